Source: an optimization exercise on an open RTL-to-GDS flow (aim: small area). Production flows keep margins and buffers that such runs may drop.
At most, simulation tests tie the RTL to the original design; equivalence was not proved.
Order is by start time. A run may have started before the one above it ended, and the first run may already hold edits.
The series may have gaps, and a smaller design here may also do less where the tests do not look.
Function not checked in run 6: the RTL went through the layout flow alone. The clock port is modelled as an ideal driver; clocking choices that lean on that would not hold on a real chip.

--- run.sh ---
#!/bin/bash
# synth_recipe.tcl (not shown) runs the flow's synth.tcl, then flattens the netlist and writes it again
# the make line also repeats each setting of config.mk as NAME=value (left out here)
make -C /OpenROAD-flow-scripts/flow DESIGN_CONFIG=/design/flow/config.mk WORK_HOME=/design/flow/orfs CLKGATE_MAP_FILE= SYNTH_SCRIPT=/design/flow/synth_recipe.tcl finish
--- design.v ---
module mkGreyscale(CLK,
		   RST_N,
		   rgb_in,
		   gry_out);
  input  CLK;
  input  RST_N;
  input  [23 : 0] rgb_in;
  output [7 : 0] gry_out;
  wire [7 : 0] gry_out;
  wire [8 : 0] _0_CONCAT_rgb_in_BITS_15_TO_8_PLUS_0_CONCAT_rgb_ETC__q1,
	       b51_PLUS_0_CONCAT_rgb_in_BITS_23_TO_16__q2,
	       b__h751;
  assign gry_out = b51_PLUS_0_CONCAT_rgb_in_BITS_23_TO_16__q2[8:1] ;
  assign _0_CONCAT_rgb_in_BITS_15_TO_8_PLUS_0_CONCAT_rgb_ETC__q1 =
	     { 1'd0, rgb_in[15:8] } + { 1'd0, rgb_in[7:0] } ;
  assign b51_PLUS_0_CONCAT_rgb_in_BITS_23_TO_16__q2 =
	     b__h751 + { 1'd0, rgb_in[23:16] } ;
  assign b__h751 =
	     { 1'd0,
	       _0_CONCAT_rgb_in_BITS_15_TO_8_PLUS_0_CONCAT_rgb_ETC__q1[8:1] } ;
endmodule   
module mkThreshold(CLK,
		   RST_N,
		   gry_in,
		   threshold,
		   bin_out);
  input  CLK;
  input  RST_N;
  input  [7 : 0] gry_in;
  input  [7 : 0] threshold;
  output bin_out;
  wire bin_out;
  assign bin_out = gry_in >= threshold ;
endmodule   
module mkBlur(CLK,
	      RST_N,
	      bin_in,
	      gry_out,
	      hsync,
	      vde);
  input  CLK;
  input  RST_N;
  input  bin_in;
  output [7 : 0] gry_out;
  input  hsync;
  input  vde;
  wire [7 : 0] gry_out;
  wire [3 : 0] blurred__wget;
  wire blurred__whas;
  reg [1 : 0] lastPxl;
  wire [1 : 0] lastPxl__D_IN;
  wire lastPxl__EN;
  reg [639 : 0] lastRow;
  wire [639 : 0] lastRow__D_IN;
  wire lastRow__EN;
  reg ready;
  wire ready__D_IN, ready__EN;
  reg working;
  wire working__D_IN, working__EN;
  reg [10 : 0] x;
  wire [10 : 0] x__D_IN;
  wire x__EN;
  wire WILL_FIRE_RL_blur_pixel, WILL_FIRE_RL_new_pixel;
  wire [10 : 0] MUX_x__write_1__VAL_1;
  wire [3 : 0] MUX_blurred__wset_1__VAL_1, MUX_blurred__wset_1__VAL_2;
  wire [639 : 0] x__h734, y__h782;
  wire [10 : 0] x__h645;
  assign gry_out = blurred__whas ? {2{blurred__wget}} : 8'd0 ;
  assign WILL_FIRE_RL_blur_pixel = ready && working ;
  assign WILL_FIRE_RL_new_pixel = !hsync && ready ;
  assign MUX_blurred__wset_1__VAL_1 =
	     { (x__h645[9:0] < 10'd640) && lastRow[x__h645[9:0]], lastPxl, bin_in } ;
  assign MUX_blurred__wset_1__VAL_2 = {4{bin_in}} ;
  assign MUX_x__write_1__VAL_1 = x + 11'd1 ;
  assign blurred__wget =
	     WILL_FIRE_RL_blur_pixel ?
	       MUX_blurred__wset_1__VAL_1 :
	       MUX_blurred__wset_1__VAL_2 ;
  assign blurred__whas = WILL_FIRE_RL_blur_pixel || ready && !working ;
  assign lastPxl__D_IN = { bin_in, lastPxl[1] } ;
  assign lastPxl__EN = WILL_FIRE_RL_blur_pixel ;
  assign lastRow__D_IN = bin_in ? lastRow | x__h734 : lastRow & y__h782 ;
  assign lastRow__EN = WILL_FIRE_RL_blur_pixel ;
  assign ready__D_IN = 1'd1 ;
  assign ready__EN = hsync && !ready ;
  assign working__D_IN = x != 11'd960 ;
  assign working__EN = x == 11'd960 || x == 11'd320 ;
  assign x__D_IN = WILL_FIRE_RL_new_pixel ? MUX_x__write_1__VAL_1 : 11'd0 ;
  assign x__EN = WILL_FIRE_RL_new_pixel || hsync && x != 11'd0 && ready ;
  assign x__h645 = x - 11'd320 ;
  assign x__h734 = 640'd1 << x__h645 ;
  assign y__h782 = ~x__h734 ;
  always@(posedge CLK)
  begin
    if (!RST_N)
      begin
        lastPxl <=  2'd0;
	lastRow <=  640'd0;
	ready <=  1'd0;
	working <=  1'd0;
	x <=  11'd0;
      end
    else
      begin
        if (lastPxl__EN) lastPxl <=  lastPxl__D_IN;
	if (lastRow__EN) lastRow <=  lastRow__D_IN;
	if (ready__EN) ready <=  ready__D_IN;
	if (working__EN) working <=  working__D_IN;
	if (x__EN) x <=  x__D_IN;
      end
  end
endmodule   
module mkEdge(CLK,
	      RST_N,
	      bin_in,
	      bin_out,
	      hsync,
	      vde);
  input  CLK;
  input  RST_N;
  input  bin_in;
  output bin_out;
  input  hsync;
  input  vde;
  wire bin_out;
  wire filtered__wget, filtered__whas;
  reg [639 : 0] lastRow;
  wire [639 : 0] lastRow__D_IN;
  wire lastRow__EN;
  reg ready;
  wire ready__D_IN, ready__EN;
  reg working;
  wire working__D_IN, working__EN;
  reg [10 : 0] x;
  wire [10 : 0] x__D_IN;
  wire x__EN;
  wire WILL_FIRE_RL_new_pixel, WILL_FIRE_RL_no_filter;
  wire [10 : 0] MUX_x__write_1__VAL_1;
  wire MUX_filtered__wset_1__SEL_2, MUX_filtered__wset_1__VAL_2;
  wire [639 : 0] x__h672, y__h720;
  wire [10 : 0] x__h648;
  wire x__h613, y__h614;
  assign bin_out = filtered__whas && filtered__wget ;
  assign WILL_FIRE_RL_no_filter = ready && !working ;
  assign WILL_FIRE_RL_new_pixel = vde && !hsync && ready ;
  assign MUX_filtered__wset_1__SEL_2 = vde && ready && working ;
  assign MUX_filtered__wset_1__VAL_2 = x__h613 & y__h614 ;
  assign MUX_x__write_1__VAL_1 = x + 11'd1 ;
  assign filtered__wget =
	     WILL_FIRE_RL_no_filter ? bin_in : MUX_filtered__wset_1__VAL_2 ;
  assign filtered__whas = WILL_FIRE_RL_no_filter || vde && ready && working ;
  assign lastRow__D_IN = bin_in ? lastRow | x__h672 : lastRow & y__h720 ;
  assign lastRow__EN = MUX_filtered__wset_1__SEL_2 ;
  assign ready__D_IN = 1'd1 ;
  assign ready__EN = hsync && !ready ;
  assign working__D_IN = x != 11'd960 ;
  assign working__EN = x == 11'd960 || x == 11'd320 ;
  assign x__D_IN = WILL_FIRE_RL_new_pixel ? MUX_x__write_1__VAL_1 : 11'd0 ;
  assign x__EN = WILL_FIRE_RL_new_pixel || hsync && x != 11'd0 && ready ;
  assign x__h613 = (x__h648[9:0] < 10'd640) && lastRow[x__h648[9:0]] ;
  assign x__h648 = x - 11'd320 ;
  assign x__h672 = 640'd1 << x__h648 ;
  assign y__h614 = ~bin_in ;
  assign y__h720 = ~x__h672 ;
  always@(posedge CLK)
  begin
    if (!RST_N)
      begin
        lastRow <=  640'd0;
	ready <=  1'd0;
	working <=  1'd0;
	x <=  11'd0;
      end
    else
      begin
        if (lastRow__EN) lastRow <=  lastRow__D_IN;
	if (ready__EN) ready <=  ready__D_IN;
	if (working__EN) working <=  working__D_IN;
	if (x__EN) x <=  x__D_IN;
      end
  end
endmodule   
module mkMix(CLK,
	     RST_N,
	     bin_in,
	     rgb_in,
	     rgb_out);
  input  CLK;
  input  RST_N;
  input  bin_in;
  input  [23 : 0] rgb_in;
  output [23 : 0] rgb_out;
  wire [23 : 0] rgb_out;
  wire [7 : 0] blue__wget, green__wget, red__wget;
  assign rgb_out = { red__wget, green__wget, blue__wget } ;
  assign red__wget = bin_in ? 8'd255 : { 2'd0, rgb_in[23:18] } ;
  assign green__wget = bin_in ? 8'd255 : { 2'd0, rgb_in[15:10] } ;
  assign blue__wget = bin_in ? 8'd255 : { 2'd0, rgb_in[7:2] } ;
endmodule   
module filters
(
	CLK,
	RST,
	HSync,
	VDE,
	Display,
	RGBin,
	Threshold,
	ProcessOut,
	DisplayOut
);
input         CLK;
input         RST;
input         HSync;
input         VDE;
input  [ 5:0] Display;
input  [23:0] RGBin;
input  [ 7:0] Threshold;
output        ProcessOut;
output [23:0] DisplayOut;
	wire [ 7:0] greyOut;
	wire        thresh1Out;
	wire [ 7:0] blurOut;
	wire        thresh2Out;
	wire        edgeOut;
	wire [23:0] mixOut;
	reg hClk, hSyncLast, hSyncLast2;
	assign ProcessOut = Display[5] ? edgeOut    :
	                    Display[4] ? edgeOut    :
	                    Display[3] ? thresh2Out :
	                    Display[2] ? blurOut[7] :
	                    Display[1] ? thresh1Out :
	                    Display[0] ? greyOut[7] :
	                                 greyOut[7] ;
	assign DisplayOut = Display[5] ?     mixOut       :
	                    Display[4] ? {24{edgeOut}}    :
	                    Display[3] ? {24{thresh2Out}} :
	                    Display[2] ? { 3{blurOut}}    :
	                    Display[1] ? {24{thresh1Out}} :
	                    Display[0] ? { 3{greyOut}}    :
	                                     RGBin        ;
	always @(posedge CLK)
	begin
		hSyncLast <= VDE;
		hSyncLast2 <= hSyncLast;
		if (hSyncLast && !hSyncLast2) begin
			hClk <= 1'b1;
		end else begin
			hClk <= 1'b0;
		end
	end
	mkGreyscale Greyscale (
		.rgb_in     (RGBin),	
		.gry_out    (greyOut)
	);
	mkThreshold Threshold1 (
		.threshold  (Threshold),
		.gry_in     (greyOut),
		.bin_out    (thresh1Out)
	);
	mkBlur Blur (
		.CLK        (CLK),
		.RST_N      (RST),
		.hsync      (hClk),
		.vde        (VDE),
		.bin_in     (thresh1Out),
		.gry_out    (blurOut)
	);
	mkThreshold Threshold2 (
		.threshold  (8'hFF),
		.gry_in     (blurOut),
		.bin_out    (thresh2Out)
	);
	mkEdge Edge (
		.CLK        (CLK),
		.RST_N      (RST),
		.hsync      (hClk),
		.vde        (VDE),
		.bin_in     (thresh2Out),
		.bin_out    (edgeOut)
	);
	mkMix Mix (
		.bin_in     (edgeOut),
		.rgb_in     (RGBin),
		.rgb_out    (mixOut)
	);
endmodule
--- config.mk ---
export PLATFORM = sky130hd
export DESIGN_NAME = filters
export DESIGN_NICKNAME = filters
export VERILOG_FILES = /design/flow/design.v
export SDC_FILE = /design/flow/constraint.sdc
export NUM_CORES = 4
export LEC_CHECK = 0
export CAP_MARGIN = 20
export CORE_MARGIN = 2
export CORE_UTILIZATION = 45
export PLACE_DENSITY = 0.6
export SLEW_MARGIN = 20
--- constraint.sdc ---
create_clock -name core_clock -period 12.0 [get_ports {CLK}]
set_input_delay 2.4000 -clock core_clock [delete_from_list [all_inputs] [get_ports {CLK}]]
set_output_delay 2.4000 -clock core_clock [all_outputs]
set_load 0.01 [all_outputs]
==> results.cfg, run 1 <==
[status]
status = complete, no violations

[synth]
ys_seq_area_share_pct = 41.4
synth_fp_nets = 7497
yosys_register_bits = 1311
yosysUniqueCellTypes = 78
synth_cells = 7409
async_reset_ff_share_pct = 0
ys_warn_count = 3
syn_area_per_cell_um2 = 8.57
synth_edf_count = 0
ys.flop_type = dfxtp_1
synth_area_um2 = 63500

[routing]
drc = 0
first_iter_violations = 7622
route.met3.wl_mm = 24.0
wl_met2_mm = 96.1
wl_per_cell_um = 25.3
wl_met1_mm = 97.4
ant_nets = 0
vias = 58300
dr.max_layer_used = met5
dr.pass1.iters = 8
viasPerCell = 6.51
totalWireLength_mm = 227

[sta]
tns_ns = 0
min_period_ns = 10.89
worst_pin_slew_ns = 1.31
fin_crit_sh_pct = 90.8
finClkSkew_ns = 0.0335
setup_viol = 0
timing_hold_violations_final = 0
final_max_slew_viol_count = 0
relSlewSlack_pct = 12.6
grt_setup_unrepaired = no
fmax_ghz = 0.0918

[global_route]
grt_antenna_before_repair = 9
track_usage_pct = 30.3
overflow = 0
grt_max_degree = 231
grt_pass1_wl_mm = 345
grt_pass1_vias = 54300

[clock_network]
cts.sinks = 1311
cts_hold_buf = 0
numCtsBuffers = 145
clk_pin_slew_ns = 0.06
cts_buffer_depth = 3
cts_setup_buffers = 0
htreeDepth = 4
cts-resized-gates = 0
insertion_delay_ns = 0.80
clockRootBuffer = clkbuf_16
cts_tree = yes

[floorplan]
start_util_pct = 45.4
dieHeight_um = 380
dieArea_um2 = 144000
die_w_um = 380
design.core.area_um2 = 140000
core.rowCount = 137
io_pins = 67

[min_path]
hp-class = flip-flop to flip-flop
min_from = hSyncLast
holdPathEnd = hSyncLast2
min_path_cells = 0

[worst_setup_path]
crit_required_ns = 9.60
cp_data_arrival_time_ns = 8.49
ff2ff_path_depth = 13
max_stage_delay_ns = 0.53
ff2ff_setup_slack_ns = 4.38
critPathCaptureType = output port
slowest_stage = mux2i_2
cp_cell_sequence = clkdlybuf4s50_1 > inv_1 > fa_1 > inv_1 > a21oi_1 > o21ai_0 > a21oi_1 > o21bai_1 > xor2_1 > ha_1 > a21o_1 > a31oi_1 > nor2b_1 > o21ai_0 > nand2_1 > ha_1 > o21ai_0 > o21ba_4 > a311oi_4 > mux2i_2 > nand2b_1 > o21ai_0 > clkdlybuf4s50_1
cp_max_fo = 19
critPathKind = input port to output port
critPathLaunchType = input port
r2r_start = Blur.x[2]
cp_common_cell = o21ai_0

[finish]
layout_commonest_cell = dfxtp_1
nets = 7044
syn2layout_area_growth_pct = 9.29
final_util_pct = 49.7
layout_common_cells = 1301 x dfxtp_1, 1015 x a21oi_1, 882 x nor2_1
fillers = 13100
drive_above_1_share_pct = 10.5

[placement]
portBuffers = 65
post-dp-hpwl_mm = 134
gp_congestion = 0.949

[flow_run]
max-cap-violations = 0
==> final cells by class <==
class | instances | area, um^2 | share of cell area (%)
diodes | 2 | 5.00 | 0.00722
clock buffers | 231 | 4440 | 6.40
clock inverters | 30 | 379 | 0.547
inverters | 37 | 146 | 0.211
multi-input cells | 5276 | 34000 | 49.0
flip-flops and latches | 1311 | 26300 | 37.9
well taps | 1876 | 2350 | 3.38
repair buffers | 185 | 1760 | 2.54
==> through the flow <==
step | hold WS (ns) | setup slack (ns) | std cells | instance area, um^2
2_1_floorplan | 0.324 | 3.18 | 7409 | 63500
4_1_cts | 0.349 | 1.06 | 8942 | 69300
3_3_place_gp | 0.328 | 1.02 | 8680 | 64400
5_1_grt | 0.363 | 0.733 | 8946 | 69400
6_report | 0.349 | 1.11 | 8948 | 69400
3_5_place_dp | 0.339 | 1.10 | 8681 | 64400
==> Yosys cell counts (9+ instances only) <==
cell	instances	area, um^2
o21ai_0	743	3720
xnor2_1	12	105
nor2_1	922	3460
mux2i_1	101	1010
xor2_1	14	123
a31oi_1	16	100
inv_1	28	105
a211oi_1	358	2690
or2_2	10	62.6
a21oi_1	1015	5080
a22oi_1	45	338
o22ai_1	18	113
clkbuf_1	565	2120
ha_1	44	551
nor3_1	22	110
a21o_1	11	82.6
buf_2	118	591
mux2_2	26	293
nand2_1	405	1520
buf_4	22	165
and3_1	14	87.6
buf_6	16	180
mux4_2	297	6690
o21a_1	10	75.1
nand3_1	685	3430
nand2b_1	17	106
buf_1	63	236
nor2b_1	28	175
and2_1	23	144
dfxtp_1	1311	26200
or3_1	57	357
a311oi_1	262	2290
o211ai_1	9	67.6
==> logic make-up (layout without fill, tap and decap cells) <==
family                   Yosys count  count (layout)  share of synthesized area (%)
adder cells (fa/ha/maj)           46              46                          0.930
XOR/XNOR                          26              26                          0.359
buffers and inverters            822             483                           5.43
AND/OR/NAND/NOR                 2226            2226                           15.4
other                              0               2                              0
AO/OA/AOI/OAI                   2553            2553                           23.9
multiplexers                     425             425                           12.6
flip-flops                      1311            1311                           41.4
==> how the worst max path moves through the flow <==
stage,to,depth (start not counted),from
2_1_floorplan,DisplayOut[19],22,RGBin[1]
3_3_place_gp,DisplayOut[23],23,RGBin[1]
3_5_place_dp,DisplayOut[23],23,RGBin[1]
4_1_cts,DisplayOut[15],23,RGBin[1]
5_1_grt,DisplayOut[6],23,RGBin[1]
6_report,DisplayOut[23],23,RGBin[1]
==> per-layer routing <==
layer	track usage (%)	vias to the layer above
li1	-	26400
met5	0	-
met4	11.7	18
met1	43.6	28300
met2	43.9	2967
met3	7.09	549
==> critical path, delay by kind of cell <==
| kind | cells | cell delay [ns] |
|---|---|---|
| muxes | 1 | 0.53 |
| and+or+nand+nor | 3 | 0.65 |
| adders and majority gates | 3 | 1.04 |
| buffers and inverters | 4 | 1.20 |
| xor gates and xnor gates | 1 | 0.23 |
| AOI/OAI and AO/OA | 11 | 2.42 |
Power of run 1 is not shown: the default activity estimate is doubtful for this run.
==> run 2, diff against run 1 <==
==> design.v (replaced) <==
module mkGreyscale(CLK,
		   RST_N,
		   rgb_in,
		   gry_out);
  input  CLK;
  input  RST_N;
  input  [23 : 0] rgb_in;
  output [7 : 0] gry_out;
  wire [7 : 0] gry_out;
  wire [8 : 0] _0_CONCAT_rgb_in_BITS_15_TO_8_PLUS_0_CONCAT_rgb_ETC__q1,
	       b51_PLUS_0_CONCAT_rgb_in_BITS_23_TO_16__q2,
	       b__h751;
  assign gry_out = b51_PLUS_0_CONCAT_rgb_in_BITS_23_TO_16__q2[8:1] ;
  assign _0_CONCAT_rgb_in_BITS_15_TO_8_PLUS_0_CONCAT_rgb_ETC__q1 =
	     { 1'd0, rgb_in[15:8] } + { 1'd0, rgb_in[7:0] } ;
  assign b51_PLUS_0_CONCAT_rgb_in_BITS_23_TO_16__q2 =
	     b__h751 + { 1'd0, rgb_in[23:16] } ;
  assign b__h751 =
	     { 1'd0,
	       _0_CONCAT_rgb_in_BITS_15_TO_8_PLUS_0_CONCAT_rgb_ETC__q1[8:1] } ;
endmodule   
module mkThreshold(CLK,
		   RST_N,
		   gry_in,
		   threshold,
		   bin_out);
  input  CLK;
  input  RST_N;
  input  [7 : 0] gry_in;
  input  [7 : 0] threshold;
  output bin_out;
  wire bin_out;
  assign bin_out = gry_in >= threshold ;
endmodule   
module mkBlur(CLK, RST_N, ready, seen, working, sh, sh_n, phase, bin_in, blur_out);
  input  CLK;
  input  RST_N;
  input  ready;
  input  seen;
  input  working;
  input  sh;
  input  sh_n;
  input  phase;
  input  bin_in;
  output [3 : 0] blur_out;
  reg [638 : 0] lastRow;
  reg [1 : 0]   lastPxl;
  wire row_bit = sh && seen && (lastRow[638] ^ phase);
  assign blur_out = working ? { row_bit, lastPxl, bin_in } :
                    ready   ? {4{bin_in}} : 4'd0;
  always @(posedge CLK)
  begin
    lastRow <= ~((lastRow | {639{sh}}) &
                 ({lastRow[637 : 0], bin_in ^ phase} | {639{sh_n}}));
    if (!RST_N)
      lastPxl <= 2'd0;
    else if (working)
      lastPxl <= { bin_in, lastPxl[1] };
  end
endmodule
module mkEdge(CLK, ready, seen, working, sh, sh_n, phase, vde, bin_in, bin_out);
  input  CLK;
  input  ready;
  input  seen;
  input  working;
  input  sh;
  input  sh_n;
  input  phase;
  input  vde;
  input  bin_in;
  output bin_out;
  reg [638 : 0] lastRow;
  wire row_bit = sh && seen && (lastRow[638] ^ phase);
  assign bin_out = ready && (working ? (vde && row_bit && !bin_in) : bin_in);
  always @(posedge CLK)
    lastRow <= ~((lastRow | {639{sh}}) &
                 ({lastRow[637 : 0], bin_in ^ phase} | {639{sh_n}}));
endmodule
module mkMix(CLK,
	     RST_N,
	     bin_in,
	     rgb_in,
	     rgb_out);
  input  CLK;
  input  RST_N;
  input  bin_in;
  input  [23 : 0] rgb_in;
  output [23 : 0] rgb_out;
  wire [23 : 0] rgb_out;
  wire [7 : 0] blue__wget, green__wget, red__wget;
  assign rgb_out = { red__wget, green__wget, blue__wget } ;
  assign red__wget = bin_in ? 8'd255 : { 2'd0, rgb_in[23:18] } ;
  assign green__wget = bin_in ? 8'd255 : { 2'd0, rgb_in[15:10] } ;
  assign blue__wget = bin_in ? 8'd255 : { 2'd0, rgb_in[7:2] } ;
endmodule   
module filters
(
	CLK,
	RST,
	HSync,
	VDE,
	Display,
	RGBin,
	Threshold,
	ProcessOut,
	DisplayOut
);
input         CLK;
input         RST;
input         HSync;
input         VDE;
input  [ 5:0] Display;
input  [23:0] RGBin;
input  [ 7:0] Threshold;
output        ProcessOut;
output [23:0] DisplayOut;
	wire [ 7:0] greyOut;
	wire        thresh1Out;
	wire [ 3:0] blur4;
	wire [ 7:0] blurOut = {2{blur4}};
	wire        thresh2Out = &blur4;
	wire        edgeOut;
	wire [23:0] mixOut;
	reg hSyncLast, hSyncLast2, hClk;
	always @(posedge CLK)
	begin
		hSyncLast  <= VDE;
		hSyncLast2 <= hSyncLast;
		hClk       <= hSyncLast && !hSyncLast2;
	end
	reg        ready, seen, working, sh, sh_n, phase;
	reg  [9:0] x;
	wire       inc       = VDE && !hClk && ready && x != 10'd961;
	wire [9:0] x_next    = inc ? x + 10'd1 : (hClk && ready) ? 10'd0 : x;
	wire       work_next = (x == 10'd960) ? 1'b0 : (x == 10'd320) ? 1'b1 : working;
	wire       sh_next   = work_next && x_next != 10'd960;
	always @(posedge CLK)
	begin
		if (!RST) begin
			ready   <= 1'b0;
			seen    <= 1'b0;
			working <= 1'b0;
			sh      <= 1'b0;
			sh_n    <= 1'b1;
			phase   <= 1'b0;
			x       <= 10'd0;
		end else begin
			if (hClk) ready <= 1'b1;
			if (hClk && ready) seen <= 1'b1;
			working <= work_next;
			sh      <= sh_next;
			sh_n    <= !sh_next;
			phase   <= !phase;
			x       <= x_next;
		end
	end
	assign ProcessOut = Display[5] ? edgeOut    :
	                    Display[4] ? edgeOut    :
	                    Display[3] ? thresh2Out :
	                    Display[2] ? blurOut[7] :
	                    Display[1] ? thresh1Out :
	                                 greyOut[7] ;
	assign DisplayOut = Display[5] ?     mixOut       :
	                    Display[4] ? {24{edgeOut}}    :
	                    Display[3] ? {24{thresh2Out}} :
	                    Display[2] ? { 3{blurOut}}    :
	                    Display[1] ? {24{thresh1Out}} :
	                    Display[0] ? { 3{greyOut}}    :
	                                     RGBin        ;
	mkGreyscale Greyscale (
		.rgb_in     (RGBin),
		.gry_out    (greyOut)
	);
	mkThreshold Threshold1 (
		.threshold  (Threshold),
		.gry_in     (greyOut),
		.bin_out    (thresh1Out)
	);
	mkBlur Blur (
		.CLK        (CLK),
		.RST_N      (RST),
		.ready      (ready),
		.seen       (seen),
		.working    (working),
		.sh         (sh),
		.sh_n       (sh_n),
		.phase      (phase),
		.bin_in     (thresh1Out),
		.blur_out   (blur4)
	);
	mkEdge Edge (
		.CLK        (CLK),
		.ready      (ready),
		.seen       (seen),
		.working    (working),
		.sh         (sh),
		.sh_n       (sh_n),
		.phase      (phase),
		.vde        (VDE),
		.bin_in     (thresh2Out),
		.bin_out    (edgeOut)
	);
	mkMix Mix (
		.bin_in     (edgeOut),
		.rgb_in     (RGBin),
		.rgb_out    (mixOut)
	);
endmodule
==> results.cfg, run 2 <==
[floorplan]
dieHeight_um = 293
io_pins = 67
die_w_um = 293
start_util_pct = 45.6
core.rowCount = 105
dieArea_um2 = 85800
design.core.area_um2 = 82400

[placement]
portBuffers = 65
dpl-instance-area_um2 = 38600
post-dp-hpwl_mm = 34.1
gp_congestion = 0.828

[routing]
ant_nets = 0
totalWireLength_mm = 61.0
dr.pass1.iters = 5
wl_met1_mm = 31.3
vias = 23600
drc = 0
viasPerCell = 5.49
wl_met2_mm = 26.5
dr.max_layer_used = met4
route.met3.wl_mm = 1.72
first_iter_violations = 1370
wl_per_cell_um = 14.2

[worst_setup_path]
timing.rr.end = Edge.lastRow[269]
critPathKind = input port to output port
cp_max_fo = 16
critPathLaunchType = input port
ff2ff_path_depth = 4
slowest_stage = o21ai_0
max_stage_delay_ns = 0.70
critPathCaptureType = output port
cp_data_arrival_time_ns = 8.32
r2r_start = sh_n
crit_required_ns = 9.60
crit_cells = 21
cp_cell_sequence = clkdlybuf4s50_1 > ha_1 > nor2b_1 > o21ai_0 > nand2b_1 > a21o_1 > a21oi_1 > xnor2_1 > ha_1 > nand2_1 > o21ba_2 > or3_1 > and2_1 > ha_1 > a21oi_1 > o21ai_0 > a21oi_2 > a21oi_1 > o21ai_0 > o221ai_1 > clkdlybuf4s50_1
ff2ff_setup_slack_ns = 7.87
critPathTopFamily = compound AO/OA/AOI/OAI gates
crit_buf_inv = 2

[finish]
layout_common_cells = 1297 x dfxtp_1, 1278 x o22ai_1, 118 x clkbuf_16
reg.largest.list = Blur.lastRow: 639 flops, Edge.lastRow: 639 flops, x: 10 flops
syn2layout_area_growth_pct = 13.6
drive_above_1_share_pct = 6.98
multi_input_area_um2 = 10300
layout_commonest_cell = dfxtp_1
diodes = 0
nets = 3207
fillers = 7004
finish.instance_area_um2 = 42700
ff_latch_area_um2 = 26000

[synth]
yosysMostFrequentCell = dfxtp_1
yosys.area.top_type = dfxtp_1
yosysUniqueCellTypes = 64
yosys_register_bits = 1299
synth_area_um2 = 37600
syn_area_per_cell_um2 = 11.6
ys_warn_count = 3
synthTopCellsByCount = 1299 x dfxtp_1, 1278 x o22ai_1, 261 x clkbuf_1, 36 x nand2_1, 35 x buf_1
ys.flop_type = dfxtp_1
async_reset_ff_share_pct = 0
synth_fp_nets = 3308
synth_top_area_share_pct = 69.2
netlist_top_cells_area = dfxtp_1 69%, o22ai_1 21%, clkbuf_1 2.6%, ha_1 0.90%, o21ai_0 0.44%
synth_edf_count = 0
synth_cells = 3237
ys_seq_area_share_pct = 69.2

[sta]
worst_pin_slew_ns = 1.10
grt_setup_unrepaired = no
timing_hold_violations_final = 0
min_period_ns = 10.72
finClkSkew_ns = 0.0268
final_max_slew_viol_count = 0
tns_ns = 0
fmax_ghz = 0.0933
setup_viol = 0
whs_ns = 0.343
relSlewSlack_pct = 26.9
fin_crit_sh_pct = 89.3

[clock_network]
numCtsBuffers = 118
cts_setup_buffers = 0
htreeDepth = 3
cts_hold_buf = 0
cts_tree = yes
cts.sinks = 1299
cts_buffer_depth = 3
insertion_delay_ns = 0.67
clk_pin_slew_ns = 0.06
clockRootBuffer = clkbuf_16
cts-resized-gates = 0

[global_route]
track_usage_pct = 14.1
grt_pass1_vias = 22600
grt_pass1_wl_mm = 106
grt_antenna_before_repair = 0
overflow = 0
grt_max_degree = 297

[min_path]
hp-class = flip-flop to flip-flop
min_from = hSyncLast
holdPathEnd = hSyncLast2
min_path_cells = 0

[status]
status = complete, no violations

[flow_run]
max-cap-violations = 0
## run 2: worst max-delay path by stage
stage	slack, ns	end	start
2_1_floorplan	3.41	DisplayOut[15]	RGBin[2]
3_3_place_gp	1.21	DisplayOut[13]	RGBin[10]
3_5_place_dp	1.22	DisplayOut[13]	RGBin[10]
4_1_cts	1.21	DisplayOut[13]	RGBin[10]
5_1_grt	0.79	DisplayOut[13]	RGBin[2]
6_report	1.28	DisplayOut[5]	RGBin[10]
## run 2: layout make-up
class                      instances  area share (%)
sequential                      1299            61.0
clock buffer                     178            8.18
tap                             1070            3.14
timing repair buffer              84            2.09
clock inverter                    42            1.26
inverter                          28           0.246
multi-input combinational       1605            24.1
## run 2: metrics by stage
step                setup WS (ns)  instances  util (%)
finish                       1.28       4306      51.8
floorplan                    3.41       3237         -
CTS                          1.21       4304      51.7
global route                0.791       4306      51.8
detailed placement           1.22       4084      46.8
global placement             1.21       4084      46.8
## run 2: routing by layer
metal,global-route usage [%],vias to the layer above
met5,0,-
met4,4.75,0
met3,2.57,108
met2,22.5,188
met1,19.2,11000
li1,-,12400
## run 2: cells by family (layout without fill, tap and decap cells)
group | after synthesis | after routing | synth area share (%)
adders and majority gates | 29 | 29 | 1.01
AOI/OAI and AO/OA | 1441 | 1441 | 24.3
DFF | 1299 | 1299 | 69.2
and+or+nand+nor | 115 | 115 | 1.58
muxes | 6 | 6 | 0.160
buffers and inverters | 333 | 332 | 3.39
xor gates and xnor gates | 14 | 14 | 0.326
Power of run 2 is not shown: the default activity estimate is doubtful for this run.
==> run 3, diff against run 2 <==
--- a/config.mk
+++ b/config.mk
@@ -10,2 +10,5 @@
 export CORE_UTILIZATION = 45
+export CTS_BUF_LIST = sky130_fd_sc_hd__clkbuf_8
+export CTS_CLUSTER_DIAMETER = 60
+export CTS_CLUSTER_SIZE = 20
 export PLACE_DENSITY = 0.6
==> results.cfg, run 3 <==
[routing]
vias = 23400
ant_nets = 0
wl_per_cell_um = 14.2
first_iter_violations = 1322
totalWireLength_mm = 60.1
drc = 0
dr.pass1.iters = 5
viasPerCell = 5.54

[worst_setup_path]
cp_data_arrival_time_ns = 8.35
crit_path_start = RGBin[10]
critPathLaunchType = input port
max_stage_delay_ns = 0.75
cp_max_fo = 16
critPathCaptureType = output port
crit_required_ns = 9.60
critPathKind = input port to output port
slowest_stage = o21ai_0
cp_cell_sequence = clkdlybuf4s50_1 > ha_1 > nor2b_1 > o21ai_0 > nand2b_1 > a21o_1 > a21oi_1 > xnor2_1 > ha_1 > nand2_1 > o21ba_2 > or3_1 > and2_1 > ha_1 > a21oi_1 > o21ai_0 > a21oi_2 > a21oi_1 > o21ai_0 > o221ai_1 > clkdlybuf4s50_1
r2r_start = sh

[sta]
relSlewSlack_pct = 25.3
min_period_ns = 10.75
fin_crit_sh_pct = 89.5
worst_pin_slew_ns = 1.12
final_max_slew_viol_count = 0
fmax_ghz = 0.0931
finClkSkew_ns = 0.0599
grt_setup_unrepaired = no
setup_viol = 0
timing_hold_violations_final = 0
tns_ns = 0

[min_path]
min_from = hSyncLast
hp-class = flip-flop to flip-flop

[synth]
yosysMostFrequentCell = dfxtp_1
synth_compound_area_share_pct = 24.3
synth_fa_ha_area_share_pct = 1.01
synth_area_um2 = 37600
synth_top_area_share_pct = 69.2
synthXorXnorAreaFrac_pct = 0.326
yosys.area_share.simple_pct = 1.58
netlist_top_cells_area = dfxtp_1 69%, o22ai_1 21%, clkbuf_1 2.6%, ha_1 0.90%, o21ai_0 0.44%
async_reset_ff_share_pct = 0
syn_area_per_cell_um2 = 11.6
yosys_register_bits = 1299
synth_top_family_by_area = compound AO/OA/AOI/OAI gates
yosys.area.top_type = dfxtp_1
ys_warn_count = 3
yosysUniqueCellTypes = 64
ys_seq_area_share_pct = 69.2
synth_cells = 3237
ys.flop_type = dfxtp_1
synthMuxAreaShare_pct = 0.160
synth_fp_nets = 3308
synthTopCellsByCount = 1299 x dfxtp_1, 1278 x o22ai_1, 261 x clkbuf_1, 36 x nand2_1, 35 x buf_1
synth_edf_count = 0

[global_route]
overflow = 0
grt_pass1_vias = 22200
grt_max_degree = 297
grt_antenna_before_repair = 1
grt_pass1_wl_mm = 104
track_usage_pct = 13.8

[finish]
nets = 3174
drive_above_1_share_pct = 5.11
layout_commonest_cell = dfxtp_1
layout_common_cells = 1297 x dfxtp_1, 1278 x o22ai_1, 89 x clkbuf_8
reg.largest.list = Blur.lastRow: 639 flops, Edge.lastRow: 639 flops, x: 10 flops
syn2layout_area_growth_pct = 7.47
fillers = 7181

[clock_network]
cts_hold_buf = 0
cts_tree = yes
insertion_delay_ns = 0.72
cts_setup_buffers = 0
cts-resized-gates = 0
numCtsBuffers = 84
cts.sinks = 1299
htreeDepth = 3
clockRootBuffer = clkbuf_8
clk_pin_slew_ns = 0.11
cts_buffer_depth = 3

[flow_run]
max-cap-violations = 0

[placement]
gp_congestion = 0.828
portBuffers = 65
post-dp-hpwl_mm = 34.1

[floorplan]
start_util_pct = 45.6
dieArea_um2 = 85800
design.core.area_um2 = 82400
dieHeight_um = 293
die_w_um = 293
core.rowCount = 105
io_pins = 67

[status]
status = complete, no violations
-- run 3: metal layers --
metal	global-route usage [%]	up-vias	wire length (um)
met3	2.31	95	1620
li1	-	12200	-
met2	22.0	161	25900
met4	4.12	0	1250
met1	19.3	10900	31300
met5	0	-	0
-- run 3: critical path, delay by kind of cell --
family | cells | cell delay [ns]
AO/OA/AOI/OAI | 10 | 2.85
buffers and inverters | 2 | 1.12
adder cells (fa/ha/maj) | 3 | 0.90
AND/OR/NAND/NOR | 5 | 0.85
XOR/XNOR | 1 | 0.21
-- run 3: per-stage QoR --
step | setup slack [ns] | util [%] | hold slack (ns) | area, um^2 | cells
after floorplan | 3.41 | - | 0.324 | 37600 | 3237
after global placement | 1.21 | 46.8 | 0.328 | 38600 | 4084
after detailed placement | 1.22 | 46.8 | 0.330 | 38600 | 4084
after CTS | 1.21 | 48.9 | 0.354 | 40300 | 4215
after global routing | 0.791 | 49.0 | 0.359 | 40400 | 4219
final | 1.25 | 49.0 | 0.351 | 40400 | 4220
-- run 3: worst paths after layout --
| path | to | slack [ns] | cells after the start |
|---|---|---|---|
| setup / recovery | DisplayOut[13] | 1.25 | 21 |
| hold / removal | hSyncLast2 | 0.35 | 0 |
| setup reg to reg | Blur.lastRow[258] | 7.88 | 5 |
| hold reg to reg | hSyncLast2 | 0.35 | 0 |
-- run 3: layout make-up --
cell class,instances,area [um^2],area share (%)
Antenna cell,2,5.00,0.0124
Clock buffer,89,1220,3.03
Clock inverter,42,492,1.22
Inverter,28,105,0.260
Multi-Input combinational cell,1605,10300,25.5
Sequential cell,1299,26000,64.4
Tap cell,1070,1340,3.32
Timing Repair Buffer,85,907,2.25
-- run 3: kinds of logic (layout without fill, tap and decap cells) --
group	count (synthesis)	count (layout)
buf+inv	333	244
simple gates	115	115
flops	1299	1299
fa+ha+maj	29	29
mux	6	6
other cells	0	2
xor+xnor	14	14
compound gates	1441	1441
Power of run 3 is not shown: the default activity estimate is doubtful for this run.
==> run 4, diff against run 3 <==
--- a/config.mk
+++ b/config.mk
@@ -10,5 +10,5 @@
 export CORE_UTILIZATION = 45
-export CTS_BUF_LIST = sky130_fd_sc_hd__clkbuf_8
-export CTS_CLUSTER_DIAMETER = 60
-export CTS_CLUSTER_SIZE = 20
+export CTS_BUF_LIST = sky130_fd_sc_hd__clkbuf_16
+export CTS_CLUSTER_DIAMETER = 80
+export CTS_CLUSTER_SIZE = 30
 export PLACE_DENSITY = 0.6
==> results.cfg, run 4 <==
[worst_setup_path]
critPathCaptureType = output port
crit_required_ns = 9.60
cp_cell_sequence = clkdlybuf4s50_1 > ha_1 > nor2b_1 > o21ai_0 > nand2b_1 > a21o_1 > a21oi_1 > xnor2_1 > ha_1 > nand2_1 > o21ba_2 > or3_1 > and2_1 > ha_1 > a21oi_1 > o21ai_0 > a21oi_2 > a21oi_1 > o21ai_0 > o221ai_1 > clkdlybuf4s50_1
critPathLaunchType = input port
critPathKind = input port to output port
max_stage_delay_ns = 0.76
cp_max_fo = 16
cp_data_arrival_time_ns = 8.37
slowest_stage = o21ai_0

[sta]
worst_pin_slew_ns = 1.08
setup_viol = 0
tns_ns = 0
finClkSkew_ns = 0.0349
final_max_slew_viol_count = 0
fin_crit_sh_pct = 89.7
grt_setup_unrepaired = no
min_period_ns = 10.77
relSlewSlack_pct = 27.7
fmax_ghz = 0.0929
timing_hold_violations_final = 0

[floorplan]
dieArea_um2 = 85800
start_util_pct = 45.6
die_w_um = 293
design.core.area_um2 = 82400
dieHeight_um = 293
io_pins = 67
core.rowCount = 105

[global_route]
grt_pass1_vias = 22000
overflow = 0
grt_antenna_before_repair = 0
grt_pass1_wl_mm = 103
grt_max_degree = 297
track_usage_pct = 13.5

[min_path]
hp-class = flip-flop to flip-flop

[clock_network]
cts_buffer_depth = 3
cts_hold_buf = 0
cts_tree = yes
cts-resized-gates = 0
clockRootBuffer = clkbuf_16
cts_setup_buffers = 0
htreeDepth = 2
insertion_delay_ns = 0.64
numCtsBuffers = 51
cts.sinks = 1299
clk_pin_slew_ns = 0.10

[finish]
layout_common_cells = 1297 x dfxtp_1, 1278 x o22ai_1, 65 x clkdlybuf4s50_1
nets = 3141
drive_above_1_share_pct = 3.15
fillers = 7163
layout_commonest_cell = dfxtp_1
syn2layout_area_growth_pct = 6.95
reg.largest.list = Blur.lastRow: 639 flops, Edge.lastRow: 639 flops, x: 10 flops

[placement]
portBuffers = 65
post-dp-hpwl_mm = 34.1
gp_congestion = 0.828

[synth]
synthTopCellsByCount = 1299 x dfxtp_1, 1278 x o22ai_1, 261 x clkbuf_1, 36 x nand2_1, 35 x buf_1
ys_seq_area_share_pct = 69.2
yosysUniqueCellTypes = 64
async_reset_ff_share_pct = 0
netlist_top_cells_area = dfxtp_1 69%, o22ai_1 21%, clkbuf_1 2.6%, ha_1 0.90%, o21ai_0 0.44%
synth_fp_nets = 3308
yosys.area.top_type = dfxtp_1
yosysMostFrequentCell = dfxtp_1
synth_area_um2 = 37600
synth_cells = 3237
yosys_register_bits = 1299
ys.flop_type = dfxtp_1
syn_area_per_cell_um2 = 11.6
synth_edf_count = 0
ys_warn_count = 3
synth_top_area_share_pct = 69.2

[routing]
drc = 0
ant_nets = 0
first_iter_violations = 1356
dr.pass1.iters = 5
viasPerCell = 5.58
wl_per_cell_um = 14.3
totalWireLength_mm = 59.2
vias = 23200

[flow_run]
max-cap-violations = 0

[status]
status = complete, no violations
## run 4: cell count changes in the layout (fill, tap and decap cells not counted), sizes merged
cell / delta
diode: -1
inv: -20
clkinvlp: -5
clkinv: -3
clkbuf: -36
bufinv: -4
## run 4: path summary, 6_finish.rpt
check | startpoint | to | slack, ns | cells past startpoint
hold reg to reg | hSyncLast | hSyncLast2 | 0.35 | 0
setup reg to reg | sh_n | Blur.lastRow[256] | 7.87 | 4
setup / recovery | RGBin[10] | DisplayOut[13] | 1.23 | 21
hold / removal | hSyncLast | hSyncLast2 | 0.35 | 0
## run 4: worst max-delay path: cells and delay by family
family / cells / cell delay (ns)
AND/OR/NAND/NOR: 5 / 0.85
adder cells (fa/ha/maj): 3 / 0.90
buffers and inverters: 2 / 1.12
AO/OA/AOI/OAI: 10 / 2.87
XOR/XNOR: 1 / 0.21
## run 4: layout make-up
cell class	instances	area [um^2]	share of cell area, %
Inverter	28	105	0.262
Timing Repair Buffer	85	907	2.26
Multi-Input combinational cell	1605	10300	25.6
Antenna cell	1	2.50	0.00623
Tap cell	1070	1340	3.33
Clock inverter	10	198	0.492
Sequential cell	1299	26000	64.7
Clock buffer	53	1330	3.30
## run 4: metrics by stage
stage          utilization, %  worst slack [ns]  instances  hold slack, ns  area, um^2
5_1_grt                  48.8             0.791       4150           0.357       40200
6_report                 48.8              1.23       4151           0.350       40200
4_1_cts                  48.7              1.21       4147           0.353       40100
3_3_place_gp             46.8              1.21       4084           0.328       38600
3_5_place_dp             46.8              1.22       4084           0.330       38600
2_1_floorplan               -              3.41       3237           0.324       37600
## run 4: logic make-up (layout without fill, tap and decap cells)
logic type	Yosys count	in the layout	synth area share [%]
AOI/OAI and AO/OA	1441	1441	24.3
xor gates and xnor gates	14	14	0.326
adders and majority gates	29	29	1.01
buffers and inverters	333	176	3.39
DFF	1299	1299	69.2
muxes	6	6	0.160
other	0	1	0
and+or+nand+nor	115	115	1.58
## run 4: metal layers
metal / track usage, % / up-vias / wire length (um)
li1: - / 12100 / -
met1: 18.8 / 10800 / 31000
met2: 22.4 / 130 / 25700
met3: 1.99 / 59 / 1490
met4: 3.01 / 0 / 955
met5: 0 / - / 0
Power of run 4 is not shown: the default activity estimate is doubtful for this run.
==> run 5, diff against run 4 <==
--- a/config.mk
+++ b/config.mk
@@ -9,3 +9,3 @@
 export CORE_MARGIN = 2
-export CORE_UTILIZATION = 45
+export CORE_UTILIZATION = 70
 export CTS_BUF_LIST = sky130_fd_sc_hd__clkbuf_16
@@ -13,3 +13,3 @@
 export CTS_CLUSTER_SIZE = 30
-export PLACE_DENSITY = 0.6
+export PLACE_DENSITY = 0.8
 export SLEW_MARGIN = 20
==> results.cfg, run 5 <==
[status]
status = complete, no violations

[sta]
finalWorstSetupSlack_ns = 1.15
relSlewSlack_pct = 26.1
setup_viol = 0
fmax_ghz = 0.0922
grt_setup_unrepaired = no
final_max_slew_viol_count = 0
min_period_ns = 10.85
timing_hold_violations_final = 0
worst_pin_slew_ns = 1.11
finClkSkew_ns = 0.0380
fin_crit_sh_pct = 90.4
tns_ns = 0

[synth]
synth_edf_count = 0
ys_warn_count = 3
synth_fp_nets = 3308
netlist_top_cells_area = dfxtp_1 69%, o22ai_1 21%, clkbuf_1 2.6%, ha_1 0.90%, o21ai_0 0.44%
yosys_register_bits = 1299
synth_top_area_share_pct = 69.2
ys.flop_type = dfxtp_1
synth_cells = 3237
synthTopCellsByCount = 1299 x dfxtp_1, 1278 x o22ai_1, 261 x clkbuf_1, 36 x nand2_1, 35 x buf_1
yosysUniqueCellTypes = 64
yosys.area.top_type = dfxtp_1
async_reset_ff_share_pct = 0
synth_area_um2 = 37600
syn_area_per_cell_um2 = 11.6
ys_seq_area_share_pct = 69.2
yosysMostFrequentCell = dfxtp_1

[global_route]
grt_util_met1_pct = 31.6
grt_max_degree = 305
use_met3_pct = 2.60
grt_antenna_before_repair = 0
top_usage_layer = met2
grt_pass1_wl_mm = 104
use_met2_pct = 34.3
overflow = 0
grt_pass1_vias = 21500
track_usage_pct = 21.6

[finish]
diodes = 0
nets = 3138
layout_common_cells = 1297 x dfxtp_1, 1278 x o22ai_1, 65 x clkdlybuf4s50_1
fillers = 3354
reg.largest.list = Blur.lastRow: 639 flops, Edge.lastRow: 639 flops, x: 10 flops
multi_input_area_um2 = 10300
drive_above_1_share_pct = 2.93
stdcell_count = 3760
syn2layout_area_growth_pct = 5.27
layout_commonest_cell = dfxtp_1
finish.instance_area_um2 = 39600
ff_latch_area_um2 = 26000

[worst_setup_path]
critPathLaunchType = input port
crit_required_ns = 9.60
timing.rr.end = Blur.lastRow[566]
critPathKind = input port to output port
ff2ff_setup_slack_ns = 8.02
critPathCaptureType = output port
cp_max_fo = 16
cp_data_arrival_time_ns = 8.45
r2r_start = sh
ff2ff_path_depth = 5

[routing]
dr.pass1.iters = 5
viasPerCell = 6.24
wl_per_cell_um = 16.4
drc = 0
first_iter_violations = 1448
ant_nets = 0
totalWireLength_mm = 61.8
vias = 23500

[floorplan]
dieArea_um2 = 55500
core.rowCount = 84
io_pins = 67
design.core.area_um2 = 52800
dieHeight_um = 236
start_util_pct = 71.2
die_w_um = 236

[flow_run]
max-cap-violations = 0

[clock_network]
cts-resized-gates = 0
cts_buffer_depth = 3
cts_hold_buf = 0
insertion_delay_ns = 0.64
clockRootBuffer = clkbuf_16
clk_pin_slew_ns = 0.09
numCtsBuffers = 50
cts.sinks = 1299
cts_tree = yes
htreeDepth = 2
cts_setup_buffers = 0

[placement]
post-dp-hpwl_mm = 35.8
portBuffers = 65
place_ws_ns = 1.22
dp.cells = 3701
dpl-instance-area_um2 = 38100
gp_congestion = 0.866

[min_path]
min_from = hSyncLast
hp-class = flip-flop to flip-flop
min_path_cells = 0
holdPathEnd = hSyncLast2
## run 5: logic make-up after synthesis
kind of cell	count (synthesis)	synth area share, %
and+or+nand+nor	115	1.58
AOI/OAI and AO/OA	1441	24.3
DFF	1299	69.2
buffers and inverters	333	3.39
adders and majority gates	29	1.01
xor gates and xnor gates	14	0.326
muxes	6	0.160
## run 5: final cells by class
| class | instances | share of cell area (%) |
|---|---|---|
| Sequential cell | 1299 | 65.8 |
| Multi-Input combinational cell | 1605 | 26.0 |
| Clock buffer | 52 | 3.29 |
| Timing Repair Buffer | 83 | 2.25 |
| Tap cell | 688 | 2.18 |
| Inverter | 28 | 0.266 |
| Clock inverter | 5 | 0.231 |
## run 5: critical path, cell delays in order
cell	delay (ns)
clkdlybuf4s50_1	0.62
ha_1	0.32
nor2b_1	0.14
o21ai_0	0.15
nand2b_1	0.11
a21o_1	0.19
a21oi_1	0.23
xnor2_1	0.18
ha_1	0.29
nand2_1	0.08
o21ba_2	0.18
or3_1	0.36
and2_1	0.18
ha_1	0.30
a21oi_1	0.17
o21ai_0	0.15
a21oi_2	0.58
a21oi_1	0.14
o21ai_0	0.76
o221ai_1	0.33
clkdlybuf4s50_1	0.57
## run 5: worst max path at each step
stage | start | to | slack (ns)
global placement | RGBin[2] | DisplayOut[23] | 1.31
floorplan | RGBin[2] | DisplayOut[15] | 3.41
detailed placement | RGBin[2] | DisplayOut[13] | 1.22
CTS | RGBin[10] | DisplayOut[13] | 1.22
global route | RGBin[10] | DisplayOut[13] | 0.82
finish | RGBin[10] | DisplayOut[13] | 1.15
## run 5: stage by stage
stage	util, %	hold slack (ns)
global route	75.0	0.376
CTS	74.8	0.365
finish	75.0	0.358
global placement	72.2	0.330
floorplan	-	0.324
detailed placement	72.2	0.349
## run 5: per-layer routing
metal / vias to the layer above / part of all wire, %
met5: - / 0
met4: 0 / 1.9
met3: 80 / 2.4
met2: 202 / 46
met1: 11100 / 50
li1: 12100 / -
Power of run 5 is not shown: the default activity estimate is doubtful for this run.
==> run 6, diff against run 5 <==
--- a/design.v
+++ b/design.v
@@ -130,8 +130,15 @@
 	end
+	localparam [9:0] X0   = 10'b0000000001;
+	localparam [9:0] X320 = 10'b1001100000;
+	localparam [9:0] X959 = 10'b0000111000;
+	localparam [9:0] X960 = 10'b0001110000;
+	localparam [9:0] X961 = 10'b0011100001;
 	reg        ready, seen, working, sh, sh_n, phase;
 	reg  [9:0] x;
-	wire       inc       = VDE && !hClk && ready && x != 10'd961;
-	wire [9:0] x_next    = inc ? x + 10'd1 : (hClk && ready) ? 10'd0 : x;
-	wire       work_next = (x == 10'd960) ? 1'b0 : (x == 10'd320) ? 1'b1 : working;
-	wire       sh_next   = work_next && x_next != 10'd960;
+	wire       at320  = x == X320;
+	wire       at959  = x == X959;
+	wire       at960  = x == X960;
+	wire       inc    = VDE && !hClk && ready && x != X961;
+	wire [9:0] x_next = inc ? {x[8:0], x[9] ^ x[6]} : (hClk && ready) ? X0 : x;
+	wire       sh_next = at320 || (sh && !(at959 && inc));
 	always @(posedge CLK)
@@ -145,3 +152,3 @@
 			phase   <= 1'b0;
-			x       <= 10'd0;
+			x       <= X0;
 		end else begin
@@ -149,3 +156,4 @@
 			if (hClk && ready) seen <= 1'b1;
-			working <= work_next;
+			if (at960) working <= 1'b0;
+			else if (at320) working <= 1'b1;
 			sh      <= sh_next;
@@ -156,15 +164,13 @@
 	end
-	assign ProcessOut = Display[5] ? edgeOut    :
-	                    Display[4] ? edgeOut    :
-	                    Display[3] ? thresh2Out :
-	                    Display[2] ? blurOut[7] :
-	                    Display[1] ? thresh1Out :
-	                                 greyOut[7] ;
-	assign DisplayOut = Display[5] ?     mixOut       :
-	                    Display[4] ? {24{edgeOut}}    :
-	                    Display[3] ? {24{thresh2Out}} :
-	                    Display[2] ? { 3{blurOut}}    :
-	                    Display[1] ? {24{thresh1Out}} :
-	                    Display[0] ? { 3{greyOut}}    :
-	                                     RGBin        ;
+	wire s54   = Display[5] | Display[4];
+	wire s3    = !s54 && Display[3];
+	wire s2    = !s54 && !Display[3] && Display[2];
+	wire s1    = !s54 && !Display[3] && !Display[2] && Display[1];
+	wire s0    = !s54 && !Display[3] && !Display[2] && !Display[1] && Display[0];
+	wire snone = !s54 && !Display[3] && !Display[2] && !Display[1] && !Display[0];
+	wire       common = (s54 && edgeOut) || (s3 && thresh2Out) || (s1 && thresh1Out);
+	wire [7:0] chan   = {8{common}} | ({8{s2}} & blurOut) | ({8{s0}} & greyOut);
+	assign ProcessOut = chan[7] || (snone && greyOut[7]);
+	assign DisplayOut = {3{chan}} | ({24{snone}} & RGBin) |
+	                    ({24{Display[5]}} & {2'b00, RGBin[23:18], 2'b00, RGBin[15:10], 2'b00, RGBin[7:2]});
 	mkGreyscale Greyscale (
==> results.cfg, run 6 <==
[status]
status = complete, no violations

[worst_setup_path]
critPathKind = input port to output port
cp_cell_sequence = clkdlybuf4s50_1 > inv_1 > fa_1 > inv_1 > a21oi_1 > o21bai_1 > a21o_1 > a21oi_1 > xnor2_1 > ha_1 > a2111o_1 > o21ai_0 > inv_1 > ha_1 > and3_1 > nand2_1 > or4_1 > and2_1 > o221ai_1 > a221o_1 > clkdlybuf4s50_1
slowest_stage = clkdlybuf4s50_1
critPathTopFamily = compound AO/OA/AOI/OAI gates
crit_cells = 21
critPathCapture = DisplayOut[16]
crit_path_start = RGBin[1]
ff2ff_path_depth = 4
cp_max_fo = 4
cp_data_arrival_time_ns = 7.91
r2r_start = sh
crit_required_ns = 9.60
timing.rr.end = Blur.lastRow[311]
crit_buf_inv = 5
critPathLaunchType = input port
max_stage_delay_ns = 0.53
critPathCaptureType = output port
cp_common_cell = inv_1
ff2ff_setup_slack_ns = 7.98

[finish]
layout_commonest_cell = dfxtp_1
layout_common_cells = 1297 x dfxtp_1, 1279 x o22ai_1, 65 x clkdlybuf4s50_1
diodes = 0
reg.largest.list = Blur.lastRow: 639 flops, Edge.lastRow: 639 flops, x: 10 flops
nets = 3024
syn2layout_area_growth_pct = 5.18
stdcell_count = 3648
drive_above_1_share_pct = 2.74
final_util_pct = 74.0

[min_path]
hp-class = flip-flop to flip-flop

[sta]
worst_pin_slew_ns = 1.14
timing_hold_violations_final = 0
finClkSkew_ns = 0.0280
setup_viol = 0
fmax_ghz = 0.0970
final_max_slew_viol_count = 0
min_period_ns = 10.31
fin_crit_sh_pct = 85.9
grt_setup_unrepaired = no
tns_ns = 0
relSlewSlack_pct = 24.0

[floorplan]
core.rowCount = 84
dieArea_um2 = 54500
dieHeight_um = 233
start_util_pct = 70.4
design.core.area_um2 = 52300
io_pins = 67
die_w_um = 233

[synth]
yosys_register_bits = 1299
synth_cells = 3113
synthTopCellsByCount = 1299 x dfxtp_1, 1279 x o22ai_1, 255 x clkbuf_1, 36 x buf_1
synth_fp_nets = 3181
yosys.area.top_type = dfxtp_1
synth_area_um2 = 36800
yosysMostFrequentCell = dfxtp_1
ys_warn_count = 3
yosysUniqueCellTypes = 56
synth_top_area_share_pct = 70.6
synth_edf_count = 0
syn_area_per_cell_um2 = 11.8
netlist_top_cells_area = dfxtp_1 71%, o22ai_1 22%, clkbuf_1 2.6%, ha_1 0.82%, a221o_1 0.41%
ys.flop_type = dfxtp_1
ys_seq_area_share_pct = 70.6
async_reset_ff_share_pct = 0

[placement]
gp_congestion = 0.864
dp.cells = 3592
post-dp-hpwl_mm = 32.1
portBuffers = 65

[global_route]
grt_pass1_vias = 21200
overflow = 0
grt_max_degree = 283
grt_antenna_before_repair = 0
track_usage_pct = 20.1
grt_pass1_wl_mm = 95.3

[flow_run]
max-cap-violations = 0

[clock_network]
cts-resized-gates = 0
htreeDepth = 2
clockRootBuffer = clkbuf_16
cts_hold_buf = 0
clk_pin_slew_ns = 0.10
cts_tree = yes
numCtsBuffers = 49
cts.sinks = 1299
cts_buffer_depth = 3
cts_setup_buffers = 0
insertion_delay_ns = 0.63

[routing]
first_iter_violations = 1266
ant_nets = 0
wl_per_cell_um = 15.5
dr.pass1.iters = 5
vias = 22500
drc = 0
viasPerCell = 6.17
totalWireLength_mm = 56.4
==> run 6: cell count changes in the layout (fill, tap and decap cells not counted), moves of 6 or more <==
| cell | delta |
|---|---|
| o21ai_0 | -20 |
| a21oi_1 | -17 |
| nand2_1 | -12 |
| o211ai_1 | -12 |
| a221o_1 | +9 |
| o21a_1 | -9 |
| a21o_1 | -8 |
| inv_1 | -7 |
| nor2b_1 | +7 |
| a211oi_1 | -6 |
| and2_1 | -6 |
| mux2i_1 | -6 |
| nor3_1 | -6 |
==> run 6: per-layer routing <==
| metal | up-vias | wire length, um | track usage, % |
|---|---|---|---|
| met4 | 0 | 921 | 5.18 |
| li1 | 11700 | - | - |
| met2 | 212 | 25800 | 34.9 |
| met1 | 10600 | 28100 | 26.8 |
| met3 | 61 | 1610 | 2.47 |
| met5 | - | 0 | 0 |
==> run 6: cell families after synthesis <==
kind of cell / count (synthesis) / share of synthesized area, %
buffers and inverters: 314 / 3.21
AO/OA/AOI/OAI: 1372 / 23.7
XOR/XNOR: 17 / 0.404
flip-flops: 1299 / 70.6
AND/OR/NAND/NOR: 85 / 1.19
adder cells (fa/ha/maj): 26 / 0.924
==> run 6: layout make-up <==
class / count / area (um^2)
flip-flops and latches: 1299 / 26000
fillers: 3554 / 13600
multi-input cells: 1500 / 9650
clock buffers: 49 / 1230
repair buffers: 85 / 868
well taps: 688 / 861
inverters: 21 / 78.8
clock inverters: 6 / 50.0
==> run 6: how the worst min path moves through the flow <==
stage	to	cells after the start	start
after global routing	hSyncLast2	0	hSyncLast
after global placement	hSyncLast2	0	hSyncLast
after detailed placement	hSyncLast2	0	hSyncLast
final	hSyncLast2	0	hSyncLast
after CTS	hSyncLast2	0	hSyncLast
after floorplan	hSyncLast2	0	hSyncLast
==> run 6: through the flow <==
step / cell area [um^2] / hold slack (ns) / worst slack (ns)
after CTS: 38700 / 0.354 / 1.63
after detailed placement: 37400 / 0.342 / 1.64
after global placement: 37400 / 0.328 / 1.71
after global routing: 38800 / 0.354 / 1.28
after floorplan: 36800 / 0.324 / 3.42
final: 38800 / 0.349 / 1.69
==> run 6: worst register-to-register path: stages (launching register included) <==
cell     delay [ns]
dfxtp_4        1.05
buf_12         0.74
buf_4          1.00
buf_6          0.77
o22ai_1        0.32
Power of run 6 is not shown: the default activity estimate is doubtful for this run.
==> run 7, diff against run 6 <==
--- a/design.v
+++ b/design.v
@@ -1,29 +1,26 @@
-module mkGreyscale(CLK,
-		   RST_N,
-		   rgb_in,
-		   gry_out);
-  input  CLK;
-  input  RST_N;
+module mkGreyscale(rgb_in, gry_out);
   input  [23 : 0] rgb_in;
   output [7 : 0] gry_out;
-  wire [7 : 0] gry_out;
-  wire [8 : 0] _0_CONCAT_rgb_in_BITS_15_TO_8_PLUS_0_CONCAT_rgb_ETC__q1,
-	       b51_PLUS_0_CONCAT_rgb_in_BITS_23_TO_16__q2,
-	       b__h751;
-  assign gry_out = b51_PLUS_0_CONCAT_rgb_in_BITS_23_TO_16__q2[8:1] ;
-  assign _0_CONCAT_rgb_in_BITS_15_TO_8_PLUS_0_CONCAT_rgb_ETC__q1 =
-	     { 1'd0, rgb_in[15:8] } + { 1'd0, rgb_in[7:0] } ;
-  assign b51_PLUS_0_CONCAT_rgb_in_BITS_23_TO_16__q2 =
-	     b__h751 + { 1'd0, rgb_in[23:16] } ;
-  assign b__h751 =
-	     { 1'd0,
-	       _0_CONCAT_rgb_in_BITS_15_TO_8_PLUS_0_CONCAT_rgb_ETC__q1[8:1] } ;
-endmodule   
-module mkThreshold(CLK,
-		   RST_N,
-		   gry_in,
-		   threshold,
-		   bin_out);
-  input  CLK;
-  input  RST_N;
+  wire [7 : 0] r = rgb_in[23:16], g = rgb_in[15:8], b = rgb_in[7:0];
+  wire [8 : 0] c1, c2;
+  wire [7 : 0] s1, s2;
+  assign c1[1] = g[0] & b[0];
+  genvar i;
+  generate
+    for (i = 1; i < 8; i = i + 1) begin : add1
+      assign s1[i]   = g[i] ^ b[i] ^ c1[i];
+      assign c1[i+1] = (g[i] & b[i]) | (c1[i] & (g[i] ^ b[i]));
+    end
+  endgenerate
+  wire [7 : 0] h = {c1[8], s1[7:1]};
+  assign c2[1] = h[0] & r[0];
+  generate
+    for (i = 1; i < 8; i = i + 1) begin : add2
+      assign s2[i]   = h[i] ^ r[i] ^ c2[i];
+      assign c2[i+1] = (h[i] & r[i]) | (c2[i] & (h[i] ^ r[i]));
+    end
+  endgenerate
+  assign gry_out = {c2[8], s2[7:1]};
+endmodule
+module mkThreshold(gry_in, threshold, bin_out);
   input  [7 : 0] gry_in;
@@ -31,5 +28,12 @@
   output bin_out;
-  wire bin_out;
-  assign bin_out = gry_in >= threshold ;
-endmodule   
+  wire [8 : 0] c;
+  assign c[0] = 1'b1;
+  genvar i;
+  generate
+    for (i = 0; i < 8; i = i + 1) begin : cmp
+      assign c[i+1] = (gry_in[i] & ~threshold[i]) | (c[i] & (gry_in[i] | ~threshold[i]));
+    end
+  endgenerate
+  assign bin_out = c[8];
+endmodule
 module mkBlur(CLK, RST_N, ready, seen, working, sh, sh_n, phase, bin_in, blur_out);
--- a/config.mk
+++ b/config.mk
@@ -7,2 +7,3 @@
 export LEC_CHECK = 0
+export ABC_AREA = 1
 export CAP_MARGIN = 20
==> results.cfg, run 7 <==
[status]
status = complete, no violations

[placement]
dpl-instance-area_um2 = 37100
post-dp-hpwl_mm = 31.5
gp_congestion = 0.917
dp.cells = 3596
portBuffers = 65

[finish]
fillers = 3344
layout_commonest_cell = dfxtp_1
syn2layout_area_growth_pct = 5.30
reg.largest.list = Blur.lastRow: 639 flops, Edge.lastRow: 639 flops, x: 10 flops
stdcell_count = 3653
layout_common_cells = 1297 x dfxtp_1, 1278 x o22ai_1, 72 x nand2_1
drive_above_1_share_pct = 2.93
nets = 3024
diodes = 0
finish.instance_area_um2 = 38500

[floorplan]
dieHeight_um = 233
dieArea_um2 = 54100
io_pins = 67
design.core.area_um2 = 51500
start_util_pct = 71.0
die_w_um = 233
core.rowCount = 83

[clock_network]
insertion_delay_ns = 0.63
clk_pin_slew_ns = 0.11
htreeDepth = 2
cts_hold_buf = 0
cts_setup_buffers = 0
numCtsBuffers = 49
cts.sinks = 1299
cts-resized-gates = 0
cts_tree = yes
clockRootBuffer = clkbuf_16
cts_buffer_depth = 3

[synth]
async_reset_ff_share_pct = 0
synth_fp_nets = 3181
ys_seq_area_share_pct = 71.1
yosysUniqueCellTypes = 30
syn_area_per_cell_um2 = 11.7
yosys.area.top_type = dfxtp_1
synth_cells = 3125
synthTopCellsByCount = 1299 x dfxtp_1, 1278 x o22ai_1, 258 x clkbuf_1, 72 x nand2_1, 55 x inv_1
synth_edf_count = 0
synth_area_um2 = 36600
ys.flop_type = dfxtp_1
yosysMostFrequentCell = dfxtp_1
synth_top_area_share_pct = 71.1
ys_warn_count = 3
yosys_register_bits = 1299
netlist_top_cells_area = dfxtp_1 71%, o22ai_1 22%, clkbuf_1 2.6%, fa_1 0.77%, nand2_1 0.74%

[worst_setup_path]
timing.rr.end = Blur.lastRow[158]
critPathKind = input port to output port
cp_common_cell = fa_1
cp_max_fo = 25
r2r_start = sh_n
cp_data_arrival_time_ns = 9.01
slowest_stage = clkdlybuf4s50_1
max_stage_delay_ns = 0.55
critPathCaptureType = output port
ff2ff_setup_slack_ns = 7.87
ff2ff_path_depth = 5
cp_cell_sequence = clkdlybuf4s50_1 > inv_1 > fa_1 > fa_1 > fa_1 > fa_1 > fa_1 > fa_1 > fa_1 > fa_1 > fa_1 > inv_1 > o21ai_0 > inv_1 > nand2_2 > nand2_2 > nand4_2 > o21ai_2 > nand2_2 > nand2_2 > nand2_2 > a21oi_4 > nand4_1 > clkdlybuf4s50_1
critPathLaunchType = input port
crit_required_ns = 9.60

[routing]
drc = 0
first_iter_violations = 1255
dr.pass1.iters = 4
vias = 22400
viasPerCell = 6.14
ant_nets = 0
wl_per_cell_um = 15.2
totalWireLength_mm = 55.5

[global_route]
grt_pass1_vias = 21200
overflow = 0
grt_antenna_before_repair = 0
grt_pass1_wl_mm = 94.9
track_usage_pct = 20.0
grt_max_degree = 288

[sta]
final_max_slew_viol_count = 0
grt_setup_unrepaired = no
worst_pin_slew_ns = 1.21
fmax_ghz = 0.0876
setup_viol = 0
relSlewSlack_pct = 19.6
fin_crit_sh_pct = 95.1
timing_hold_violations_final = 0
whs_ns = 0.373
finClkSkew_ns = 0.0408
min_period_ns = 11.41
tns_ns = 0

[min_path]
holdPathEnd = hSyncLast2
hp-class = flip-flop to flip-flop
min_from = hSyncLast
min_path_cells = 0

[flow_run]
max-cap-violations = 0
[run 7: cell count changes after synthesis, moves of 6 or more]
| cell | before | now |
|---|---|---|
| nand2b_1 | 6 | 0 |
| a22oi_1 | 7 | 18 |
| a221o_1 | 15 | 0 |
| nor2b_1 | 11 | 0 |
| nand2_1 | 24 | 72 |
| o21ai_0 | 13 | 5 |
| fa_1 | 2 | 14 |
| inv_1 | 21 | 55 |
| xnor2_1 | 12 | 1 |
| ha_1 | 24 | 0 |
| nand4_1 | 1 | 26 |
[run 7: cell families (layout without fill, tap and decap cells)]
logic type,Yosys count,after routing,synth area share (%)
compound gates,1324,1324,22.7
xor+xnor,3,3,0.0719
fa+ha+maj,14,14,0.766
buf+inv,349,197,3.62
flops,1299,1299,71.1
simple gates,136,136,1.70
[run 7: worst max-delay path, delay by kind of cell]
kind / cells / cell delay (ns)
AO/OA/AOI/OAI: 3 / 0.67
adder cells (fa/ha/maj): 9 / 3.89
buffers and inverters: 5 / 1.32
AND/OR/NAND/NOR: 7 / 0.72
[run 7: per-layer routing]
metal | vias to the layer above | GRT usage, % | part of all wire [%]
li1 | 11700 | - | -
met1 | 10500 | 26.2 | 49
met2 | 224 | 35.1 | 47
met3 | 73 | 2.46 | 2.8
met4 | 0 | 5.12 | 1.7
met5 | - | 0 | 0
[run 7: how the worst max path moves through the flow]
stage / start / end / slack, ns / cells past startpoint
final: RGBin[1] / DisplayOut[14] / 0.59 / 24
after global placement: RGBin[1] / DisplayOut[5] / 0.66 / 24
after global routing: RGBin[1] / DisplayOut[14] / 0.12 / 24
after detailed placement: RGBin[1] / DisplayOut[5] / 0.56 / 24
after floorplan: RGBin[1] / DisplayOut[10] / 2.16 / 23
after CTS: RGBin[1] / DisplayOut[5] / 0.55 / 24
[run 7: area by class of cell]
class	instances	area (um^2)	area share, %
multi-input combinational	1477	9240	24.0
sequential	1299	26000	67.6
clock inverter	5	43.8	0.114
clock buffer	51	1280	3.31
inverter	57	214	0.556
tap	680	851	2.21
timing repair buffer	84	870	2.26
[run 7: stage by stage]
step	worst slack, ns	utilization (%)
3_3_place_gp	0.660	72.1
2_1_floorplan	2.16	-
3_5_place_dp	0.560	72.1
4_1_cts	0.554	74.7
6_report	0.591	74.7
5_1_grt	0.121	74.7
Power of run 7 is not shown: the default activity estimate is doubtful for this run.
==> run 8, diff against run 7 <==
--- a/config.mk
+++ b/config.mk
@@ -7,3 +7,2 @@
 export LEC_CHECK = 0
-export ABC_AREA = 1
 export CAP_MARGIN = 20
==> results.cfg, run 8 <==
[synth]
synth_edf_count = 0
synth_top_area_share_pct = 71.1
synthTopCellsByCount = 1299 x dfxtp_1, 1283 x o22ai_1, 253 x clkbuf_1, 38 x nand2_1, 32 x buf_1
netlist_top_cells_area = dfxtp_1 71%, o22ai_1 22%, clkbuf_1 2.6%, fa_1 0.77%, nand2_1 0.39%
yosys_register_bits = 1299
syn_area_per_cell_um2 = 11.9
yosysUniqueCellTypes = 48
synth_fp_nets = 3128
ys.flop_type = dfxtp_1
ys_seq_area_share_pct = 71.1
yosysMostFrequentCell = dfxtp_1
async_reset_ff_share_pct = 0
synth_cells = 3072
yosys.area.top_type = dfxtp_1
synth_area_um2 = 36600
ys_warn_count = 3

[sta]
timing_hold_violations_final = 0
min_period_ns = 11.54
setup_viol = 0
finClkSkew_ns = 0.0206
relSlewSlack_pct = 25.0
worst_pin_slew_ns = 1.12
fmax_ghz = 0.0866
tns_ns = 0
final_max_slew_viol_count = 0
fin_crit_sh_pct = 96.2
finalWorstSetupSlack_ns = 0.458
grt_setup_unrepaired = no

[placement]
gp_congestion = 0.795
dp.cells = 3542
portBuffers = 65
post-dp-hpwl_mm = 32.2
place_ws_ns = 0.450

[worst_setup_path]
critPathCaptureType = output port
critPathTopFamily = adder cells
crit_buf_inv = 3
crit_required_ns = 9.60
cp_common_cell = fa_1
critPathLaunchType = input port
slowest_stage = fa_1
cp_cell_sequence = clkdlybuf4s50_1 > inv_1 > fa_1 > fa_1 > fa_1 > fa_1 > fa_1 > fa_1 > fa_1 > fa_1 > fa_1 > a222oi_1 > o211a_1 > o21a_4 > a2bb2oi_4 > o221ai_1 > clkdlybuf4s50_1
critPathKind = input port to output port
cp_max_fo = 19
max_stage_delay_ns = 0.56
cp_data_arrival_time_ns = 9.14

[global_route]
track_usage_pct = 20.3
grt_antenna_before_repair = 0
grt_pass1_wl_mm = 95.5
grt_max_degree = 242
grt_pass1_vias = 20500
overflow = 0

[finish]
layout_common_cells = 1297 x dfxtp_1, 1283 x o22ai_1, 65 x clkdlybuf4s50_1
diodes = 0
nets = 2969
stdcell_count = 3598
layout_commonest_cell = dfxtp_1
reg.largest.list = Blur.lastRow: 639 flops, Edge.lastRow: 639 flops, x: 10 flops
drive_above_1_share_pct = 2.88
syn2layout_area_growth_pct = 5.21

[clock_network]
clk_pin_slew_ns = 0.11
cts_hold_buf = 0
cts_tree = yes
cts.sinks = 1299
htreeDepth = 2
cts-resized-gates = 0
numCtsBuffers = 49
insertion_delay_ns = 0.62
clockRootBuffer = clkbuf_16
cts_setup_buffers = 0
cts_buffer_depth = 3

[floorplan]
io_pins = 67
design.core.area_um2 = 51500
dieArea_um2 = 54100
core.rowCount = 83
die_w_um = 233
dieHeight_um = 233
start_util_pct = 71.0

[status]
status = complete, no violations

[routing]
drc = 0
viasPerCell = 6.15
dr.pass1.iters = 5
ant_nets = 0
wl_per_cell_um = 15.6
vias = 22100
totalWireLength_mm = 56.0
first_iter_violations = 1296

[min_path]
hp-class = flip-flop to flip-flop

[flow_run]
max-cap-violations = 0
-- run 8: per-stage QoR --
step	area (um^2)	utilization, %	hold WS, ns
after CTS	38400	74.6	0.359
after floorplan	36600	-	0.324
after global placement	37100	72.1	0.331
after global routing	38500	74.7	0.365
after detailed placement	37100	72.1	0.338
final	38500	74.7	0.356
-- run 8: final timing paths --
| path | cells after the start | endpoint | slack (ns) | startpoint |
|---|---|---|---|---|
| setup reg to reg | 5 | Edge.lastRow[88] | 7.12 | sh |
| setup / recovery | 17 | ProcessOut | 0.46 | RGBin[1] |
| hold reg to reg | 0 | hSyncLast2 | 0.36 | hSyncLast |
| hold / removal | 0 | hSyncLast2 | 0.36 | hSyncLast |
-- run 8: worst reg2reg max path: cells and delay by family, from the launching register on --
kind	cells	cell delay (ns)
compound gates	1	0.28
buf+inv	4	3.53
flops	1	0.91
-- run 8: cells by family after synthesis --
| family | synth area share, % |
|---|---|
| AOI/OAI and AO/OA | 23.5 |
| DFF | 71.1 |
| buffers and inverters | 3.33 |
| and+or+nand+nor | 1.16 |
| adders and majority gates | 0.766 |
| xor gates and xnor gates | 0.120 |
| muxes | 0.0547 |
-- run 8: area by class of cell --
class	instances	area [um^2]
clock buffers	51	1280
clock inverters	5	40.0
fillers	3405	13000
inverters	26	97.6
multi-input cells	1454	9350
flip-flops and latches	1299	26000
well taps	680	851
repair buffers	83	848
-- run 8: per-layer routing --
layer  global-route usage, %  wire [um]
met4                    4.70        852
met5                       0          0
met3                    2.48       1100
met1                    29.1      28000
met2                    33.2      26000
Power of run 8 is not shown: the default activity estimate is doubtful for this run.
==> run 9, diff against run 8 <==
--- a/config.mk
+++ b/config.mk
@@ -7,3 +7,3 @@
 export LEC_CHECK = 0
-export CAP_MARGIN = 20
+export CAP_MARGIN = 0
 export CORE_MARGIN = 2
@@ -14,2 +14,2 @@
 export PLACE_DENSITY = 0.8
-export SLEW_MARGIN = 20
+export SLEW_MARGIN = 0
==> results.cfg, run 9 <==
[synth]
synth_area_um2 = 36600
synth_top_area_share_pct = 71.1
yosys.area.top_type = dfxtp_1
synth_cells = 3072
synth_fp_nets = 3128
yosysUniqueCellTypes = 48
yosys_register_bits = 1299
synth_edf_count = 0
ys_warn_count = 3
ys_seq_area_share_pct = 71.1
ys.flop_type = dfxtp_1
async_reset_ff_share_pct = 0
synthTopCellsByCount = 1299 x dfxtp_1, 1283 x o22ai_1, 253 x clkbuf_1, 38 x nand2_1, 32 x buf_1
yosysMostFrequentCell = dfxtp_1
syn_area_per_cell_um2 = 11.9
netlist_top_cells_area = dfxtp_1 71%, o22ai_1 22%, clkbuf_1 2.6%, fa_1 0.77%, nand2_1 0.39%

[floorplan]
io_pins = 67
core.rowCount = 83
dieHeight_um = 233
start_util_pct = 71.0
dieArea_um2 = 54100
design.core.area_um2 = 51500
die_w_um = 233

[placement]
dpl-instance-area_um2 = 37100
gp_congestion = 0.795
place_ws_ns = 0.450
post-dp-hpwl_mm = 32.2
portBuffers = 65

[finish]
finish.instance_area_um2 = 38400
layout_commonest_cell = dfxtp_1
fillers = 3411
ff_latch_area_um2 = 26000
drive_above_1_share_pct = 2.88
diodes = 0
syn2layout_area_growth_pct = 5.10
reg.largest.list = Blur.lastRow: 639 flops, Edge.lastRow: 639 flops, x: 10 flops
nets = 2969
multi_input_area_um2 = 9350
layout_common_cells = 1297 x dfxtp_1, 1283 x o22ai_1, 65 x clkdlybuf4s50_1

[routing]
vias = 22100
dr.pass1.iters = 5
totalWireLength_mm = 56.1
drc = 0
wl_per_cell_um = 15.6
first_iter_violations = 1217
viasPerCell = 6.15
ant_nets = 0

[clock_network]
cts_tree = yes
insertion_delay_ns = 0.62
cts.sinks = 1299
cts-resized-gates = 0
clk_pin_slew_ns = 0.11
htreeDepth = 2
clockRootBuffer = clkbuf_16
numCtsBuffers = 49
cts_hold_buf = 0
cts_buffer_depth = 3
cts_setup_buffers = 0

[worst_setup_path]
cp_common_cell = fa_1
crit_required_ns = 9.60
critPathKind = input port to output port
slowest_stage = fa_1
max_stage_delay_ns = 0.56
cp_max_fo = 19
cp_data_arrival_time_ns = 9.15
cp_cell_sequence = clkdlybuf4s50_1 > inv_1 > fa_1 > fa_1 > fa_1 > fa_1 > fa_1 > fa_1 > fa_1 > fa_1 > fa_1 > a222oi_1 > o211a_1 > o21a_4 > a2bb2oi_4 > o221ai_1 > clkdlybuf4s50_1
critPathLaunchType = input port
critPathCaptureType = output port
ff2ff_setup_slack_ns = 6.68

[sta]
min_period_ns = 11.55
grt_setup_unrepaired = no
tns_ns = 0
fmax_ghz = 0.0866
setup_viol = 0
final_max_slew_viol_count = 0
relSlewSlack_pct = 18.5
finalWorstSetupSlack_ns = 0.453
fin_crit_sh_pct = 96.2
timing_hold_violations_final = 0
worst_pin_slew_ns = 1.22
finClkSkew_ns = 0.0220

[global_route]
grt_antenna_before_repair = 0
overflow = 0
track_usage_pct = 20.3
grt_pass1_wl_mm = 95.5
grt_max_degree = 242
grt_pass1_vias = 20500

[min_path]
hp-class = flip-flop to flip-flop

[flow_run]
max-cap-violations = 0

[status]
status = complete, no violations
[run 9: cell types whose count changed in the layout (fill, tap and decap cells not counted)]
cell	change
buf_4	+10
buf_6	-10
[run 9: cells by family after synthesis]
group,count (synthesis),synth area share (%)
AO/OA/AOI/OAI,1350,23.5
flip-flops,1299,71.1
buffers and inverters,319,3.33
AND/OR/NAND/NOR,83,1.16
adder cells (fa/ha/maj),14,0.766
XOR/XNOR,5,0.120
multiplexers,2,0.0547
[run 9: worst paths after layout]
check / from / endpoint / cells past startpoint
worst max-delay path: RGBin[1] / ProcessOut / 17
worst min-delay path: hSyncLast / hSyncLast2 / 0
worst min register to register: hSyncLast / hSyncLast2 / 0
worst max register to register: sh / Blur.lastRow[321] / 5
[run 9: critical path: cells and delay by family]
kind	cells	cell delay, ns
buffers and inverters	3	1.07
AOI/OAI and AO/OA	5	1.65
adders and majority gates	9	4.03
[run 9: per-stage QoR]
step	util, %	cells	hold slack [ns]
after global placement	72.1	3542	0.331
after CTS	74.6	3598	0.359
after global routing	74.6	3598	0.365
after floorplan	-	3072	0.324
after detailed placement	72.1	3542	0.338
final	74.6	3598	0.356
[run 9: cell type report]
| type | count | area share [%] |
|---|---|---|
| Timing Repair Buffer | 83 | 2.11 |
| Sequential cell | 1299 | 67.7 |
| Multi-Input combinational cell | 1454 | 24.3 |
| Tap cell | 680 | 2.21 |
| Clock inverter | 5 | 0.104 |
| Clock buffer | 51 | 3.32 |
| Inverter | 26 | 0.254 |
[run 9: metal layers]
metal	GRT usage (%)	up-vias	part of all wire (%)
met2	33.2	160	46
met1	29.1	10400	50
met4	4.70	0	1.5
met3	2.48	51	2.0
li1	-	11500	-
met5	0	-	0
Power of run 9 is not shown: the default activity estimate is doubtful for this run.
==> run 10, diff against run 9 <==
==> flow/run.sh (new file) <==
#!/bin/bash
# The standard layout, with the ports buffered by the smallest buffer cell
# instead of the one buffer_ports picks by default.
set -euo pipefail
export BUFFER_PORTS_ARGS="-buffer_cell sky130_fd_sc_hd__buf_1"
bash standard.sh > standard.log 2>&1
==> standard.sh (new file) <==
#!/bin/bash
# synth_recipe.tcl (not shown) runs the flow's synth.tcl, then flattens the netlist and writes it again
# the make line also repeats each setting of config.mk as NAME=value (left out here)
make -C /OpenROAD-flow-scripts/flow DESIGN_CONFIG=/design/flow/config.mk WORK_HOME=/design/flow/orfs CLKGATE_MAP_FILE= SYNTH_SCRIPT=/design/flow/synth_recipe.tcl "${@:-finish}"
--- a/config.mk
+++ b/config.mk
@@ -7,3 +7,3 @@
 export LEC_CHECK = 0
-export CAP_MARGIN = 0
+export CAP_MARGIN = 20
 export CORE_MARGIN = 2
@@ -14,2 +14,2 @@
 export PLACE_DENSITY = 0.8
-export SLEW_MARGIN = 0
+export SLEW_MARGIN = 20
removed: run.sh
==> results.cfg, run 10 <==
[global_route]
track_usage_pct = 20.3
grt_pass1_wl_mm = 95.8
grt_max_degree = 295
grt_pass1_vias = 20900
grt_antenna_before_repair = 0
overflow = 0

[sta]
final_max_slew_viol_count = 0
fmax_ghz = 0.0927
fin_crit_sh_pct = 89.9
setup_viol = 0
timing_hold_violations_final = 0
relSlewSlack_pct = 21.8
grt_setup_unrepaired = no
worst_pin_slew_ns = 1.17
finClkSkew_ns = 0.0150
min_period_ns = 10.79
tns_ns = 0

[synth]
syn_area_per_cell_um2 = 11.9
synth_cells = 3072
yosys.area_share.simple_pct = 1.16
ys_warn_count = 3
synthMuxAreaShare_pct = 0.0547
yosysMostFrequentCell = dfxtp_1
synth_top_family_by_area = compound AO/OA/AOI/OAI gates
ys.flop_type = dfxtp_1
async_reset_ff_share_pct = 0
ys_seq_area_share_pct = 71.1
yosys_register_bits = 1299
synth_top_area_share_pct = 71.1
synth_edf_count = 0
netlist_top_cells_area = dfxtp_1 71%, o22ai_1 22%, clkbuf_1 2.6%, fa_1 0.77%, nand2_1 0.39%
synth_compound_area_share_pct = 23.5
synth_fp_nets = 3128
synth_fa_ha_area_share_pct = 0.766
yosysUniqueCellTypes = 48
synth_area_um2 = 36600
synthXorXnorAreaFrac_pct = 0.120
synthTopCellsByCount = 1299 x dfxtp_1, 1283 x o22ai_1, 253 x clkbuf_1, 38 x nand2_1, 32 x buf_1
yosys.area.top_type = dfxtp_1

[finish]
multi_input_area_um2 = 9350
syn2layout_area_growth_pct = 4.09
layout_common_cells = 1297 x dfxtp_1, 1283 x o22ai_1, 65 x buf_1
reg.largest.list = Blur.lastRow: 639 flops, Edge.lastRow: 639 flops, x: 10 flops
drive_above_1_share_pct = 2.81
nets = 2970
ff_latch_area_um2 = 26000
layout_commonest_cell = dfxtp_1
fillers = 3428
diodes = 0

[clock_network]
clk_pin_slew_ns = 0.10
cts_buffer_depth = 3
cts_tree = yes
insertion_delay_ns = 0.61
htreeDepth = 2
cts_hold_buf = 0
cts_setup_buffers = 0
cts.sinks = 1299
numCtsBuffers = 49
clockRootBuffer = clkbuf_16
cts-resized-gates = 0

[worst_setup_path]
cp_data_arrival_time_ns = 8.39
critPathTopFamily = adder cells
crit_required_ns = 9.60
critPathLaunchType = input port
crit_buf_inv = 3
slowest_stage = fa_1
cp_cell_sequence = buf_1 > inv_1 > fa_1 > fa_1 > fa_1 > fa_1 > fa_1 > fa_1 > fa_1 > fa_1 > fa_1 > a222oi_1 > o211a_1 > o21a_4 > a2bb2oi_4 > o221ai_1 > buf_1
critPathKind = input port to output port
cp_max_fo = 19
critPathCaptureType = output port
max_stage_delay_ns = 0.55
cp_common_cell = fa_1

[floorplan]
dieHeight_um = 233
die_w_um = 233
core.rowCount = 83
design.core.area_um2 = 51500
start_util_pct = 71.0
io_pins = 67
dieArea_um2 = 54100

[status]
status = complete, no violations

[routing]
vias = 22200
viasPerCell = 6.19
wl_per_cell_um = 15.5
first_iter_violations = 1308
dr.pass1.iters = 5
drc = 0
ant_nets = 0
totalWireLength_mm = 55.7

[flow_run]
max-cap-violations = 0

[min_path]
hp-class = flip-flop to flip-flop

[placement]
gp_congestion = 0.817
post-dp-hpwl_mm = 31.4
portBuffers = 65
==> run 10: cell counts after synthesis <==
No cell type changed its count.
==> run 10: path summary, 6_finish.rpt <==
path	startpoint	endpoint	slack (ns)	depth (start not counted)
hold reg to reg	hSyncLast	hSyncLast2	0.35	0
setup reg to reg	sh	Blur.lastRow[184]	6.51	6
setup / recovery	RGBin[1]	ProcessOut	1.21	17
hold / removal	hSyncLast	hSyncLast2	0.35	0
==> run 10: cell type report <==
| type | instances | area share (%) |
|---|---|---|
| Clock buffer | 49 | 3.22 |
| Clock inverter | 3 | 0.0723 |
| Inverter | 26 | 0.256 |
| Multi-Input combinational cell | 1454 | 24.6 |
| Sequential cell | 1299 | 68.3 |
| Tap cell | 680 | 2.24 |
| Timing Repair Buffer | 84 | 1.31 |
==> run 10: cell families after synthesis <==
family | Yosys count
AOI/OAI and AO/OA | 1350
xor gates and xnor gates | 5
muxes | 2
DFF | 1299
adders and majority gates | 14
buffers and inverters | 319
and+or+nand+nor | 83
==> run 10: metal layers <==
layer | part of all wire [%] | routed length [um] | vias to the layer above | GRT usage (%)
met5 | 0 | 0 | - | 0
met2 | 46 | 25600 | 165 | 33.8
met4 | 2.0 | 1130 | 0 | 5.77
li1 | - | - | 11500 | -
met1 | 50 | 27800 | 10500 | 28.3
met3 | 2.1 | 1140 | 78 | 2.43
==> run 10: per-stage QoR <==
stage               hold slack (ns)  utilization (%)  worst slack [ns]  instance area (um^2)  std cells
floorplan                     0.324                -              2.05                 36600       3072
global placement              0.334             71.3              1.25                 36700       3540
detailed placement            0.330             71.3              1.20                 36700       3540
CTS                           0.353             73.7              1.17                 38000       3592
global route                  0.357             73.9             0.882                 38100       3595
finish                        0.350             73.9              1.21                 38100       3595
Power of run 10 is not shown: the default activity estimate is doubtful for this run.
==> run 11, diff against run 10 <==
==> flow/run.sh (replaced) <==
#!/bin/bash
set -euo pipefail
export BUFFER_PORTS_ARGS="-buffer_cell sky130_fd_sc_hd__buf_1"
export CTS_ARGS="-sink_clustering_enable -repair_clock_nets -buf_list sky130_fd_sc_hd__clkbuf_16 -sink_clustering_size 30 -sink_clustering_max_diameter 80 -dont_use_dummy_load"
bash standard.sh > standard.log 2>&1
--- a/config.mk
+++ b/config.mk
@@ -10,5 +10,2 @@
 export CORE_UTILIZATION = 70
-export CTS_BUF_LIST = sky130_fd_sc_hd__clkbuf_16
-export CTS_CLUSTER_DIAMETER = 80
-export CTS_CLUSTER_SIZE = 30
 export PLACE_DENSITY = 0.8
==> results.cfg, run 11 <==
[status]
status = complete, no violations

[synth]
yosysUniqueCellTypes = 48
async_reset_ff_share_pct = 0
ys_warn_count = 3
netlist_top_cells_area = dfxtp_1 71%, o22ai_1 22%, clkbuf_1 2.6%, fa_1 0.77%, nand2_1 0.39%
synth_fp_nets = 3128
yosysMostFrequentCell = dfxtp_1
yosys.area.top_type = dfxtp_1
synth_top_area_share_pct = 71.1
synth_edf_count = 0
synth_area_um2 = 36600
yosys_register_bits = 1299
ys.flop_type = dfxtp_1
syn_area_per_cell_um2 = 11.9
ys_seq_area_share_pct = 71.1
synth_cells = 3072
synthTopCellsByCount = 1299 x dfxtp_1, 1283 x o22ai_1, 253 x clkbuf_1, 38 x nand2_1, 32 x buf_1

[finish]
layout_common_cells = 1297 x dfxtp_1, 1283 x o22ai_1, 65 x buf_1
diodes = 0
drive_above_1_share_pct = 2.78
layout_commonest_cell = dfxtp_1
reg.largest.list = Blur.lastRow: 639 flops, Edge.lastRow: 639 flops, x: 10 flops
nets = 2970
finish.instance_area_um2 = 38000
stdcell_count = 3592
syn2layout_area_growth_pct = 4.01

[routing]
totalWireLength_mm = 55.7
first_iter_violations = 1403
vias = 22200
viasPerCell = 6.18
ant_nets = 0
dr.pass1.iters = 4
drc = 0
wl_per_cell_um = 15.5

[clock_network]
cts_tree = yes
insertion_delay_ns = 0.61
cts-resized-gates = 0
clk_pin_slew_ns = 0.10
cts_setup_buffers = 0
cts.sinks = 1299
cts_buffer_depth = 3
htreeDepth = 2
clockRootBuffer = clkbuf_16
numCtsBuffers = 49
cts_hold_buf = 0

[sta]
whs_ns = 0.351
fmax_ghz = 0.0925
fin_crit_sh_pct = 90.1
grt_setup_unrepaired = no
finClkSkew_ns = 0.0405
final_max_slew_viol_count = 0
setup_viol = 0
tns_ns = 0
worst_pin_slew_ns = 1.11
timing_hold_violations_final = 0
min_period_ns = 10.81
relSlewSlack_pct = 25.9

[min_path]
min_path_cells = 0
hp-class = flip-flop to flip-flop

[worst_setup_path]
critPathCaptureType = output port
slowest_stage = fa_1
crit_required_ns = 9.60
max_stage_delay_ns = 0.56
crit_cells = 17
critPathTopFamily = adder cells
critPathKind = input port to output port
critPathLaunchType = input port
ff2ff_path_depth = 6
cp_data_arrival_time_ns = 8.41
cp_max_fo = 19
cp_common_cell = fa_1
cp_cell_sequence = buf_1 > inv_1 > fa_1 > fa_1 > fa_1 > fa_1 > fa_1 > fa_1 > fa_1 > fa_1 > fa_1 > a222oi_1 > o211a_1 > o21a_4 > a2bb2oi_4 > o221ai_1 > buf_1
crit_buf_inv = 3

[global_route]
track_usage_pct = 20.4
grt_pass1_vias = 20900
grt_pass1_wl_mm = 95.9
grt_antenna_before_repair = 0
grt_max_degree = 295
overflow = 0

[floorplan]
dieHeight_um = 233
design.core.area_um2 = 51500
start_util_pct = 71.0
io_pins = 67
dieArea_um2 = 54100
core.rowCount = 83
die_w_um = 233

[placement]
post-dp-hpwl_mm = 31.4
portBuffers = 65
dp.cells = 3540
gp_congestion = 0.817
dpl-instance-area_um2 = 36700

[flow_run]
max-cap-violations = 0
[run 11: cell counts after synthesis]
No cell type changed its count.
[run 11: kinds of logic after synthesis]
family | after synthesis | synth area share [%]
flops | 1299 | 71.1
compound gates | 1350 | 23.5
mux | 2 | 0.0547
simple gates | 83 | 1.16
fa+ha+maj | 14 | 0.766
buf+inv | 319 | 3.33
xor+xnor | 5 | 0.120
[run 11: routing by layer]
metal	GRT usage (%)	share of wire, %
met1	28.5	50
met2	33.7	46
met3	2.50	2.1
met4	5.65	1.9
met5	0	0
[run 11: final cells by class]
type                       instances  area, um^2
sequential                      1299       26000
fill                            3434       13500
tap                              680         851
timing repair buffer              84         500
multi-input combinational       1454        9350
inverter                          26        97.6
clock buffer                      49        1230
[run 11: per-stage QoR]
| stage | setup slack [ns] | util (%) |
|---|---|---|
| 6_report | 1.19 | 73.8 |
| 5_1_grt | 0.882 | 73.8 |
| 4_1_cts | 1.17 | 73.7 |
| 3_5_place_dp | 1.20 | 71.3 |
| 3_3_place_gp | 1.25 | 71.3 |
| 2_1_floorplan | 2.05 | - |
[run 11: worst paths after layout]
path,slack (ns),end,start
worst max register to register,6.51,Blur.lastRow[218],sh
worst min-delay path,0.35,hSyncLast2,hSyncLast
worst max-delay path,1.19,ProcessOut,RGBin[1]
worst min register to register,0.35,hSyncLast2,hSyncLast
[run 11: worst reg2reg max path, delay by kind of cell (launching register included)]
kind | cells | cell delay [ns]
AO/OA/AOI/OAI | 1 | 0.27
flip-flops | 1 | 0.87
buffers and inverters | 5 | 4.22
Power of run 11 is not shown: the default activity estimate is doubtful for this run.
==> run 12, diff against run 11 <==
==> flow/run.sh (replaced) <==
#!/bin/bash
set -euo pipefail
export BUFFER_PORTS_ARGS="-buffer_cell sky130_fd_sc_hd__buf_1"
export CTS_ARGS="-sink_clustering_enable -repair_clock_nets -buf_list sky130_fd_sc_hd__clkbuf_16 -sink_clustering_size 36 -sink_clustering_max_diameter 60"
bash standard.sh > standard.log 2>&1
==> results.cfg, run 12 <==
[synth]
synth_fp_nets = 3128
ys.flop_type = dfxtp_1
yosysMostFrequentCell = dfxtp_1
yosys_register_bits = 1299
yosysUniqueCellTypes = 48
async_reset_ff_share_pct = 0
synth_edf_count = 0
yosys.area.top_type = dfxtp_1
synth_area_um2 = 36600
ys_seq_area_share_pct = 71.1
netlist_top_cells_area = dfxtp_1 71%, o22ai_1 22%, clkbuf_1 2.6%, fa_1 0.77%, nand2_1 0.39%
synth_cells = 3072
synthTopCellsByCount = 1299 x dfxtp_1, 1283 x o22ai_1, 253 x clkbuf_1, 38 x nand2_1, 32 x buf_1
syn_area_per_cell_um2 = 11.9
ys_warn_count = 3
synth_top_area_share_pct = 71.1

[placement]
post-dp-hpwl_mm = 31.4
place_ws_ns = 1.20
dpl-instance-area_um2 = 36700
portBuffers = 65
gp_congestion = 0.817

[sta]
setup_viol = 0
fmax_ghz = 0.0927
finClkSkew_ns = 0.0357
grt_setup_unrepaired = no
final_max_slew_viol_count = 0
tns_ns = 0
timing_hold_violations_final = 0
fin_crit_sh_pct = 89.9
relSlewSlack_pct = 27.3
min_period_ns = 10.79
finalWorstSetupSlack_ns = 1.21
worst_pin_slew_ns = 1.09

[finish]
fillers = 3333
finish.instance_area_um2 = 38600
layout_commonest_cell = dfxtp_1
reg.largest.list = Blur.lastRow: 639 flops, Edge.lastRow: 639 flops, x: 10 flops
nets = 2972
syn2layout_area_growth_pct = 5.56
layout_common_cells = 1297 x dfxtp_1, 1283 x o22ai_1, 65 x buf_1
diodes = 0
drive_above_1_share_pct = 4.00

[status]
status = complete, no violations

[worst_setup_path]
critPathKind = input port to output port
critPathLaunchType = input port
crit_required_ns = 9.60
cp_max_fo = 19
timing.rr.end = Blur.lastRow[177]
r2r_start = sh
ff2ff_setup_slack_ns = 6.41
cp_data_arrival_time_ns = 8.39
critPathCaptureType = output port
ff2ff_path_depth = 6

[clock_network]
cts.sinks = 1299
cts_hold_buf = 0
cts_tree = yes
insertion_delay_ns = 0.65
cts_buffer_depth = 3
cts-resized-gates = 0
clk_pin_slew_ns = 0.11
htreeDepth = 2
numCtsBuffers = 51
clockRootBuffer = clkbuf_16
cts_setup_buffers = 0

[global_route]
grt_pass1_vias = 20800
grt_pass1_wl_mm = 96.8
track_usage_pct = 20.5
overflow = 0
grt_antenna_before_repair = 0
grt_max_degree = 295

[floorplan]
dieArea_um2 = 54100
die_w_um = 233
core.rowCount = 83
io_pins = 67
design.core.area_um2 = 51500
start_util_pct = 71.0
dieHeight_um = 233

[flow_run]
max-cap-violations = 0

[min_path]
hp-class = flip-flop to flip-flop
min_path_cells = 0
min_from = hSyncLast
holdPathEnd = hSyncLast2

[routing]
dr.pass1.iters = 5
wl_per_cell_um = 15.5
vias = 22300
drc = 0
viasPerCell = 6.13
first_iter_violations = 1273
totalWireLength_mm = 56.4
ant_nets = 0
-- run 12: how the worst max path moves through the flow --
stage              from              to  cells past startpoint
2_1_floorplan  RGBin[1]  DisplayOut[10]                     16
3_5_place_dp   RGBin[1]      ProcessOut                     17
6_report       RGBin[1]      ProcessOut                     17
5_1_grt        RGBin[9]      ProcessOut                     17
4_1_cts        RGBin[1]      ProcessOut                     17
3_3_place_gp   RGBin[1]      ProcessOut                     17
-- run 12: kinds of logic after synthesis --
kind of cell | Yosys count | share of synthesized area [%]
buffers and inverters | 319 | 3.33
flip-flops | 1299 | 71.1
multiplexers | 2 | 0.0547
AO/OA/AOI/OAI | 1350 | 23.5
XOR/XNOR | 5 | 0.120
AND/OR/NAND/NOR | 83 | 1.16
adder cells (fa/ha/maj) | 14 | 0.766
-- run 12: critical path, stage by stage --
cell	delay, ns
buf_1	0.10
inv_1	0.06
fa_1	0.45
fa_1	0.40
fa_1	0.47
fa_1	0.41
fa_1	0.43
fa_1	0.45
fa_1	0.45
fa_1	0.43
fa_1	0.56
a222oi_1	0.46
o211a_1	0.30
o21a_4	0.19
a2bb2oi_4	0.42
o221ai_1	0.22
buf_1	0.17
-- run 12: routing by layer --
layer / global-route usage, % / routed length (um)
met1: 29.4 / 28000
met2: 33.3 / 26200
met3: 2.67 / 1330
met4: 5.25 / 911
met5: 0 / 0
-- run 12: stage by stage --
step | utilization [%] | hold slack (ns) | cells
after CTS | 74.8 | 0.354 | 3630
after global routing | 74.9 | 0.358 | 3633
final | 74.9 | 0.352 | 3633
after global placement | 71.3 | 0.334 | 3540
after detailed placement | 71.3 | 0.330 | 3540
after floorplan | - | 0.324 | 3072
-- run 12: cell type report --
class                      count  area, um^2  area share (%)
clock buffer                  52        1300            3.37
clock inverter                38         483            1.25
inverter                      26        97.6           0.253
multi-input combinational   1454        9350            24.2
sequential                  1299       26000            67.4
tap                          680         851            2.20
timing repair buffer          84         508            1.32
Power of run 12 is not shown: the default activity estimate is doubtful for this run.
==> run 13, diff against run 12 <==
==> flow/run.sh (replaced) <==
#!/bin/bash
set -euo pipefail
export BUFFER_PORTS_ARGS="-buffer_cell sky130_fd_sc_hd__buf_1"
export CTS_ARGS="-sink_clustering_enable -repair_clock_nets -buf_list sky130_fd_sc_hd__clkbuf_16 -sink_clustering_size 40 -sink_clustering_max_diameter 50"
bash standard.sh > standard.log 2>&1
==> results.cfg, run 13 <==
[floorplan]
die_w_um = 233
io_pins = 67
core.rowCount = 83
start_util_pct = 71.0
design.core.area_um2 = 51500
dieHeight_um = 233
dieArea_um2 = 54100

[routing]
drc = 0
viasPerCell = 6.13
totalWireLength_mm = 58.0
dr.pass1.iters = 5
ant_nets = 0
wl_per_cell_um = 15.8
first_iter_violations = 1418
vias = 22500

[sta]
worst_pin_slew_ns = 1.13
tns_ns = 0
relSlewSlack_pct = 24.7
fmax_ghz = 0.0927
finClkSkew_ns = 0.0197
whs_ns = 0.345
min_period_ns = 10.78
final_max_slew_viol_count = 0
setup_viol = 0
fin_crit_sh_pct = 89.9
grt_setup_unrepaired = no
timing_hold_violations_final = 0

[placement]
dpl-instance-area_um2 = 36700
gp_congestion = 0.817
post-dp-hpwl_mm = 31.4
portBuffers = 65

[finish]
layout_common_cells = 1297 x dfxtp_1, 1283 x o22ai_1, 69 x clkbuf_16
syn2layout_area_growth_pct = 7.15
fillers = 3200
diodes = 0
nets = 2990
drive_above_1_share_pct = 4.98
layout_commonest_cell = dfxtp_1
final_util_pct = 76.1
finish.instance_area_um2 = 39200
reg.largest.list = Blur.lastRow: 639 flops, Edge.lastRow: 639 flops, x: 10 flops

[synth]
yosysMostFrequentCell = dfxtp_1
async_reset_ff_share_pct = 0
ys_seq_area_share_pct = 71.1
synthTopCellsByCount = 1299 x dfxtp_1, 1283 x o22ai_1, 253 x clkbuf_1, 38 x nand2_1, 32 x buf_1
synth_top_area_share_pct = 71.1
synth_edf_count = 0
ys_warn_count = 3
ys.flop_type = dfxtp_1
synth_area_um2 = 36600
synth_cells = 3072
yosysUniqueCellTypes = 48
yosys_register_bits = 1299
synth_fp_nets = 3128
yosys.area.top_type = dfxtp_1
netlist_top_cells_area = dfxtp_1 71%, o22ai_1 22%, clkbuf_1 2.6%, fa_1 0.77%, nand2_1 0.39%
syn_area_per_cell_um2 = 11.9

[clock_network]
numCtsBuffers = 69
clk_pin_slew_ns = 0.07
clockRootBuffer = clkbuf_16
htreeDepth = 3
cts_setup_buffers = 0
cts-resized-gates = 0
cts_hold_buf = 0
cts_tree = yes
cts_buffer_depth = 3
insertion_delay_ns = 0.63
cts.sinks = 1299

[global_route]
track_usage_pct = 21.2
grt_pass1_wl_mm = 99.2
overflow = 0
grt_max_degree = 295
grt_antenna_before_repair = 0
grt_pass1_vias = 21100

[worst_setup_path]
critPathLaunchType = input port
critPathTopFamily = adder cells
crit_cells = 17
crit_buf_inv = 3
crit_path_start = RGBin[1]
cp_cell_sequence = buf_1 > inv_1 > fa_1 > fa_1 > fa_1 > fa_1 > fa_1 > fa_1 > fa_1 > fa_1 > fa_1 > a222oi_1 > o211a_1 > o21a_4 > a2bb2oi_4 > o221ai_1 > buf_1
slowest_stage = fa_1
critPathKind = input port to output port
r2r_start = sh
crit_required_ns = 9.60
ff2ff_setup_slack_ns = 6.45
timing.rr.end = Blur.lastRow[177]
critPathCaptureType = output port
max_stage_delay_ns = 0.56
ff2ff_path_depth = 6
cp_data_arrival_time_ns = 8.38
cp_common_cell = fa_1
critPathCapture = ProcessOut
cp_max_fo = 19

[flow_run]
max-cap-violations = 0

[min_path]
hp-class = flip-flop to flip-flop
min_path_cells = 0

[status]
status = complete, no violations
## run 13: cell counts after synthesis
Identical to the previous run, type by type.
## run 13: cell families (layout without fill, tap and decap cells)
group	Yosys count	after routing	share of synthesized area, %
DFF	1299	1299	71.1
and+or+nand+nor	83	83	1.16
muxes	2	2	0.0547
buffers and inverters	319	237	3.33
xor gates and xnor gates	5	5	0.120
adders and majority gates	14	14	0.766
AOI/OAI and AO/OA	1350	1350	23.5
## run 13: cell type report
type / instances / area [um^2] / share of cell area (%)
Sequential cell: 1299 / 26000 / 66.4
Multi-Input combinational cell: 1454 / 9350 / 23.9
Clock buffer: 69 / 1730 / 4.41
Tap cell: 680 / 851 / 2.17
Clock inverter: 58 / 639 / 1.63
Timing Repair Buffer: 84 / 508 / 1.30
Inverter: 26 / 97.6 / 0.249
## run 13: routing by layer
layer / global-route usage [%] / part of all wire, % / up-vias
li1: - / - / 11600
met1: 30.3 / 49 / 10600
met2: 33.7 / 47 / 184
met3: 2.95 / 2.4 / 85
met4: 6.67 / 1.8 / 0
met5: 0 / 0 / -
## run 13: worst min-delay path by stage
stage / startpoint / end / slack, ns
after floorplan: hSyncLast / hSyncLast2 / 0.32
after global placement: hSyncLast / hSyncLast2 / 0.33
after detailed placement: hSyncLast / hSyncLast2 / 0.33
after CTS: hSyncLast / hSyncLast2 / 0.35
after global routing: hSyncLast / hSyncLast2 / 0.35
final: hSyncLast / hSyncLast2 / 0.34
## run 13: worst register-to-register path, stage by stage (launching register included)
cell and delay [ns]:
dfxtp_4 0.87, buf_4 0.86, buf_6 0.74, buf_12 0.78
buf_4 0.97, buf_4 0.88, o22ai_1 0.29
## run 13: per-stage QoR
stage,std cells,worst slack [ns]
floorplan,3072,2.05
detailed placement,3540,1.20
CTS,3667,1.17
finish,3670,1.22
global route,3670,0.882
global placement,3540,1.25
Power of run 13 is not shown: the default activity estimate is doubtful for this run.
==> run 14, diff against run 13 <==
--- a/design.v
+++ b/design.v
@@ -139,10 +139,10 @@
 	localparam [9:0] X961 = 10'b0011100001;
-	reg        ready, seen, working, sh, sh_n, phase;
+	reg        seen, working, sh, sh_n, phase;
 	reg  [9:0] x;
-	wire       at320  = x == X320;
-	wire       at959  = x == X959;
-	wire       at960  = x == X960;
-	wire       inc    = VDE && !hClk && ready && x != X961;
-	wire [9:0] x_next = inc ? {x[8:0], x[9] ^ x[6]} : (hClk && ready) ? X0 : x;
-	wire       sh_next = at320 || (sh && !(at959 && inc));
+	wire       ready   = |x;
+	wire       at320   = x == X320;
+	wire       at959   = x == X959;
+	wire       at960   = x == X960;
+	wire [9:0] x_next  = hClk ? X0 : (x == X961) ? x : {x[8:0], x[9] ^ x[6]};
+	wire       sh_next = at320 || (sh && !at959);
 	always @(posedge CLK)
@@ -150,3 +150,2 @@
 		if (!RST) begin
-			ready   <= 1'b0;
 			seen    <= 1'b0;
@@ -156,5 +155,4 @@
 			phase   <= 1'b0;
-			x       <= X0;
+			x       <= 10'd0;
 		end else begin
-			if (hClk) ready <= 1'b1;
 			if (hClk && ready) seen <= 1'b1;
==> flow/run.sh (replaced) <==
#!/bin/bash
# The standard layout (standard.sh) with two changes:
#  - the ports are buffered with the smallest buffer cell, buf_1, instead of
#    the cell buffer_ports picks by default;
#  - clock tree synthesis puts up to 30 flip-flops on each leaf clkbuf_16
#    and inserts no dummy loads.
# make's full output goes to standard.log in this folder; ORFS writes each
# step's own log under orfs/logs/.
set -euo pipefail
export BUFFER_PORTS_ARGS="-buffer_cell sky130_fd_sc_hd__buf_1"
export CTS_ARGS="-sink_clustering_enable -repair_clock_nets -buf_list sky130_fd_sc_hd__clkbuf_16 -sink_clustering_size 30 -sink_clustering_max_diameter 80 -dont_use_dummy_load"
bash standard.sh > standard.log 2>&1
==> results.cfg, run 14 <==
[sta]
timing_hold_violations_final = 0
setup_viol = 0
tns_ns = 0
min_period_ns = 10.64
fin_crit_sh_pct = 88.6
grt_setup_unrepaired = no
fmax_ghz = 0.0940
finClkSkew_ns = 0.0523
worst_pin_slew_ns = 1.17
final_max_slew_viol_count = 0
relSlewSlack_pct = 21.8

[routing]
drc = 0
totalWireLength_mm = 54.7
wl_per_cell_um = 15.2
viasPerCell = 6.18
vias = 22200
first_iter_violations = 1275
dr.pass1.iters = 5
ant_nets = 0

[placement]
post-dp-hpwl_mm = 30.8
gp_congestion = 0.835
portBuffers = 65

[finish]
nets = 2966
fillers = 3445
layout_common_cells = 1296 x dfxtp_1, 1280 x o22ai_1, 65 x buf_1
drive_above_1_share_pct = 2.82
syn2layout_area_growth_pct = 3.99
reg.largest.list = Blur.lastRow: 639 flops, Edge.lastRow: 639 flops, x: 10 flops
diodes = 0
layout_commonest_cell = dfxtp_1

[floorplan]
io_pins = 67
start_util_pct = 70.9
design.core.area_um2 = 51400
dieArea_um2 = 53900
core.rowCount = 83
die_w_um = 232
dieHeight_um = 232

[worst_setup_path]
cp_max_fo = 19
cp_data_arrival_time_ns = 8.24
critPathCaptureType = output port
crit_required_ns = 9.60
critPathKind = input port to output port
ff2ff_setup_slack_ns = 6.96
critPathLaunchType = input port

[clock_network]
htreeDepth = 2
cts_buffer_depth = 3
insertion_delay_ns = 0.61
clockRootBuffer = clkbuf_16
cts_hold_buf = 0
cts_setup_buffers = 0
clk_pin_slew_ns = 0.06
cts_tree = yes
numCtsBuffers = 49
cts.sinks = 1298
cts-resized-gates = 0

[global_route]
grt_max_degree = 295
overflow = 0
grt_pass1_vias = 20700
track_usage_pct = 20.0
grt_antenna_before_repair = 0
grt_pass1_wl_mm = 94.1

[synth]
synth_edf_count = 0
async_reset_ff_share_pct = 0
synth_cells = 3067
synthTopCellsByCount = 1298 x dfxtp_1, 1280 x o22ai_1, 267 x clkbuf_1, 32 x nand2_1, 28 x inv_1
ys.flop_type = dfxtp_1
yosys.area.top_type = dfxtp_1
yosys_register_bits = 1298
synth_fp_nets = 3123
syn_area_per_cell_um2 = 11.9
netlist_top_cells_area = dfxtp_1 71%, o22ai_1 22%, clkbuf_1 2.7%, fa_1 0.77%, a221oi_1 0.36%
yosysMostFrequentCell = dfxtp_1
ys_seq_area_share_pct = 71.3
synth_top_area_share_pct = 71.3
yosysUniqueCellTypes = 44
ys_warn_count = 3
synth_area_um2 = 36500

[flow_run]
max-cap-violations = 0

[status]
status = complete, no violations

[min_path]
hp-class = flip-flop to flip-flop
[run 14: cell types whose count changed after synthesis, moves of 7 or more]
| cell | delta |
|---|---|
| a21boi_0 | -10 |
| buf_1 | -15 |
| clkbuf_1 | +14 |
| nor2_1 | +7 |
| o21ai_0 | -7 |
[run 14: layout make-up]
| cell class | instances | area [um^2] | share of cell area, % |
|---|---|---|---|
| Tap cell | 680 | 851 | 2.24 |
| Sequential cell | 1298 | 26000 | 68.6 |
| Timing Repair Buffer | 84 | 479 | 1.26 |
| Inverter | 28 | 105 | 0.277 |
| Multi-Input combinational cell | 1449 | 9250 | 24.4 |
| Clock buffer | 49 | 1230 | 3.23 |
[run 14: through the flow]
stage	util [%]	hold slack, ns	worst slack, ns	area (um^2)	instances
floorplan	-	0.324	1.98	36500	3067
global placement	71.2	0.330	1.45	36600	3537
detailed placement	71.2	0.333	1.33	36600	3537
CTS	73.6	0.347	1.33	37800	3586
global route	73.7	0.355	1.06	37900	3588
finish	73.7	0.344	1.36	37900	3588
[run 14: routing by layer]
metal  up-vias  share of wire [%]  GRT usage [%]
met5         -                  0              0
met4         0                1.6           4.49
met3        60                2.8           3.00
met2       241                 46           34.4
met1     10400                 49           26.8
li1      11500                  -              -
[run 14: path summary, 6_finish.rpt]
kind             start                end  cells past startpoint
max           RGBin[8]      DisplayOut[7]                     18
min          hSyncLast         hSyncLast2                      0
max reg2reg         sh  Blur.lastRow[422]                      5
min reg2reg  hSyncLast         hSyncLast2                      0
[run 14: worst max-delay path, cell delays in order]
cell and delay, ns:
buf_1 0.13, nand2_1 0.12, fa_1 0.40, fa_1 0.39, fa_1 0.45, fa_1 0.40
fa_1 0.43, fa_1 0.43, fa_1 0.43, fa_1 0.42, fa_1 0.57, a31oi_1 0.18
nor2_1 0.06, maj3_2 0.33, a211oi_2 0.36, a2bb2oi_4 0.45, nand2_1 0.13, buf_1 0.16
[run 14: cell families (layout without fill, tap and decap cells)]
| family | count (synthesis) | in the layout | share of synthesized area, % |
|---|---|---|---|
| flip-flops | 1298 | 1298 | 71.3 |
| adder cells (fa/ha/maj) | 15 | 15 | 0.800 |
| buffers and inverters | 320 | 161 | 3.34 |
| multiplexers | 2 | 2 | 0.0549 |
| XOR/XNOR | 5 | 5 | 0.120 |
| AND/OR/NAND/NOR | 91 | 91 | 1.23 |
| AO/OA/AOI/OAI | 1336 | 1336 | 23.2 |
Power of run 14 is not shown: the default activity estimate is doubtful for this run.
==> run 15, diff against run 14 <==
==> run.sh (new file) <==
#!/bin/bash
# synth_recipe.tcl (not shown) runs the flow's synth.tcl, then flattens the netlist and writes it again
# the make line also repeats each setting of config.mk as NAME=value (left out here)
make -C /OpenROAD-flow-scripts/flow DESIGN_CONFIG=/design/flow/config.mk WORK_HOME=/design/flow/orfs CLKGATE_MAP_FILE= SYNTH_SCRIPT=/design/flow/synth_recipe.tcl finish
--- a/config.mk
+++ b/config.mk
@@ -10,2 +10,5 @@
 export CORE_UTILIZATION = 70
+export CTS_BUF_LIST = sky130_fd_sc_hd__clkbuf_16
+export CTS_CLUSTER_DIAMETER = 80
+export CTS_CLUSTER_SIZE = 30
 export PLACE_DENSITY = 0.8
removed: flow/run.sh
removed: standard.sh
==> results.cfg, run 15 <==
[status]
status = complete, no violations

[synth]
syn_area_per_cell_um2 = 11.9
synth_compound_area_share_pct = 23.2
synth_edf_count = 0
synth_area_um2 = 36500
synthTopCellsByCount = 1298 x dfxtp_1, 1280 x o22ai_1, 267 x clkbuf_1, 32 x nand2_1, 28 x inv_1
synthMuxAreaShare_pct = 0.0549
synth_fa_ha_area_share_pct = 0.800
synth_top_family_by_area = compound AO/OA/AOI/OAI gates
ys.flop_type = dfxtp_1
yosys.area_share.simple_pct = 1.23
ys_warn_count = 3
synth_fp_nets = 3123
yosys_register_bits = 1298
synthXorXnorAreaFrac_pct = 0.120
synth_top_area_share_pct = 71.3
netlist_top_cells_area = dfxtp_1 71%, o22ai_1 22%, clkbuf_1 2.7%, fa_1 0.77%, a221oi_1 0.36%
synth_cells = 3067
yosys.area.top_type = dfxtp_1
yosysMostFrequentCell = dfxtp_1
yosysUniqueCellTypes = 44
async_reset_ff_share_pct = 0
ys_seq_area_share_pct = 71.3

[finish]
drive_above_1_share_pct = 2.99
multi_input_area_um2 = 9250
diodes = 0
nets = 2967
syn2layout_area_growth_pct = 5.34
fillers = 3362
stdcell_count = 3594
layout_commonest_cell = dfxtp_1
layout_common_cells = 1296 x dfxtp_1, 1280 x o22ai_1, 65 x clkdlybuf4s50_1
reg.largest.list = Blur.lastRow: 639 flops, Edge.lastRow: 639 flops, x: 10 flops
finish.instance_area_um2 = 38400
ff_latch_area_um2 = 26000

[routing]
first_iter_violations = 1358
wl_met2_mm = 25.9
totalWireLength_mm = 55.7
drc = 0
wl_per_cell_um = 15.5
dr.max_layer_used = met4
route.met3.wl_mm = 1.58
viasPerCell = 6.17
dr.pass1.iters = 5
wl_met1_mm = 27.4
vias = 22200
ant_nets = 0

[floorplan]
dieHeight_um = 232
dieArea_um2 = 53900
io_pins = 67
core.rowCount = 83
die_w_um = 232
design.core.area_um2 = 51400
start_util_pct = 70.9

[sta]
tns_ns = 0
fin_crit_sh_pct = 94.4
grt_setup_unrepaired = no
final_max_slew_viol_count = 0
min_period_ns = 11.32
worst_pin_slew_ns = 1.11
finClkSkew_ns = 0.0184
timing_hold_violations_final = 0
fmax_ghz = 0.0883
finalWorstSetupSlack_ns = 0.675
setup_viol = 0
relSlewSlack_pct = 26.1

[clock_network]
numCtsBuffers = 49
htreeDepth = 2
clockRootBuffer = clkbuf_16
cts_buffer_depth = 3
insertion_delay_ns = 0.61
cts_tree = yes
cts_hold_buf = 0
clk_pin_slew_ns = 0.11
cts-resized-gates = 0
cts.sinks = 1298
cts_setup_buffers = 0

[global_route]
grt_max_degree = 311
grt_pass1_vias = 20800
overflow = 0
grt_pass1_wl_mm = 95.6
grt_antenna_before_repair = 0
track_usage_pct = 20.3

[placement]
dp.cells = 3538
post-dp-hpwl_mm = 31.5
dpl-instance-area_um2 = 37000
place_ws_ns = 0.625
portBuffers = 65
gp_congestion = 0.812

[worst_setup_path]
critPathCaptureType = output port
critPathLaunchType = input port
critPathKind = input port to output port
cp_max_fo = 19
cp_data_arrival_time_ns = 8.92
crit_required_ns = 9.60

[min_path]
hp-class = flip-flop to flip-flop

[flow_run]
max-cap-violations = 0
==> run 15: changes by cell type in the layout (fill, tap and decap cells not counted), sizes merged <==
cell           delta
clkdlybuf4s50    +65
buf              -64
clkbuf            +2
inv               +2
clkinv            +1
==> run 15: layout make-up <==
class / instances / area share, %
flip-flops and latches: 1298 / 67.7
multi-input cells: 1449 / 24.1
inverters: 28 / 0.274
repair buffers: 85 / 2.29
clock buffers: 51 / 3.32
well taps: 680 / 2.22
clock inverters: 3 / 0.111
==> run 15: per-stage QoR <==
step / hold WS (ns) / utilization (%)
global route: 0.364 / 74.7
finish: 0.356 / 74.7
floorplan: 0.324 / -
detailed placement: 0.337 / 72.0
CTS: 0.358 / 74.6
global placement: 0.331 / 72.0
==> run 15: worst paths after layout <==
kind,end,startpoint,slack [ns],depth (start not counted)
worst min register to register,hSyncLast2,hSyncLast,0.36,0
worst max-delay path,DisplayOut[17],RGBin[0],0.68,18
worst min-delay path,hSyncLast2,hSyncLast,0.36,0
worst max register to register,Edge.lastRow[293],sh,8.15,4
==> run 15: per-layer routing <==
metal  up-vias  GRT usage, %
met2       197          33.8
met5         -             0
li1      11500             -
met3        61          3.06
met1     10500          28.1
met4         0          4.39
==> run 15: kinds of logic (layout without fill, tap and decap cells) <==
kind of cell | count (synthesis) | after routing
xor+xnor | 5 | 5
simple gates | 91 | 91
compound gates | 1336 | 1336
flops | 1298 | 1298
mux | 2 | 2
fa+ha+maj | 15 | 15
buf+inv | 320 | 167
==> run 15: worst max-delay path, stage by stage <==
cell             delay, ns
clkdlybuf4s50_1       0.50
nand2_1               0.10
fa_1                  0.39
fa_1                  0.38
fa_1                  0.46
fa_1                  0.40
fa_1                  0.42
fa_1                  0.42
fa_1                  0.44
fa_1                  0.43
fa_1                  0.54
a31oi_1               0.17
nor2_1                0.06
maj3_2                0.33
a211oi_2              0.34
a2bb2oi_4             0.48
nand2_1               0.13
clkdlybuf4s50_1       0.51
Power of run 15 is not shown: the default activity estimate is doubtful for this run.
==> run 16, diff against run 15 <==
==> flow/run.sh (new file) <==
#!/bin/bash
set -euo pipefail
export BUFFER_PORTS_ARGS="-buffer_cell sky130_fd_sc_hd__buf_1"
export CTS_ARGS="-sink_clustering_enable -repair_clock_nets -buf_list sky130_fd_sc_hd__clkbuf_16 -dont_use_dummy_load -sink_clustering_size 30 -sink_clustering_max_diameter 80"
bash standard.sh > standard.log 2>&1
==> standard.sh (new file) <==
#!/bin/bash
# synth_recipe.tcl (not shown) runs the flow's synth.tcl, then flattens the netlist and writes it again
# the make line also repeats each setting of config.mk as NAME=value (left out here)
make -C /OpenROAD-flow-scripts/flow DESIGN_CONFIG=/design/flow/config.mk WORK_HOME=/design/flow/orfs CLKGATE_MAP_FILE= SYNTH_SCRIPT=/design/flow/synth_recipe.tcl "${@:-finish}"
--- a/config.mk
+++ b/config.mk
@@ -9,7 +9,4 @@
 export CORE_MARGIN = 2
-export CORE_UTILIZATION = 70
-export CTS_BUF_LIST = sky130_fd_sc_hd__clkbuf_16
-export CTS_CLUSTER_DIAMETER = 80
-export CTS_CLUSTER_SIZE = 30
-export PLACE_DENSITY = 0.8
+export CORE_UTILIZATION = 75
+export PLACE_DENSITY = 0.85
 export SLEW_MARGIN = 20
removed: run.sh
==> results.cfg, run 16 <==
[synth]
synth_area_um2 = 36500
ys_warn_count = 3
yosysUniqueCellTypes = 44
netlist_top_cells_area = dfxtp_1 71%, o22ai_1 22%, clkbuf_1 2.7%, fa_1 0.77%, a221oi_1 0.36%
ys.flop_type = dfxtp_1
yosys_register_bits = 1298
synth_fp_nets = 3123
synth_top_area_share_pct = 71.3
async_reset_ff_share_pct = 0
ys_seq_area_share_pct = 71.3
yosysMostFrequentCell = dfxtp_1
synth_cells = 3067
synth_edf_count = 0
syn_area_per_cell_um2 = 11.9
yosys.area.top_type = dfxtp_1
synthTopCellsByCount = 1298 x dfxtp_1, 1280 x o22ai_1, 267 x clkbuf_1, 32 x nand2_1, 28 x inv_1

[status]
status = complete, no violations

[clock_network]
clk_pin_slew_ns = 0.08
cts_setup_buffers = 0
insertion_delay_ns = 0.63
cts-resized-gates = 0
cts_hold_buf = 0
cts_tree = yes
clockRootBuffer = clkbuf_16
cts.sinks = 1298
numCtsBuffers = 49
htreeDepth = 2
cts_buffer_depth = 3

[sta]
fmax_ghz = 0.0942
setup_viol = 0
timing_hold_violations_final = 0
tns_ns = 0
grt_setup_unrepaired = no
relSlewSlack_pct = 31.3
final_max_slew_viol_count = 0
min_period_ns = 10.62
finClkSkew_ns = 0.0488
worst_pin_slew_ns = 1.03
fin_crit_sh_pct = 88.5

[worst_setup_path]
crit_required_ns = 9.60
critPathKind = input port to output port
cp_data_arrival_time_ns = 8.22
ff2ff_path_depth = 4
critPathCaptureType = output port
ff2ff_setup_slack_ns = 8.74
critPathLaunchType = input port
cp_max_fo = 19
timing.rr.end = Edge.lastRow[325]
r2r_start = sh

[routing]
first_iter_violations = 1555
viasPerCell = 6.38
drc = 0
totalWireLength_mm = 59.1
wl_per_cell_um = 16.8
ant_nets = 0
vias = 22500
dr.pass1.iters = 5

[global_route]
track_usage_pct = 22.8
grt_antenna_before_repair = 0
overflow = 0
grt_pass1_vias = 21000
grt_pass1_wl_mm = 99.3
grt_max_degree = 315

[floorplan]
die_w_um = 224
io_pins = 67
design.core.area_um2 = 47800
dieArea_um2 = 50400
dieHeight_um = 224
core.rowCount = 80
start_util_pct = 76.2

[min_path]
min_from = hSyncLast
hp-class = flip-flop to flip-flop
holdPathEnd = hSyncLast2
min_path_cells = 0

[finish]
layout_common_cells = 1296 x dfxtp_1, 1280 x o22ai_1, 65 x buf_1
layout_commonest_cell = dfxtp_1
syn2layout_area_growth_pct = 4.09
nets = 2967
fillers = 2755
diodes = 0
drive_above_1_share_pct = 2.82
reg.largest.list = Blur.lastRow: 639 flops, Edge.lastRow: 639 flops, x: 10 flops

[placement]
post-dp-hpwl_mm = 32.3
gp_congestion = 0.797
portBuffers = 65

[flow_run]
max-cap-violations = 0
## run 16: cell counts after synthesis
Identical to the previous run, type by type.
## run 16: cell type report
class	count	area, um^2	share of cell area, %
Clock buffer	49	1230	3.23
Inverter	28	105	0.277
Multi-Input combinational cell	1449	9250	24.4
Sequential cell	1298	26000	68.5
Tap cell	615	769	2.03
Timing Repair Buffer	85	601	1.58
## run 16: worst max-delay path, stage by stage
cell	delay, ns
buf_1	0.11
nand2_1	0.12
fa_1	0.41
fa_1	0.39
fa_1	0.46
fa_1	0.40
fa_1	0.44
fa_1	0.43
fa_1	0.43
fa_1	0.43
fa_1	0.55
a31oi_1	0.17
nor2_1	0.06
maj3_2	0.33
a211oi_2	0.33
a2bb2oi_4	0.46
nand2_1	0.11
buf_1	0.17
## run 16: worst max-delay path by stage
stage / start / to / slack (ns) / depth (start not counted)
2_1_floorplan: RGBin[1] / DisplayOut[10] / 1.98 / 17
3_3_place_gp: RGBin[8] / DisplayOut[5] / 1.46 / 18
3_5_place_dp: RGBin[0] / DisplayOut[17] / 1.34 / 18
4_1_cts: RGBin[0] / DisplayOut[17] / 1.35 / 18
5_1_grt: RGBin[0] / DisplayOut[9] / 1.10 / 18
6_report: RGBin[8] / DisplayOut[19] / 1.38 / 18
## run 16: kinds of logic (layout without fill, tap and decap cells)
logic type                 Yosys count  after routing  share of synthesized area [%]
AOI/OAI and AO/OA                 1336           1336                           23.2
DFF                               1298           1298                           71.3
buffers and inverters              320            162                           3.34
and+or+nand+nor                     91             91                           1.23
adders and majority gates           15             15                          0.800
xor gates and xnor gates             5              5                          0.120
muxes                                2              2                         0.0549
## run 16: stage by stage
| stage | std cells | instance area (um^2) | hold slack, ns | util, % | setup slack, ns |
|---|---|---|---|---|---|
| floorplan | 3067 | 36500 | 0.324 | - | 1.98 |
| global route | 3524 | 37900 | 0.368 | 79.3 | 1.10 |
| global placement | 3468 | 36500 | 0.331 | 76.4 | 1.46 |
| CTS | 3518 | 37800 | 0.354 | 78.9 | 1.35 |
| detailed placement | 3469 | 36500 | 0.337 | 76.4 | 1.34 |
| finish | 3524 | 37900 | 0.353 | 79.3 | 1.38 |
## run 16: per-layer routing
metal  share of wire [%]  vias to the layer above  global-route usage [%]  wire [um]
met5                   0                        -                       0          0
met3                 2.8                       92                    2.98       1670
met1                  47                    10600                    32.3      27800
li1                    -                    11400                       -          -
met4                 1.9                        0                    5.79       1100
met2                  48                      319                    37.4      28500
Power of run 16 is not shown: the default activity estimate is doubtful for this run.
==> run 17, diff against run 16 <==
--- a/config.mk
+++ b/config.mk
@@ -9,4 +9,4 @@
 export CORE_MARGIN = 2
-export CORE_UTILIZATION = 75
-export PLACE_DENSITY = 0.85
+export CORE_UTILIZATION = 65
+export PLACE_DENSITY = 0.75
 export SLEW_MARGIN = 20
==> results.cfg, run 17 <==
[synth]
ys_seq_area_share_pct = 71.3
synth_fp_nets = 3123
yosys_register_bits = 1298
yosysUniqueCellTypes = 44
async_reset_ff_share_pct = 0
synth_top_area_share_pct = 71.3
syn_area_per_cell_um2 = 11.9
yosysMostFrequentCell = dfxtp_1
synth_edf_count = 0
ys.flop_type = dfxtp_1
synthTopCellsByCount = 1298 x dfxtp_1, 1280 x o22ai_1, 267 x clkbuf_1, 32 x nand2_1, 28 x inv_1
synth_area_um2 = 36500
yosys.area.top_type = dfxtp_1
netlist_top_cells_area = dfxtp_1 71%, o22ai_1 22%, clkbuf_1 2.7%, fa_1 0.77%, a221oi_1 0.36%
synth_cells = 3067
ys_warn_count = 3

[clock_network]
clk_pin_slew_ns = 0.09
insertion_delay_ns = 0.62
htreeDepth = 2
cts-resized-gates = 0
cts_hold_buf = 0
cts_tree = yes
numCtsBuffers = 49
cts_setup_buffers = 0
clockRootBuffer = clkbuf_16
cts.sinks = 1298
cts_buffer_depth = 3

[routing]
drc = 0
dr.max_layer_used = met4
dr.pass1.iters = 5
totalWireLength_mm = 53.5
first_iter_violations = 1461
wl_met2_mm = 23.7
route.met3.wl_mm = 1.55
viasPerCell = 6.07
ant_nets = 0
wl_met1_mm = 27.0
vias = 22200
wl_per_cell_um = 14.6

[global_route]
track_usage_pct = 18.4
grt_pass1_wl_mm = 93.4
overflow = 0
grt_max_degree = 263
grt_pass1_vias = 20600
grt_antenna_before_repair = 0

[finish]
layout_common_cells = 1296 x dfxtp_1, 1280 x o22ai_1, 65 x buf_1
drive_above_1_share_pct = 2.82
layout_commonest_cell = dfxtp_1
finish.instance_area_um2 = 38000
diodes = 0
fillers = 3982
nets = 2966
syn2layout_area_growth_pct = 4.15
reg.largest.list = Blur.lastRow: 639 flops, Edge.lastRow: 639 flops, x: 10 flops

[sta]
whs_ns = 0.358
timing_hold_violations_final = 0
fmax_ghz = 0.0937
tns_ns = 0
worst_pin_slew_ns = 1.09
finClkSkew_ns = 0.0275
final_max_slew_viol_count = 0
grt_setup_unrepaired = no
fin_crit_sh_pct = 88.9
setup_viol = 0
min_period_ns = 10.67
relSlewSlack_pct = 27.4

[floorplan]
design.core.area_um2 = 55300
die_w_um = 241
core.rowCount = 86
dieHeight_um = 241
start_util_pct = 65.9
dieArea_um2 = 58000
io_pins = 67

[worst_setup_path]
critPathKind = input port to output port
critPathCaptureType = output port
cp_cell_sequence = buf_1 > inv_1 > fa_1 > fa_1 > fa_1 > fa_1 > fa_1 > fa_1 > fa_1 > fa_1 > fa_1 > a31oi_1 > nor2_1 > maj3_2 > a211oi_2 > a2bb2oi_4 > nand2_1 > buf_1
max_stage_delay_ns = 0.54
cp_data_arrival_time_ns = 8.27
cp_max_fo = 19
critPathLaunchType = input port
cp_common_cell = fa_1
slowest_stage = fa_1
crit_required_ns = 9.60

[placement]
portBuffers = 65
post-dp-hpwl_mm = 30.2
gp_congestion = 0.840
dpl-instance-area_um2 = 36700

[min_path]
hp-class = flip-flop to flip-flop

[status]
status = complete, no violations

[flow_run]
max-cap-violations = 0
## run 17: cell counts after synthesis
Identical to the previous run, type by type.
## run 17: worst paths after layout
kind | from | to | slack [ns] | cells past startpoint
setup / recovery | RGBin[1] | DisplayOut[15] | 1.33 | 18
hold / removal | hSyncLast | hSyncLast2 | 0.36 | 0
setup reg to reg | sh_n | Edge.lastRow[393] | 8.08 | 4
hold reg to reg | hSyncLast | hSyncLast2 | 0.36 | 0
## run 17: cell families (layout without fill, tap and decap cells)
logic type                 after synthesis  count (layout)  synth area share (%)
adders and majority gates               15              15                 0.800
DFF                                   1298            1298                  71.3
muxes                                    2               2                0.0549
and+or+nand+nor                         91              91                  1.23
xor gates and xnor gates                 5               5                 0.120
AOI/OAI and AO/OA                     1336            1336                  23.2
buffers and inverters                  320             161                  3.34
## run 17: cell type report
type,count,area (um^2),share of cell area (%)
Clock buffer,49,1230,3.23
Inverter,28,105,0.277
Multi-Input combinational cell,1449,9250,24.4
Sequential cell,1298,26000,68.5
Tap cell,748,936,2.47
Timing Repair Buffer,84,454,1.20
## run 17: stage by stage
stage          setup slack [ns]  instances  utilization (%)
6_report                   1.33       3656             68.6
5_1_grt                    1.01       3656             68.6
4_1_cts                    1.32       3655             68.5
3_5_place_dp               1.33       3606             66.3
3_3_place_gp               1.43       3606             66.3
2_1_floorplan              1.98       3067                -
## run 17: layer usage
metal	track usage (%)	vias to the layer above
met3	2.52	90
li1	-	11500
met1	25.1	10400
met2	30.6	246
met5	0	-
met4	5.54	0
## run 17: critical path, delay by kind of cell
family,cells,cell delay (ns)
AOI/OAI and AO/OA,3,0.97
and+or+nand+nor,2,0.18
adders and majority gates,10,4.28
buffers and inverters,3,0.44
Power of run 17 is not shown: the default activity estimate is doubtful for this run.
==> run 18, diff against run 17 <==
==> flow/run.sh (replaced) <==
#!/bin/bash
set -euo pipefail
export BUFFER_PORTS_ARGS="-buffer_cell sky130_fd_sc_hd__buf_1"
export CTS_ARGS="-sink_clustering_enable -repair_clock_nets -buf_list sky130_fd_sc_hd__clkbuf_16 -dont_use_dummy_load -sink_clustering_size 33 -sink_clustering_max_diameter 90"
bash standard.sh > standard.log 2>&1
--- a/config.mk
+++ b/config.mk
@@ -9,4 +9,4 @@
 export CORE_MARGIN = 2
-export CORE_UTILIZATION = 65
-export PLACE_DENSITY = 0.75
+export CORE_UTILIZATION = 70
+export PLACE_DENSITY = 0.8
 export SLEW_MARGIN = 20
==> results.cfg, run 18 <==
[worst_setup_path]
cp_cell_sequence = buf_1 > nand2_1 > fa_1 > fa_1 > fa_1 > fa_1 > fa_1 > fa_1 > fa_1 > fa_1 > fa_1 > a31oi_1 > nor2_1 > maj3_2 > a211oi_2 > a2bb2oi_4 > nand2_1 > buf_1
critPathTopFamily = adder cells
timing.rr.end = Blur.lastRow[278]
crit_required_ns = 9.60
crit_path_start = RGBin[8]
critPathKind = input port to output port
critPathCapture = DisplayOut[7]
ff2ff_path_depth = 5
cp_max_fo = 19
ff2ff_setup_slack_ns = 6.99
max_stage_delay_ns = 0.57
critPathCaptureType = output port
cp_data_arrival_time_ns = 8.23
critPathLaunchType = input port
r2r_start = sh
crit_cells = 18
cp_common_cell = fa_1
slowest_stage = fa_1
crit_buf_inv = 2

[finish]
layout_commonest_cell = dfxtp_1
diodes = 0
layout_common_cells = 1296 x dfxtp_1, 1280 x o22ai_1, 65 x buf_1
drive_above_1_share_pct = 2.69
reg.largest.list = Blur.lastRow: 639 flops, Edge.lastRow: 639 flops, x: 10 flops
stdcell_count = 3584
final_util_pct = 73.5
nets = 2962
finish.instance_area_um2 = 37800
syn2layout_area_growth_pct = 3.71

[placement]
post-dp-hpwl_mm = 30.8
portBuffers = 65
gp_congestion = 0.835
dp.cells = 3537
dpl-instance-area_um2 = 36600

[synth]
synth_fp_nets = 3123
synthTopCellsByCount = 1298 x dfxtp_1, 1280 x o22ai_1, 267 x clkbuf_1, 32 x nand2_1, 28 x inv_1
yosys_register_bits = 1298
ys_seq_area_share_pct = 71.3
async_reset_ff_share_pct = 0
yosysUniqueCellTypes = 44
synth_cells = 3067
yosysMostFrequentCell = dfxtp_1
synth_top_area_share_pct = 71.3
synth_area_um2 = 36500
synth_edf_count = 0
ys_warn_count = 3
yosys.area.top_type = dfxtp_1
syn_area_per_cell_um2 = 11.9
ys.flop_type = dfxtp_1
netlist_top_cells_area = dfxtp_1 71%, o22ai_1 22%, clkbuf_1 2.7%, fa_1 0.77%, a221oi_1 0.36%

[sta]
timing_hold_violations_final = 0
worst_pin_slew_ns = 1.29
relSlewSlack_pct = 14.2
grt_setup_unrepaired = no
finClkSkew_ns = 0.0516
tns_ns = 0
min_period_ns = 10.63
fin_crit_sh_pct = 88.6
fmax_ghz = 0.0941
setup_viol = 0
final_max_slew_viol_count = 0

[clock_network]
cts_setup_buffers = 0
insertion_delay_ns = 0.60
htreeDepth = 2
cts_buffer_depth = 3
cts-resized-gates = 0
cts.sinks = 1298
numCtsBuffers = 45
clk_pin_slew_ns = 0.06
clockRootBuffer = clkbuf_16
cts_hold_buf = 0
cts_tree = yes

[routing]
wl_per_cell_um = 15.2
ant_nets = 0
viasPerCell = 6.17
first_iter_violations = 1183
totalWireLength_mm = 54.5
drc = 0
dr.pass1.iters = 6
vias = 22100

[floorplan]
design.core.area_um2 = 51400
dieHeight_um = 232
start_util_pct = 70.9
dieArea_um2 = 53900
core.rowCount = 83
io_pins = 67
die_w_um = 232

[global_route]
grt_pass1_vias = 20700
overflow = 0
grt_pass1_wl_mm = 93.7
grt_antenna_before_repair = 0
track_usage_pct = 19.9
grt_max_degree = 295

[flow_run]
max-cap-violations = 0

[min_path]
hp-class = flip-flop to flip-flop

[status]
status = complete, no violations
## run 18: cell counts after synthesis
No cell type changed its count.
## run 18: per-layer routing
layer / GRT usage, % / part of all wire, % / vias up
li1: - / - / 11400
met1: 26.7 / 50 / 10400
met2: 34.2 / 46 / 218
met3: 2.84 / 2.8 / 68
met4: 4.57 / 1.8 / 0
met5: 0 / 0 / -
## run 18: stage by stage
stage                     setup slack (ns)  hold slack, ns
after floorplan                       1.98           0.324
after global placement                1.45           0.330
after detailed placement              1.33           0.333
after CTS                             1.33           0.347
after global routing                  1.06           0.354
final                                 1.37           0.343
## run 18: cell type report
class / count / area [um^2]
Sequential cell: 1298 / 26000
Clock buffer: 45 / 1130
Timing Repair Buffer: 84 / 479
Inverter: 28 / 105
Fill cell: 3460 / 13600
Multi-Input combinational cell: 1449 / 9250
Tap cell: 680 / 851
## run 18: worst min path at each step
stage | from | end | cells after the start
after detailed placement | hSyncLast | hSyncLast2 | 0
after floorplan | hSyncLast | hSyncLast2 | 0
after global placement | hSyncLast | hSyncLast2 | 0
after CTS | hSyncLast | hSyncLast2 | 0
after global routing | hSyncLast | hSyncLast2 | 0
final | hSyncLast | hSyncLast2 | 0
## run 18: kinds of logic after synthesis
| kind of cell | Yosys count | synth area share [%] |
|---|---|---|
| AO/OA/AOI/OAI | 1336 | 23.2 |
| flip-flops | 1298 | 71.3 |
| buffers and inverters | 320 | 3.34 |
| AND/OR/NAND/NOR | 91 | 1.23 |
| adder cells (fa/ha/maj) | 15 | 0.800 |
| XOR/XNOR | 5 | 0.120 |
| multiplexers | 2 | 0.0549 |
Power of run 18 is not shown: the default activity estimate is doubtful for this run.
==> run 19, diff against run 18 <==
==> flow/run.sh (replaced) <==
#!/bin/bash
set -euo pipefail
export BUFFER_PORTS_ARGS="-buffer_cell sky130_fd_sc_hd__buf_1"
export CTS_ARGS="-sink_clustering_enable -repair_clock_nets -dont_use_dummy_load -buf_list sky130_fd_sc_hd__clkbuf_16 -sink_clustering_size 35 -sink_clustering_max_diameter 100"
bash standard.sh > standard.log 2>&1
==> results.cfg, run 19 <==
[status]
status = complete, no violations

[synth]
ys_warn_count = 3
synth_edf_count = 0
synth_area_um2 = 36500
yosysUniqueCellTypes = 44
ys_seq_area_share_pct = 71.3
synth_fp_nets = 3123
yosysMostFrequentCell = dfxtp_1
synth_top_area_share_pct = 71.3
async_reset_ff_share_pct = 0
syn_area_per_cell_um2 = 11.9
yosys.area.top_type = dfxtp_1
yosys_register_bits = 1298
synth_cells = 3067
ys.flop_type = dfxtp_1
synthTopCellsByCount = 1298 x dfxtp_1, 1280 x o22ai_1, 267 x clkbuf_1, 32 x nand2_1, 28 x inv_1
netlist_top_cells_area = dfxtp_1 71%, o22ai_1 22%, clkbuf_1 2.7%, fa_1 0.77%, a221oi_1 0.36%

[clock_network]
numCtsBuffers = 43
insertion_delay_ns = 0.61
cts_tree = yes
cts_setup_buffers = 0
clockRootBuffer = clkbuf_16
cts-resized-gates = 0
htreeDepth = 2
cts.sinks = 1298
cts_buffer_depth = 3
cts_hold_buf = 0
clk_pin_slew_ns = 0.07

[global_route]
track_usage_pct = 19.8
grt_antenna_before_repair = 0
grt_pass1_wl_mm = 93.6
overflow = 0
grt_pass1_vias = 20800
grt_max_degree = 295

[worst_setup_path]
cp_max_fo = 19
critPathKind = input port to output port
critPathCaptureType = output port
crit_buf_inv = 2
max_stage_delay_ns = 0.57
slowest_stage = fa_1
critPathTopFamily = adder cells
cp_data_arrival_time_ns = 8.22
critPathLaunchType = input port
cp_cell_sequence = buf_1 > nand2_1 > fa_1 > fa_1 > fa_1 > fa_1 > fa_1 > fa_1 > fa_1 > fa_1 > fa_1 > a31oi_1 > nor2_1 > maj3_2 > a211oi_2 > a2bb2oi_4 > nand2_1 > buf_1
crit_required_ns = 9.60
cp_common_cell = fa_1

[routing]
totalWireLength_mm = 54.2
first_iter_violations = 1295
wl_per_cell_um = 15.1
dr.pass1.iters = 7
viasPerCell = 6.18
ant_nets = 0
vias = 22100
drc = 0

[finish]
syn2layout_area_growth_pct = 3.58
finish.instance_area_um2 = 37800
multi_input_area_um2 = 9250
ff_latch_area_um2 = 26000
layout_commonest_cell = dfxtp_1
nets = 2960
diodes = 0
reg.largest.list = Blur.lastRow: 639 flops, Edge.lastRow: 639 flops, x: 10 flops
fillers = 3471
layout_common_cells = 1296 x dfxtp_1, 1280 x o22ai_1, 65 x buf_1
drive_above_1_share_pct = 2.62

[placement]
place_ws_ns = 1.33
portBuffers = 65
post-dp-hpwl_mm = 30.8
dpl-instance-area_um2 = 36600
gp_congestion = 0.835

[sta]
finalWorstSetupSlack_ns = 1.38
fmax_ghz = 0.0942
finClkSkew_ns = 0.0572
final_max_slew_viol_count = 0
worst_pin_slew_ns = 1.18
grt_setup_unrepaired = no
min_period_ns = 10.62
fin_crit_sh_pct = 88.5
timing_hold_violations_final = 0
relSlewSlack_pct = 21.6
setup_viol = 0
tns_ns = 0

[floorplan]
start_util_pct = 70.9
design.core.area_um2 = 51400
dieArea_um2 = 53900
dieHeight_um = 232
io_pins = 67
core.rowCount = 83
die_w_um = 232

[flow_run]
max-cap-violations = 0

[min_path]
hp-class = flip-flop to flip-flop
run 19: worst paths after layout:
kind                  start                 to  slack (ns)  cells after the start
setup / recovery   RGBin[8]      DisplayOut[7]        1.38                     18
hold / removal    hSyncLast         hSyncLast2        0.35                      0
setup reg to reg         sh  Blur.lastRow[265]        6.97                      5
hold reg to reg   hSyncLast         hSyncLast2        0.35                      0
run 19: worst register-to-register path, cell delays in order, from the launching register on:
cell,delay [ns]
dfxtp_4,0.95
buf_4,0.89
buf_4,0.94
buf_4,0.93
buf_4,0.92
o22ai_1,0.27
run 19: routing by layer:
layer / vias up / GRT usage [%] / wire length (um)
met1: 10400 / 26.3 / 26800
met4: 0 / 5.19 / 983
li1: 11400 / - / -
met3: 65 / 2.43 / 1490
met2: 216 / 34.5 / 24900
met5: - / 0 / 0
run 19: final cells by class:
cell class                      count  share of cell area, %
Inverter                           28                  0.278
Clock buffer                       43                   2.85
Tap cell                          680                   2.25
Sequential cell                  1298                   68.8
Timing Repair Buffer               84                   1.27
Multi-Input combinational cell   1449                   24.5
run 19: metrics by stage:
step	util, %	hold WS, ns	cells
floorplan	-	0.324	3067
global placement	71.2	0.330	3537
detailed placement	71.2	0.333	3537
CTS	73.3	0.350	3580
global route	73.4	0.355	3582
finish	73.4	0.347	3582
run 19: cell families (layout without fill, tap and decap cells):
| logic type | count (synthesis) | after routing | synth area share (%) |
|---|---|---|---|
| buffers and inverters | 320 | 155 | 3.34 |
| AND/OR/NAND/NOR | 91 | 91 | 1.23 |
| flip-flops | 1298 | 1298 | 71.3 |
| adder cells (fa/ha/maj) | 15 | 15 | 0.800 |
| XOR/XNOR | 5 | 5 | 0.120 |
| multiplexers | 2 | 2 | 0.0549 |
| AO/OA/AOI/OAI | 1336 | 1336 | 23.2 |
Power of run 19 is not shown: the default activity estimate is doubtful for this run.
==> run 20, diff against run 19 <==
==> flow/run.sh (replaced) <==
#!/bin/bash
set -euo pipefail
export BUFFER_PORTS_ARGS="-buffer_cell sky130_fd_sc_hd__buf_1"
export CTS_ARGS="-sink_clustering_enable -repair_clock_nets -dont_use_dummy_load -buf_list sky130_fd_sc_hd__clkbuf_16 -sink_clustering_size 33 -sink_clustering_max_diameter 90 -tree_buf sky130_fd_sc_hd__clkbuf_8"
bash standard.sh > standard.log 2>&1
==> results.cfg, run 20 <==
[floorplan]
dieHeight_um = 232
design.core.area_um2 = 51400
io_pins = 67
dieArea_um2 = 53900
die_w_um = 232
start_util_pct = 70.9
core.rowCount = 83

[sta]
timing_hold_violations_final = 0
final_max_slew_viol_count = 0
min_period_ns = 10.63
tns_ns = 0
grt_setup_unrepaired = no
setup_viol = 0
worst_pin_slew_ns = 1.29
relSlewSlack_pct = 14.2
whs_ns = 0.343
fin_crit_sh_pct = 88.6
finClkSkew_ns = 0.0516
fmax_ghz = 0.0941

[synth]
yosysUniqueCellTypes = 44
synth_fp_nets = 3123
async_reset_ff_share_pct = 0
netlist_top_cells_area = dfxtp_1 71%, o22ai_1 22%, clkbuf_1 2.7%, fa_1 0.77%, a221oi_1 0.36%
yosysMostFrequentCell = dfxtp_1
synthTopCellsByCount = 1298 x dfxtp_1, 1280 x o22ai_1, 267 x clkbuf_1, 32 x nand2_1, 28 x inv_1
synth_top_area_share_pct = 71.3
ys_warn_count = 3
synth_cells = 3067
yosys_register_bits = 1298
ys.flop_type = dfxtp_1
syn_area_per_cell_um2 = 11.9
ys_seq_area_share_pct = 71.3
synth_edf_count = 0
synth_area_um2 = 36500
yosys.area.top_type = dfxtp_1

[finish]
layout_commonest_cell = dfxtp_1
ff_latch_area_um2 = 26000
reg.largest.list = Blur.lastRow: 639 flops, Edge.lastRow: 639 flops, x: 10 flops
diodes = 0
multi_input_area_um2 = 9250
syn2layout_area_growth_pct = 3.71
fillers = 3460
nets = 2962
layout_common_cells = 1296 x dfxtp_1, 1280 x o22ai_1, 65 x buf_1
final_util_pct = 73.5
drive_above_1_share_pct = 2.69

[worst_setup_path]
cp_cell_sequence = buf_1 > nand2_1 > fa_1 > fa_1 > fa_1 > fa_1 > fa_1 > fa_1 > fa_1 > fa_1 > fa_1 > a31oi_1 > nor2_1 > maj3_2 > a211oi_2 > a2bb2oi_4 > nand2_1 > buf_1
critPathCaptureType = output port
max_stage_delay_ns = 0.57
critPathLaunchType = input port
cp_data_arrival_time_ns = 8.23
crit_required_ns = 9.60
slowest_stage = fa_1
crit_buf_inv = 2
critPathTopFamily = adder cells
crit_cells = 18
cp_common_cell = fa_1
critPathKind = input port to output port
cp_max_fo = 19
ff2ff_path_depth = 5

[global_route]
grt_util_met1_pct = 26.7
grt_pass1_vias = 20700
use_met3_pct = 2.84
track_usage_pct = 19.9
top_usage_layer = met2
overflow = 0
grt_antenna_before_repair = 0
grt_max_degree = 295
use_met2_pct = 34.2
grt_pass1_wl_mm = 93.7

[routing]
totalWireLength_mm = 54.5
viasPerCell = 6.17
dr.pass1.iters = 6
drc = 0
wl_per_cell_um = 15.2
vias = 22100
first_iter_violations = 1183
ant_nets = 0

[flow_run]
max-cap-violations = 0

[clock_network]
cts.sinks = 1298
insertion_delay_ns = 0.60
cts_tree = yes
clk_pin_slew_ns = 0.06
cts_setup_buffers = 0
cts_buffer_depth = 3
numCtsBuffers = 45
cts-resized-gates = 0
cts_hold_buf = 0
clockRootBuffer = clkbuf_16
htreeDepth = 2

[placement]
post-dp-hpwl_mm = 30.8
portBuffers = 65
gp_congestion = 0.835

[min_path]
hp-class = flip-flop to flip-flop
min_path_cells = 0

[status]
status = complete, no violations
[run 20: cell counts after synthesis]
Identical to the previous run, type by type.
[run 20: worst paths after layout]
kind / startpoint / end / slack, ns
setup / recovery: RGBin[8] / DisplayOut[7] / 1.37
hold / removal: hSyncLast / hSyncLast2 / 0.34
setup reg to reg: sh / Blur.lastRow[278] / 6.99
hold reg to reg: hSyncLast / hSyncLast2 / 0.34
[run 20: through the flow]
step	setup slack [ns]	cell area [um^2]	cells
finish	1.37	37800	3584
global route	1.06	37800	3584
CTS	1.33	37700	3582
detailed placement	1.33	36600	3537
global placement	1.45	36600	3537
floorplan	1.98	36500	3067
[run 20: logic make-up after synthesis]
family / Yosys count / share of synthesized area [%]
xor gates and xnor gates: 5 / 0.120
adders and majority gates: 15 / 0.800
AOI/OAI and AO/OA: 1336 / 23.2
buffers and inverters: 320 / 3.34
DFF: 1298 / 71.3
muxes: 2 / 0.0549
and+or+nand+nor: 91 / 1.23
[run 20: per-layer routing]
metal  wire length, um  part of all wire, %
met3              1500                  2.8
met4               998                  1.8
met2             24900                   46
met5                 0                    0
met1             27100                   50
[run 20: area by class of cell]
cell class / instances / share of cell area, %
Inverter: 28 / 0.278
Timing Repair Buffer: 84 / 1.27
Multi-Input combinational cell: 1449 / 24.5
Tap cell: 680 / 2.25
Sequential cell: 1298 / 68.8
Clock buffer: 45 / 2.98
[run 20: worst reg2reg max path, cell delays in order, from the launching register on]
cell     delay, ns
dfxtp_4       0.96
buf_4         0.91
buf_4         0.94
buf_4         0.89
buf_4         0.90
o22ai_1       0.25
Power of run 20 is not shown: the default activity estimate is doubtful for this run.
==> run 21, diff against run 20 <==
==> flow/run.sh (replaced) <==
#!/bin/bash
# The standard layout (standard.sh) with two changes:
#  - the ports are buffered with the smallest buffer cell, buf_1, instead of
#    the cell buffer_ports picks by default;
#  - clock tree synthesis puts up to 33 flip-flops (within 90 um) on each leaf clkbuf_16
#    and inserts no dummy loads.
# make's full output goes to standard.log in this folder; ORFS writes each
# step's own log under orfs/logs/.
set -euo pipefail
export BUFFER_PORTS_ARGS="-buffer_cell sky130_fd_sc_hd__buf_1"
export CTS_ARGS="-sink_clustering_enable -repair_clock_nets -buf_list sky130_fd_sc_hd__clkbuf_16 -sink_clustering_size 33 -sink_clustering_max_diameter 90 -dont_use_dummy_load"
bash standard.sh > standard.log 2>&1
==> results.cfg, run 21 <==
[clock_network]
cts_setup_buffers = 0
cts_tree = yes
cts.sinks = 1298
cts_buffer_depth = 3
insertion_delay_ns = 0.60
cts_hold_buf = 0
htreeDepth = 2
clk_pin_slew_ns = 0.06
cts-resized-gates = 0
numCtsBuffers = 45
clockRootBuffer = clkbuf_16

[floorplan]
die_w_um = 232
design.core.area_um2 = 51400
io_pins = 67
dieHeight_um = 232
core.rowCount = 83
start_util_pct = 70.9
dieArea_um2 = 53900

[global_route]
grt_max_degree = 295
grt_antenna_before_repair = 0
grt_pass1_wl_mm = 93.7
track_usage_pct = 19.9
grt_pass1_vias = 20700
overflow = 0

[finish]
multi_input_area_um2 = 9250
diodes = 0
nets = 2962
syn2layout_area_growth_pct = 3.71
finish.instance_area_um2 = 37800
layout_commonest_cell = dfxtp_1
layout_common_cells = 1296 x dfxtp_1, 1280 x o22ai_1, 65 x buf_1
drive_above_1_share_pct = 2.69
ff_latch_area_um2 = 26000
fillers = 3460
reg.largest.list = Blur.lastRow: 639 flops, Edge.lastRow: 639 flops, x: 10 flops

[worst_setup_path]
crit_path_start = RGBin[8]
critPathCaptureType = output port
ff2ff_setup_slack_ns = 6.99
ff2ff_path_depth = 5
critPathKind = input port to output port
crit_required_ns = 9.60
r2r_start = sh
critPathCapture = DisplayOut[7]
slowest_stage = fa_1
cp_data_arrival_time_ns = 8.23
cp_max_fo = 19
cp_common_cell = fa_1
max_stage_delay_ns = 0.57
cp_cell_sequence = buf_1 > nand2_1 > fa_1 > fa_1 > fa_1 > fa_1 > fa_1 > fa_1 > fa_1 > fa_1 > fa_1 > a31oi_1 > nor2_1 > maj3_2 > a211oi_2 > a2bb2oi_4 > nand2_1 > buf_1
timing.rr.end = Blur.lastRow[278]
critPathLaunchType = input port

[synth]
synth_top_area_share_pct = 71.3
yosys.area.top_type = dfxtp_1
synth_edf_count = 0
synth_fp_nets = 3123
synthXorXnorAreaFrac_pct = 0.120
yosys.area_share.simple_pct = 1.23
yosys_register_bits = 1298
yosysUniqueCellTypes = 44
async_reset_ff_share_pct = 0
ys_warn_count = 3
synth_cells = 3067
yosysMostFrequentCell = dfxtp_1
ys.flop_type = dfxtp_1
synthMuxAreaShare_pct = 0.0549
netlist_top_cells_area = dfxtp_1 71%, o22ai_1 22%, clkbuf_1 2.7%, fa_1 0.77%, a221oi_1 0.36%
ys_seq_area_share_pct = 71.3
synth_compound_area_share_pct = 23.2
synth_area_um2 = 36500
synthTopCellsByCount = 1298 x dfxtp_1, 1280 x o22ai_1, 267 x clkbuf_1, 32 x nand2_1, 28 x inv_1
syn_area_per_cell_um2 = 11.9
synth_top_family_by_area = compound AO/OA/AOI/OAI gates
synth_fa_ha_area_share_pct = 0.800

[routing]
viasPerCell = 6.17
dr.pass1.iters = 6
first_iter_violations = 1183
totalWireLength_mm = 54.5
wl_per_cell_um = 15.2
vias = 22100
drc = 0
ant_nets = 0

[sta]
fin_crit_sh_pct = 88.6
whs_ns = 0.343
grt_setup_unrepaired = no
finalWorstSetupSlack_ns = 1.37
relSlewSlack_pct = 14.2
worst_pin_slew_ns = 1.29
final_max_slew_viol_count = 0
timing_hold_violations_final = 0
setup_viol = 0
tns_ns = 0
min_period_ns = 10.63
finClkSkew_ns = 0.0516
fmax_ghz = 0.0941

[min_path]
hp-class = flip-flop to flip-flop
min_path_cells = 0

[placement]
dpl-instance-area_um2 = 36600
place_ws_ns = 1.33
gp_congestion = 0.835
portBuffers = 65
post-dp-hpwl_mm = 30.8

[status]
status = complete, no violations

[flow_run]
max-cap-violations = 0
-- run 21: layout make-up --
cell class              instances  share of cell area, %
clock buffers                  45                   2.98
inverters                      28                  0.278
multi-input cells            1449                   24.5
flip-flops and latches       1298                   68.8
well taps                     680                   2.25
repair buffers                 84                   1.27
-- run 21: worst max-delay path: cells and delay by family --
kind,cells,cell delay [ns]
AND/OR/NAND/NOR,3,0.31
AO/OA/AOI/OAI,3,0.99
buffers and inverters,2,0.28
adder cells (fa/ha/maj),10,4.25
-- run 21: routing by layer --
metal  wire (um)  global-route usage, %
met4         998                   4.57
met1       27100                   26.7
met5           0                      0
met3        1500                   2.84
met2       24900                   34.2
-- run 21: how the worst min path moves through the flow --
stage / from / end / slack (ns)
finish: hSyncLast / hSyncLast2 / 0.34
global route: hSyncLast / hSyncLast2 / 0.35
CTS: hSyncLast / hSyncLast2 / 0.35
detailed placement: hSyncLast / hSyncLast2 / 0.33
global placement: hSyncLast / hSyncLast2 / 0.33
floorplan: hSyncLast / hSyncLast2 / 0.32
-- run 21: kinds of logic after synthesis --
kind of cell    Yosys count
simple gates             91
xor+xnor                  5
fa+ha+maj                15
mux                       2
compound gates         1336
flops                  1298
buf+inv                 320
-- run 21: metrics by stage --
stage | cells | util, %
final | 3584 | 73.5
after global routing | 3584 | 73.5
after CTS | 3582 | 73.4
after detailed placement | 3537 | 71.2
after global placement | 3537 | 71.2
after floorplan | 3067 | -
Power of run 21 is not shown: the default activity estimate is doubtful for this run.
==> run 22, diff against run 21 <==
==> flow/run.sh (replaced) <==
#!/bin/bash
set -euo pipefail
export BUFFER_PORTS_ARGS="-buffer_cell sky130_fd_sc_hd__buf_1"
export CTS_ARGS="-sink_clustering_enable -repair_clock_nets -dont_use_dummy_load -buf_list sky130_fd_sc_hd__clkbuf_16 -sink_clustering_size 33 -sink_clustering_max_diameter 90"
bash standard.sh > standard.log 2>&1
--- a/config.mk
+++ b/config.mk
@@ -7,3 +7,3 @@
 export LEC_CHECK = 0
-export CAP_MARGIN = 20
+export CAP_MARGIN = 0
 export CORE_MARGIN = 2
@@ -11,2 +11,2 @@
 export PLACE_DENSITY = 0.8
-export SLEW_MARGIN = 20
+export SLEW_MARGIN = 0
==> results.cfg, run 22 <==
[sta]
fin_crit_sh_pct = 88.5
setup_viol = 0
min_period_ns = 10.61
timing_hold_violations_final = 0
finClkSkew_ns = 0.0491
fmax_ghz = 0.0942
final_max_slew_viol_count = 0
relSlewSlack_pct = 12.1
grt_setup_unrepaired = no
finalWorstSetupSlack_ns = 1.39
tns_ns = 0
worst_pin_slew_ns = 1.31

[finish]
diodes = 0
layout_commonest_cell = dfxtp_1
layout_common_cells = 1296 x dfxtp_1, 1280 x o22ai_1, 65 x buf_1
final_util_pct = 73.4
syn2layout_area_growth_pct = 3.51
finish.instance_area_um2 = 37700
drive_above_1_share_pct = 2.58
fillers = 3470
reg.largest.list = Blur.lastRow: 639 flops, Edge.lastRow: 639 flops, x: 10 flops
nets = 2960

[synth]
syn_area_per_cell_um2 = 11.9
ys_warn_count = 3
synth_edf_count = 0
synthTopCellsByCount = 1298 x dfxtp_1, 1280 x o22ai_1, 267 x clkbuf_1, 32 x nand2_1, 28 x inv_1
yosysUniqueCellTypes = 44
ys_seq_area_share_pct = 71.3
yosys_register_bits = 1298
yosysMostFrequentCell = dfxtp_1
async_reset_ff_share_pct = 0
yosys.area.top_type = dfxtp_1
netlist_top_cells_area = dfxtp_1 71%, o22ai_1 22%, clkbuf_1 2.7%, fa_1 0.77%, a221oi_1 0.36%
ys.flop_type = dfxtp_1
synth_cells = 3067
synth_area_um2 = 36500
synth_top_area_share_pct = 71.3
synth_fp_nets = 3123

[worst_setup_path]
crit_required_ns = 9.60
critPathCaptureType = output port
cp_data_arrival_time_ns = 8.21
critPathKind = input port to output port
cp_max_fo = 19
critPathLaunchType = input port

[global_route]
overflow = 0
grt_antenna_before_repair = 0
grt_pass1_wl_mm = 93.7
grt_pass1_vias = 20700
grt_max_degree = 295
track_usage_pct = 19.9

[routing]
wl_per_cell_um = 15.1
totalWireLength_mm = 54.3
drc = 0
first_iter_violations = 1173
ant_nets = 0
viasPerCell = 6.17
dr.pass1.iters = 7
vias = 22100

[clock_network]
htreeDepth = 2
clk_pin_slew_ns = 0.06
numCtsBuffers = 45
cts.sinks = 1298
cts_buffer_depth = 3
cts_setup_buffers = 0
cts_hold_buf = 0
cts-resized-gates = 0
clockRootBuffer = clkbuf_16
insertion_delay_ns = 0.60
cts_tree = yes

[placement]
gp_congestion = 0.835
post-dp-hpwl_mm = 30.8
dpl-instance-area_um2 = 36600
portBuffers = 65
place_ws_ns = 1.33

[status]
status = complete, no violations

[min_path]
hp-class = flip-flop to flip-flop

[floorplan]
io_pins = 67
dieArea_um2 = 53900
core.rowCount = 83
die_w_um = 232
design.core.area_um2 = 51400
dieHeight_um = 232
start_util_pct = 70.9

[flow_run]
max-cap-violations = 0
run 22: cell counts after synthesis:
No cell type changed its count.
run 22: worst paths after layout:
kind	from	to	slack, ns	cells past startpoint
setup / recovery	RGBin[8]	DisplayOut[7]	1.39	18
hold / removal	hSyncLast	hSyncLast2	0.34	0
setup reg to reg	sh	Blur.lastRow[281]	6.98	5
hold reg to reg	hSyncLast	hSyncLast2	0.34	0
run 22: critical path, stage by stage:
cell       delay [ns]
buf_1            0.12
nand2_1          0.12
fa_1             0.40
fa_1             0.39
fa_1             0.45
fa_1             0.40
fa_1             0.43
fa_1             0.43
fa_1             0.43
fa_1             0.42
fa_1             0.56
a31oi_1          0.17
nor2_1           0.06
maj3_2           0.33
a211oi_2         0.37
a2bb2oi_4        0.46
nand2_1          0.12
buf_1            0.15
run 22: layout make-up:
type / count / area, um^2 / area share (%)
clock buffers: 45 / 1130 / 2.98
inverters: 28 / 105 / 0.279
multi-input cells: 1449 / 9250 / 24.5
flip-flops and latches: 1298 / 26000 / 68.9
well taps: 680 / 851 / 2.25
repair buffers: 82 / 409 / 1.08
run 22: metal layers:
layer / vias to the layer above / part of all wire [%] / routed length, um / track usage (%)
met4: 0 / 1.7 / 933 / 4.57
met3: 61 / 2.8 / 1520 / 2.84
met2: 204 / 46 / 24900 / 34.2
met5: - / 0 / 0 / 0
li1: 11400 / - / - / -
met1: 10400 / 50 / 26900 / 26.7
run 22: cell families after synthesis:
group | share of synthesized area [%]
AO/OA/AOI/OAI | 23.2
flip-flops | 71.3
buffers and inverters | 3.34
AND/OR/NAND/NOR | 1.23
adder cells (fa/ha/maj) | 0.800
XOR/XNOR | 0.120
multiplexers | 0.0549
run 22: stage by stage:
step	std cells	hold WS, ns
floorplan	3067	0.324
global placement	3537	0.330
detailed placement	3537	0.333
CTS	3582	0.347
global route	3582	0.354
finish	3582	0.343
Power of run 22 is not shown: the default activity estimate is doubtful for this run.
==> run 23, diff against run 22 <==
==> flow/run.sh (replaced) <==
#!/bin/bash
set -euo pipefail
export BUFFER_PORTS_ARGS="-buffer_cell sky130_fd_sc_hd__buf_1"
export CTS_ARGS="-sink_clustering_enable -repair_clock_nets -dont_use_dummy_load -buf_list sky130_fd_sc_hd__clkbuf_16 -sink_clustering_size 33 -sink_clustering_max_diameter 90 -sink_clustering_levels 1"
bash standard.sh > standard.log 2>&1
--- a/config.mk
+++ b/config.mk
@@ -7,3 +7,3 @@
 export LEC_CHECK = 0
-export CAP_MARGIN = 0
+export CAP_MARGIN = 20
 export CORE_MARGIN = 2
@@ -11,2 +11,2 @@
 export PLACE_DENSITY = 0.8
-export SLEW_MARGIN = 0
+export SLEW_MARGIN = 20
==> results.cfg, run 23 <==
[finish]
syn2layout_area_growth_pct = 3.71
layout_common_cells = 1296 x dfxtp_1, 1280 x o22ai_1, 65 x buf_1
layout_commonest_cell = dfxtp_1
final_util_pct = 73.5
nets = 2962
diodes = 0
drive_above_1_share_pct = 2.69
stdcell_count = 3584
reg.largest.list = Blur.lastRow: 639 flops, Edge.lastRow: 639 flops, x: 10 flops

[sta]
whs_ns = 0.343
timing_hold_violations_final = 0
final_max_slew_viol_count = 0
min_period_ns = 10.63
setup_viol = 0
finClkSkew_ns = 0.0516
tns_ns = 0
worst_pin_slew_ns = 1.29
relSlewSlack_pct = 14.2
fmax_ghz = 0.0941
fin_crit_sh_pct = 88.6
grt_setup_unrepaired = no

[routing]
viasPerCell = 6.17
drc = 0
totalWireLength_mm = 54.5
first_iter_violations = 1183
vias = 22100
wl_per_cell_um = 15.2
dr.pass1.iters = 6
ant_nets = 0

[synth]
synth_fp_nets = 3123
ys_seq_area_share_pct = 71.3
synth_edf_count = 0
synth_cells = 3067
ys.flop_type = dfxtp_1
synthTopCellsByCount = 1298 x dfxtp_1, 1280 x o22ai_1, 267 x clkbuf_1, 32 x nand2_1, 28 x inv_1
syn_area_per_cell_um2 = 11.9
synth_top_area_share_pct = 71.3
yosys_register_bits = 1298
yosysUniqueCellTypes = 44
ys_warn_count = 3
async_reset_ff_share_pct = 0
synth_area_um2 = 36500
yosys.area.top_type = dfxtp_1
netlist_top_cells_area = dfxtp_1 71%, o22ai_1 22%, clkbuf_1 2.7%, fa_1 0.77%, a221oi_1 0.36%
yosysMostFrequentCell = dfxtp_1

[worst_setup_path]
critPathKind = input port to output port
ff2ff_setup_slack_ns = 6.99
critPathLaunchType = input port
crit_required_ns = 9.60
cp_data_arrival_time_ns = 8.23
critPathCaptureType = output port
cp_max_fo = 19

[clock_network]
clk_pin_slew_ns = 0.06
cts_buffer_depth = 3
insertion_delay_ns = 0.60
numCtsBuffers = 45
cts-resized-gates = 0
htreeDepth = 2
clockRootBuffer = clkbuf_16
cts_hold_buf = 0
cts.sinks = 1298
cts_setup_buffers = 0
cts_tree = yes

[placement]
gp_congestion = 0.835
post-dp-hpwl_mm = 30.8
portBuffers = 65
dp.cells = 3537

[global_route]
overflow = 0
grt_pass1_wl_mm = 93.7
track_usage_pct = 19.9
grt_pass1_vias = 20700
grt_max_degree = 295
grt_antenna_before_repair = 0

[floorplan]
dieHeight_um = 232
design.core.area_um2 = 51400
die_w_um = 232
core.rowCount = 83
io_pins = 67
start_util_pct = 70.9
dieArea_um2 = 53900

[status]
status = complete, no violations

[flow_run]
max-cap-violations = 0

[min_path]
hp-class = flip-flop to flip-flop
[run 23: path summary, 6_finish.rpt]
path	endpoint	from	cells past startpoint
hold / removal	hSyncLast2	hSyncLast	0
hold reg to reg	hSyncLast2	hSyncLast	0
setup / recovery	DisplayOut[7]	RGBin[8]	18
setup reg to reg	Blur.lastRow[278]	sh	5
[run 23: logic make-up (layout without fill, tap and decap cells)]
logic type / Yosys count / count (layout) / share of synthesized area, %
flops: 1298 / 1298 / 71.3
simple gates: 91 / 91 / 1.23
fa+ha+maj: 15 / 15 / 0.800
buf+inv: 320 / 157 / 3.34
compound gates: 1336 / 1336 / 23.2
xor+xnor: 5 / 5 / 0.120
mux: 2 / 2 / 0.0549
[run 23: routing by layer]
layer  GRT usage [%]  share of wire [%]
met5               0                  0
met4            4.57                1.8
met3            2.84                2.8
met2            34.2                 46
met1            26.7                 50
[run 23: cell type report]
| class | instances | area (um^2) |
|---|---|---|
| timing repair buffer | 84 | 479 |
| clock buffer | 45 | 1130 |
| inverter | 28 | 105 |
| tap | 680 | 851 |
| fill | 3460 | 13600 |
| sequential | 1298 | 26000 |
| multi-input combinational | 1449 | 9250 |
[run 23: metrics by stage]
step / cell area [um^2] / setup slack (ns)
detailed placement: 36600 / 1.33
CTS: 37700 / 1.33
global placement: 36600 / 1.45
finish: 37800 / 1.37
global route: 37800 / 1.06
floorplan: 36500 / 1.98
[run 23: critical path: stages]
cell and delay (ns):
buf_1 0.12, nand2_1 0.12, fa_1 0.40, fa_1 0.39, fa_1 0.45, fa_1 0.40
fa_1 0.43, fa_1 0.43, fa_1 0.43, fa_1 0.42, fa_1 0.57, a31oi_1 0.17
nor2_1 0.06, maj3_2 0.33, a211oi_2 0.36, a2bb2oi_4 0.46, nand2_1 0.13, buf_1 0.16
Power of run 23 is not shown: the default activity estimate is doubtful for this run.
==> run 24, diff against run 23 <==
==> flow/run.sh (replaced) <==
#!/bin/bash
set -euo pipefail
export BUFFER_PORTS_ARGS="-buffer_cell sky130_fd_sc_hd__buf_1"
export CTS_ARGS="-sink_clustering_enable -repair_clock_nets -dont_use_dummy_load -buf_list sky130_fd_sc_hd__clkbuf_16 -sink_clustering_size 33 -sink_clustering_max_diameter 90 -root_buf sky130_fd_sc_hd__clkbuf_8 -tree_buf sky130_fd_sc_hd__clkbuf_8"
bash standard.sh > standard.log 2>&1
==> results.cfg, run 24 <==
[synth]
yosysMostFrequentCell = dfxtp_1
synth_area_um2 = 36500
netlist_top_cells_area = dfxtp_1 71%, o22ai_1 22%, clkbuf_1 2.7%, fa_1 0.77%, a221oi_1 0.36%
yosys_register_bits = 1298
synth_fp_nets = 3123
synth_top_family_by_area = compound AO/OA/AOI/OAI gates
synth_top_area_share_pct = 71.3
synth_cells = 3067
async_reset_ff_share_pct = 0
yosys.area.top_type = dfxtp_1
synth_fa_ha_area_share_pct = 0.800
synth_compound_area_share_pct = 23.2
ys.flop_type = dfxtp_1
ys_warn_count = 3
syn_area_per_cell_um2 = 11.9
synthXorXnorAreaFrac_pct = 0.120
yosysUniqueCellTypes = 44
ys_seq_area_share_pct = 71.3
synth_edf_count = 0
yosys.area_share.simple_pct = 1.23
synthMuxAreaShare_pct = 0.0549
synthTopCellsByCount = 1298 x dfxtp_1, 1280 x o22ai_1, 267 x clkbuf_1, 32 x nand2_1, 28 x inv_1

[sta]
tns_ns = 0
setup_viol = 0
relSlewSlack_pct = 19.6
timing_hold_violations_final = 0
finClkSkew_ns = 0.0622
worst_pin_slew_ns = 1.21
fmax_ghz = 0.0939
grt_setup_unrepaired = no
min_period_ns = 10.65
fin_crit_sh_pct = 88.7
final_max_slew_viol_count = 0

[worst_setup_path]
critPathKind = input port to output port
crit_buf_inv = 2
cp_cell_sequence = buf_1 > nand2_1 > fa_1 > fa_1 > fa_1 > fa_1 > fa_1 > fa_1 > fa_1 > fa_1 > fa_1 > a31oi_1 > nor2_1 > maj3_2 > a211oi_2 > a2bb2oi_4 > nand2_1 > buf_1
crit_cells = 18
cp_max_fo = 19
cp_common_cell = fa_1
critPathTopFamily = adder cells
ff2ff_setup_slack_ns = 6.99
critPathCaptureType = output port
slowest_stage = fa_1
critPathLaunchType = input port
ff2ff_path_depth = 5
crit_required_ns = 9.60
max_stage_delay_ns = 0.57
cp_data_arrival_time_ns = 8.25

[global_route]
track_usage_pct = 19.8
overflow = 0
grt_pass1_vias = 20700
grt_antenna_before_repair = 1
grt_pass1_wl_mm = 93.6
grt_max_degree = 295

[routing]
ant_nets = 0
drc = 0
totalWireLength_mm = 54.3
wl_per_cell_um = 15.2
viasPerCell = 6.18
vias = 22200
first_iter_violations = 1238
dr.pass1.iters = 6

[floorplan]
die_w_um = 232
design.core.area_um2 = 51400
dieHeight_um = 232
io_pins = 67
dieArea_um2 = 53900
start_util_pct = 70.9
core.rowCount = 83

[clock_network]
cts_buffer_depth = 3
cts.sinks = 1298
insertion_delay_ns = 0.71
cts_setup_buffers = 0
clockRootBuffer = clkbuf_8
cts-resized-gates = 0
htreeDepth = 2
cts_tree = yes
clk_pin_slew_ns = 0.06
cts_hold_buf = 0
numCtsBuffers = 45

[finish]
layout_commonest_cell = dfxtp_1
layout_common_cells = 1296 x dfxtp_1, 1280 x o22ai_1, 65 x buf_1
nets = 2962
syn2layout_area_growth_pct = 3.57
drive_above_1_share_pct = 2.69
reg.largest.list = Blur.lastRow: 639 flops, Edge.lastRow: 639 flops, x: 10 flops

[placement]
post-dp-hpwl_mm = 30.8
gp_congestion = 0.835
portBuffers = 65

[status]
status = complete, no violations

[min_path]
hp-class = flip-flop to flip-flop
min_path_cells = 0

[flow_run]
max-cap-violations = 0
run 24: cell counts after synthesis:
No cell type changed its count.
run 24: cells by family (layout without fill, tap and decap cells):
kind of cell	count (synthesis)	in the layout
buffers and inverters	320	157
multiplexers	2	2
AO/OA/AOI/OAI	1336	1336
adder cells (fa/ha/maj)	15	15
other	0	1
flip-flops	1298	1298
XOR/XNOR	5	5
AND/OR/NAND/NOR	91	91
run 24: per-stage QoR:
stage / setup WS (ns) / utilization (%) / cell area, um^2 / hold WS (ns) / cells
3_3_place_gp: 1.45 / 71.2 / 36600 / 0.330 / 3537
4_1_cts: 1.33 / 73.3 / 37700 / 0.348 / 3582
5_1_grt: 1.06 / 73.4 / 37800 / 0.355 / 3585
3_5_place_dp: 1.33 / 71.2 / 36600 / 0.333 / 3537
2_1_floorplan: 1.98 / - / 36500 / 0.324 / 3067
6_report: 1.35 / 73.4 / 37800 / 0.344 / 3585
run 24: layout make-up:
| class | instances | area, um^2 |
|---|---|---|
| Clock buffer | 45 | 1070 |
| Timing Repair Buffer | 84 | 479 |
| Inverter | 28 | 105 |
| Sequential cell | 1298 | 26000 |
| Tap cell | 680 | 851 |
| Multi-Input combinational cell | 1449 | 9250 |
| Fill cell | 3474 | 13700 |
| Antenna cell | 1 | 2.50 |
run 24: worst paths after layout:
kind / start / endpoint
max: RGBin[8] / DisplayOut[7]
min: hSyncLast / hSyncLast2
max reg2reg: sh / Blur.lastRow[278]
min reg2reg: hSyncLast / hSyncLast2
run 24: layer usage:
metal	track usage [%]	share of wire [%]	wire, um	vias to the layer above
met4	4.63	1.9	1020	0
met5	0	0	0	-
met2	34.0	45	24700	240
met1	26.7	50	27100	10400
met3	2.81	2.8	1530	72
li1	-	-	-	11400
Power of run 24 is not shown: the default activity estimate is doubtful for this run.
==> run 25, diff against run 24 <==
--- a/config.mk
+++ b/config.mk
@@ -7,3 +7,3 @@
 export LEC_CHECK = 0
-export CAP_MARGIN = 20
+export CAP_MARGIN = 0
 export CORE_MARGIN = 2
@@ -11,2 +11,2 @@
 export PLACE_DENSITY = 0.8
-export SLEW_MARGIN = 20
+export SLEW_MARGIN = 0
==> results.cfg, run 25 <==
[status]
status = complete, no violations

[worst_setup_path]
critPathLaunchType = input port
slowest_stage = fa_1
cp_common_cell = fa_1
ff2ff_setup_slack_ns = 6.98
critPathCapture = DisplayOut[7]
timing.rr.end = Blur.lastRow[281]
ff2ff_path_depth = 5
cp_cell_sequence = buf_1 > nand2_1 > fa_1 > fa_1 > fa_1 > fa_1 > fa_1 > fa_1 > fa_1 > fa_1 > fa_1 > a31oi_1 > nor2_1 > maj3_2 > a211oi_2 > a2bb2oi_4 > nand2_1 > buf_1
max_stage_delay_ns = 0.56
r2r_start = sh
critPathCaptureType = output port
crit_required_ns = 9.60
cp_data_arrival_time_ns = 8.23
crit_path_start = RGBin[8]
critPathKind = input port to output port
cp_max_fo = 19

[finish]
syn2layout_area_growth_pct = 3.37
final_util_pct = 73.3
reg.largest.list = Blur.lastRow: 639 flops, Edge.lastRow: 639 flops, x: 10 flops
drive_above_1_share_pct = 2.58
nets = 2960
layout_commonest_cell = dfxtp_1
layout_common_cells = 1296 x dfxtp_1, 1280 x o22ai_1, 65 x buf_1

[routing]
wl_per_cell_um = 15.1
dr.pass1.iters = 7
first_iter_violations = 1269
viasPerCell = 6.17
drc = 0
vias = 22100
ant_nets = 0
totalWireLength_mm = 54.1

[flow_run]
max-cap-violations = 0

[global_route]
grt_max_degree = 295
overflow = 0
grt_pass1_vias = 20700
grt_pass1_wl_mm = 93.6
grt_antenna_before_repair = 1
track_usage_pct = 19.8

[synth]
synth_fp_nets = 3123
yosysUniqueCellTypes = 44
ys.flop_type = dfxtp_1
ys_seq_area_share_pct = 71.3
synth_area_um2 = 36500
async_reset_ff_share_pct = 0
netlist_top_cells_area = dfxtp_1 71%, o22ai_1 22%, clkbuf_1 2.7%, fa_1 0.77%, a221oi_1 0.36%
yosys.area.top_type = dfxtp_1
yosysMostFrequentCell = dfxtp_1
synth_edf_count = 0
ys_warn_count = 3
yosys_register_bits = 1298
synthTopCellsByCount = 1298 x dfxtp_1, 1280 x o22ai_1, 267 x clkbuf_1, 32 x nand2_1, 28 x inv_1
synth_cells = 3067
syn_area_per_cell_um2 = 11.9
synth_top_area_share_pct = 71.3

[clock_network]
numCtsBuffers = 45
cts_setup_buffers = 0
cts-resized-gates = 0
clockRootBuffer = clkbuf_8
cts_hold_buf = 0
insertion_delay_ns = 0.71
cts.sinks = 1298
clk_pin_slew_ns = 0.06
cts_tree = yes
htreeDepth = 2
cts_buffer_depth = 3

[placement]
gp_congestion = 0.835
place_ws_ns = 1.33
portBuffers = 65
post-dp-hpwl_mm = 30.8

[sta]
finClkSkew_ns = 0.0625
timing_hold_violations_final = 0
finalWorstSetupSlack_ns = 1.37
worst_pin_slew_ns = 1.33
grt_setup_unrepaired = no
setup_viol = 0
fin_crit_sh_pct = 88.6
final_max_slew_viol_count = 0
relSlewSlack_pct = 11.3
min_period_ns = 10.63
fmax_ghz = 0.0941
tns_ns = 0

[min_path]
hp-class = flip-flop to flip-flop

[floorplan]
core.rowCount = 83
dieArea_um2 = 53900
io_pins = 67
die_w_um = 232
dieHeight_um = 232
start_util_pct = 70.9
design.core.area_um2 = 51400
run 25: area by class of cell:
type / count / area (um^2)
Inverter: 28 / 105
Antenna cell: 1 / 2.50
Timing Repair Buffer: 82 / 409
Tap cell: 680 / 851
Clock buffer: 45 / 1070
Multi-Input combinational cell: 1449 / 9250
Fill cell: 3484 / 13700
Sequential cell: 1298 / 26000
run 25: per-layer routing:
metal	wire length, um	vias to the layer above	global-route usage, %
met5	0	-	0
met4	1010	0	4.63
met3	1570	72	2.81
met2	24700	237	34.0
met1	26800	10400	26.7
li1	-	11400	-
run 25: cell families after synthesis:
logic type / count (synthesis) / share of synthesized area [%]
compound gates: 1336 / 23.2
flops: 1298 / 71.3
buf+inv: 320 / 3.34
simple gates: 91 / 1.23
fa+ha+maj: 15 / 0.800
xor+xnor: 5 / 0.120
mux: 2 / 0.0549
run 25: worst max-delay path: cells and delay by family:
kind	cells	cell delay, ns
AND/OR/NAND/NOR	3	0.31
adder cells (fa/ha/maj)	10	4.24
buffers and inverters	2	0.27
AO/OA/AOI/OAI	3	0.99
run 25: worst min-delay path by stage:
stage                    from         end  slack [ns]  cells after the start
detailed placement  hSyncLast  hSyncLast2        0.33                      0
finish              hSyncLast  hSyncLast2        0.34                      0
floorplan           hSyncLast  hSyncLast2        0.32                      0
CTS                 hSyncLast  hSyncLast2        0.35                      0
global placement    hSyncLast  hSyncLast2        0.33                      0
global route        hSyncLast  hSyncLast2        0.35                      0
run 25: through the flow:
| step | cell area [um^2] | instances | hold slack (ns) |
|---|---|---|---|
| 2_1_floorplan | 36500 | 3067 | 0.324 |
| 3_3_place_gp | 36600 | 3537 | 0.330 |
| 3_5_place_dp | 36600 | 3537 | 0.333 |
| 4_1_cts | 37700 | 3582 | 0.348 |
| 5_1_grt | 37700 | 3583 | 0.355 |
| 6_report | 37700 | 3583 | 0.344 |
Power of run 25 is not shown: the default activity estimate is doubtful for this run.
==> run 26, diff against run 25 <==
--- a/config.mk
+++ b/config.mk
@@ -7,3 +7,3 @@
 export LEC_CHECK = 0
-export CAP_MARGIN = 0
+export CAP_MARGIN = 10
 export CORE_MARGIN = 2
@@ -11,2 +11,2 @@
 export PLACE_DENSITY = 0.8
-export SLEW_MARGIN = 0
+export SLEW_MARGIN = 10
==> results.cfg, run 26 <==
[clock_network]
cts_buffer_depth = 3
cts.sinks = 1298
cts-resized-gates = 0
cts_tree = yes
insertion_delay_ns = 0.71
numCtsBuffers = 45
cts_setup_buffers = 0
clk_pin_slew_ns = 0.06
clockRootBuffer = clkbuf_8
cts_hold_buf = 0
htreeDepth = 2

[floorplan]
design.core.area_um2 = 51400
start_util_pct = 70.9
dieHeight_um = 232
die_w_um = 232
core.rowCount = 83
io_pins = 67
dieArea_um2 = 53900

[synth]
yosys.area.top_type = dfxtp_1
synth_compound_area_share_pct = 23.2
synth_area_um2 = 36500
async_reset_ff_share_pct = 0
synthXorXnorAreaFrac_pct = 0.120
synth_fa_ha_area_share_pct = 0.800
synth_cells = 3067
yosysMostFrequentCell = dfxtp_1
yosys.area_share.simple_pct = 1.23
yosysUniqueCellTypes = 44
ys_seq_area_share_pct = 71.3
synth_fp_nets = 3123
yosys_register_bits = 1298
synth_edf_count = 0
synth_top_family_by_area = compound AO/OA/AOI/OAI gates
synth_top_area_share_pct = 71.3
synthMuxAreaShare_pct = 0.0549
synthTopCellsByCount = 1298 x dfxtp_1, 1280 x o22ai_1, 267 x clkbuf_1, 32 x nand2_1, 28 x inv_1
syn_area_per_cell_um2 = 11.9
ys.flop_type = dfxtp_1
netlist_top_cells_area = dfxtp_1 71%, o22ai_1 22%, clkbuf_1 2.7%, fa_1 0.77%, a221oi_1 0.36%
ys_warn_count = 3

[global_route]
grt_pass1_wl_mm = 93.6
grt_antenna_before_repair = 1
grt_max_degree = 295
track_usage_pct = 19.8
grt_pass1_vias = 20700
overflow = 0

[routing]
wl_met2_mm = 24.8
first_iter_violations = 1250
dr.pass1.iters = 5
dr.max_layer_used = met4
ant_nets = 0
route.met3.wl_mm = 1.51
wl_met1_mm = 26.9
viasPerCell = 6.16
vias = 22100
totalWireLength_mm = 54.2
wl_per_cell_um = 15.1
drc = 0

[flow_run]
max-cap-violations = 0

[finish]
fillers = 3477
syn2layout_area_growth_pct = 3.45
layout_common_cells = 1296 x dfxtp_1, 1280 x o22ai_1, 65 x buf_1
nets = 2961
layout_commonest_cell = dfxtp_1
ff_latch_area_um2 = 26000
drive_above_1_share_pct = 2.65
reg.largest.list = Blur.lastRow: 639 flops, Edge.lastRow: 639 flops, x: 10 flops
multi_input_area_um2 = 9250

[sta]
worst_pin_slew_ns = 1.18
setup_viol = 0
grt_setup_unrepaired = no
timing_hold_violations_final = 0
final_max_slew_viol_count = 0
min_period_ns = 10.65
finClkSkew_ns = 0.0620
fin_crit_sh_pct = 88.7
fmax_ghz = 0.0939
tns_ns = 0
relSlewSlack_pct = 21.0

[worst_setup_path]
crit_required_ns = 9.60
cp_max_fo = 19
ff2ff_setup_slack_ns = 6.95
critPathCaptureType = output port
critPathKind = input port to output port
critPathLaunchType = input port
cp_data_arrival_time_ns = 8.25

[placement]
portBuffers = 65
gp_congestion = 0.835
post-dp-hpwl_mm = 30.8

[status]
status = complete, no violations

[min_path]
hp-class = flip-flop to flip-flop
## run 26: final cells by class
type | count | share of cell area, %
diodes | 1 | 0.00664
clock buffers | 45 | 2.84
inverters | 28 | 0.279
multi-input cells | 1449 | 24.5
flip-flops and latches | 1298 | 68.9
well taps | 680 | 2.26
repair buffers | 83 | 1.16
## run 26: per-stage QoR
step	hold slack (ns)	setup WS, ns	std cells	cell area (um^2)	utilization, %
3_3_place_gp	0.330	1.45	3537	36600	71.2
2_1_floorplan	0.324	1.98	3067	36500	-
3_5_place_dp	0.333	1.33	3537	36600	71.2
6_report	0.344	1.35	3584	37700	73.4
4_1_cts	0.348	1.33	3582	37700	73.3
5_1_grt	0.355	1.06	3584	37700	73.4
## run 26: metal layers
| layer | up-vias | track usage, % |
|---|---|---|
| li1 | 11400 | - |
| met4 | 0 | 4.63 |
| met2 | 227 | 34.0 |
| met3 | 69 | 2.81 |
| met5 | - | 0 |
| met1 | 10300 | 26.7 |
## run 26: critical path: stages
cell       delay, ns
buf_1           0.12
nand2_1         0.12
fa_1            0.40
fa_1            0.39
fa_1            0.45
fa_1            0.40
fa_1            0.43
fa_1            0.43
fa_1            0.43
fa_1            0.42
fa_1            0.57
a31oi_1         0.17
nor2_1          0.06
maj3_2          0.33
a211oi_2        0.36
a2bb2oi_4       0.46
nand2_1         0.14
buf_1           0.16
## run 26: path summary, 6_finish.rpt
check                           end  depth (start not counted)       from
hold / removal           hSyncLast2                          0  hSyncLast
setup / recovery      DisplayOut[9]                         18   RGBin[8]
hold reg to reg          hSyncLast2                          0  hSyncLast
setup reg to reg  Blur.lastRow[281]                          5         sh
## run 26: cell families after synthesis
| logic type | Yosys count |
|---|---|
| AND/OR/NAND/NOR | 91 |
| buffers and inverters | 320 |
| AO/OA/AOI/OAI | 1336 |
| flip-flops | 1298 |
| adder cells (fa/ha/maj) | 15 |
| XOR/XNOR | 5 |
| multiplexers | 2 |
Power of run 26 is not shown: the default activity estimate is doubtful for this run.
==> run 27, diff against run 26 <==
==> flow/run.sh (replaced) <==
#!/bin/bash
# The standard layout (standard.sh) with two changes:
#  - the ports are buffered with the smallest buffer cell, buf_1, instead of
#    the cell buffer_ports picks by default;
#  - clock tree synthesis puts up to 33 flip-flops (within 90 um) on each
#    leaf clkbuf_16, uses clkbuf_8 for the root and the few buffers above
#    the leaves, and inserts no dummy loads.
# make's full output goes to standard.log in this folder; ORFS writes each
# step's own log under orfs/logs/.
set -euo pipefail
export BUFFER_PORTS_ARGS="-buffer_cell sky130_fd_sc_hd__buf_1"
export CTS_ARGS="-sink_clustering_enable -repair_clock_nets -buf_list sky130_fd_sc_hd__clkbuf_16 -sink_clustering_size 33 -sink_clustering_max_diameter 90 -root_buf sky130_fd_sc_hd__clkbuf_8 -tree_buf sky130_fd_sc_hd__clkbuf_8 -dont_use_dummy_load"
bash standard.sh > standard.log 2>&1
==> results.cfg, run 27 <==
[sta]
fin_crit_sh_pct = 88.7
grt_setup_unrepaired = no
setup_viol = 0
whs_ns = 0.344
fmax_ghz = 0.0939
tns_ns = 0
finClkSkew_ns = 0.0620
timing_hold_violations_final = 0
worst_pin_slew_ns = 1.18
min_period_ns = 10.65
final_max_slew_viol_count = 0
relSlewSlack_pct = 21.0

[floorplan]
dieArea_um2 = 53900
core.rowCount = 83
dieHeight_um = 232
die_w_um = 232
design.core.area_um2 = 51400
io_pins = 67
start_util_pct = 70.9

[finish]
syn2layout_area_growth_pct = 3.45
layout_commonest_cell = dfxtp_1
drive_above_1_share_pct = 2.65
final_util_pct = 73.4
layout_common_cells = 1296 x dfxtp_1, 1280 x o22ai_1, 65 x buf_1
reg.largest.list = Blur.lastRow: 639 flops, Edge.lastRow: 639 flops, x: 10 flops
nets = 2961

[clock_network]
insertion_delay_ns = 0.71
numCtsBuffers = 45
clk_pin_slew_ns = 0.06
cts_tree = yes
cts_setup_buffers = 0
clockRootBuffer = clkbuf_8
htreeDepth = 2
cts_hold_buf = 0
cts_buffer_depth = 3
cts.sinks = 1298
cts-resized-gates = 0

[synth]
ys_warn_count = 3
netlist_top_cells_area = dfxtp_1 71%, o22ai_1 22%, clkbuf_1 2.7%, fa_1 0.77%, a221oi_1 0.36%
synth_area_um2 = 36500
synth_top_area_share_pct = 71.3
async_reset_ff_share_pct = 0
yosysUniqueCellTypes = 44
ys_seq_area_share_pct = 71.3
yosys_register_bits = 1298
synth_cells = 3067
ys.flop_type = dfxtp_1
synth_edf_count = 0
syn_area_per_cell_um2 = 11.9
synthTopCellsByCount = 1298 x dfxtp_1, 1280 x o22ai_1, 267 x clkbuf_1, 32 x nand2_1, 28 x inv_1
yosysMostFrequentCell = dfxtp_1
synth_fp_nets = 3123
yosys.area.top_type = dfxtp_1

[routing]
wl_per_cell_um = 15.1
viasPerCell = 6.16
dr.pass1.iters = 5
totalWireLength_mm = 54.2
drc = 0
vias = 22100
ant_nets = 0
first_iter_violations = 1250

[global_route]
track_usage_pct = 19.8
grt_antenna_before_repair = 1
grt_pass1_vias = 20700
grt_max_degree = 295
overflow = 0
grt_pass1_wl_mm = 93.6

[worst_setup_path]
critPathLaunchType = input port
cp_cell_sequence = buf_1 > nand2_1 > fa_1 > fa_1 > fa_1 > fa_1 > fa_1 > fa_1 > fa_1 > fa_1 > fa_1 > a31oi_1 > nor2_1 > maj3_2 > a211oi_2 > a2bb2oi_4 > nand2_1 > buf_1
cp_max_fo = 19
cp_data_arrival_time_ns = 8.25
max_stage_delay_ns = 0.57
slowest_stage = fa_1
crit_required_ns = 9.60
cp_common_cell = fa_1
critPathCaptureType = output port
critPathKind = input port to output port

[placement]
portBuffers = 65
gp_congestion = 0.835
post-dp-hpwl_mm = 30.8

[flow_run]
max-cap-violations = 0

[status]
status = complete, no violations

[min_path]
hp-class = flip-flop to flip-flop
-- run 27: cell counts in the layout (fill, tap and decap cells not counted) --
No cell type changed its count.
-- run 27: worst max-delay path, delay by kind of cell --
kind | cells | cell delay, ns
fa+ha+maj | 10 | 4.25
compound gates | 3 | 0.99
simple gates | 3 | 0.32
buf+inv | 2 | 0.28
-- run 27: cell type report --
cell class	instances	area (um^2)
flip-flops and latches	1298	26000
fillers	3477	13700
multi-input cells	1449	9250
clock buffers	45	1070
well taps	680	851
repair buffers	83	437
inverters	28	105
diodes	1	2.50
-- run 27: layer usage --
metal | up-vias | GRT usage (%) | share of wire [%]
met3 | 69 | 2.81 | 2.8
met5 | - | 0 | 0
li1 | 11400 | - | -
met4 | 0 | 4.63 | 1.8
met1 | 10300 | 26.7 | 50
met2 | 227 | 34.0 | 46
-- run 27: path summary, 6_finish.rpt --
path             start                 to  slack [ns]  cells after the start
max           RGBin[8]      DisplayOut[9]        1.35                     18
min          hSyncLast         hSyncLast2        0.34                      0
min reg2reg  hSyncLast         hSyncLast2        0.34                      0
max reg2reg         sh  Blur.lastRow[281]        6.95                      5
-- run 27: kinds of logic after synthesis --
| logic type | count (synthesis) | share of synthesized area (%) |
|---|---|---|
| xor+xnor | 5 | 0.120 |
| buf+inv | 320 | 3.34 |
| fa+ha+maj | 15 | 0.800 |
| mux | 2 | 0.0549 |
| compound gates | 1336 | 23.2 |
| simple gates | 91 | 1.23 |
| flops | 1298 | 71.3 |
-- run 27: per-stage QoR --
stage / cell area, um^2 / instances / setup WS, ns
final: 37700 / 3584 / 1.35
after global routing: 37700 / 3584 / 1.06
after CTS: 37700 / 3582 / 1.33
after detailed placement: 36600 / 3537 / 1.33
after global placement: 36600 / 3537 / 1.45
after floorplan: 36500 / 3067 / 1.98
Power of run 27 is not shown: the default activity estimate is doubtful for this run.
==> run 28, diff against run 27 <==
==> flow/run.sh (replaced) <==
#!/bin/bash
# The standard layout (standard.sh) with three changes:
#  - after the standard synthesis, the combinational logic is mapped again
#    by ABC for area (flow/reopt.tcl); the flip-flops are left as they are;
#  - the ports are buffered with the smallest buffer cell, buf_1, instead of
#    the cell buffer_ports picks by default;
#  - clock tree synthesis puts up to 33 flip-flops (within 90 um) on each
#    leaf clkbuf_16, uses clkbuf_8 for the root and the few buffers above
#    the leaves, and inserts no dummy loads.
# Each tool's full output goes to a log file in this folder (synth.log,
# reopt.log, standard.log); ORFS writes each step's own log under orfs/logs/.
set -euo pipefail
export BUFFER_PORTS_ARGS="-buffer_cell sky130_fd_sc_hd__buf_1"
export CTS_ARGS="-sink_clustering_enable -repair_clock_nets -buf_list sky130_fd_sc_hd__clkbuf_16 -sink_clustering_size 33 -sink_clustering_max_diameter 90 -root_buf sky130_fd_sc_hd__clkbuf_8 -tree_buf sky130_fd_sc_hd__clkbuf_8 -dont_use_dummy_load"
bash standard.sh synth > synth.log 2>&1
R=orfs/results/$FLOW_PLATFORM/filters/base
cp $R/1_2_yosys.v standard_synth.v
export REOPT_LIB=$FLOW_HOME/platforms/$FLOW_PLATFORM/lib/sky130_fd_sc_hd__tt_025C_1v80.lib
export REOPT_IN=$PWD/standard_synth.v
export REOPT_OUT=$PWD/reopt.v
export REOPT_ABC=$PWD/flow/area.abc
export DONT_USE_CELLS="$(sed -n '/DONT_USE_CELLS += /,/^#/p' $FLOW_HOME/platforms/$FLOW_PLATFORM/config.mk | grep -o 'sky130_fd_sc_hd__[a-z0-9_]*' | tr '\n' ' ')"
yosys -c flow/reopt.tcl > reopt.log 2>&1
cp reopt.v $R/1_2_yosys.v
touch $R/1_2_yosys.v
rm -f $R/1_synth.odb $R/1_synth.sdc
bash standard.sh > standard.log 2>&1
==> flow/area.abc (new file) <==
strash; balance; rewrite; refactor; balance; rewrite; rewrite -z; balance; refactor -z; rewrite -z; balance; dch -f; amap; topo
==> flow/reopt.tcl (new file) <==
# Re-map the combinational logic of the standard synthesis netlist for area.
# Flip-flops (names, cells and connections), full adders and the line-buffer
# gates are kept as they are; every other cell is read as its liberty
# function and mapped again by ABC with an area-oriented script.
yosys -import
set lib $::env(REOPT_LIB)
set dont_use {}
foreach c $::env(DONT_USE_CELLS) { lappend dont_use -dont_use $c }
read_liberty -ignore_miss_func -overwrite $lib
read_verilog $::env(REOPT_IN)
hierarchy -top $::env(FLOW_TOP)
setattr -mod -set keep_hierarchy 1 sky130_fd_sc_hd__dfxtp_1 sky130_fd_sc_hd__fa_1 sky130_fd_sc_hd__ha_1 sky130_fd_sc_hd__o22ai_1 sky130_fd_sc_hd__conb_1
flatten
yosys rename -hide w:_*_.*
opt_clean -purge
select -module $::env(FLOW_TOP)
abc -liberty $lib {*}$dont_use -script $::env(REOPT_ABC)
select -clear
read_liberty -lib -overwrite $lib
opt_clean -purge
splitnets
opt_clean -purge
hilomap -singleton -hicell sky130_fd_sc_hd__conb_1 HI -locell sky130_fd_sc_hd__conb_1 LO
insbuf -buf sky130_fd_sc_hd__buf_4 A X
check
stat -liberty $lib
write_verilog -noattr -noexpr -nohex -nodec $::env(REOPT_OUT)
==> results.cfg, run 28 <==
[worst_setup_path]
r2r_start = sh
timing.rr.end = Edge.lastRow[357]
crit_required_ns = 9.60
ff2ff_path_depth = 5
critPathCaptureType = output port
critPathLaunchType = input port
cp_max_fo = 11
ff2ff_setup_slack_ns = 7.13
cp_data_arrival_time_ns = 8.94
crit_path_start = RGBin[1]
critPathKind = input port to output port

[min_path]
hp-class = flip-flop to flip-flop
min_path_cells = 0
holdPathEnd = hSyncLast2
min_from = hSyncLast

[sta]
relSlewSlack_pct = 21.0
grt_setup_unrepaired = no
min_period_ns = 11.34
setup_viol = 0
fmax_ghz = 0.0882
tns_ns = 0
finClkSkew_ns = 0.0527
fin_crit_sh_pct = 94.5
worst_pin_slew_ns = 1.18
timing_hold_violations_final = 0
final_max_slew_viol_count = 0

[synth]
synth_cells = 2772
ys_warn_count = 3
synth_area_um2 = 35200
synth_fp_nets = 2828
syn_area_per_cell_um2 = 12.7

[flow_run]
max-cap-violations = 0

[clock_network]
cts_buffer_depth = 3
clockRootBuffer = clkbuf_8
cts_tree = yes
cts_hold_buf = 0
cts-resized-gates = 0
cts_setup_buffers = 0
clk_pin_slew_ns = 0.11
numCtsBuffers = 45
cts.sinks = 1298
htreeDepth = 2
insertion_delay_ns = 0.75

[finish]
layout_common_cells = 1296 x dfxtp_1, 1291 x o22ai_1, 65 x buf_1
drive_above_1_share_pct = 2.31
layout_commonest_cell = dfxtp_1
reg.largest.list = Blur.lastRow: 639 flops, Edge.lastRow: 639 flops, x: 10 flops
nets = 2959
syn2layout_area_growth_pct = 6.67

[floorplan]
core.rowCount = 82
dieArea_um2 = 52100
io_pins = 67
die_w_um = 228
design.core.area_um2 = 50000
start_util_pct = 70.5
dieHeight_um = 228

[routing]
totalWireLength_mm = 55.1
wl_per_cell_um = 15.4
first_iter_violations = 1342
dr.pass1.iters = 5
ant_nets = 0
viasPerCell = 6.15
drc = 0
vias = 22000

[placement]
portBuffers = 65
post-dp-hpwl_mm = 30.9
gp_congestion = 0.829

[status]
status = complete, no violations

[global_route]
grt_pass1_wl_mm = 96.8
grt_antenna_before_repair = 0
grt_max_degree = 301
overflow = 0
grt_pass1_vias = 20900
track_usage_pct = 21.0
==> run 28: area by class of cell <==
cell class | count | area, um^2
Antenna cell | 1 | 2.50
Sequential cell | 1298 | 26000
Multi-Input combinational cell | 1426 | 9070
Fill cell | 3355 | 12400
Clock buffer | 45 | 1070
Inverter | 48 | 180
Timing Repair Buffer | 84 | 424
Tap cell | 672 | 841
==> run 28: stage by stage <==
step	instances	util (%)	hold slack, ns	instance area, um^2	setup WS (ns)
detailed placement	3528	73.1	0.344	36500	0.0545
global placement	3528	73.1	0.325	36500	0.166
CTS	3573	75.2	0.347	37600	0.0654
global route	3573	75.2	0.359	37600	0.155
floorplan	2772	-	0.324	35200	0.919
finish	3574	75.2	0.349	37600	0.657
==> run 28: routing by layer <==
layer / vias to the layer above / GRT usage [%] / routed length [um] / part of all wire (%)
met5: - / 0 / 0 / 0
met4: 0 / 4.92 / 933 / 1.7
met3: 75 / 3.13 / 1320 / 2.4
met2: 156 / 34.4 / 25700 / 47
met1: 10300 / 29.9 / 27200 / 49
li1: 11400 / - / - / -
==> run 28: how the worst max path moves through the flow <==
stage               cells after the start  slack [ns]        endpoint
finish                                 19        0.66      ProcessOut
CTS                                    19        0.07      ProcessOut
global placement                       19        0.17      ProcessOut
detailed placement                     19        0.05      ProcessOut
floorplan                               8        0.92  DisplayOut[11]
global route                           19        0.16      ProcessOut
==> run 28: worst max-delay path, stage by stage <==
cell and delay (ns):
buf_1 0.08, clkinv_1 0.11, fa_1 0.48, fa_1 0.39, fa_1 0.46, fa_1 0.40
fa_1 0.44, fa_1 0.43, fa_1 0.43, fa_1 0.43, fa_1 0.54, o22ai_1 0.19
nor2_1 0.06, a221oi_1 0.66, o31ai_1 0.23, o21ai_2 0.42, clkinv_1 0.40, o211ai_1 0.18
buf_1 0.21
Power of run 28 is not shown: the default activity estimate is doubtful for this run.
==> run 29, diff against run 28 <==
==> flow/area.abc (replaced) <==
strash; &get -n; &deepsyn -T 60; &put; dch -f; amap; topo
--- a/flow/reopt.tcl
+++ b/flow/reopt.tcl
@@ -13,2 +13,3 @@
 flatten
+simplemap
 yosys rename -hide w:_*_.*
==> results.cfg, run 29 <==
[floorplan]
die_w_um = 228
io_pins = 67
start_util_pct = 70.5
dieHeight_um = 228
design.core.area_um2 = 49900
core.rowCount = 82
dieArea_um2 = 52000

[finish]
layout_common_cells = 1296 x dfxtp_1, 1282 x o22ai_1, 65 x buf_1
nets = 2949
reg.largest.list = Blur.lastRow: 639 flops, Edge.lastRow: 639 flops, x: 10 flops
drive_above_1_share_pct = 2.32
syn2layout_area_growth_pct = 6.78
layout_commonest_cell = dfxtp_1

[worst_setup_path]
critPathKind = input port to output port
slowest_stage = fa_1
cp_common_cell = fa_1
crit_required_ns = 9.60
cp_data_arrival_time_ns = 9.00
max_stage_delay_ns = 0.54
cp_cell_sequence = buf_1 > clkinv_1 > fa_1 > fa_1 > fa_1 > fa_1 > fa_1 > fa_1 > fa_1 > fa_1 > fa_1 > o22ai_1 > nor2_1 > a221oi_1 > buf_4 > nor2b_1 > nor4_1 > a31oi_1 > buf_4 > clkinv_1 > a22oi_1 > o21ai_0 > a221o_1 > buf_1
critPathLaunchType = input port
crit_buf_inv = 6
critPathTopFamily = adder cells
critPathCaptureType = output port
cp_max_fo = 5

[sta]
setup_viol = 0
worst_pin_slew_ns = 1.15
min_period_ns = 11.40
finClkSkew_ns = 0.0882
fin_crit_sh_pct = 95.0
fmax_ghz = 0.0877
tns_ns = 0
final_max_slew_viol_count = 0
relSlewSlack_pct = 23.3
timing_hold_violations_final = 0
grt_setup_unrepaired = no

[global_route]
track_usage_pct = 20.8
overflow = 0
grt_pass1_vias = 20700
grt_pass1_wl_mm = 95.8
grt_max_degree = 285
grt_antenna_before_repair = 1

[clock_network]
htreeDepth = 2
cts_buffer_depth = 3
cts_hold_buf = 0
insertion_delay_ns = 0.74
clk_pin_slew_ns = 0.11
numCtsBuffers = 46
cts_tree = yes
cts.sinks = 1298
clockRootBuffer = clkbuf_8
cts-resized-gates = 0
cts_setup_buffers = 0

[synth]
syn_area_per_cell_um2 = 12.7
synth_area_um2 = 35100
synth_cells = 2761
ys_warn_count = 3
synth_fp_nets = 2817

[routing]
wl_met2_mm = 25.4
ant_nets = 0
dr.max_layer_used = met4
drc = 0
wl_met1_mm = 27.0
first_iter_violations = 1453
totalWireLength_mm = 54.9
dr.pass1.iters = 4
viasPerCell = 6.16
wl_per_cell_um = 15.4
vias = 21900
route.met3.wl_mm = 1.49

[placement]
post-dp-hpwl_mm = 30.8
portBuffers = 65
gp_congestion = 0.791

[min_path]
hp-class = flip-flop to flip-flop

[flow_run]
max-cap-violations = 0

[status]
status = complete, no violations
-- run 29: layout make-up --
type                       count  area, um^2
sequential                  1298       26000
fill                        3307       12300
multi-input combinational   1418        8980
clock buffer                  46        1090
tap                          672         841
timing repair buffer          84         437
inverter                      45         169
antenna                        1        2.50
-- run 29: routing by layer --
| metal | track usage [%] | vias to the layer above |
|---|---|---|
| li1 | - | 11400 |
| met1 | 29.7 | 10300 |
| met3 | 3.15 | 78 |
| met5 | 0 | - |
| met4 | 4.70 | 0 |
| met2 | 33.8 | 206 |
-- run 29: worst reg2reg max path: stages (launching register included) --
cell and delay [ns]:
dfxtp_4 0.56, buf_4 0.66, buf_12 0.74, buf_4 1.19, o22ai_1 0.26
-- run 29: per-stage QoR --
step	instances	util [%]	instance area, um^2	hold WS, ns	setup WS [ns]
floorplan	2761	-	35100	0.324	0.812
finish	3564	75.2	37500	0.365	0.596
global route	3564	75.2	37500	0.383	0.199
global placement	3517	73.0	36400	0.350	0.583
detailed placement	3517	73.0	36400	0.352	0.590
CTS	3563	75.2	37500	0.359	0.564
-- run 29: final timing paths --
| path | from | cells after the start | to | slack, ns |
|---|---|---|---|---|
| setup / recovery | RGBin[1] | 24 | DisplayOut[2] | 0.60 |
| hold / removal | Blur.lastRow[116] | 1 | Blur.lastRow[117] | 0.37 |
| setup reg to reg | sh | 4 | Edge.lastRow[340] | 8.46 |
| hold reg to reg | Blur.lastRow[116] | 1 | Blur.lastRow[117] | 0.37 |
Power of run 29 is not shown: the default activity estimate is doubtful for this run.
==> run 30, diff against run 29 <==
--- a/flow/run.sh
+++ b/flow/run.sh
@@ -10,3 +10,3 @@
 # Each tool's full output goes to a log file in this folder (synth.log,
-# reopt.log, standard.log); ORFS writes each step's own log under orfs/logs/.
+# reopt.log, equiv.log, standard.log); ORFS writes each step's own log under orfs/logs/.
 set -euo pipefail
@@ -22,6 +22,9 @@
 export DONT_USE_CELLS="$(sed -n '/DONT_USE_CELLS += /,/^#/p' $FLOW_HOME/platforms/$FLOW_PLATFORM/config.mk | grep -o 'sky130_fd_sc_hd__[a-z0-9_]*' | tr '\n' ' ')"
-yosys -c flow/reopt.tcl > reopt.log 2>&1
-cp reopt.v $R/1_2_yosys.v
-touch $R/1_2_yosys.v
-rm -f $R/1_synth.odb $R/1_synth.sdc
+# The re-mapped netlist replaces the standard one only if it is proven
+# equivalent to it (flow/equiv.tcl).
+if yosys -c flow/reopt.tcl > reopt.log 2>&1 && yosys -c flow/equiv.tcl > equiv.log 2>&1; then
+  cp reopt.v $R/1_2_yosys.v
+  touch $R/1_2_yosys.v
+  rm -f $R/1_synth.odb $R/1_synth.sdc
+fi
 bash standard.sh > standard.log 2>&1
==> flow/equiv.tcl (new file) <==
# Prove that the re-mapped netlist (REOPT_OUT) does what the standard
# synthesis netlist (REOPT_IN) does: both are read with the liberty cell
# functions, and their flip-flops are paired by name.
yosys -import
set lib $::env(REOPT_LIB)
read_liberty -ignore_miss_func $lib
read_verilog $::env(REOPT_IN)
yosys rename $::env(FLOW_TOP) gold
read_verilog $::env(REOPT_OUT)
yosys rename $::env(FLOW_TOP) gate
flatten gold gate
opt_clean
equiv_make gold gate equiv
hierarchy -top equiv
equiv_simple -seq 2
equiv_induct
equiv_status -assert
==> results.cfg, run 30 <==
[global_route]
grt_max_degree = 285
grt_antenna_before_repair = 1
track_usage_pct = 20.8
grt_pass1_wl_mm = 95.8
grt_pass1_vias = 20700
overflow = 0

[synth]
synth_fp_nets = 2817
syn_area_per_cell_um2 = 12.7
ys_warn_count = 3
synth_cells = 2761
synth_area_um2 = 35100

[routing]
dr.pass1.iters = 4
drc = 0
viasPerCell = 6.16
wl_per_cell_um = 15.4
ant_nets = 0
first_iter_violations = 1453
vias = 21900
totalWireLength_mm = 54.9

[clock_network]
insertion_delay_ns = 0.74
clockRootBuffer = clkbuf_8
cts_buffer_depth = 3
htreeDepth = 2
clk_pin_slew_ns = 0.11
cts.sinks = 1298
cts_hold_buf = 0
numCtsBuffers = 46
cts_setup_buffers = 0
cts_tree = yes
cts-resized-gates = 0

[sta]
fmax_ghz = 0.0877
worst_pin_slew_ns = 1.15
relSlewSlack_pct = 23.3
min_period_ns = 11.40
finClkSkew_ns = 0.0882
timing_hold_violations_final = 0
final_max_slew_viol_count = 0
fin_crit_sh_pct = 95.0
setup_viol = 0
tns_ns = 0
grt_setup_unrepaired = no
whs_ns = 0.365

[worst_setup_path]
slowest_stage = fa_1
timing.rr.end = Edge.lastRow[340]
max_stage_delay_ns = 0.54
crit_buf_inv = 6
critPathCaptureType = output port
crit_required_ns = 9.60
cp_cell_sequence = buf_1 > clkinv_1 > fa_1 > fa_1 > fa_1 > fa_1 > fa_1 > fa_1 > fa_1 > fa_1 > fa_1 > o22ai_1 > nor2_1 > a221oi_1 > buf_4 > nor2b_1 > nor4_1 > a31oi_1 > buf_4 > clkinv_1 > a22oi_1 > o21ai_0 > a221o_1 > buf_1
cp_common_cell = fa_1
ff2ff_setup_slack_ns = 8.46
critPathTopFamily = adder cells
critPathKind = input port to output port
cp_data_arrival_time_ns = 9.00
cp_max_fo = 5
ff2ff_path_depth = 4
critPathLaunchType = input port
r2r_start = sh

[placement]
dpl-instance-area_um2 = 36400
post-dp-hpwl_mm = 30.8
gp_congestion = 0.791
portBuffers = 65

[min_path]
holdPathEnd = Blur.lastRow[117]
min_from = Blur.lastRow[116]
min_path_cells = 1
hp-class = flip-flop to flip-flop

[finish]
layout_common_cells = 1296 x dfxtp_1, 1282 x o22ai_1, 65 x buf_1
layout_commonest_cell = dfxtp_1
nets = 2949
reg.largest.list = Blur.lastRow: 639 flops, Edge.lastRow: 639 flops, x: 10 flops
syn2layout_area_growth_pct = 6.78
finish.instance_area_um2 = 37500
drive_above_1_share_pct = 2.32

[flow_run]
max-cap-violations = 0

[floorplan]
core.rowCount = 82
dieHeight_um = 228
design.core.area_um2 = 49900
start_util_pct = 70.5
io_pins = 67
dieArea_um2 = 52000
die_w_um = 228

[status]
status = complete, no violations
## run 30: worst max path at each step
stage	start	to	slack (ns)	cells after the start
after global routing	RGBin[1]	DisplayOut[21]	0.20	24
after global placement	RGBin[1]	DisplayOut[21]	0.58	24
final	RGBin[1]	DisplayOut[2]	0.60	24
after floorplan	sh	DisplayOut[15]	0.81	11
after CTS	RGBin[1]	DisplayOut[21]	0.56	24
after detailed placement	RGBin[1]	DisplayOut[21]	0.59	24
## run 30: stage by stage
stage | instances | setup slack (ns) | util [%]
after floorplan | 2761 | 0.812 | -
after global placement | 3517 | 0.583 | 73.0
after detailed placement | 3517 | 0.590 | 73.0
after CTS | 3563 | 0.564 | 75.2
after global routing | 3564 | 0.199 | 75.2
final | 3564 | 0.596 | 75.2
## run 30: metal layers
metal	vias up	GRT usage, %	wire [um]
met1	10300	29.7	27000
met3	78	3.15	1490
met2	206	33.8	25400
met4	0	4.70	989
li1	11400	-	-
met5	-	0	0
## run 30: area by class of cell
type,count,area (um^2)
clock buffer,46,1090
antenna,1,2.50
inverter,45,169
tap,672,841
multi-input combinational,1418,8980
sequential,1298,26000
fill,3307,12300
timing repair buffer,84,437
## run 30: worst register-to-register path, cell delays in order, from the launching register on
cell and delay (ns):
dfxtp_4 0.56, buf_4 0.66, buf_12 0.74, buf_4 1.19, o22ai_1 0.26
Power of run 30 is not shown: the default activity estimate is doubtful for this run.
==> run 31, diff against run 30 <==
--- a/flow/run.sh
+++ b/flow/run.sh
@@ -12,2 +12,3 @@
 set -euo pipefail
+export RECOVER_POWER=100
 export BUFFER_PORTS_ARGS="-buffer_cell sky130_fd_sc_hd__buf_1"
==> results.cfg, run 31 <==
[clock_network]
cts_setup_buffers = 0
htreeDepth = 2
cts_tree = yes
cts-resized-gates = 0
clk_pin_slew_ns = 0.11
cts_hold_buf = 0
insertion_delay_ns = 0.74
cts_buffer_depth = 3
clockRootBuffer = clkbuf_8
numCtsBuffers = 46
cts.sinks = 1298

[floorplan]
start_util_pct = 70.5
dieHeight_um = 228
die_w_um = 228
core.rowCount = 82
design.core.area_um2 = 49900
io_pins = 67
dieArea_um2 = 52000

[sta]
timing_hold_violations_final = 0
fmax_ghz = 0.0880
grt_setup_unrepaired = no
relSlewSlack_pct = -220
worst_pin_slew_ns = 4.81
fin_crit_sh_pct = 94.7
tns_ns = 0
finClkSkew_ns = 0.0889
setup_viol = 0
whs_ns = 0.364
min_period_ns = 11.37
final_max_slew_viol_count = 1495

[routing]
totalWireLength_mm = 54.7
first_iter_violations = 1507
vias = 21900
ant_nets = 0
wl_per_cell_um = 15.4
dr.max_layer_used = met4
route.met3.wl_mm = 1.43
dr.pass1.iters = 5
wl_met1_mm = 27.0
drc = 0
wl_met2_mm = 25.3
viasPerCell = 6.15

[worst_setup_path]
r2r_start = sh
cp_data_arrival_time_ns = 8.97
ff2ff_setup_slack_ns = 2.37
timing.rr.end = Edge.lastRow[393]
ff2ff_path_depth = 4
crit_required_ns = 9.60
cp_max_fo = 5
critPathKind = input port to output port
critPathCaptureType = output port
critPathLaunchType = input port

[placement]
post-dp-hpwl_mm = 30.8
gp_congestion = 0.791
portBuffers = 65

[status]
check-failures = max-capacitance violations, max-slew violations
status = failed layout checks

[flow_run]
max-cap-violations = 13

[synth]
ys_warn_count = 3
syn_area_per_cell_um2 = 12.7
synth_fp_nets = 2817
synth_cells = 2761
synth_area_um2 = 35100

[min_path]
holdPathEnd = Blur.lastRow[117]
min_from = Blur.lastRow[116]
hp-class = flip-flop to flip-flop
min_path_cells = 1

[finish]
layout_commonest_cell = dfxtp_1
reg.largest.list = Blur.lastRow: 639 flops, Edge.lastRow: 639 flops, x: 10 flops
drive_above_1_share_pct = 1.87
nets = 2949
fillers = 3326
layout_common_cells = 1298 x dfxtp_1, 1282 x o22ai_1, 65 x buf_1
syn2layout_area_growth_pct = 6.61

[global_route]
grt_pass1_wl_mm = 95.8
track_usage_pct = 20.8
grt_antenna_before_repair = 1
grt_pass1_vias = 20700
overflow = 0
grt_max_degree = 285
[run 31: layer usage]
metal / global-route usage (%) / vias to the layer above
met3: 3.15 / 78
met1: 29.7 / 10300
met2: 33.8 / 190
met4: 4.70 / 0
met5: 0 / -
li1: - / 11400
[run 31: worst max-delay path, stage by stage]
cell and delay (ns):
buf_1 0.10, clkinv_1 0.10, fa_1 0.46, fa_1 0.40
fa_1 0.46, fa_1 0.40, fa_1 0.44, fa_1 0.43
fa_1 0.45, fa_1 0.43, fa_1 0.53, o22ai_1 0.19
nor2_1 0.05, a221oi_1 0.28, buf_4 0.19, nor2b_1 0.21
nor4_1 0.07, a31oi_1 0.17, buf_4 0.17, clkinv_1 0.09
a22oi_1 0.27, o21ai_0 0.24, a221o_1 0.31, buf_1 0.13
[run 31: worst max path at each step]
| stage | from | to | slack, ns | depth (start not counted) |
|---|---|---|---|---|
| after floorplan | sh | DisplayOut[15] | 0.81 | 11 |
| after global placement | RGBin[1] | DisplayOut[21] | 0.58 | 24 |
| after detailed placement | RGBin[1] | DisplayOut[21] | 0.59 | 24 |
| after CTS | RGBin[1] | DisplayOut[21] | 0.56 | 24 |
| after global routing | RGBin[1] | DisplayOut[21] | 0.20 | 24 |
| final | RGBin[1] | DisplayOut[1] | 0.63 | 24 |
[run 31: metrics by stage]
stage	std cells	instance area [um^2]	worst slack (ns)	utilization (%)
floorplan	2761	35100	0.812	-
global placement	3517	36400	0.583	73.0
detailed placement	3517	36400	0.590	73.0
CTS	3563	37500	0.564	75.2
global route	3564	37500	0.199	75.1
finish	3564	37500	0.633	75.1
[run 31: cell type report]
type | count | area (um^2) | share of cell area, %
antenna | 1 | 2.50 | 0.00668
clock buffer | 46 | 1090 | 2.92
inverter | 45 | 169 | 0.451
multi-input combinational | 1418 | 8980 | 24.0
sequential | 1298 | 26000 | 69.4
tap | 672 | 841 | 2.24
timing repair buffer | 84 | 383 | 1.02
Power of run 31 is not shown: the default activity estimate is doubtful for this run.
==> run 32, diff against run 31 <==
--- a/flow/run.sh
+++ b/flow/run.sh
@@ -12,5 +12,4 @@
 set -euo pipefail
-export RECOVER_POWER=100
 export BUFFER_PORTS_ARGS="-buffer_cell sky130_fd_sc_hd__buf_1"
-export CTS_ARGS="-sink_clustering_enable -repair_clock_nets -buf_list sky130_fd_sc_hd__clkbuf_16 -sink_clustering_size 33 -sink_clustering_max_diameter 90 -root_buf sky130_fd_sc_hd__clkbuf_8 -tree_buf sky130_fd_sc_hd__clkbuf_8 -dont_use_dummy_load"
+export CTS_ARGS="-sink_clustering_enable -repair_clock_nets -buf_list sky130_fd_sc_hd__clkbuf_16 -sink_clustering_size 34 -sink_clustering_max_diameter 120 -root_buf sky130_fd_sc_hd__clkbuf_8 -tree_buf sky130_fd_sc_hd__clkbuf_8 -dont_use_dummy_load"
 bash standard.sh synth > synth.log 2>&1
==> results.cfg, run 32 <==
[worst_setup_path]
crit_buf_inv = 6
max_stage_delay_ns = 0.54
r2r_start = sh
critPathKind = input port to output port
cp_data_arrival_time_ns = 8.96
critPathTopFamily = adder cells
critPathCaptureType = output port
cp_max_fo = 5
cp_common_cell = fa_1
slowest_stage = fa_1
ff2ff_path_depth = 4
ff2ff_setup_slack_ns = 8.42
cp_cell_sequence = buf_1 > clkinv_1 > fa_1 > fa_1 > fa_1 > fa_1 > fa_1 > fa_1 > fa_1 > fa_1 > fa_1 > o22ai_1 > nor2_1 > a221oi_1 > buf_4 > nor2b_1 > nor4_1 > a31oi_1 > buf_4 > clkinv_1 > a22oi_1 > o21ai_0 > a221o_1 > buf_1
critPathLaunchType = input port
timing.rr.end = Blur.lastRow[370]
crit_required_ns = 9.60

[routing]
totalWireLength_mm = 54.7
dr.pass1.iters = 5
vias = 21800
ant_nets = 0
drc = 0
wl_per_cell_um = 15.4
viasPerCell = 6.13
first_iter_violations = 1565

[sta]
finClkSkew_ns = 0.0636
fmax_ghz = 0.0880
final_max_slew_viol_count = 0
setup_viol = 0
fin_crit_sh_pct = 94.7
relSlewSlack_pct = 21.6
min_period_ns = 11.36
tns_ns = 0
timing_hold_violations_final = 0
worst_pin_slew_ns = 1.18
grt_setup_unrepaired = no

[finish]
layout_common_cells = 1296 x dfxtp_1, 1282 x o22ai_1, 65 x buf_1
ff_latch_area_um2 = 26000
multi_input_area_um2 = 8980
syn2layout_area_growth_pct = 6.64
reg.largest.list = Blur.lastRow: 639 flops, Edge.lastRow: 639 flops, x: 10 flops
nets = 2947
layout_commonest_cell = dfxtp_1
drive_above_1_share_pct = 2.25
fillers = 3312

[global_route]
grt_pass1_vias = 20600
overflow = 0
track_usage_pct = 20.7
grt_max_degree = 285
grt_pass1_wl_mm = 95.5
grt_antenna_before_repair = 1

[min_path]
min_path_cells = 1
min_from = Blur.lastRow[6]
hp-class = flip-flop to flip-flop
holdPathEnd = Blur.lastRow[7]

[synth]
syn_area_per_cell_um2 = 12.7
synth_fp_nets = 2817
ys_warn_count = 3
synth_cells = 2761
synth_area_um2 = 35100

[clock_network]
clockRootBuffer = clkbuf_8
cts-resized-gates = 0
cts.sinks = 1298
numCtsBuffers = 44
cts_setup_buffers = 0
cts_tree = yes
clk_pin_slew_ns = 0.11
cts_buffer_depth = 3
htreeDepth = 2
insertion_delay_ns = 0.70
cts_hold_buf = 0

[floorplan]
die_w_um = 228
design.core.area_um2 = 49900
io_pins = 67
core.rowCount = 82
dieHeight_um = 228
dieArea_um2 = 52000
start_util_pct = 70.5

[placement]
gp_congestion = 0.791
post-dp-hpwl_mm = 30.8
portBuffers = 65

[status]
status = complete, no violations

[flow_run]
max-cap-violations = 0
run 32: final cells by class:
type                       instances  share of cell area (%)
antenna                            1                 0.00668
inverter                          45                   0.451
sequential                      1298                    69.4
clock buffer                      44                    2.79
tap                              672                    2.24
multi-input combinational       1418                    24.0
timing repair buffer              84                    1.17
run 32: how the worst max path moves through the flow:
| stage | start | to | slack (ns) | cells past startpoint |
|---|---|---|---|---|
| global placement | RGBin[1] | DisplayOut[21] | 0.58 | 24 |
| global route | RGBin[1] | DisplayOut[21] | 0.20 | 24 |
| detailed placement | RGBin[1] | DisplayOut[21] | 0.59 | 24 |
| CTS | RGBin[1] | DisplayOut[21] | 0.56 | 24 |
| floorplan | sh | DisplayOut[15] | 0.81 | 11 |
| finish | RGBin[1] | DisplayOut[1] | 0.64 | 24 |
run 32: layer usage:
layer / GRT usage [%] / up-vias / share of wire (%)
li1: - / 11400 / -
met1: 29.7 / 10200 / 50
met2: 33.5 / 190 / 46
met3: 3.19 / 69 / 2.7
met4: 4.31 / 0 / 1.3
met5: 0 / - / 0
run 32: worst register-to-register path: stages, from the launching register on:
cell and delay [ns]:
dfxtp_4 0.56, buf_4 0.64, buf_12 0.78, buf_4 1.19, o22ai_1 0.27
run 32: through the flow:
stage / setup slack, ns / hold WS (ns) / utilization, % / std cells / cell area (um^2)
finish: 0.635 / 0.370 / 75.1 / 3562 / 37500
global route: 0.199 / 0.373 / 75.1 / 3562 / 37500
CTS: 0.564 / 0.366 / 75.1 / 3561 / 37500
detailed placement: 0.590 / 0.352 / 73.0 / 3517 / 36400
global placement: 0.583 / 0.350 / 73.0 / 3517 / 36400
floorplan: 0.812 / 0.324 / - / 2761 / 35100
Power of run 32 is not shown: the default activity estimate is doubtful for this run.
==> run 33, diff against run 32 <==
--- a/flow/run.sh
+++ b/flow/run.sh
@@ -13,3 +13,3 @@
 export BUFFER_PORTS_ARGS="-buffer_cell sky130_fd_sc_hd__buf_1"
-export CTS_ARGS="-sink_clustering_enable -repair_clock_nets -buf_list sky130_fd_sc_hd__clkbuf_16 -sink_clustering_size 34 -sink_clustering_max_diameter 120 -root_buf sky130_fd_sc_hd__clkbuf_8 -tree_buf sky130_fd_sc_hd__clkbuf_8 -dont_use_dummy_load"
+export CTS_ARGS="-sink_clustering_enable -repair_clock_nets -buf_list sky130_fd_sc_hd__clkbuf_16 -sink_clustering_size 35 -sink_clustering_max_diameter 100 -root_buf sky130_fd_sc_hd__clkbuf_8 -tree_buf sky130_fd_sc_hd__clkbuf_8 -dont_use_dummy_load"
 bash standard.sh synth > synth.log 2>&1
==> results.cfg, run 33 <==
[worst_setup_path]
cp_common_cell = fa_1
critPathTopFamily = adder cells
crit_path_start = RGBin[1]
critPathLaunchType = input port
cp_cell_sequence = buf_1 > clkinv_1 > fa_1 > fa_1 > fa_1 > fa_1 > fa_1 > fa_1 > fa_1 > fa_1 > fa_1 > o22ai_1 > nor2_1 > a221oi_1 > buf_4 > nor2b_1 > nor4_1 > a31oi_1 > buf_4 > clkinv_1 > a22oi_1 > o21ai_0 > a221o_1 > buf_1
crit_cells = 24
crit_buf_inv = 6
crit_required_ns = 9.60
r2r_start = sh
cp_max_fo = 5
cp_data_arrival_time_ns = 8.98
critPathCaptureType = output port
max_stage_delay_ns = 0.54
critPathKind = input port to output port
ff2ff_path_depth = 4
slowest_stage = fa_1

[floorplan]
start_util_pct = 70.5
dieHeight_um = 228
core.rowCount = 82
die_w_um = 228
io_pins = 67
design.core.area_um2 = 49900
dieArea_um2 = 52000

[global_route]
grt_pass1_vias = 20700
grt_antenna_before_repair = 1
grt_max_degree = 285
overflow = 0
grt_pass1_wl_mm = 96.1
track_usage_pct = 20.8

[routing]
dr.pass1.iters = 5
ant_nets = 0
vias = 21900
totalWireLength_mm = 54.9
wl_per_cell_um = 15.4
viasPerCell = 6.15
drc = 0
first_iter_violations = 1506

[synth]
synth_cells = 2761
synth_fp_nets = 2817
synth_area_um2 = 35100
ys_warn_count = 3
syn_area_per_cell_um2 = 12.7

[clock_network]
cts_setup_buffers = 0
insertion_delay_ns = 0.68
cts_hold_buf = 0
clockRootBuffer = clkbuf_8
numCtsBuffers = 43
cts_buffer_depth = 3
cts-resized-gates = 0
htreeDepth = 2
cts_tree = yes
cts.sinks = 1298
clk_pin_slew_ns = 0.11

[finish]
syn2layout_area_growth_pct = 6.57
layout_commonest_cell = dfxtp_1
layout_common_cells = 1296 x dfxtp_1, 1282 x o22ai_1, 65 x buf_1
fillers = 3291
reg.largest.list = Blur.lastRow: 639 flops, Edge.lastRow: 639 flops, x: 10 flops
nets = 2946
drive_above_1_share_pct = 2.22

[sta]
setup_viol = 0
fmax_ghz = 0.0879
worst_pin_slew_ns = 1.16
final_max_slew_viol_count = 0
grt_setup_unrepaired = no
relSlewSlack_pct = 22.9
tns_ns = 0
timing_hold_violations_final = 0
finClkSkew_ns = 0.0733
min_period_ns = 11.38
fin_crit_sh_pct = 94.8

[placement]
portBuffers = 65
post-dp-hpwl_mm = 30.8
gp_congestion = 0.791

[min_path]
hp-class = flip-flop to flip-flop
min_path_cells = 1
min_from = Blur.lastRow[98]

[status]
status = complete, no violations

[flow_run]
max-cap-violations = 0
run 33: cell types whose count changed in the layout (fill, tap and decap cells not counted), sizes merged:
cell,change
clkbuf,-1
run 33: path summary, 6_finish.rpt:
path                       endpoint  slack (ns)
setup / recovery      DisplayOut[2]        0.62
hold / removal     Blur.lastRow[99]        0.36
setup reg to reg  Blur.lastRow[360]        8.43
hold reg to reg    Blur.lastRow[99]        0.36
run 33: cell type report:
cell class              count  area [um^2]  share of cell area (%)
inverters                  45          169                   0.451
well taps                 672          841                    2.25
clock buffers              43         1020                    2.72
multi-input cells        1418         8980                    24.0
diodes                      1         2.50                 0.00668
flip-flops and latches   1298        26000                    69.4
repair buffers             84          437                    1.17
run 33: per-layer routing:
layer | vias to the layer above | routed length [um] | global-route usage, %
li1 | 11400 | - | -
met1 | 10300 | 26900 | 29.7
met2 | 199 | 25700 | 34.2
met3 | 63 | 1440 | 3.09
met4 | 0 | 857 | 4.33
met5 | - | 0 | 0
run 33: through the flow:
step	worst slack (ns)	utilization (%)	cells	area, um^2	hold WS (ns)
finish	0.620	75.1	3561	37400	0.359
global route	0.199	75.1	3561	37400	0.359
CTS	0.564	75.1	3560	37400	0.359
detailed placement	0.590	73.0	3517	36400	0.352
global placement	0.583	73.0	3517	36400	0.350
floorplan	0.812	-	2761	35100	0.324
Power of run 33 is not shown: the default activity estimate is doubtful for this run.
==> run 34, diff against run 33 <==
--- a/flow/run.sh
+++ b/flow/run.sh
@@ -6,3 +6,3 @@
 #    the cell buffer_ports picks by default;
-#  - clock tree synthesis puts up to 33 flip-flops (within 90 um) on each
+#  - clock tree synthesis puts up to 35 flip-flops (within 100 um) on each
 #    leaf clkbuf_16, uses clkbuf_8 for the root and the few buffers above
==> results.cfg, run 34 <==
[worst_setup_path]
critPathCaptureType = output port
critPathLaunchType = input port
max_stage_delay_ns = 0.54
crit_buf_inv = 6
cp_common_cell = fa_1
cp_data_arrival_time_ns = 8.98
cp_cell_sequence = buf_1 > clkinv_1 > fa_1 > fa_1 > fa_1 > fa_1 > fa_1 > fa_1 > fa_1 > fa_1 > fa_1 > o22ai_1 > nor2_1 > a221oi_1 > buf_4 > nor2b_1 > nor4_1 > a31oi_1 > buf_4 > clkinv_1 > a22oi_1 > o21ai_0 > a221o_1 > buf_1
critPathTopFamily = adder cells
crit_required_ns = 9.60
critPathKind = input port to output port
slowest_stage = fa_1
cp_max_fo = 5

[finish]
reg.largest.list = Blur.lastRow: 639 flops, Edge.lastRow: 639 flops, x: 10 flops
layout_common_cells = 1296 x dfxtp_1, 1282 x o22ai_1, 65 x buf_1
drive_above_1_share_pct = 2.22
nets = 2946
fillers = 3291
syn2layout_area_growth_pct = 6.57
layout_commonest_cell = dfxtp_1

[routing]
vias = 21900
ant_nets = 0
drc = 0
totalWireLength_mm = 54.9
wl_per_cell_um = 15.4
viasPerCell = 6.15
dr.pass1.iters = 5
first_iter_violations = 1506

[sta]
fmax_ghz = 0.0879
whs_ns = 0.359
min_period_ns = 11.38
timing_hold_violations_final = 0
worst_pin_slew_ns = 1.16
grt_setup_unrepaired = no
final_max_slew_viol_count = 0
relSlewSlack_pct = 22.9
setup_viol = 0
tns_ns = 0
finClkSkew_ns = 0.0733
fin_crit_sh_pct = 94.8

[global_route]
grt_antenna_before_repair = 1
grt_pass1_wl_mm = 96.1
grt_pass1_vias = 20700
track_usage_pct = 20.8
grt_max_degree = 285
overflow = 0

[floorplan]
io_pins = 67
design.core.area_um2 = 49900
start_util_pct = 70.5
core.rowCount = 82
die_w_um = 228
dieHeight_um = 228
dieArea_um2 = 52000

[clock_network]
cts_buffer_depth = 3
insertion_delay_ns = 0.68
cts.sinks = 1298
cts_hold_buf = 0
cts-resized-gates = 0
cts_tree = yes
numCtsBuffers = 43
clockRootBuffer = clkbuf_8
clk_pin_slew_ns = 0.11
htreeDepth = 2
cts_setup_buffers = 0

[min_path]
hp-class = flip-flop to flip-flop

[placement]
post-dp-hpwl_mm = 30.8
portBuffers = 65
gp_congestion = 0.791

[status]
status = complete, no violations

[synth]
synth_area_um2 = 35100
syn_area_per_cell_um2 = 12.7
synth_cells = 2761
ys_warn_count = 3
synth_fp_nets = 2817

[flow_run]
max-cap-violations = 0
## run 34: metrics by stage
| stage | util [%] | setup slack (ns) | cell area, um^2 | cells |
|---|---|---|---|---|
| 2_1_floorplan | - | 0.812 | 35100 | 2761 |
| 3_3_place_gp | 73.0 | 0.583 | 36400 | 3517 |
| 3_5_place_dp | 73.0 | 0.590 | 36400 | 3517 |
| 4_1_cts | 75.1 | 0.564 | 37400 | 3560 |
| 5_1_grt | 75.1 | 0.199 | 37400 | 3561 |
| 6_report | 75.1 | 0.620 | 37400 | 3561 |
## run 34: layout make-up
cell class              instances  area (um^2)  share of cell area [%]
well taps                     672          841                    2.25
inverters                      45          169                   0.451
repair buffers                 84          437                    1.17
clock buffers                  43         1020                    2.72
flip-flops and latches       1298        26000                    69.4
multi-input cells            1418         8980                    24.0
diodes                          1         2.50                 0.00668
## run 34: path summary, 6_finish.rpt
path	slack, ns	start	depth (start not counted)	to
max	0.62	RGBin[1]	24	DisplayOut[2]
min	0.36	Blur.lastRow[98]	1	Blur.lastRow[99]
max reg2reg	8.43	sh	4	Blur.lastRow[360]
min reg2reg	0.36	Blur.lastRow[98]	1	Blur.lastRow[99]
## run 34: per-layer routing
| layer | track usage, % | part of all wire (%) | wire [um] | vias to the layer above |
|---|---|---|---|---|
| li1 | - | - | - | 11400 |
| met1 | 29.7 | 49 | 26900 | 10300 |
| met2 | 34.2 | 47 | 25700 | 199 |
| met3 | 3.09 | 2.6 | 1440 | 63 |
| met4 | 4.33 | 1.6 | 857 | 0 |
| met5 | 0 | 0 | 0 | - |
Power of run 34 is not shown: the default activity estimate is doubtful for this run.

afterwards: timing with drivers on the ports:
Ports are ideal in the flow. The routed layouts listed here were re-timed in OpenROAD. Step 1 (the two cells are an assumption about what drives the block):
set clk [get_ports {CLK}]
set_driving_cell -lib_cell sky130_fd_sc_hd__clkbuf_16 $clk
set_driving_cell -lib_cell sky130_fd_sc_hd__buf_2 [delete_from_list [all_inputs] $clk]
Step 2, shift: input delay + t, output delay - t, t = (earliest + latest rising clock arrival at the registers) / 2. This alone moves slack from input paths to output paths. a / b / c = ideal / step 1 / step 2; a / b = the first two.
run	t (ns)	setup WS [ns]	worst hold slack (ns)	clock arrival spread, ns	worst register clock-pin slew, ns
run 1	0.855	1.109 / 1.080 / 1.080	0.349 / 0.349 / 0.349	0.034 / 0.033	0.07 / 0.07
run 2	0.718	1.280 / 1.253 / 1.253	0.343 / 0.343 / 0.343	0.032 / 0.031	0.08 / 0.08
run 3	0.745	1.254 / 1.227 / 1.227	0.351 / 0.351 / 0.351	0.061 / 0.060	0.12 / 0.12
run 4	0.674	1.232 / 1.205 / 1.205	0.350 / 0.350 / 0.350	0.062 / 0.063	0.11 / 0.11
run 5	0.671	1.150 / 1.128 / 1.128	0.358 / 0.358 / 0.358	0.051 / 0.051	0.11 / 0.11
run 6	0.672	1.693 / 1.653 / 1.653	0.349 / 0.349 / 0.349	0.033 / 0.033	0.11 / 0.11
run 7	0.675	0.591 / 0.564 / 0.564	0.373 / 0.373 / 0.373	0.041 / 0.042	0.11 / 0.11
run 8	0.664	0.458 / 0.418 / 0.418	0.356 / 0.356 / 0.356	0.024 / 0.024	0.11 / 0.11
run 9	0.667	0.453 / 0.413 / 0.413	0.356 / 0.356 / 0.356	0.025 / 0.025	0.11 / 0.11
run 10	0.667	1.213 / 1.183 / 1.183	0.350 / 0.350 / 0.350	0.019 / 0.019	0.11 / 0.11
run 11	0.652	1.192 / 1.162 / 1.162	0.351 / 0.351 / 0.351	0.047 / 0.046	0.11 / 0.11
run 12	0.690	1.208 / 1.178 / 1.178	0.352 / 0.352 / 0.352	0.045 / 0.045	0.12 / 0.12
run 13	0.685	1.215 / 1.185 / 1.185	0.345 / 0.345 / 0.345	0.036 / 0.036	0.11 / 0.11
run 14	0.650	1.363 / 1.337 / 1.337	0.344 / 0.344 / 0.344	0.066 / 0.066	0.10 / 0.10
run 15	0.670	0.675 / 0.640 / 0.640	0.356 / 0.356 / 0.356	0.023 / 0.024	0.11 / 0.11
run 16	0.662	1.381 / 1.353 / 1.353	0.353 / 0.353 / 0.353	0.051 / 0.050	0.11 / 0.11
run 17	0.659	1.329 / 1.307 / 1.307	0.358 / 0.358 / 0.358	0.045 / 0.045	0.10 / 0.10
run 18	0.645	1.368 / 1.338 / 1.338	0.343 / 0.343 / 0.343	0.065 / 0.064	0.11 / 0.11
run 19	0.641	1.380 / 1.350 / 1.350	0.347 / 0.347 / 0.347	0.064 / 0.064	0.12 / 0.12
run 20	0.645	1.368 / 1.338 / 1.338	0.343 / 0.343 / 0.343	0.065 / 0.064	0.11 / 0.11
run 21	0.645	1.368 / 1.338 / 1.338	0.343 / 0.343 / 0.343	0.065 / 0.064	0.11 / 0.11
run 22	0.645	1.386 / 1.353 / 1.353	0.343 / 0.343 / 0.343	0.064 / 0.065	0.11 / 0.11
run 23	0.645	1.368 / 1.338 / 1.338	0.343 / 0.343 / 0.343	0.065 / 0.064	0.11 / 0.11
run 24	0.744	1.352 / 1.323 / 1.323	0.344 / 0.344 / 0.344	0.080 / 0.080	0.12 / 0.12
run 25	0.742	1.373 / 1.347 / 1.347	0.344 / 0.344 / 0.344	0.080 / 0.080	0.12 / 0.12
run 26	0.743	1.351 / 1.321 / 1.321	0.344 / 0.344 / 0.344	0.080 / 0.080	0.11 / 0.11
run 27	0.743	1.351 / 1.321 / 1.321	0.344 / 0.344 / 0.344	0.080 / 0.080	0.11 / 0.11
run 28	0.760	0.657 / 0.635 / 0.635	0.349 / 0.349 / 0.349	0.087 / 0.087	0.11 / 0.11
run 29	0.754	0.596 / 0.572 / 0.572	0.365 / 0.365 / 0.365	0.091 / 0.091	0.12 / 0.12
run 30	0.754	0.596 / 0.572 / 0.572	0.365 / 0.365 / 0.365	0.091 / 0.091	0.12 / 0.12
run 31	0.755	0.633 / 0.609 / 0.609	0.364 / 0.364 / 0.364	0.091 / 0.092	0.12 / 0.12
run 32	0.736	0.635 / 0.612 / 0.612	0.370 / 0.370 / 0.370	0.086 / 0.085	0.12 / 0.12
run 33	0.727	0.620 / 0.596 / 0.596	0.359 / 0.359 / 0.359	0.127 / 0.127	0.12 / 0.12
run 34	0.727	0.620 / 0.596 / 0.596	0.359 / 0.359 / 0.359	0.127 / 0.127	0.12 / 0.12
